Source: an optimization exercise on an open RTL-to-GDS flow (aim: small area and a short achievable clock period). Production flows keep margins and buffers that such runs may drop.
At most, simulation tests tie the RTL to the original design; equivalence was not proved.
The runs stand in the order in which they began. Some may have run side by side, so a run need not build on the results above it, and the first need not be the original design.
Not every run is shown, and edits may drop behaviour that the tests do not exercise.
Only the layout flow was run in runs 2, 3 and 6 to 9; the RTL was not checked for function there.
Power figures rest on the tool's default switching activity, not on a simulated workload.

==> design/flow/design.v <==
module pipeline(
	input				clk,			 
	input				rst_n,		 
	output [9:0]	imem_addr,	 
	input  [15:0]	imem_data,	 
	output			wb_en,		 
	output [3:0]	wb_addr,		 
	output [15:0]	wb_data		 
);
integer i;
reg mult, mult1, mult2, mult3;  
reg [9:0] PC;						 
reg [15:0] IRF; 					 
reg [15:0] IRD; 					 
reg [15:0] IRE; 					 
reg [15:0] IRM0;
reg [15:0] IRM1;
reg [15:0] IRM2;
reg [15:0] IRM3;
reg [15:0] aux1;
reg [15:0] aux2;
reg [15:0] aux3;
reg [15:0] IRW; 					 
reg [15:0] registers [15:0];	 
reg [15:0] saida_ula; 			 
reg [15:0] saida_ulaW; 			 
reg [15:0] R1E; 					 
reg [15:0] R2E; 					 
reg [15:0] ula;					 
reg START;							 
wire run = START & rst_n;
assign imem_addr = PC;
assign wb_en   = run && (IRW != 16'b0000000000000000);
assign wb_addr = IRW[11:8];
assign wb_data = saida_ulaW;
always@(posedge clk)  
begin
		if(rst_n == 0)	 
		begin
			PC <= 1023;
			START <= 0;
			IRF <= 0;
			IRD <= 0;
		end
		else if(START == 0)	 
		begin
			START <= 1;
		end
		else	 
		begin
			IRF <= imem_data;	 
			PC <= PC + 1;			 
			IRD <= IRF;				 
		end
end
always@(posedge clk)  
begin
	if(rst_n == 0)
	begin
		mult <= 0;
		IRE <= 0;
	end
	else if(START == 1)
	begin
		R2E <= registers[IRD[3:0]];	 
		if(IRD[15:12] == 4'b0011)  
		begin
			R1E <= IRD[7:4];  
		end
		else if(IRD[15:12] == 4'b0111)  
		begin
			R1E <= IRD[7:4];
		end
		else if(IRD[15:12] == 4'b1000)  
		begin
			R1E <= IRD[7:4];
		end
		else if(IRD[15:12] == 4'b1001)  
		begin
			R1E <= IRD[7:4];
		end
		else if(IRD[15:12] == 4'b1010)  
		begin
			R1E <= IRD[7:4];
		end
		else if(IRD[15:12] == 4'b1011)  
		begin
			R1E <= IRD[7:4];
		end
		else
		begin
			R1E <= registers[IRD[7:4]];    
		end
		if(IRD[15:12] == 4'b1100)
		begin
			mult <= 1;
			IRM0 <= IRD;
			IRE <= 0;
		end
		else
		begin
			mult <= 0;
			IRE <= IRD;							 
		end
	end
end
always@(*)  
begin
		ula = saida_ula;
		if((IRE[15:12] == 4'b0001) || (IRE[15:12] == 4'b1010))		 
		begin
			ula = R1E + R2E;
		end
		else if((IRE[15:12] == 4'b0010) || (IRE[15:12] == 4'b1011))  
		begin
			ula = R1E - R2E;
		end
		if(IRE[15:12] == 4'b0011)  
		begin
			if(R2E > R1E)
			begin
				ula = 1;
			end
			else
			begin
				ula = 0;
			end
		end
		else if((IRE[15:12] == 4'b0100) || (IRE[15:12] == 4'b0111))  
		begin
			ula = R1E & R2E;
		end
		if((IRE[15:12] == 4'b0101) || (IRE[15:12] == 4'b1000))  
		begin
			ula = R1E | R2E;
		end
		else if((IRE[15:12] == 4'b0110) || (IRE[15:12] == 4'b1001))  
		begin
			ula = R1E ^ R2E;
		end
end
always@(posedge clk)  
begin
	if(rst_n == 0)
	begin
		saida_ula <= 0;
		IRW <= 0;
	end
	else if(START == 1)
	begin
		saida_ula <= ula;
		if(mult3 == 1)  
		begin
			IRW <= IRM3;
			saida_ulaW <= aux3;
		end
		else
		begin
			IRW <= IRE;						 
			saida_ulaW <= ula;
		end
	end
end
always@(posedge clk)  
begin
	if(rst_n == 0)
	begin
		mult1 <= 0;
	end
	else if(START == 1 && mult == 1)
	begin
		mult1 <= 1;
		IRM1 <= IRM0;
		aux1 <= R1E * R2E;
	end
	else if(START == 1 && mult == 0)
	begin
		mult1 <= 0;
	end
end
always@(posedge clk)  
begin
	if(rst_n == 0)
	begin
		mult2 <= 0;
	end
	else if(START == 1 && mult1 == 1)
	begin
		mult2 <= 1;
		IRM2 <= IRM1;
		aux2 <= aux1;
	end
	else if(START == 1 && mult1 == 0)
	begin
		mult2 <= 0;
	end
end
always@(posedge clk)  
begin
	if(rst_n == 0)
	begin
		mult3 <= 0;
	end
	else if(START == 1 && mult2 == 1)
	begin
		mult3 <= 1;
		IRM3 <= IRM2;
		aux3 <= aux2;
	end
	else if(START == 1 && mult2 == 0)
	begin
		mult3 <= 0;
	end
end
always@(posedge clk)  
begin
	if(rst_n == 0)
	begin
		for(i = 0; i < 16; i = i + 1)
		begin
			registers[i] <= 16'b0000000000000000;
		end
		registers[1] <= 16'b0000000000000011;
		registers[2] <= 16'b0000000000000011;
	end
	else if(wb_en)
	begin
		registers[IRW[11:8]] <= saida_ulaW;	 
	end
end
endmodule
==> design/flow/run.sh <==
#!/bin/bash
# synth_recipe.tcl (not shown) runs the flow's synth.tcl, then flattens the netlist and writes it again
# the make line also repeats each setting of config.mk as NAME=value (left out here)
make -C /OpenROAD-flow-scripts/flow DESIGN_CONFIG=/design/flow/config.mk WORK_HOME=/design/flow/orfs CLKGATE_MAP_FILE= SYNTH_SCRIPT=/design/flow/synth_recipe.tcl finish
==> design/flow/config.mk <==
export PLATFORM = sky130hd
export DESIGN_NAME = pipeline
export DESIGN_NICKNAME = pipeline
export VERILOG_FILES = /design/flow/design.v
export SDC_FILE = /design/flow/constraint.sdc
export NUM_CORES = 4
export LEC_CHECK = 0
export CAP_MARGIN = 20
export CORE_MARGIN = 2
export CORE_UTILIZATION = 40
export SLEW_MARGIN = 20
==> design/flow/constraint.sdc <==
create_clock -name core_clock -period 6.0 [get_ports {clk}]
set_input_delay 1.2000 -clock core_clock [delete_from_list [all_inputs] [get_ports {clk}]]
set_output_delay 1.2000 -clock core_clock [all_outputs]
set_load 0.01 [all_outputs]
==> results by group, run 1 <==
Worst setup path
  – Critical Setup Path Class: register to register
  – Max FO, Critical Path: 7
  – WP data arrival: 6.04 ns
  – CP Launch Type: register
  – CP endpoint kind: register
  – CP Data Required Time: 6.35 ns
  – Reg2reg setup slack: 0.31 ns

Clocking
  – Clock latency on the worst-skew pair: 0.62 ns
  – Reg clk slew, reported paths: 0.06 ns
  – Post-CTS sizing: 0
  – Clock sinks: 515
  – CTS root buf: clkbuf_16
  – Clock tree buffer depth: 3
  – CTS tree: yes
  – Number of H-tree levels: 2
  – Post-CTS setup buffers: 0
  – Hold_buf cts: 0
  – Total CTS buffers: 54

STA
  – Final Setup Violations: 0
  – Slew margin rel.: 0.271
  – Fin crit period: 5.69 ns
  – Final period utilization: 0.948
  – Post-route setup TNS: 0 ns
  – Max Clock Skew: 0.0230 ns
  – Unrepaired setup endpoints after global routing: false
  – Fin. Hold Viols: 0
  – Slew Limit Fails: 0
  – Post-route setup slack: 0.309 ns
  – Worst Tran Pin Value: 1.09 ns
  – Fmax: 0.176 GHz

Finish
  – Share of post-route cells with drive strength above 1: 0.145
  – Commonest non-fill, non-tap cell in the layout: edfxtp_1
  – Area of the multi-input gates: 0.0129 mm²
  – FILL cells: 6448
  – Diodes inserted: 0
  – Most frequent cells in the layout: 416 x edfxtp_1, 343 x nor2_1, 185 x nand2_1, 160 x inv_1, 160 x mux4_2
  – Area Overhead vs Synth: 11.6%
  – Nets@finish: 2519
  – Register area: 0.0145 mm²
  – Design area: 0.0320 mm²

Synthesis
  – Netlist Area Pre-Place: 0.0287 mm²
  – Post-synth top flop: edfxtp_1
  – Synth Instances: 2321
  – Post-synthesis sequential area ratio: 0.505
  – #FFs+latches synth: 515
  – Syn nets: 2520
  – Warnings, synthesis: 1
  – Synth async-reset ratio: 0
  – Netlist cell types: 84
  – Number of flops mapped to enable cells by yosys: 416
  – Avg Cell Area, Syn: 12.3 µm²

Worst hold path
  – HP Class: register to register

Route
  – Post-DRT Antenna Nets: 0
  – Routed vias/inst: 5.67
  – Vias: 18800
  – DRC Markers: 0
  – Total Routed Length: 80.3 mm
  – TritonRoute pass-1 iters: 7
  – Avg WL per Cell: 24.2 µm
  – Drt first-iter violations: 2036

GRT
  – Initial antenna violation count: 1
  – Largest net degree at the start of global routing: 76
  – First-pass GRT wire length: 122 mm
  – Total GRT Usage: 0.218
  – Grt ovf: 0
  – Number of global-route vias before repair: 19000

Floorplanning
  – Initial core utilization: 0.402
  – Die Y: 272 µm
  – Die X: 272 µm
  – Core area: 0.0712 mm²
  – IO Pins: 49
  – Die area: 0.0738 mm²
  – Row count: 98

Placement
  – Area post-placement: 0.0301 mm²
  – Pre-CTS WS: 0.354 ns
  – I/O Buffers: 48
  – DP HPWL: 60.1 mm
  – Placer Congestion: 0.906

Run status
  – Status: no timing/DRC/antenna violations

Power and ir drop
  – Pwr Density: 326 mW/mm²
  – Tot Pwr: 10.4 mW
  – P_leak: 11.9 nW
  – Peak VDD IR: 0.254 mV

Flow run
  – Max_cap viols: 0
## cell usage after synthesis (49+ instances only)
master | n | area [µm²]
nor2_1 | 343 | 1290
mux4_2 | 160 | 3600
ha_1 | 100 | 1250
nor2b_1 | 59 | 369
dfxtp_1 | 99 | 1980
clkbuf_1 | 116 | 435
edfxtp_1 | 416 | 12500
inv_1 | 161 | 604
mux2i_1 | 54 | 541
nand2_1 | 185 | 694
fa_1 | 81 | 1620
a21oi_1 | 69 | 345
o21ai_0 | 49 | 245
## layout make-up
type / instances / area share
multi-input combinational: 1482 / 0.404
tap: 950 / 0.0372
timing repair buffer: 99 / 0.0268
clock buffer: 77 / 0.0484
inverter: 168 / 0.0197
sequential: 515 / 0.453
clock inverter: 25 / 0.0104
## path summary, 6_finish.rpt
kind                               start  endpoint  depth (start not counted)
worst max-delay path              R2E[5]  aux1[15]                         18
worst min-delay path            IRM0[10]  IRM1[10]                          0
worst max register to register    R2E[5]  aux1[15]                         18
worst min register to register  IRM0[10]  IRM1[10]                          0
## critical path, cell delays in order (launching register included)
cell,delay [ns]
edfxtp_1,0.52
ha_1,0.29
xnor2_1,0.15
ha_1,0.19
a31oi_1,0.25
fa_1,0.50
fa_1,0.52
fa_1,0.55
inv_1,0.05
fa_1,0.47
inv_1,0.05
fa_1,0.48
inv_1,0.05
ha_1,0.34
and2_1,0.19
o21ai_0,0.18
o21ai_0,0.16
o41ai_1,0.36
xnor2_1,0.12
## cells by family after synthesis
| logic type | count (synthesis) | share of synthesized area |
|---|---|---|
| buf+inv | 324 | 0.0442 |
| fa+ha+maj | 181 | 0.100 |
| mux | 224 | 0.149 |
| simple gates | 715 | 0.109 |
| flops | 515 | 0.505 |
| xor+xnor | 52 | 0.0159 |
| compound gates | 310 | 0.0765 |
## sequential cells by signal (all words and copies together) (netlist names), named ones only
register and count:
START 1, IRM3 16, R2E 16, mult3 1, mult1 1, IRM0 16, R1E 16, mult2 1
registers 256, saida_ulaW 16, aux3 16, IRE 16, aux1 16, IRW 16, saida_ula 16, IRF 16
aux2 16, IRM1 16, mult 1, IRM2 16, IRD 16, PC 10
## layer usage
layer  GRT usage  part of all wire
met5           0           0.00016
met4      0.0590             0.027
met3      0.0292             0.057
met2       0.366              0.49
met1       0.298              0.43
## report_power, final
part / internal [mW] / switching [mW] / total [mW]
sequential: 4.08 / 0.129 / 4.21
clock: 2.07 / 1.44 / 3.51
combinational: 1.19 / 1.52 / 2.71
total: 7.34 / 3.09 / 10.4
## through the flow
step	util	hold slack, ns	cells
finish	0.449	0.412	3316
global route	0.449	0.421	3316
CTS	0.449	0.413	3316
detailed placement	0.422	0.405	3214
global placement	0.422	0.401	3214
floorplan	-	0.400	2321
==> run 2: changes to the inputs <==
==> design/flow/design.v (replaced) <==
module pipeline(
	input				clk,			 
	input				rst_n,		 
	output [9:0]	imem_addr,	 
	input  [15:0]	imem_data,	 
	output			wb_en,		 
	output [3:0]	wb_addr,		 
	output [15:0]	wb_data		 
);
reg [9:0]  PC;
reg        START;
reg [15:0] IRF;
reg [15:0] IRD;
reg [3:0]  E_op;      
reg [3:0]  E_rd;
reg        E_nz;      
reg        E_sub;     
reg [15:0] R1E;
reg [15:0] R2E;       
reg [15:0] saida_ula;
reg        mult, mult1, mult2, mult3;
reg [3:0]  M0_rd, M1_rd, M2_rd, M3_rd;
reg [15:0] aux2, aux3;
reg [3:0]  W_rd;
reg        W_nz;
reg [15:0] saida_ulaW;
reg [15:0] registers [15:0];
assign imem_addr = PC;
assign wb_en   = rst_n & W_nz;
assign wb_addr = W_rd;
assign wb_data = saida_ulaW;
always @(posedge clk) begin
	if (!rst_n) begin
		PC <= 10'd1023;
		START <= 1'b0;
		IRF <= 16'd0;
	end else if (!START) begin
		START <= 1'b1;
	end else begin
		IRF <= imem_data;
		PC <= PC + 10'd1;
	end
end
always @(posedge clk) begin
	if (!rst_n) IRD <= 16'd0;
	else        IRD <= IRF;
end
wire [3:0] D_op = IRD[15:12];
wire D_imm = (D_op == 4'h3) || (D_op == 4'h7) || (D_op == 4'h8) ||
             (D_op == 4'h9) || (D_op == 4'hA) || (D_op == 4'hB);
wire D_sub = (D_op == 4'h2) || (D_op == 4'h3) || (D_op == 4'hB);
wire D_mul = (D_op == 4'hC);
wire [15:0] rs_val = registers[IRD[7:4]];
wire [15:0] rt_val = registers[IRD[3:0]];
always @(posedge clk) begin
	if (!rst_n) begin
		E_op <= 4'd0;
		E_nz <= 1'b0;
		mult <= 1'b0;
	end else begin
		E_op <= D_mul ? 4'd0 : D_op;
		E_nz <= !D_mul && (IRD != 16'd0);
		mult <= D_mul;
	end
end
always @(posedge clk) begin
	E_rd  <= IRD[11:8];
	E_sub <= D_sub;
	M0_rd <= IRD[11:8];
	R1E   <= D_imm ? {12'd0, IRD[7:4]} : rs_val;
	R2E   <= D_sub ? ~rt_val : rt_val;
end
wire [17:0] sum = {1'b0, R1E, 1'b1} + {1'b0, R2E, E_sub};
wire E_add = (E_op == 4'h1) || (E_op == 4'h2) || (E_op == 4'hA) || (E_op == 4'hB);
wire E_slt = (E_op == 4'h3);
wire E_and = (E_op == 4'h4) || (E_op == 4'h7);
wire E_or  = (E_op == 4'h5) || (E_op == 4'h8);
wire E_xor = (E_op == 4'h6) || (E_op == 4'h9);
reg [15:0] ula;
always @(*) begin
	ula = saida_ula;
	if (E_add) ula = sum[16:1];
	if (E_slt) ula = {15'd0, ~sum[17]};
	if (E_and) ula = R1E & R2E;
	if (E_or)  ula = R1E | R2E;
	if (E_xor) ula = R1E ^ R2E;
end
always @(posedge clk) begin
	if (!rst_n) saida_ula <= 16'd0;
	else        saida_ula <= ula;
end
wire mw0 = R1E[0] & R2E[0];
wire mw1 = R1E[1] & R2E[0];
wire mw2 = R1E[2] & R2E[0];
wire mw3 = R1E[3] & R2E[0];
wire mw4 = R1E[4] & R2E[0];
wire mw5 = R1E[5] & R2E[0];
wire mw6 = R1E[6] & R2E[0];
wire mw7 = R1E[7] & R2E[0];
wire mw8 = R1E[8] & R2E[0];
wire mw9 = R1E[9] & R2E[0];
wire mw10 = R1E[10] & R2E[0];
wire mw11 = R1E[11] & R2E[0];
wire mw12 = R1E[12] & R2E[0];
wire mw13 = R1E[13] & R2E[0];
wire mw14 = R1E[14] & R2E[0];
wire mw15 = R1E[15] & R2E[0];
wire mw16 = R1E[0] & R2E[1];
wire mw17 = R1E[1] & R2E[1];
wire mw18 = R1E[2] & R2E[1];
wire mw19 = R1E[3] & R2E[1];
wire mw20 = R1E[4] & R2E[1];
wire mw21 = R1E[5] & R2E[1];
wire mw22 = R1E[6] & R2E[1];
wire mw23 = R1E[7] & R2E[1];
wire mw24 = R1E[8] & R2E[1];
wire mw25 = R1E[9] & R2E[1];
wire mw26 = R1E[10] & R2E[1];
wire mw27 = R1E[11] & R2E[1];
wire mw28 = R1E[12] & R2E[1];
wire mw29 = R1E[13] & R2E[1];
wire mw30 = R1E[14] & R2E[1];
wire mw31 = R1E[0] & R2E[2];
wire mw32 = R1E[1] & R2E[2];
wire mw33 = R1E[2] & R2E[2];
wire mw34 = R1E[3] & R2E[2];
wire mw35 = R1E[4] & R2E[2];
wire mw36 = R1E[5] & R2E[2];
wire mw37 = R1E[6] & R2E[2];
wire mw38 = R1E[7] & R2E[2];
wire mw39 = R1E[8] & R2E[2];
wire mw40 = R1E[9] & R2E[2];
wire mw41 = R1E[10] & R2E[2];
wire mw42 = R1E[11] & R2E[2];
wire mw43 = R1E[12] & R2E[2];
wire mw44 = R1E[13] & R2E[2];
wire mw45 = R1E[0] & R2E[3];
wire mw46 = R1E[1] & R2E[3];
wire mw47 = R1E[2] & R2E[3];
wire mw48 = R1E[3] & R2E[3];
wire mw49 = R1E[4] & R2E[3];
wire mw50 = R1E[5] & R2E[3];
wire mw51 = R1E[6] & R2E[3];
wire mw52 = R1E[7] & R2E[3];
wire mw53 = R1E[8] & R2E[3];
wire mw54 = R1E[9] & R2E[3];
wire mw55 = R1E[10] & R2E[3];
wire mw56 = R1E[11] & R2E[3];
wire mw57 = R1E[12] & R2E[3];
wire mw58 = R1E[0] & R2E[4];
wire mw59 = R1E[1] & R2E[4];
wire mw60 = R1E[2] & R2E[4];
wire mw61 = R1E[3] & R2E[4];
wire mw62 = R1E[4] & R2E[4];
wire mw63 = R1E[5] & R2E[4];
wire mw64 = R1E[6] & R2E[4];
wire mw65 = R1E[7] & R2E[4];
wire mw66 = R1E[8] & R2E[4];
wire mw67 = R1E[9] & R2E[4];
wire mw68 = R1E[10] & R2E[4];
wire mw69 = R1E[11] & R2E[4];
wire mw70 = R1E[0] & R2E[5];
wire mw71 = R1E[1] & R2E[5];
wire mw72 = R1E[2] & R2E[5];
wire mw73 = R1E[3] & R2E[5];
wire mw74 = R1E[4] & R2E[5];
wire mw75 = R1E[5] & R2E[5];
wire mw76 = R1E[6] & R2E[5];
wire mw77 = R1E[7] & R2E[5];
wire mw78 = R1E[8] & R2E[5];
wire mw79 = R1E[9] & R2E[5];
wire mw80 = R1E[10] & R2E[5];
wire mw81 = R1E[0] & R2E[6];
wire mw82 = R1E[1] & R2E[6];
wire mw83 = R1E[2] & R2E[6];
wire mw84 = R1E[3] & R2E[6];
wire mw85 = R1E[4] & R2E[6];
wire mw86 = R1E[5] & R2E[6];
wire mw87 = R1E[6] & R2E[6];
wire mw88 = R1E[7] & R2E[6];
wire mw89 = R1E[8] & R2E[6];
wire mw90 = R1E[9] & R2E[6];
wire mw91 = R1E[0] & R2E[7];
wire mw92 = R1E[1] & R2E[7];
wire mw93 = R1E[2] & R2E[7];
wire mw94 = R1E[3] & R2E[7];
wire mw95 = R1E[4] & R2E[7];
wire mw96 = R1E[5] & R2E[7];
wire mw97 = R1E[6] & R2E[7];
wire mw98 = R1E[7] & R2E[7];
wire mw99 = R1E[8] & R2E[7];
wire mw100 = R1E[0] & R2E[8];
wire mw101 = R1E[1] & R2E[8];
wire mw102 = R1E[2] & R2E[8];
wire mw103 = R1E[3] & R2E[8];
wire mw104 = R1E[4] & R2E[8];
wire mw105 = R1E[5] & R2E[8];
wire mw106 = R1E[6] & R2E[8];
wire mw107 = R1E[7] & R2E[8];
wire mw108 = R1E[0] & R2E[9];
wire mw109 = R1E[1] & R2E[9];
wire mw110 = R1E[2] & R2E[9];
wire mw111 = R1E[3] & R2E[9];
wire mw112 = R1E[4] & R2E[9];
wire mw113 = R1E[5] & R2E[9];
wire mw114 = R1E[6] & R2E[9];
wire mw115 = R1E[0] & R2E[10];
wire mw116 = R1E[1] & R2E[10];
wire mw117 = R1E[2] & R2E[10];
wire mw118 = R1E[3] & R2E[10];
wire mw119 = R1E[4] & R2E[10];
wire mw120 = R1E[5] & R2E[10];
wire mw121 = R1E[0] & R2E[11];
wire mw122 = R1E[1] & R2E[11];
wire mw123 = R1E[2] & R2E[11];
wire mw124 = R1E[3] & R2E[11];
wire mw125 = R1E[4] & R2E[11];
wire mw126 = R1E[0] & R2E[12];
wire mw127 = R1E[1] & R2E[12];
wire mw128 = R1E[2] & R2E[12];
wire mw129 = R1E[3] & R2E[12];
wire mw130 = R1E[0] & R2E[13];
wire mw131 = R1E[1] & R2E[13];
wire mw132 = R1E[2] & R2E[13];
wire mw133 = R1E[0] & R2E[14];
wire mw134 = R1E[1] & R2E[14];
wire mw135 = R1E[0] & R2E[15];
wire mw136 = mw13 ^ mw28;
wire mw137 = mw13 & mw28;
wire mw138 = mw14 ^ mw29 ^ mw43;
wire mw139 = (mw14 & mw29) | (mw14 & mw43) | (mw29 & mw43);
wire mw140 = mw56 ^ mw68;
wire mw141 = mw56 & mw68;
wire mw142 = mw15 ^ mw30 ^ mw44;
wire mw143 = mw57 ^ mw69 ^ mw80;
wire mw144 = mw90 ^ mw99;
wire mw145 = mw9 ^ mw24;
wire mw146 = mw9 & mw24;
wire mw147 = mw10 ^ mw25 ^ mw39;
wire mw148 = (mw10 & mw25) | (mw10 & mw39) | (mw25 & mw39);
wire mw149 = mw52 ^ mw64;
wire mw150 = mw52 & mw64;
wire mw151 = mw11 ^ mw26 ^ mw40;
wire mw152 = (mw11 & mw26) | (mw11 & mw40) | (mw26 & mw40);
wire mw153 = mw53 ^ mw65 ^ mw76;
wire mw154 = (mw53 & mw65) | (mw53 & mw76) | (mw65 & mw76);
wire mw155 = mw86 ^ mw95;
wire mw156 = mw86 & mw95;
wire mw157 = mw12 ^ mw27 ^ mw41;
wire mw158 = (mw12 & mw27) | (mw12 & mw41) | (mw27 & mw41);
wire mw159 = mw54 ^ mw66 ^ mw77;
wire mw160 = (mw54 & mw66) | (mw54 & mw77) | (mw66 & mw77);
wire mw161 = mw87 ^ mw96 ^ mw104;
wire mw162 = (mw87 & mw96) | (mw87 & mw104) | (mw96 & mw104);
wire mw163 = mw111 ^ mw117;
wire mw164 = mw111 & mw117;
wire mw165 = mw136 ^ mw42 ^ mw55;
wire mw166 = (mw136 & mw42) | (mw136 & mw55) | (mw42 & mw55);
wire mw167 = mw67 ^ mw78 ^ mw88;
wire mw168 = (mw67 & mw78) | (mw67 & mw88) | (mw78 & mw88);
wire mw169 = mw97 ^ mw105 ^ mw112;
wire mw170 = (mw97 & mw105) | (mw97 & mw112) | (mw105 & mw112);
wire mw171 = mw118 ^ mw123 ^ mw127;
wire mw172 = (mw118 & mw123) | (mw118 & mw127) | (mw123 & mw127);
wire mw173 = mw138 ^ mw140 ^ mw79;
wire mw174 = (mw138 & mw140) | (mw138 & mw79) | (mw140 & mw79);
wire mw175 = mw89 ^ mw98 ^ mw106;
wire mw176 = (mw89 & mw98) | (mw89 & mw106) | (mw98 & mw106);
wire mw177 = mw113 ^ mw119 ^ mw124;
wire mw178 = (mw113 & mw119) | (mw113 & mw124) | (mw119 & mw124);
wire mw179 = mw128 ^ mw131 ^ mw133;
wire mw180 = (mw128 & mw131) | (mw128 & mw133) | (mw131 & mw133);
wire mw181 = mw142 ^ mw143 ^ mw144;
wire mw182 = mw107 ^ mw114 ^ mw120;
wire mw183 = mw125 ^ mw129 ^ mw132;
wire mw184 = mw134 ^ mw135 ^ mw139;
wire mw185 = mw6 ^ mw21;
wire mw186 = mw6 & mw21;
wire mw187 = mw7 ^ mw22 ^ mw36;
wire mw188 = (mw7 & mw22) | (mw7 & mw36) | (mw22 & mw36);
wire mw189 = mw49 ^ mw61;
wire mw190 = mw49 & mw61;
wire mw191 = mw8 ^ mw23 ^ mw37;
wire mw192 = (mw8 & mw23) | (mw8 & mw37) | (mw23 & mw37);
wire mw193 = mw50 ^ mw62 ^ mw73;
wire mw194 = (mw50 & mw62) | (mw50 & mw73) | (mw62 & mw73);
wire mw195 = mw83 ^ mw92;
wire mw196 = mw83 & mw92;
wire mw197 = mw145 ^ mw38 ^ mw51;
wire mw198 = (mw145 & mw38) | (mw145 & mw51) | (mw38 & mw51);
wire mw199 = mw63 ^ mw74 ^ mw84;
wire mw200 = (mw63 & mw74) | (mw63 & mw84) | (mw74 & mw84);
wire mw201 = mw93 ^ mw101 ^ mw108;
wire mw202 = (mw93 & mw101) | (mw93 & mw108) | (mw101 & mw108);
wire mw203 = mw147 ^ mw149 ^ mw75;
wire mw204 = (mw147 & mw149) | (mw147 & mw75) | (mw149 & mw75);
wire mw205 = mw85 ^ mw94 ^ mw102;
wire mw206 = (mw85 & mw94) | (mw85 & mw102) | (mw94 & mw102);
wire mw207 = mw109 ^ mw115 ^ mw146;
wire mw208 = (mw109 & mw115) | (mw109 & mw146) | (mw115 & mw146);
wire mw209 = mw151 ^ mw153 ^ mw155;
wire mw210 = (mw151 & mw153) | (mw151 & mw155) | (mw153 & mw155);
wire mw211 = mw103 ^ mw110 ^ mw116;
wire mw212 = (mw103 & mw110) | (mw103 & mw116) | (mw110 & mw116);
wire mw213 = mw121 ^ mw148 ^ mw150;
wire mw214 = (mw121 & mw148) | (mw121 & mw150) | (mw148 & mw150);
wire mw215 = mw157 ^ mw159 ^ mw161;
wire mw216 = (mw157 & mw159) | (mw157 & mw161) | (mw159 & mw161);
wire mw217 = mw163 ^ mw122 ^ mw126;
wire mw218 = (mw163 & mw122) | (mw163 & mw126) | (mw122 & mw126);
wire mw219 = mw152 ^ mw154 ^ mw156;
wire mw220 = (mw152 & mw154) | (mw152 & mw156) | (mw154 & mw156);
wire mw221 = mw165 ^ mw167 ^ mw169;
wire mw222 = (mw165 & mw167) | (mw165 & mw169) | (mw167 & mw169);
wire mw223 = mw171 ^ mw130 ^ mw158;
wire mw224 = (mw171 & mw130) | (mw171 & mw158) | (mw130 & mw158);
wire mw225 = mw160 ^ mw162 ^ mw164;
wire mw226 = (mw160 & mw162) | (mw160 & mw164) | (mw162 & mw164);
wire mw227 = mw173 ^ mw175 ^ mw177;
wire mw228 = (mw173 & mw175) | (mw173 & mw177) | (mw175 & mw177);
wire mw229 = mw179 ^ mw137 ^ mw166;
wire mw230 = (mw179 & mw137) | (mw179 & mw166) | (mw137 & mw166);
wire mw231 = mw168 ^ mw170 ^ mw172;
wire mw232 = (mw168 & mw170) | (mw168 & mw172) | (mw170 & mw172);
wire mw233 = mw181 ^ mw182 ^ mw183;
wire mw234 = mw184 ^ mw141 ^ mw174;
wire mw235 = mw176 ^ mw178 ^ mw180;
wire mw236 = mw4 ^ mw19;
wire mw237 = mw4 & mw19;
wire mw238 = mw5 ^ mw20 ^ mw34;
wire mw239 = (mw5 & mw20) | (mw5 & mw34) | (mw20 & mw34);
wire mw240 = mw47 ^ mw59;
wire mw241 = mw47 & mw59;
wire mw242 = mw185 ^ mw35 ^ mw48;
wire mw243 = (mw185 & mw35) | (mw185 & mw48) | (mw35 & mw48);
wire mw244 = mw60 ^ mw71 ^ mw81;
wire mw245 = (mw60 & mw71) | (mw60 & mw81) | (mw71 & mw81);
wire mw246 = mw187 ^ mw189 ^ mw72;
wire mw247 = (mw187 & mw189) | (mw187 & mw72) | (mw189 & mw72);
wire mw248 = mw82 ^ mw91 ^ mw186;
wire mw249 = (mw82 & mw91) | (mw82 & mw186) | (mw91 & mw186);
wire mw250 = mw191 ^ mw193 ^ mw195;
wire mw251 = (mw191 & mw193) | (mw191 & mw195) | (mw193 & mw195);
wire mw252 = mw100 ^ mw188 ^ mw190;
wire mw253 = (mw100 & mw188) | (mw100 & mw190) | (mw188 & mw190);
wire mw254 = mw197 ^ mw199 ^ mw201;
wire mw255 = (mw197 & mw199) | (mw197 & mw201) | (mw199 & mw201);
wire mw256 = mw192 ^ mw194 ^ mw196;
wire mw257 = (mw192 & mw194) | (mw192 & mw196) | (mw194 & mw196);
wire mw258 = mw203 ^ mw205 ^ mw207;
wire mw259 = (mw203 & mw205) | (mw203 & mw207) | (mw205 & mw207);
wire mw260 = mw198 ^ mw200 ^ mw202;
wire mw261 = (mw198 & mw200) | (mw198 & mw202) | (mw200 & mw202);
wire mw262 = mw209 ^ mw211 ^ mw213;
wire mw263 = (mw209 & mw211) | (mw209 & mw213) | (mw211 & mw213);
wire mw264 = mw204 ^ mw206 ^ mw208;
wire mw265 = (mw204 & mw206) | (mw204 & mw208) | (mw206 & mw208);
wire mw266 = mw215 ^ mw217 ^ mw219;
wire mw267 = (mw215 & mw217) | (mw215 & mw219) | (mw217 & mw219);
wire mw268 = mw210 ^ mw212 ^ mw214;
wire mw269 = (mw210 & mw212) | (mw210 & mw214) | (mw212 & mw214);
wire mw270 = mw221 ^ mw223 ^ mw225;
wire mw271 = (mw221 & mw223) | (mw221 & mw225) | (mw223 & mw225);
wire mw272 = mw216 ^ mw218 ^ mw220;
wire mw273 = (mw216 & mw218) | (mw216 & mw220) | (mw218 & mw220);
wire mw274 = mw227 ^ mw229 ^ mw231;
wire mw275 = (mw227 & mw229) | (mw227 & mw231) | (mw229 & mw231);
wire mw276 = mw222 ^ mw224 ^ mw226;
wire mw277 = (mw222 & mw224) | (mw222 & mw226) | (mw224 & mw226);
wire mw278 = mw233 ^ mw234 ^ mw235;
wire mw279 = mw228 ^ mw230 ^ mw232;
reg [57:0] mcs;  
always @(posedge clk) mcs <= {mw277, mw275, mw279, mw278, mw273, mw271, mw276, mw274, mw269, mw267, mw272, mw270, mw265, mw263, mw268, mw266, mw261, mw259, mw264, mw262, mw257, mw255, mw260, mw258, mw253, mw251, mw256, mw254, mw249, mw247, mw252, mw250, mw245, mw243, mw248, mw246, mw241, mw239, mw244, mw242, mw237, mw70, mw240, mw238, mw58, mw46, mw33, mw236, mw45, mw32, mw18, mw3, mw31, mw17, mw2, mw16, mw1, mw0};
wire mw280 = mcs[6] ^ mcs[7];
wire mw281 = mcs[6] & mcs[7];
wire mw282 = mcs[10] ^ mcs[11] ^ mcs[12];
wire mw283 = (mcs[10] & mcs[11]) | (mcs[10] & mcs[12]) | (mcs[11] & mcs[12]);
wire mw284 = mcs[14] ^ mcs[15] ^ mcs[16];
wire mw285 = (mcs[14] & mcs[15]) | (mcs[14] & mcs[16]) | (mcs[15] & mcs[16]);
wire mw286 = mcs[18] ^ mcs[19] ^ mcs[20];
wire mw287 = (mcs[18] & mcs[19]) | (mcs[18] & mcs[20]) | (mcs[19] & mcs[20]);
wire mw288 = mcs[22] ^ mcs[23] ^ mcs[24];
wire mw289 = (mcs[22] & mcs[23]) | (mcs[22] & mcs[24]) | (mcs[23] & mcs[24]);
wire mw290 = mcs[26] ^ mcs[27] ^ mcs[28];
wire mw291 = (mcs[26] & mcs[27]) | (mcs[26] & mcs[28]) | (mcs[27] & mcs[28]);
wire mw292 = mcs[30] ^ mcs[31] ^ mcs[32];
wire mw293 = (mcs[30] & mcs[31]) | (mcs[30] & mcs[32]) | (mcs[31] & mcs[32]);
wire mw294 = mcs[34] ^ mcs[35] ^ mcs[36];
wire mw295 = (mcs[34] & mcs[35]) | (mcs[34] & mcs[36]) | (mcs[35] & mcs[36]);
wire mw296 = mcs[38] ^ mcs[39] ^ mcs[40];
wire mw297 = (mcs[38] & mcs[39]) | (mcs[38] & mcs[40]) | (mcs[39] & mcs[40]);
wire mw298 = mcs[42] ^ mcs[43] ^ mcs[44];
wire mw299 = (mcs[42] & mcs[43]) | (mcs[42] & mcs[44]) | (mcs[43] & mcs[44]);
wire mw300 = mcs[46] ^ mcs[47] ^ mcs[48];
wire mw301 = (mcs[46] & mcs[47]) | (mcs[46] & mcs[48]) | (mcs[47] & mcs[48]);
wire mw302 = mcs[50] ^ mcs[51] ^ mcs[52];
wire mw303 = (mcs[50] & mcs[51]) | (mcs[50] & mcs[52]) | (mcs[51] & mcs[52]);
wire mw304 = mcs[54] ^ mcs[55] ^ mcs[56];
wire mw305 = mcs[3] ^ mcs[4];
wire mw306 = mcs[3] & mcs[4];
wire mw307 = mw280 ^ mcs[8] ^ mcs[9];
wire mw308 = (mw280 & mcs[8]) | (mw280 & mcs[9]) | (mcs[8] & mcs[9]);
wire mw309 = mw282 ^ mcs[13] ^ mw281;
wire mw310 = (mw282 & mcs[13]) | (mw282 & mw281) | (mcs[13] & mw281);
wire mw311 = mw284 ^ mcs[17] ^ mw283;
wire mw312 = (mw284 & mcs[17]) | (mw284 & mw283) | (mcs[17] & mw283);
wire mw313 = mw286 ^ mcs[21] ^ mw285;
wire mw314 = (mw286 & mcs[21]) | (mw286 & mw285) | (mcs[21] & mw285);
wire mw315 = mw288 ^ mcs[25] ^ mw287;
wire mw316 = (mw288 & mcs[25]) | (mw288 & mw287) | (mcs[25] & mw287);
wire mw317 = mw290 ^ mcs[29] ^ mw289;
wire mw318 = (mw290 & mcs[29]) | (mw290 & mw289) | (mcs[29] & mw289);
wire mw319 = mw292 ^ mcs[33] ^ mw291;
wire mw320 = (mw292 & mcs[33]) | (mw292 & mw291) | (mcs[33] & mw291);
wire mw321 = mw294 ^ mcs[37] ^ mw293;
wire mw322 = (mw294 & mcs[37]) | (mw294 & mw293) | (mcs[37] & mw293);
wire mw323 = mw296 ^ mcs[41] ^ mw295;
wire mw324 = (mw296 & mcs[41]) | (mw296 & mw295) | (mcs[41] & mw295);
wire mw325 = mw298 ^ mcs[45] ^ mw297;
wire mw326 = (mw298 & mcs[45]) | (mw298 & mw297) | (mcs[45] & mw297);
wire mw327 = mw300 ^ mcs[49] ^ mw299;
wire mw328 = (mw300 & mcs[49]) | (mw300 & mw299) | (mcs[49] & mw299);
wire mw329 = mw302 ^ mcs[53] ^ mw301;
wire mw330 = (mw302 & mcs[53]) | (mw302 & mw301) | (mcs[53] & mw301);
wire mw331 = mw304 ^ mcs[57] ^ mw303;
wire [15:0] mrow0 = {mw331, mw329, mw327, mw325, mw323, mw321, mw319, mw317, mw315, mw313, mw311, mw309, mw307, mw305, mcs[1], mcs[0]};
wire [15:0] mrow1 = {mw330, mw328, mw326, mw324, mw322, mw320, mw318, mw316, mw314, mw312, mw310, mw308, mw306, mcs[5], mcs[2], 1'b0};
wire [15:0] mprod = mrow0 + mrow1;
always @(posedge clk) begin
	if (!rst_n) begin
		mult1 <= 1'b0;
		mult2 <= 1'b0;
		mult3 <= 1'b0;
	end else begin
		mult1 <= mult;
		mult2 <= mult1;
		mult3 <= mult2;
	end
end
always @(posedge clk) begin
	M1_rd <= M0_rd;
	M2_rd <= M1_rd;
	M3_rd <= M2_rd;
	aux2  <= mprod;
	aux3  <= aux2;
end
always @(posedge clk) begin
	if (!rst_n) W_nz <= 1'b0;
	else        W_nz <= mult3 | E_nz;
	W_rd       <= mult3 ? M3_rd : E_rd;
	saida_ulaW <= mult3 ? aux3 : ula;
end
integer i;
always @(posedge clk) begin
	for (i = 0; i < 16; i = i + 1) begin
		if (!rst_n)
			registers[i] <= (i == 1 || i == 2) ? 16'd3 : 16'd0;
		else if (W_nz && W_rd == i)
			registers[i] <= saida_ulaW;
	end
end
endmodule
--- a/design/flow/config.mk
+++ b/design/flow/config.mk
@@ -9,3 +9,4 @@
 export CORE_MARGIN = 2
 export CORE_UTILIZATION = 40
+export SETUP_SLACK_MARGIN = 3.2
 export SLEW_MARGIN = 20
==> results by group, run 2 <==
Route
  – Routed vias/inst: 6.23
  – DRC Markers: 0
  – Avg WL per Cell: 28.1 µm
  – Post-DRT Antenna Nets: 0
  – TritonRoute pass-1 iters: 10
  – Vias: 23700
  – Total Routed Length: 107 mm
  – Drt first-iter violations: 3386

Worst setup path
  – CP endpoint kind: register
  – Reg2reg end: aux2[14]
  – Reg2reg setup slack: 3.02 ns
  – Critical Setup Path Class: register to register
  – Max FO, Critical Path: 4
  – CP Launch Type: register
  – WP data arrival: 3.51 ns
  – CP Data Required Time: 6.53 ns
  – Reg2Reg Depth: 10
  – Reg2reg start: mcs[12]

Synthesis
  – Post-synthesis sequential area ratio: 0.399
  – Warnings, synthesis: 2
  – Synth async-reset ratio: 0
  – Yosys top cell by area: dfxtp_1
  – Top cells by area, synth: dfxtp_1 40%, nand2_1 10%, a21oi_1 7.3%
  – Synth Instances: 2966
  – #FFs+latches synth: 484
  – Commonest cells in the netlist: 652 x nand2_1, 484 x dfxtp_1, 354 x a21oi_1
  – Netlist Area Pre-Place: 0.0243 mm²
  – Share of the synthesized area in the top cell type: 0.399
  – Syn nets: 3124
  – Netlist cell types: 84
  – Avg Cell Area, Syn: 8.18 µm²
  – Number of flops mapped to enable cells by yosys: 0
  – Most common cell in the netlist: nand2_1
  – Post-synth top flop: dfxtp_1

Worst hold path
  – WHS Path Cells: 0
  – HP Class: register to register
  – Hold Crit Endpoint: M3_rd[0]
  – Hold_sp: M2_rd[0]

Power and ir drop
  – Combinational power share: 0.195
  – Tot Pwr: 8.85 mW
  – Internal: 6.11 mW
  – Pwr Density: 316 mW/mm²
  – Switching Fraction: 0.309
  – P_leak: 10.4 nW
  – Psw: 2.74 mW
  – Clk pwr share: 0.384
  – Flop pwr share: 0.422
  – Peak VDD IR: 0.232 mV

Finish
  – Commonest non-fill, non-tap cell in the layout: nand2_1
  – Design area: 0.0280 mm²
  – FILL cells: 5911
  – Area Overhead vs Synth: 15.6%
  – Post-layout util: 0.466
  – Nets@finish: 3133
  – Max reg flops: 256
  – Share of post-route cells with drive strength above 1: 0.123
  – Most frequent cells in the layout: 649 x nand2_1, 442 x dfxtp_1, 348 x a21oi_1, 226 x nor2_1, 100 x inv_1
  – Regs by FF count: registers: 256 flops, mcs: 58 flops
  – Largest Register: registers

Floorplanning
  – IO Pins: 49
  – Core area: 0.0601 mm²
  – Die X: 250 µm
  – Row count: 90
  – Initial core utilization: 0.403
  – Die Y: 250 µm
  – Die area: 0.0626 mm²

STA
  – Post-route setup slack: 3.02 ns
  – Fin. Hold Viols: 0
  – Unrepaired setup endpoints after global routing: true
  – Fin crit period: 2.98 ns
  – Max Clock Skew: 0.0415 ns
  – Slew margin rel.: 0.139
  – Final Setup Violations: 0
  – Post-route setup TNS: 0 ns
  – Slew Limit Fails: 0
  – Worst Tran Pin Value: 1.29 ns
  – Final period utilization: 0.497
  – Fmax: 0.335 GHz

Clocking
  – Reg clk slew, reported paths: 0.06 ns
  – Clock tree buffer depth: 3
  – Total CTS buffers: 52
  – Clock sinks: 484
  – Clock latency on the worst-skew pair: 0.64 ns
  – Number of H-tree levels: 2
  – CTS root buf: clkbuf_16
  – Hold_buf cts: 0
  – CTS tree: yes

Placement
  – Pre-CTS WS: 2.68 ns
  – Placer Congestion: 1.06
  – DP HPWL: 72.0 mm
  – I/O Buffers: 48
  – Area post-placement: 0.0255 mm²

GRT
  – GR Util met2: 0.522
  – Largest net degree at the start of global routing: 163
  – Number of global-route vias before repair: 22800
  – Met3 usage: 0.0794
  – Total GRT Usage: 0.332
  – Routing usage on met1: 0.397
  – Grt ovf: 0
  – Busiest grt layer: met2
  – First-pass GRT wire length: 154 mm
  – Initial antenna violation count: 2

Flow run
  – Max_cap viols: 0

Run status
  – Status: no timing/DRC/antenna violations
==> run 2: layer usage <==
layer	part of all wire	vias up	routed length, µm
met5	0	-	0
met4	0.085	0	9080
met3	0.11	554	11200
met2	0.44	1605	46800
met1	0.37	11300	39500
li1	-	10200	-
==> run 2: worst max path at each step <==
stage	start	end	slack (ns)	cells after the start
floorplan	rst_n	wb_en	3.18	3
global placement	IRD[1]	R2E[2]	2.71	8
detailed placement	mcs[12]	aux2[15]	2.68	10
CTS	mcs[12]	aux2[14]	2.99	10
global route	mcs[12]	aux2[10]	2.89	10
finish	mcs[12]	aux2[14]	3.02	10
==> run 2: final cells by class <==
class,instances,area (µm²),share of cell area
Multi-Input combinational cell,2165,13600,0.487
Sequential cell,484,9810,0.350
Clock buffer,71,1470,0.0525
Timing Repair Buffer,156,1350,0.0482
Tap cell,782,978,0.0349
Inverter,116,472,0.0168
Clock inverter,23,310,0.0111
Antenna cell,1,2.50,0.0000893
==> run 2: critical path, cell delays in order, from the launching register on <==
cell and delay, ns:
dfxtp_2 0.32, fa_1 0.55, fa_1 0.46, ha_4 0.26, and2_4 0.13, a311o_1 0.32, o22ai_4 0.24, o21ai_2 0.08
a21o_1 0.21, a21oi_2 0.16, xnor2_1 0.14
==> run 2: timing repair <==
item                                    4_1_cts  5_1_grt
setup buffers                                29       15
endpoints found under the setup margin       70       45
resized for setup                           127       53
pin swaps                                    13        3
cloned                                        0        0
==> run 2: logic make-up (layout without fill, tap and decap cells) <==
logic type               after synthesis  after routing  synth area share
AND/OR/NAND/NOR                     1110           1110             0.191
AO/OA/AOI/OAI                        779            779             0.205
flip-flops                           484            484             0.399
buffers and inverters                317            366            0.0526
adder cells (fa/ha/maj)              142            142            0.0978
multiplexers                          68             68            0.0301
XOR/XNOR                              66             66            0.0238
other                                  0              1                 0
==> run 2: power groups by stage <==
stage | Clock (mW) | Sequential (mW) | Combinational [mW]
2_1_floorplan | 0 | 3.66 | 1.03
3_3_place_gp | 0 | 3.88 | 1.42
3_5_place_dp | 0 | 3.89 | 1.44
4_1_cts | 3.44 | 3.73 | 1.64
5_1_grt | 3.56 | 3.75 | 1.84
6_report | 3.39 | 3.73 | 1.72
==> run 2: stage by stage <==
stage	hold slack, ns	cells
3_3_place_gp	0.310	3657
4_1_cts	0.315	3781
2_1_floorplan	0.310	2966
5_1_grt	0.323	3797
6_report	0.316	3798
3_5_place_dp	0.312	3658
==> run 3: changes to the inputs <==
--- a/design/flow/config.mk
+++ b/design/flow/config.mk
@@ -9,4 +9,4 @@
 export CORE_MARGIN = 2
 export CORE_UTILIZATION = 40
-export SETUP_SLACK_MARGIN = 3.2
+export SETUP_SLACK_MARGIN = 3.5
 export SLEW_MARGIN = 20
==> results by group, run 3 <==
Synthesis
  – Synth async-reset ratio: 0
  – Compound-cell area share of the yosys netlist: 0.205
  – #FFs+latches synth: 484
  – Netlist Area Pre-Place: 0.0243 mm²
  – Synth Area in Adders: 0.0978
  – Top cells by area, synth: dfxtp_1 40%, nand2_1 10%, a21oi_1 7.3%
  – Yosys top cell by area: dfxtp_1
  – Commonest cells in the netlist: 652 x nand2_1, 484 x dfxtp_1, 354 x a21oi_1
  – Post-synthesis sequential area ratio: 0.399
  – Area share of xor/xnor cells in the synthesized design: 0.0238
  – Avg Cell Area, Syn: 8.18 µm²
  – Most common cell in the netlist: nand2_1
  – Netlist cell types: 84
  – Warnings, synthesis: 2
  – Main combinational cell family by area after synthesis: compound AO/OA/AOI/OAI gates
  – Syn nets: 3124
  – Post-synth top flop: dfxtp_1
  – Synth Area in Simple Gates: 0.191
  – Fraction of synthesized area in multiplexers: 0.0301
  – Share of the synthesized area in the top cell type: 0.399
  – Synth Instances: 2966
  – Number of flops mapped to enable cells by yosys: 0

Clocking
  – Clock sinks: 484
  – CTS root buf: clkbuf_16
  – Clock tree buffer depth: 3
  – CTS tree: yes
  – Clock latency on the worst-skew pair: 0.63 ns
  – Reg clk slew, reported paths: 0.06 ns
  – Number of H-tree levels: 2
  – Hold_buf cts: 0
  – Total CTS buffers: 54

STA
  – Slew margin rel.: 0.196
  – Final period utilization: 0.501
  – Worst Tran Pin Value: 1.20 ns
  – Final Setup Violations: 0
  – Post-route setup TNS: 0 ns
  – Unrepaired setup endpoints after global routing: true
  – Fmax: 0.332 GHz
  – Fin Hold WS: 0.304 ns
  – Slew Limit Fails: 0
  – Fin. Hold Viols: 0
  – Fin crit period: 3.01 ns
  – Max Clock Skew: 0.0425 ns

Route
  – Metal-1 WL: 41.0 mm
  – Routed vias/inst: 6.23
  – DR WL met3: 11.0 mm
  – Drt first-iter violations: 3516
  – Vias: 24000
  – Avg WL per Cell: 28.6 µm
  – DRC Markers: 0
  – Post-DRT Antenna Nets: 0
  – Highest Signal Layer: met5
  – Metal2 WL: 48.7 mm
  – TritonRoute pass-1 iters: 7
  – Total Routed Length: 110 mm

Worst setup path
  – CP endpoint kind: register
  – Reg2reg start: mcs[12]
  – Reg2reg end: aux2[14]
  – WP data arrival: 3.53 ns
  – Slowest cell on crit path: fa_1
  – CP dominant cell by count: fa_1
  – Crit path cell chain: fa_1 -> fa_1 -> ha_4 -> and2_4 -> a311o_1 -> o22ai_4 -> o21ai_2 -> a21o_1 -> a21oi_2 -> xnor2_2
  – Reg2Reg Depth: 10
  – CP Launch Type: register
  – CP startpoint: mcs[12]
  – CP Data Required Time: 6.52 ns
  – Reg2reg setup slack: 2.99 ns
  – Crit-path max cell delay: 0.56 ns
  – Max FO, Critical Path: 5
  – Setup crit end: aux2[14]
  – Critical Setup Path Class: register to register

GRT
  – Initial antenna violation count: 2
  – Largest net degree at the start of global routing: 154
  – Grt ovf: 0
  – First-pass GRT wire length: 157 mm
  – Total GRT Usage: 0.340
  – Number of global-route vias before repair: 22800

Floorplanning
  – Row count: 90
  – Die Y: 250 µm
  – Die X: 250 µm
  – Core area: 0.0601 mm²
  – Die area: 0.0626 mm²
  – Initial core utilization: 0.403
  – IO Pins: 49

Placement
  – DP HPWL: 72.5 mm
  – I/O Buffers: 48
  – Placer Congestion: 1.06
  – Placed Instances: 3663

Finish
  – Max reg flops: 256
  – Largest Register: registers
  – Regs by FF count: registers: 256 flops, mcs: 58 flops
  – Share of post-route cells with drive strength above 1: 0.168
  – Non-filler cells, final: 3843
  – Area Overhead vs Synth: 20.0%
  – Nets@finish: 3176
  – Commonest non-fill, non-tap cell in the layout: nand2_1
  – Diodes inserted: 0
  – Most frequent cells in the layout: 644 x nand2_1, 432 x dfxtp_1, 345 x a21oi_1, 217 x nor2_1, 127 x buf_4
  – FILL cells: 5802
  – Area of the multi-input gates: 0.0141 mm²
  – Register area: 0.00983 mm²

Flow run
  – Max_cap viols: 0

Power and ir drop
  – Tot Pwr: 9.12 mW
  – Peak VDD IR: 0.195 mV
  – Pwr Density: 313 mW/mm²
  – P_leak: 10.8 nW

Worst hold path
  – HP Class: register to register

Run status
  – Status: no timing/DRC/antenna violations
[run 3: how the worst min path moves through the flow]
stage / endpoint / start / cells after the start
2_1_floorplan: M2_rd[0] / M1_rd[0] / 0
3_3_place_gp: M2_rd[1] / M1_rd[1] / 0
3_5_place_dp: aux3[5] / aux2[5] / 0
6_report: aux3[8] / aux2[8] / 0
5_1_grt: aux3[8] / aux2[8] / 0
4_1_cts: aux3[8] / aux2[8] / 0
[run 3: worst max-delay path: cells and delay by family (launching register included)]
family / cells / cell delay, ns
fa+ha+maj: 3 / 1.29
compound gates: 5 / 1.02
flops: 1 / 0.32
xor+xnor: 1 / 0.14
simple gates: 1 / 0.13
[run 3: power breakdown]
part | internal, mW | total, mW | switching (mW)
Clock | 2.11 | 3.55 | 1.44
Sequential | 3.49 | 3.71 | 0.225
Combinational | 0.710 | 1.86 | 1.15
Total | 6.31 | 9.12 | 2.81
[run 3: stage by stage]
stage | worst slack, ns | cell area (µm²) | util
finish | 2.99 | 29100 | 0.484
global route | 2.88 | 29100 | 0.484
CTS | 2.95 | 28600 | 0.476
detailed placement | 2.69 | 25600 | 0.425
global placement | 2.71 | 25500 | 0.425
floorplan | 3.18 | 24400 | -
[run 3: final cells by class]
type | count | area share
clock buffers | 70 | 0.0516
clock inverters | 29 | 0.0130
inverters | 116 | 0.0167
multi-input cells | 2165 | 0.485
flip-flops and latches | 484 | 0.338
well taps | 782 | 0.0336
repair buffers | 197 | 0.0617
[run 3: cell families after synthesis]
family	after synthesis
compound gates	779
xor+xnor	66
fa+ha+maj	142
buf+inv	317
flops	484
mux	68
simple gates	1110
[run 3: what timing repair did]
item                       in CTS  in global routing
pin swaps                      27                 24
resized for setup             252                 98
cloned                          1                  1
setup endpoints to repair     259                222
setup buffers                  61                 18
[run 3: routing by layer]
| layer | track usage | vias to the layer above |
|---|---|---|
| met2 | 0.540 | 1632 |
| met3 | 0.0677 | 546 |
| li1 | - | 10300 |
| met4 | 0.226 | 4 |
| met1 | 0.419 | 11500 |
| met5 | 0 | - |
==> run 4: changes to the inputs <==
--- a/design/flow/design.v
+++ b/design/flow/design.v
@@ -21,5 +21,5 @@
 reg        mult, mult1, mult2, mult3;
 reg [3:0]  M0_rd, M1_rd, M2_rd, M3_rd;
-reg [15:0] aux2, aux3;
+reg [15:0] aux3;
 reg [3:0]  W_rd;
 reg        W_nz;
@@ -51,6 +51,14 @@
 wire D_sub = (D_op == 4'h2) || (D_op == 4'h3) || (D_op == 4'hB);
 wire D_mul = (D_op == 4'hC);
-wire [15:0] rs_val = registers[IRD[7:4]];
-wire [15:0] rt_val = registers[IRD[3:0]];
+reg [15:0] rs_val, rt_val;
+integer j;
+always @(*) begin
+	rs_val = 16'd0;
+	rt_val = 16'd0;
+	for (j = 0; j < 16; j = j + 1) begin
+		rs_val = rs_val | (registers[j] & {16{IRD[7:4] == j}});
+		rt_val = rt_val | (registers[j] & {16{IRD[3:0] == j}});
+	end
+end
 always @(posedge clk) begin
 	if (!rst_n) begin
@@ -424,6 +432,8 @@
 wire mw330 = (mw302 & mcs[53]) | (mw302 & mw301) | (mcs[53] & mw301);
 wire mw331 = mw304 ^ mcs[57] ^ mw303;
-wire [15:0] mrow0 = {mw331, mw329, mw327, mw325, mw323, mw321, mw319, mw317, mw315, mw313, mw311, mw309, mw307, mw305, mcs[1], mcs[0]};
-wire [15:0] mrow1 = {mw330, mw328, mw326, mw324, mw322, mw320, mw318, mw316, mw314, mw312, mw310, mw308, mw306, mcs[5], mcs[2], 1'b0};
+reg [30:0] mcs2;  
+always @(posedge clk) mcs2 <= {mw330, mw331, mw328, mw329, mw326, mw327, mw324, mw325, mw322, mw323, mw320, mw321, mw318, mw319, mw316, mw317, mw314, mw315, mw312, mw313, mw310, mw311, mw308, mw309, mw306, mw307, mcs[5], mw305, mcs[2], mcs[1], mcs[0]};
+wire [15:0] mrow0 = {mcs2[29], mcs2[27], mcs2[25], mcs2[23], mcs2[21], mcs2[19], mcs2[17], mcs2[15], mcs2[13], mcs2[11], mcs2[9], mcs2[7], mcs2[5], mcs2[3], mcs2[1], mcs2[0]};
+wire [15:0] mrow1 = {mcs2[30], mcs2[28], mcs2[26], mcs2[24], mcs2[22], mcs2[20], mcs2[18], mcs2[16], mcs2[14], mcs2[12], mcs2[10], mcs2[8], mcs2[6], mcs2[4], mcs2[2], 1'b0};
 wire [15:0] mprod = mrow0 + mrow1;
 always @(posedge clk) begin
@@ -442,6 +452,5 @@
 	M2_rd <= M1_rd;
 	M3_rd <= M2_rd;
-	aux2  <= mprod;
-	aux3  <= aux2;
+	aux3  <= mprod;
 end
 always @(posedge clk) begin
@@ -451,12 +460,10 @@
 	saida_ulaW <= mult3 ? aux3 : ula;
 end
-integer i;
-always @(posedge clk) begin
-	for (i = 0; i < 16; i = i + 1) begin
-		if (!rst_n)
-			registers[i] <= (i == 1 || i == 2) ? 16'd3 : 16'd0;
-		else if (W_nz && W_rd == i)
-			registers[i] <= saida_ulaW;
-	end
-end
+wire [15:0] wd_rst = saida_ulaW & {16{rst_n}};
+genvar g;
+generate for (g = 0; g < 16; g = g + 1) begin : rf
+	wire we = !rst_n || (W_nz && W_rd == g);
+	wire [15:0] wd = (g == 1 || g == 2) ? (wd_rst | {14'd0, !rst_n, !rst_n}) : wd_rst;
+	always @(posedge clk) if (we) registers[g] <= wd;
+end endgenerate
 endmodule
--- a/design/flow/config.mk
+++ b/design/flow/config.mk
@@ -9,4 +9,4 @@
 export CORE_MARGIN = 2
 export CORE_UTILIZATION = 40
-export SETUP_SLACK_MARGIN = 3.5
+export SETUP_SLACK_MARGIN = 3.4
 export SLEW_MARGIN = 20
==> results by group, run 4 <==
Run status
  – Status: no timing/DRC/antenna violations

Finish
  – Max reg flops: 256
  – Nets@finish: 2247
  – Regs by FF count: registers: 256 flops, mcs: 58 flops, mcs2: 31 flops
  – Largest Register: registers
  – Share of post-route cells with drive strength above 1: 0.168
  – Most frequent cells in the layout: 256 x edfxtp_1, 204 x dfxtp_1, 173 x nor2_1, 108 x nand2_1, 99 x a22oi_1
  – Non-filler cells, final: 2898
  – FILL cells: 5252
  – Area Overhead vs Synth: 16.6%
  – Commonest non-fill, non-tap cell in the layout: edfxtp_1

Worst setup path
  – Critical Setup Path Class: input port to primary output
  – WP data arrival: 1.53 ns
  – CP startpoint: rst_n
  – Reg2Reg Depth: 6
  – Reg2reg start: IRD[6]
  – Reg2reg setup slack: 3.32 ns
  – CP Data Required Time: 4.80 ns
  – CP endpoint kind: primary output
  – CP Launch Type: input port
  – Reg2reg end: R1E[12]
  – Setup crit end: wb_en
  – Max FO, Critical Path: 2

Route
  – Vias: 17900
  – TritonRoute pass-1 iters: 7
  – Post-DRT Antenna Nets: 0
  – DRC Markers: 0
  – Routed vias/inst: 6.19
  – Total Routed Length: 81.2 mm
  – Drt first-iter violations: 2659
  – Avg WL per Cell: 28.0 µm

Floorplanning
  – Die area: 0.0605 mm²
  – Core area: 0.0578 mm²
  – Row count: 88
  – Initial core utilization: 0.405
  – IO Pins: 49
  – Die Y: 246 µm
  – Die X: 246 µm

STA
  – Unrepaired setup endpoints after global routing: true
  – Slew margin rel.: 0.343
  – Fin crit period: 2.73 ns
  – Fin Hold WS: 0.326 ns
  – Final Setup Violations: 0
  – Worst Tran Pin Value: 0.985 ns
  – Slew Limit Fails: 0
  – Final period utilization: 0.454
  – Post-route setup TNS: 0 ns
  – Fmax: 0.367 GHz
  – Fin. Hold Viols: 0
  – Max Clock Skew: 0.0282 ns

Synthesis
  – Warnings, synthesis: 2
  – Synth Instances: 2009
  – Share of the synthesized area in the top cell type: 0.328
  – Synth async-reset ratio: 0
  – Main combinational cell family by area after synthesis: compound AO/OA/AOI/OAI gates
  – Fraction of synthesized area in multiplexers: 0.0249
  – Avg Cell Area, Syn: 11.7 µm²
  – Area share of xor/xnor cells in the synthesized design: 0.0246
  – Compound-cell area share of the yosys netlist: 0.156
  – Yosys top cell by area: edfxtp_1
  – Number of flops mapped to enable cells by yosys: 256
  – Synth Area in Adders: 0.101
  – Netlist cell types: 91
  – Most common cell in the netlist: edfxtp_1
  – Commonest cells in the netlist: 256 x edfxtp_1, 243 x dfxtp_1, 184 x nor2_1
  – Post-synthesis sequential area ratio: 0.536
  – Syn nets: 2167
  – Top cells by area, synth: edfxtp_1 33%, dfxtp_1 21%, fa_1 6.8%
  – Post-synth top flop: edfxtp_1
  – #FFs+latches synth: 499
  – Netlist Area Pre-Place: 0.0234 mm²
  – Synth Area in Simple Gates: 0.121

Clocking
  – Number of H-tree levels: 2
  – CTS tree: yes
  – Hold_buf cts: 0
  – Reg clk slew, reported paths: 0.06 ns
  – Total CTS buffers: 51
  – Clock sinks: 499
  – CTS root buf: clkbuf_16
  – Clock latency on the worst-skew pair: 0.61 ns
  – Clock tree buffer depth: 3

Placement
  – DP HPWL: 53.6 mm
  – Placer Congestion: 0.966
  – Placed Instances: 2764
  – I/O Buffers: 48

Power and ir drop
  – Psw: 3.10 mW
  – Internal: 6.90 mW
  – Switching Fraction: 0.310
  – P_leak: 10.3 nW
  – Flop pwr share: 0.458
  – Clk pwr share: 0.318
  – Pwr Density: 366 mW/mm²
  – Peak VDD IR: 0.251 mV
  – Combinational power share: 0.223

GRT
  – Number of global-route vias before repair: 18000
  – Largest net degree at the start of global routing: 80
  – Total GRT Usage: 0.265
  – Initial antenna violation count: 2
  – First-pass GRT wire length: 118 mm
  – Grt ovf: 0

Worst hold path
  – HP Class: register to register

Flow run
  – Max_cap viols: 0
==> run 4: changes by cell type after synthesis, sizes merged, moves of 15 or more <==
cell / delta
a21oi: -290
o21ai: -20
dfxtp: -241
clkbuf: -78
o22ai: -20
nand2: -544
nor2: -63
edfxtp: +256
a22oi: +26
inv: -17
a221oi: +24
nor3: -15
==> run 4: kinds of logic (layout without fill, tap and decap cells) <==
| family | after synthesis | after routing |
|---|---|---|
| compound gates | 493 | 493 |
| xor+xnor | 65 | 65 |
| fa+ha+maj | 141 | 141 |
| buf+inv | 211 | 333 |
| flops | 499 | 499 |
| mux | 55 | 55 |
| other cells | 0 | 2 |
| simple gates | 545 | 545 |
==> run 4: cell type report <==
cell class | instances | area, µm² | area share
Antenna cell | 2 | 5.00 | 0.000183
Timing Repair Buffer | 139 | 1150 | 0.0420
Clock buffer | 67 | 1450 | 0.0531
Clock inverter | 28 | 239 | 0.00875
Sequential cell | 499 | 12600 | 0.463
Inverter | 99 | 403 | 0.0148
Tap cell | 765 | 957 | 0.0350
Multi-Input combinational cell | 1299 | 10500 | 0.384
==> run 4: power groups by stage <==
stage                     sequential (mW)  clock [mW]  combinational, mW
after floorplan                      4.46           0               1.39
after global placement               4.62           0               2.08
after detailed placement             4.62           0               2.11
after CTS                            4.57        3.23               2.18
after global routing                 4.63        3.37               2.47
final                                4.58        3.18               2.23
==> run 4: worst min-delay path by stage <==
stage	cells past startpoint	from	endpoint
finish	0	M1_rd[2]	M2_rd[2]
detailed placement	0	M1_rd[1]	M2_rd[1]
floorplan	0	M1_rd[0]	M2_rd[0]
global route	0	M1_rd[3]	M2_rd[3]
CTS	0	M1_rd[2]	M2_rd[2]
global placement	0	M1_rd[1]	M2_rd[1]
==> run 4: through the flow <==
step                worst slack (ns)  cell area (µm²)  power (mW)  utilization
floorplan                       3.20            23500        5.85            -
global placement                2.66            24900        6.69        0.431
detailed placement              2.86            24900        6.74        0.431
CTS                             3.27            27000        9.98        0.467
global route                    3.24            27300        10.5        0.472
finish                          3.27            27300        10.0        0.472
==> run 4: layer usage <==
metal | vias to the layer above | global-route usage | routed length, µm
li1 | 7634 | - | -
met1 | 8748 | 0.340 | 31800
met2 | 1212 | 0.410 | 35800
met3 | 347 | 0.0687 | 8750
met4 | 2 | 0.144 | 4810
met5 | - | 0 | 12
==> run 4: timing repair <==
action	4_1_cts	5_1_grt
pin swaps	3	15
buffers inserted	18	19
gates resized for setup	137	51
endpoints found under the setup margin	101	41
==> run 4: worst max-delay path, stage by stage <==
cell    delay (ns)
buf_6         0.09
and2_4        0.12
buf_6         0.11
==> run 5: changes to the inputs <==
--- a/design/flow/config.mk
+++ b/design/flow/config.mk
@@ -9,4 +9,6 @@
 export CORE_MARGIN = 2
 export CORE_UTILIZATION = 40
+export CTS_BUF_LIST = sky130_fd_sc_hd__clkbuf_8
+export CTS_CLUSTER_SIZE = 30
 export SETUP_SLACK_MARGIN = 3.4
 export SLEW_MARGIN = 20
==> results by group, run 5 <==
Run status
  – Status: no timing/DRC/antenna violations

Synthesis
  – Yosys top cell by area: edfxtp_1
  – Netlist Area Pre-Place: 0.0234 mm²
  – #FFs+latches synth: 499
  – Number of flops mapped to enable cells by yosys: 256
  – Avg Cell Area, Syn: 11.7 µm²
  – Top cells by area, synth: edfxtp_1 33%, dfxtp_1 21%, fa_1 6.8%
  – Most common cell in the netlist: edfxtp_1
  – Warnings, synthesis: 2
  – Synth async-reset ratio: 0
  – Post-synth top flop: edfxtp_1
  – Post-synthesis sequential area ratio: 0.536
  – Synth Instances: 2009
  – Commonest cells in the netlist: 256 x edfxtp_1, 243 x dfxtp_1, 184 x nor2_1
  – Syn nets: 2167
  – Netlist cell types: 91
  – Share of the synthesized area in the top cell type: 0.328

STA
  – Max Clock Skew: 0.0414 ns
  – Worst Tran Pin Value: 1.00 ns
  – Slew margin rel.: 0.331
  – Slew Limit Fails: 0
  – Fmax: 0.367 GHz
  – Post-route setup TNS: 0 ns
  – Fin Hold WS: 0.325 ns
  – Final period utilization: 0.454
  – Fin crit period: 2.73 ns
  – Fin. Hold Viols: 0
  – Post-route setup slack: 3.27 ns
  – Final Setup Violations: 0
  – Unrepaired setup endpoints after global routing: true

GRT
  – Initial antenna violation count: 2
  – Number of global-route vias before repair: 18300
  – Total GRT Usage: 0.268
  – Largest net degree at the start of global routing: 80
  – First-pass GRT wire length: 119 mm
  – Grt ovf: 0

Placement
  – DP HPWL: 53.6 mm
  – Area post-placement: 0.0249 mm²
  – Placer Congestion: 0.966
  – Pre-CTS WS: 2.86 ns
  – I/O Buffers: 48
  – Placed Instances: 2764

Floorplanning
  – IO Pins: 49
  – Initial core utilization: 0.405
  – Row count: 88
  – Die Y: 246 µm
  – Core area: 0.0578 mm²
  – Die area: 0.0605 mm²
  – Die X: 246 µm

Power and ir drop
  – Tot Pwr: 9.71 mW
  – Peak VDD IR: 0.207 mV
  – P_leak: 10.4 nW
  – Internal: 6.61 mW
  – Clk pwr share: 0.300
  – Switching Fraction: 0.319
  – Pwr Density: 357 mW/mm²
  – Flop pwr share: 0.472
  – Combinational power share: 0.228
  – Psw: 3.10 mW

Route
  – Total Routed Length: 81.8 mm
  – Post-DRT Antenna Nets: 0
  – Avg WL per Cell: 27.7 µm
  – DRC Markers: 0
  – Drt first-iter violations: 2483
  – Routed vias/inst: 6.20
  – Vias: 18300
  – TritonRoute pass-1 iters: 7

Clocking
  – Clock tree buffer depth: 3
  – Total CTS buffers: 81
  – Number of H-tree levels: 3
  – Clock sinks: 499
  – Reg clk slew, reported paths: 0.06 ns
  – Clock latency on the worst-skew pair: 0.69 ns
  – CTS tree: yes
  – CTS root buf: clkbuf_8

Worst hold path
  – HP Class: register to register

Finish
  – Regs by FF count: registers: 256 flops, mcs: 58 flops, mcs2: 31 flops
  – FILL cells: 5256
  – Max reg flops: 256
  – Commonest non-fill, non-tap cell in the layout: edfxtp_1
  – Post-layout util: 0.470
  – Most frequent cells in the layout: 256 x edfxtp_1, 200 x dfxtp_1, 175 x nor2_1, 113 x inv_1, 108 x nand2_1
  – Non-filler cells, final: 2954
  – Nets@finish: 2279
  – Design area: 0.0272 mm²
  – Area Overhead vs Synth: 16.0%
  – Share of post-route cells with drive strength above 1: 0.179
  – Largest Register: registers

Worst setup path
  – CP endpoint kind: primary output
  – WP data arrival: 1.53 ns
  – CP Data Required Time: 4.80 ns
  – Critical Setup Path Class: input port to primary output
  – Max FO, Critical Path: 2
  – CP Launch Type: input port

Flow run
  – Max_cap viols: 0
[run 5: worst paths after layout]
kind / endpoint / startpoint / slack, ns / cells after the start
worst max-delay path: wb_en / rst_n / 3.27 / 3
worst min-delay path: M3_rd[3] / M2_rd[3] / 0.33 / 0
worst max register to register: saida_ula[15] / R1E[1] / 3.33 / 9
worst min register to register: M3_rd[3] / M2_rd[3] / 0.33 / 0
[run 5: routing by layer]
layer / global-route usage / wire length [µm]
met1: 0.338 / 31500
met2: 0.412 / 36000
met4: 0.143 / 4890
met3: 0.0814 / 9440
met5: 0 / 12
[run 5: power groups by stage]
stage	logic [mW]	clock network [mW]	registers [mW]
2_1_floorplan	1.39	0	4.46
3_3_place_gp	2.08	0	4.62
3_5_place_dp	2.11	0	4.62
4_1_cts	2.19	2.97	4.57
5_1_grt	2.44	3.12	4.63
6_report	2.22	2.91	4.58
[run 5: repair_timing]
item	4_1_cts	5_1_grt
setup endpoints to repair	98	59
buffers inserted	27	12
gates resized for setup	151	53
hold buffers	0	0
pin swaps	4	5
[run 5: kinds of logic (layout without fill, tap and decap cells)]
family / count (synthesis) / count (layout) / share of synthesized area
AO/OA/AOI/OAI: 493 / 493 / 0.156
multiplexers: 55 / 55 / 0.0249
buffers and inverters: 211 / 389 / 0.0369
other: 0 / 2 / 0
XOR/XNOR: 65 / 65 / 0.0246
flip-flops: 499 / 499 / 0.536
AND/OR/NAND/NOR: 545 / 545 / 0.121
adder cells (fa/ha/maj): 141 / 141 / 0.101
[run 5: worst max-delay path, stage by stage]
cell and delay (ns):
buf_6 0.09, and2_4 0.12, buf_6 0.11
[run 5: area by class of cell]
| type | count | area [µm²] | area share |
|---|---|---|---|
| multi-input combinational | 1299 | 10400 | 0.383 |
| timing repair buffer | 141 | 1180 | 0.0435 |
| antenna | 2 | 5.00 | 0.000184 |
| sequential | 499 | 12600 | 0.465 |
| inverter | 99 | 400 | 0.0147 |
| clock buffer | 91 | 1250 | 0.0461 |
| tap | 765 | 957 | 0.0352 |
| clock inverter | 58 | 343 | 0.0126 |
==> run 6: changes to the inputs <==
--- a/design/flow/design.v
+++ b/design/flow/design.v
@@ -432,9 +432,10 @@
 wire mw330 = (mw302 & mcs[53]) | (mw302 & mw301) | (mcs[53] & mw301);
 wire mw331 = mw304 ^ mcs[57] ^ mw303;
-reg [30:0] mcs2;  
-always @(posedge clk) mcs2 <= {mw330, mw331, mw328, mw329, mw326, mw327, mw324, mw325, mw322, mw323, mw320, mw321, mw318, mw319, mw316, mw317, mw314, mw315, mw312, mw313, mw310, mw311, mw308, mw309, mw306, mw307, mcs[5], mw305, mcs[2], mcs[1], mcs[0]};
-wire [15:0] mrow0 = {mcs2[29], mcs2[27], mcs2[25], mcs2[23], mcs2[21], mcs2[19], mcs2[17], mcs2[15], mcs2[13], mcs2[11], mcs2[9], mcs2[7], mcs2[5], mcs2[3], mcs2[1], mcs2[0]};
-wire [15:0] mrow1 = {mcs2[30], mcs2[28], mcs2[26], mcs2[24], mcs2[22], mcs2[20], mcs2[18], mcs2[16], mcs2[14], mcs2[12], mcs2[10], mcs2[8], mcs2[6], mcs2[4], mcs2[2], 1'b0};
-wire [15:0] mprod = mrow0 + mrow1;
+wire [12:0] mlo = {1'b0, mw323, mw321, mw319, mw317, mw315, mw313, mw311, mw309, mw307, mw305, mcs[1], mcs[0]} + {1'b0, mw322, mw320, mw318, mw316, mw314, mw312, mw310, mw308, mw306, mcs[5], mcs[2], 1'b0};
+reg [12:0] mlo_q;  
+reg [7:0] mcs2;  
+always @(posedge clk) begin mlo_q <= mlo; mcs2 <= {mw330, mw331, mw328, mw329, mw326, mw327, mw324, mw325}; end
+wire [3:0] mhi = {mcs2[6], mcs2[4], mcs2[2], mcs2[0]} + {mcs2[7], mcs2[5], mcs2[3], mcs2[1]} + mlo_q[12];
+wire [15:0] mprod = {mhi, mlo_q[11:0]};
 always @(posedge clk) begin
 	if (!rst_n) begin
--- a/design/flow/config.mk
+++ b/design/flow/config.mk
@@ -8,7 +8,8 @@
 export CAP_MARGIN = 20
 export CORE_MARGIN = 2
-export CORE_UTILIZATION = 40
+export CORE_UTILIZATION = 55
 export CTS_BUF_LIST = sky130_fd_sc_hd__clkbuf_8
-export CTS_CLUSTER_SIZE = 30
-export SETUP_SLACK_MARGIN = 3.4
+export CTS_CLUSTER_DIAMETER = 60
+export CTS_CLUSTER_SIZE = 15
+export SETUP_SLACK_MARGIN = 3.28
 export SLEW_MARGIN = 20
==> results by group, run 6 <==
Run status
  – Status: no timing/DRC/antenna violations

Worst setup path
  – Reg2Reg Depth: 7
  – CP Data Required Time: 6.51 ns
  – CP endpoint kind: register
  – WP data arrival: 3.29 ns
  – Max FO, Critical Path: 18
  – CP Launch Type: register
  – Critical Setup Path Class: register to register

Finish
  – Largest Register: registers
  – Diodes inserted: 0
  – Design area: 0.0260 mm²
  – Area Overhead vs Synth: 13.6%
  – FILL cells: 3238
  – Max reg flops: 256
  – Register area: 0.0124 mm²
  – Regs by FF count: registers: 256 flops, mcs: 58 flops
  – Area of the multi-input gates: 0.0102 mm²
  – Share of post-route cells with drive strength above 1: 0.161
  – Commonest non-fill, non-tap cell in the layout: edfxtp_1
  – Nets@finish: 2232
  – Most frequent cells in the layout: 256 x edfxtp_1, 192 x dfxtp_1, 171 x nor2_1, 135 x nand2_1, 116 x inv_1
  – Post-layout util: 0.635

Floorplanning
  – Initial core utilization: 0.559
  – Die area: 0.0433 mm²
  – IO Pins: 49
  – Die X: 208 µm
  – Core area: 0.0410 mm²
  – Row count: 74
  – Die Y: 208 µm

Synthesis
  – Top cells by area, synth: edfxtp_1 34%, dfxtp_1 20%, fa_1 7.2%
  – Post-synthesis sequential area ratio: 0.539
  – Share of the synthesized area in the top cell type: 0.335
  – Post-synth top flop: edfxtp_1
  – Number of flops mapped to enable cells by yosys: 256
  – #FFs+latches synth: 489
  – Netlist Area Pre-Place: 0.0229 mm²
  – Synth Instances: 1971
  – Netlist cell types: 90
  – Most common cell in the netlist: edfxtp_1
  – Syn nets: 2130
  – Commonest cells in the netlist: 256 x edfxtp_1, 233 x dfxtp_1, 183 x nor2_1
  – Yosys top cell by area: edfxtp_1
  – Synth async-reset ratio: 0
  – Warnings, synthesis: 2
  – Avg Cell Area, Syn: 11.6 µm²

Route
  – Routed vias/inst: 6.79
  – Vias: 17900
  – DRC Markers: 0
  – Drt first-iter violations: 2773
  – Total Routed Length: 80.6 mm
  – Post-DRT Antenna Nets: 0
  – TritonRoute pass-1 iters: 9
  – Avg WL per Cell: 30.6 µm

Power and ir drop
  – P_leak: 10.1 nW
  – Peak VDD IR: 0.217 mV
  – Pwr Density: 335 mW/mm²
  – Tot Pwr: 8.73 mW

GRT
  – Total GRT Usage: 0.370
  – Number of global-route vias before repair: 17500
  – Grt ovf: 0
  – Largest net degree at the start of global routing: 44
  – First-pass GRT wire length: 116 mm
  – Initial antenna violation count: 2

STA
  – Final period utilization: 0.463
  – Unrepaired setup endpoints after global routing: true
  – Fin crit period: 2.78 ns
  – Fin. Hold Viols: 0
  – Max Clock Skew: 0.0439 ns
  – Slew Limit Fails: 0
  – Final Setup Violations: 0
  – Slew margin rel.: 0.299
  – Fmax: 0.360 GHz
  – Worst Tran Pin Value: 1.03 ns
  – Post-route setup TNS: 0 ns

Clocking
  – Clock tree buffer depth: 3
  – Reg clk slew, reported paths: 0.10 ns
  – Clock sinks: 489
  – Number of H-tree levels: 2
  – CTS tree: yes
  – CTS root buf: clkbuf_8
  – Total CTS buffers: 44
  – Hold_buf cts: 0
  – Clock latency on the worst-skew pair: 0.67 ns

Worst hold path
  – HP Class: register to register
  – WHS Path Cells: 0

Flow run
  – Max_cap viols: 0

Placement
  – I/O Buffers: 48
  – DP HPWL: 53.1 mm
  – Placer Congestion: 0.978
  – Area post-placement: 0.0242 mm²
## run 6: cell count changes after synthesis, moves of 12 or more
| cell | previous run | this run |
|---|---|---|
| a221oi_1 | 43 | 63 |
| a22o_1 | 45 | 64 |
| a22oi_1 | 99 | 61 |
| clkbuf_1 | 62 | 44 |
| inv_1 | 92 | 110 |
| mux2_2 | 26 | 12 |
| nand2_1 | 108 | 135 |
| o21a_1 | 20 | 8 |
## run 6: cell type report
| cell class | instances | share of cell area |
|---|---|---|
| clock buffer | 46 | 0.0243 |
| tap | 532 | 0.0256 |
| sequential | 489 | 0.478 |
| inverter | 115 | 0.0180 |
| clock inverter | 29 | 0.00956 |
| timing repair buffer | 158 | 0.0537 |
| multi-input combinational | 1265 | 0.391 |
## run 6: path summary, 6_finish.rpt
path | startpoint | to | slack (ns)
worst min-delay path | mlo_q[10] | aux3[10] | 0.32
worst max register to register | IRD[4] | R1E[5] | 3.22
worst max-delay path | IRD[4] | R1E[5] | 3.22
worst min register to register | mlo_q[10] | aux3[10] | 0.32
## run 6: layer usage
layer | track usage | vias to the layer above | share of wire
met5 | 0 | - | 0
met3 | 0.0836 | 375 | 0.11
met2 | 0.587 | 1364 | 0.45
li1 | - | 7451 | -
met1 | 0.464 | 8700 | 0.36
met4 | 0.225 | 0 | 0.074
## run 6: metrics by stage
stage	instances	hold WS (ns)	setup WS, ns
2_1_floorplan	1971	0.310	3.20
3_3_place_gp	2500	0.312	2.05
3_5_place_dp	2500	0.312	2.01
4_1_cts	2606	0.332	3.14
5_1_grt	2634	0.337	3.17
6_report	2634	0.324	3.22
## run 6: cell families (layout without fill, tap and decap cells)
family	count (synthesis)	after routing	synth area share
and+or+nand+nor	541	541	0.116
DFF	489	489	0.539
AOI/OAI and AO/OA	469	469	0.154
buffers and inverters	217	348	0.0396
adders and majority gates	142	142	0.104
xor gates and xnor gates	67	67	0.0256
muxes	46	46	0.0215
## run 6: where the power goes
part           total, mW  switching (mW)  internal, mW
Sequential          4.42           0.370          4.05
Clock               2.05            1.18         0.866
Combinational       2.26            1.34         0.919
## run 6: worst max-delay path, cell delays in order (launching register included)
cell,delay [ns]
dfxtp_2,0.45
buf_4,0.28
nor4b_4,0.67
buf_4,0.40
a22o_1,0.20
a221oi_1,0.07
o221a_2,0.18
a31oi_1,0.36
## run 6: repair_timing
action	in CTS	in global routing
cloned	1	0
setup endpoints to repair	120	38
gates resized for setup	133	34
setup buffers	30	27
pin swaps	11	15
==> run 7: changes to the inputs <==
--- a/design/flow/config.mk
+++ b/design/flow/config.mk
@@ -8,8 +8,7 @@
 export CAP_MARGIN = 20
 export CORE_MARGIN = 2
-export CORE_UTILIZATION = 55
+export CORE_UTILIZATION = 40
 export CTS_BUF_LIST = sky130_fd_sc_hd__clkbuf_8
-export CTS_CLUSTER_DIAMETER = 60
-export CTS_CLUSTER_SIZE = 15
+export CTS_CLUSTER_SIZE = 30
 export SETUP_SLACK_MARGIN = 3.28
 export SLEW_MARGIN = 20
==> results by group, run 7 <==
Run status
  – Status: no timing/DRC/antenna violations

Finish
  – Regs by FF count: registers: 256 flops, mcs: 58 flops
  – Share of post-route cells with drive strength above 1: 0.175
  – Max reg flops: 256
  – Nets@finish: 2271
  – Largest Register: registers
  – Commonest non-fill, non-tap cell in the layout: edfxtp_1
  – Non-filler cells, final: 2933
  – Area Overhead vs Synth: 17.9%
  – Design area: 0.0270 mm²
  – Most frequent cells in the layout: 256 x edfxtp_1, 202 x dfxtp_1, 166 x nor2_1, 135 x nand2_1, 130 x inv_1

GRT
  – Initial antenna violation count: 8
  – First-pass GRT wire length: 119 mm
  – Number of global-route vias before repair: 17700
  – Total GRT Usage: 0.273
  – Grt ovf: 0
  – Largest net degree at the start of global routing: 50

STA
  – Fmax: 0.362 GHz
  – Post-route setup TNS: 0 ns
  – Final period utilization: 0.460
  – Max Clock Skew: 0.0410 ns
  – Fin. Hold Viols: 0
  – Post-route setup slack: 3.24 ns
  – Worst Tran Pin Value: 1.10 ns
  – Final Setup Violations: 0
  – Slew margin rel.: 0.267
  – Slew Limit Fails: 0
  – Unrepaired setup endpoints after global routing: true
  – Fin crit period: 2.76 ns

Synthesis
  – Commonest cells in the netlist: 256 x edfxtp_1, 233 x dfxtp_1, 183 x nor2_1
  – Synth Instances: 1971
  – Netlist cell types: 90
  – Avg Cell Area, Syn: 11.6 µm²
  – Synth async-reset ratio: 0
  – Main combinational cell family by area after synthesis: compound AO/OA/AOI/OAI gates
  – Warnings, synthesis: 2
  – Post-synth top flop: edfxtp_1
  – #FFs+latches synth: 489
  – Share of the synthesized area in the top cell type: 0.335
  – Number of flops mapped to enable cells by yosys: 256
  – Top cells by area, synth: edfxtp_1 34%, dfxtp_1 20%, fa_1 7.2%
  – Compound-cell area share of the yosys netlist: 0.154
  – Syn nets: 2130
  – Yosys top cell by area: edfxtp_1
  – Post-synthesis sequential area ratio: 0.539
  – Most common cell in the netlist: edfxtp_1
  – Synth Area in Simple Gates: 0.116
  – Synth Area in Adders: 0.104
  – Area share of xor/xnor cells in the synthesized design: 0.0256
  – Fraction of synthesized area in multiplexers: 0.0215
  – Netlist Area Pre-Place: 0.0229 mm²

Clocking
  – CTS root buf: clkbuf_8
  – Clock sinks: 489
  – CTS tree: yes
  – Clock tree buffer depth: 3
  – Reg clk slew, reported paths: 0.06 ns
  – Clock latency on the worst-skew pair: 0.70 ns
  – Number of H-tree levels: 3
  – Total CTS buffers: 80

Power and ir drop
  – Peak VDD IR: 0.276 mV
  – Pwr Density: 356 mW/mm²
  – Tot Pwr: 9.61 mW
  – P_leak: 10.6 nW

Placement
  – Placer Congestion: 0.965
  – Placed Instances: 2719
  – Pre-CTS WS: 2.48 ns
  – I/O Buffers: 48
  – DP HPWL: 53.0 mm
  – Area post-placement: 0.0245 mm²

Floorplanning
  – Die area: 0.0593 mm²
  – Die X: 243 µm
  – IO Pins: 49
  – Core area: 0.0565 mm²
  – Initial core utilization: 0.406
  – Row count: 87
  – Die Y: 243 µm

Route
  – Avg WL per Cell: 28.0 µm
  – Post-DRT Antenna Nets: 0
  – Vias: 17900
  – Routed vias/inst: 6.12
  – Total Routed Length: 82.0 mm
  – DRC Markers: 0
  – Drt first-iter violations: 2470
  – TritonRoute pass-1 iters: 7

Worst setup path
  – CP Launch Type: register
  – Reg2Reg Depth: 7
  – CP endpoint kind: register
  – Reg2reg setup slack: 3.24 ns
  – CP Data Required Time: 6.51 ns
  – WP data arrival: 3.27 ns
  – Critical Setup Path Class: register to register
  – Max FO, Critical Path: 27

Worst hold path
  – HP Class: register to register
  – WHS Path Cells: 0

Flow run
  – Max_cap viols: 0
## run 7: cell counts after synthesis
No cell type changed its count.
## run 7: logic make-up after synthesis
logic type | Yosys count
buffers and inverters | 217
XOR/XNOR | 67
adder cells (fa/ha/maj) | 142
AND/OR/NAND/NOR | 541
flip-flops | 489
multiplexers | 46
AO/OA/AOI/OAI | 469
## run 7: path summary, 6_finish.rpt
| path | start | to |
|---|---|---|
| max | IRD[7] | R1E[9] |
| min | M2_rd[3] | M3_rd[3] |
| max reg2reg | IRD[7] | R1E[9] |
| min reg2reg | M2_rd[3] | M3_rd[3] |
## run 7: per-layer routing
layer | vias up | wire, µm | track usage
met5 | - | 30 | 0.00245
met4 | 6 | 4780 | 0.144
met3 | 350 | 8680 | 0.0757
met2 | 1283 | 37100 | 0.430
met1 | 8740 | 31400 | 0.342
li1 | 7566 | - | -
## run 7: through the flow
step / hold slack (ns) / utilization
2_1_floorplan: 0.310 / -
3_3_place_gp: 0.310 / 0.433
3_5_place_dp: 0.314 / 0.433
4_1_cts: 0.330 / 0.472
5_1_grt: 0.331 / 0.478
6_report: 0.310 / 0.478
## run 7: timing repair
item                                    in CTS  in global routing
hold buffers                                 0                  0
resized for setup                          110                 43
setup buffers                               43                 23
gates cloned                                 0                  1
endpoints found under the setup margin      93                 45
pin swaps                                   15                 16
## run 7: final cells by class
type | instances | area, µm²
multi-input cells | 1265 | 10200
clock inverters | 54 | 352
repair buffers | 161 | 1390
flip-flops and latches | 489 | 12400
well taps | 756 | 946
diodes | 1 | 2.50
inverters | 115 | 469
fillers | 4998 | 29500
clock buffers | 92 | 1270
## run 7: critical path: stages (launching register included)
cell and delay [ns]:
dfxtp_1 0.30, buf_4 0.39, nand2_1 0.34, nor3_2 0.48, buf_4 0.34, a222oi_1 0.14
and3_1 0.20, a31oi_1 0.38
## run 7: power by group
part | switching (mW) | internal (mW) | total, mW
clock network | 1.36 | 1.58 | 2.95
logic | 1.32 | 0.918 | 2.23
registers | 0.374 | 4.06 | 4.43
total | 3.05 | 6.56 | 9.61
==> run 8: changes to the inputs <==
--- a/design/flow/config.mk
+++ b/design/flow/config.mk
@@ -8,7 +8,8 @@
 export CAP_MARGIN = 20
 export CORE_MARGIN = 2
-export CORE_UTILIZATION = 40
+export CORE_UTILIZATION = 55
 export CTS_BUF_LIST = sky130_fd_sc_hd__clkbuf_8
-export CTS_CLUSTER_SIZE = 30
-export SETUP_SLACK_MARGIN = 3.28
+export CTS_CLUSTER_DIAMETER = 60
+export CTS_CLUSTER_SIZE = 15
+export SETUP_SLACK_MARGIN = 3.4
 export SLEW_MARGIN = 20
==> results by group, run 8 <==
Run status
  – Status: no timing/DRC/antenna violations

Finish
  – Nets@finish: 2242
  – Non-filler cells, final: 2644
  – Largest Register: registers
  – Area Overhead vs Synth: 14.5%
  – Commonest non-fill, non-tap cell in the layout: edfxtp_1
  – Max reg flops: 256
  – Post-layout util: 0.640
  – Share of post-route cells with drive strength above 1: 0.183
  – Most frequent cells in the layout: 256 x edfxtp_1, 178 x dfxtp_1, 166 x nor2_1, 135 x nand2_1, 114 x inv_1
  – Diodes inserted: 0
  – Regs by FF count: registers: 256 flops, mcs: 58 flops

GRT
  – Total GRT Usage: 0.373
  – Largest net degree at the start of global routing: 34
  – Initial antenna violation count: 3
  – Number of global-route vias before repair: 17600
  – First-pass GRT wire length: 117 mm
  – Grt ovf: 0

Route
  – DRC Markers: 0
  – Vias: 17800
  – TritonRoute pass-1 iters: 9
  – Drt first-iter violations: 2664
  – Total Routed Length: 81.2 mm
  – Post-DRT Antenna Nets: 0
  – Routed vias/inst: 6.75
  – Avg WL per Cell: 30.7 µm

Floorplanning
  – IO Pins: 49
  – Initial core utilization: 0.559
  – Die Y: 208 µm
  – Row count: 74
  – Core area: 0.0410 mm²
  – Die area: 0.0433 mm²
  – Die X: 208 µm

Power and ir drop
  – Clk pwr share: 0.225
  – Switching Fraction: 0.336
  – Combinational power share: 0.267
  – P_leak: 10.2 nW
  – Internal: 5.81 mW
  – Flop pwr share: 0.508
  – Psw: 2.94 mW
  – Pwr Density: 333 mW/mm²
  – Peak VDD IR: 0.214 mV
  – Tot Pwr: 8.75 mW

STA
  – Fin. Hold Viols: 0
  – Final period utilization: 0.475
  – Unrepaired setup endpoints after global routing: true
  – Post-route setup slack: 3.15 ns
  – Slew Limit Fails: 0
  – Post-route setup TNS: 0 ns
  – Final Setup Violations: 0
  – Max Clock Skew: 0.0418 ns
  – Fin crit period: 2.85 ns
  – Fmax: 0.351 GHz
  – Worst Tran Pin Value: 0.892 ns
  – Slew margin rel.: 0.401

Synthesis
  – Share of the synthesized area in the top cell type: 0.335
  – Synth async-reset ratio: 0
  – Warnings, synthesis: 2
  – #FFs+latches synth: 489
  – Top cells by area, synth: edfxtp_1 34%, dfxtp_1 20%, fa_1 7.2%
  – Synth Instances: 1971
  – Most common cell in the netlist: edfxtp_1
  – Yosys top cell by area: edfxtp_1
  – Avg Cell Area, Syn: 11.6 µm²
  – Syn nets: 2130
  – Post-synthesis sequential area ratio: 0.539
  – Post-synth top flop: edfxtp_1
  – Netlist Area Pre-Place: 0.0229 mm²
  – Commonest cells in the netlist: 256 x edfxtp_1, 233 x dfxtp_1, 183 x nor2_1
  – Netlist cell types: 90
  – Number of flops mapped to enable cells by yosys: 256

Placement
  – Pre-CTS WS: 2.41 ns
  – I/O Buffers: 48
  – DP HPWL: 52.5 mm
  – Placer Congestion: 0.989
  – Placed Instances: 2497

Worst setup path
  – CP endpoint kind: primary output
  – CP Data Required Time: 4.80 ns
  – CP Launch Type: input port
  – WP data arrival: 1.65 ns
  – Max FO, Critical Path: 2
  – Critical Setup Path Class: input port to primary output

Clocking
  – CTS root buf: clkbuf_8
  – Total CTS buffers: 43
  – Number of H-tree levels: 2
  – Clock tree buffer depth: 3
  – Reg clk slew, reported paths: 0.09 ns
  – CTS tree: yes
  – Clock latency on the worst-skew pair: 0.68 ns
  – Clock sinks: 489

Worst hold path
  – HP Class: register to register

Flow run
  – Max_cap viols: 0
==> run 8: cell counts after synthesis <==
No cell type changed its count.
==> run 8: cell families (layout without fill, tap and decap cells) <==
kind of cell | after synthesis | count (layout) | share of synthesized area
flops | 489 | 489 | 0.539
simple gates | 541 | 541 | 0.116
fa+ha+maj | 142 | 142 | 0.104
compound gates | 469 | 469 | 0.154
xor+xnor | 67 | 67 | 0.0256
buf+inv | 217 | 358 | 0.0396
mux | 46 | 46 | 0.0215
==> run 8: worst paths after layout <==
kind / from / to / slack, ns / cells past startpoint
setup / recovery: rst_n / wb_en / 3.15 / 4
hold reg to reg: M1_rd[3] / M2_rd[3] / 0.33 / 0
setup reg to reg: R2E[0] / mcs[50] / 3.27 / 9
hold / removal: M1_rd[3] / M2_rd[3] / 0.33 / 0
==> run 8: power groups by stage <==
stage	Combinational (mW)	Clock (mW)	Sequential (mW)
after floorplan	1.35	0	4.31
after global placement	2.00	0	4.48
after detailed placement	2.03	0	4.48
after CTS	2.25	1.98	4.42
after global routing	2.55	2.10	4.48
final	2.33	1.97	4.44
==> run 8: area by class of cell <==
type	count	area [µm²]
clock buffer	46	633
clock inverter	28	186
fill	3272	14800
inverter	115	469
multi-input combinational	1265	10300
sequential	489	12500
tap	532	666
timing repair buffer	169	1540
==> run 8: layer usage <==
layer / GRT usage / vias up / share of wire
met5: 0 / - / 0.00015
met4: 0.225 / 2 / 0.074
met3: 0.0712 / 385 / 0.11
met2: 0.601 / 1394 / 0.46
met1: 0.469 / 8599 / 0.36
li1: - / 7461 / -
==> run 8: timing repair <==
item                       CTS  global route
setup endpoints to repair  109            43
setup buffers               47            24
hold buffers                 0             0
pin swaps                   32            27
gates cloned                 2             0
gates resized for setup    168            57
==> run 8: stage by stage <==
step           area, µm²  hold slack (ns)
4_1_cts            25900            0.335
3_5_place_dp       24200            0.313
2_1_floorplan      23000            0.310
6_report           26300            0.325
3_3_place_gp       24200            0.313
5_1_grt            26300            0.328
==> run 8: critical path, cell delays in order <==
cell and delay (ns):
buf_12 0.10, buf_12 0.11, and2_4 0.13, buf_6 0.11
==> run 9: changes to the inputs <==
==> design/flow/flow/run.sh (new file) <==
#!/bin/bash
set -euo pipefail
export BUFFER_PORTS_ARGS="-buffer_cell sky130_fd_sc_hd__buf_2"
bash standard.sh finish > standard_flow.log 2>&1
==> design/flow/standard.sh (new file) <==
#!/bin/bash
# synth_recipe.tcl (not shown) runs the flow's synth.tcl, then flattens the netlist and writes it again
# the make line also repeats each setting of config.mk as NAME=value (left out here)
make -C /OpenROAD-flow-scripts/flow DESIGN_CONFIG=/design/flow/config.mk WORK_HOME=/design/flow/orfs CLKGATE_MAP_FILE= SYNTH_SCRIPT=/design/flow/synth_recipe.tcl "${@:-finish}"
removed: design/flow/run.sh
==> results by group, run 9 <==
Route
  – Avg WL per Cell: 31.0 µm
  – Vias: 17800
  – Post-DRT Antenna Nets: 0
  – DRC Markers: 0
  – TritonRoute pass-1 iters: 9
  – Drt first-iter violations: 2494
  – Routed vias/inst: 6.75
  – Total Routed Length: 81.5 mm

Finish
  – Diodes inserted: 0
  – Most frequent cells in the layout: 256 x edfxtp_1, 198 x dfxtp_1, 166 x nor2_1, 135 x nand2_1, 118 x inv_1
  – Register area: 0.0124 mm²
  – FILL cells: 3319
  – Max reg flops: 256
  – Nets@finish: 2229
  – Area Overhead vs Synth: 13.2%
  – Share of post-route cells with drive strength above 1: 0.187
  – Area of the multi-input gates: 0.0103 mm²
  – Commonest non-fill, non-tap cell in the layout: edfxtp_1
  – Largest Register: registers
  – Regs by FF count: registers: 256 flops, mcs: 58 flops

STA
  – Slew Limit Fails: 0
  – Final period utilization: 0.458
  – Slew margin rel.: 0.198
  – Post-route setup TNS: 0 ns
  – Max Clock Skew: 0.0412 ns
  – Worst Tran Pin Value: 1.20 ns
  – Fin Hold WS: 0.329 ns
  – Unrepaired setup endpoints after global routing: true
  – Fmax: 0.364 GHz
  – Fin. Hold Viols: 0
  – Final Setup Violations: 0
  – Fin crit period: 2.75 ns

Placement
  – Placer Congestion: 0.993
  – I/O Buffers: 48
  – DP HPWL: 52.2 mm

Synthesis
  – Post-synth top flop: edfxtp_1
  – Yosys top cell by area: edfxtp_1
  – Synth async-reset ratio: 0
  – Number of flops mapped to enable cells by yosys: 256
  – Netlist Area Pre-Place: 0.0229 mm²
  – Top cells by area, synth: edfxtp_1 34%, dfxtp_1 20%, fa_1 7.2%
  – Avg Cell Area, Syn: 11.6 µm²
  – #FFs+latches synth: 489
  – Commonest cells in the netlist: 256 x edfxtp_1, 233 x dfxtp_1, 183 x nor2_1
  – Syn nets: 2130
  – Synth Instances: 1971
  – Most common cell in the netlist: edfxtp_1
  – Post-synthesis sequential area ratio: 0.539
  – Warnings, synthesis: 2
  – Share of the synthesized area in the top cell type: 0.335
  – Netlist cell types: 90

GRT
  – Met3 usage: 0.0798
  – First-pass GRT wire length: 117 mm
  – Number of global-route vias before repair: 17500
  – GR Util met2: 0.602
  – Routing usage on met1: 0.469
  – Initial antenna violation count: 0
  – Busiest grt layer: met2
  – Grt ovf: 0
  – Largest net degree at the start of global routing: 55
  – Total GRT Usage: 0.375

Floorplanning
  – Core area: 0.0410 mm²
  – Row count: 74
  – Die Y: 208 µm
  – Initial core utilization: 0.559
  – Die area: 0.0433 mm²
  – Die X: 208 µm
  – IO Pins: 49

Clocking
  – Clock sinks: 489
  – CTS tree: yes
  – CTS root buf: clkbuf_8
  – Reg clk slew, reported paths: 0.09 ns
  – Clock latency on the worst-skew pair: 0.68 ns
  – Total CTS buffers: 42
  – Number of H-tree levels: 2
  – Clock tree buffer depth: 3

Worst setup path
  – CP endpoint kind: primary output
  – Max FO, Critical Path: 2
  – WP data arrival: 1.55 ns
  – CP Data Required Time: 4.80 ns
  – CP Launch Type: input port
  – Critical Setup Path Class: input port to primary output

Power and ir drop
  – Peak VDD IR: 0.234 mV
  – Flop pwr share: 0.503
  – Combinational power share: 0.264
  – Internal: 5.91 mW
  – Pwr Density: 340 mW/mm²
  – Psw: 2.92 mW
  – Switching Fraction: 0.330
  – Clk pwr share: 0.233
  – P_leak: 10.1 nW

Worst hold path
  – HP Class: register to register

Flow run
  – Max_cap viols: 0

Run status
  – Status: no timing/DRC/antenna violations
## run 9: area by class of cell
| class | count | area share |
|---|---|---|
| repair buffers | 157 | 0.0461 |
| flip-flops and latches | 489 | 0.478 |
| multi-input cells | 1265 | 0.398 |
| well taps | 532 | 0.0256 |
| inverters | 115 | 0.0183 |
| clock inverters | 30 | 0.0101 |
| clock buffers | 45 | 0.0239 |
## run 9: final timing paths
| path | end | slack [ns] | from | depth (start not counted) |
|---|---|---|---|---|
| hold reg to reg | M3_rd[1] | 0.33 | M2_rd[1] | 0 |
| hold / removal | M3_rd[1] | 0.33 | M2_rd[1] | 0 |
| setup / recovery | wb_en | 3.25 | rst_n | 3 |
| setup reg to reg | mlo_q[10] | 3.32 | mcs[20] | 7 |
## run 9: power by group through the flow
stage	logic (mW)	registers [mW]	clock network, mW
2_1_floorplan	1.35	4.31	0
3_3_place_gp	1.96	4.49	0
3_5_place_dp	2.00	4.49	0
4_1_cts	2.21	4.43	2.07
5_1_grt	2.55	4.47	2.19
6_report	2.33	4.44	2.06
## run 9: stage by stage
step	utilization	cells	total power [mW]	worst slack, ns	cell area [µm²]
2_1_floorplan	-	1971	5.67	3.20	23000
3_3_place_gp	0.585	2494	6.45	2.86	24000
3_5_place_dp	0.585	2496	6.48	2.83	24000
4_1_cts	0.624	2613	8.70	3.26	25600
5_1_grt	0.633	2633	9.21	3.25	26000
6_report	0.633	2633	8.83	3.25	26000
## run 9: kinds of logic after synthesis
| kind of cell | Yosys count | synth area share |
|---|---|---|
| fa+ha+maj | 142 | 0.104 |
| simple gates | 541 | 0.116 |
| mux | 46 | 0.0215 |
| buf+inv | 217 | 0.0396 |
| xor+xnor | 67 | 0.0256 |
| compound gates | 469 | 0.154 |
| flops | 489 | 0.539 |
## run 9: repair_timing
action,4_1_cts,5_1_grt
hold buffers,0,0
endpoints found under the setup margin,72,46
gates cloned,1,0
pin swaps,19,17
buffers inserted,41,20
gates resized for setup,94,51
## run 9: worst max-delay path, cell delays in order
cell	delay, ns
buf_12	0.10
and2_4	0.13
buf_6	0.11
## run 9: routing by layer
| layer | wire [µm] | vias up |
|---|---|---|
| li1 | - | 7430 |
| met1 | 29600 | 8683 |
| met2 | 37600 | 1284 |
| met3 | 8610 | 365 |
| met4 | 5700 | 0 |
| met5 | 0 | - |
==> run 10: changes to the inputs <==
--- a/design/flow/design.v
+++ b/design/flow/design.v
@@ -11,5 +11,5 @@
 reg        START;
 reg [15:0] IRF;
-reg [15:0] IRD;
+reg [15:8] IRD;       
 reg [3:0]  E_op;      
 reg [3:0]  E_rd;
@@ -42,8 +42,21 @@
 	end
 end
+reg [7:0] rs_oh, rt_oh;    
+function [3:0] oh2(input [1:0] v);
+	oh2 = 4'b0001 << v;
+endfunction
 always @(posedge clk) begin
-	if (!rst_n) IRD <= 16'd0;
-	else        IRD <= IRF;
+	if (!rst_n) begin
+		IRD[15:8] <= 8'd0;
+		rs_oh <= 8'h11;
+		rt_oh <= 8'h11;
+	end else begin
+		IRD[15:8] <= IRF[15:8];
+		rs_oh <= {oh2(IRF[7:6]), oh2(IRF[5:4])};
+		rt_oh <= {oh2(IRF[3:2]), oh2(IRF[1:0])};
+	end
 end
+wire [3:0] D_imm4 = {rs_oh[6] | rs_oh[7], rs_oh[5] | rs_oh[7], rs_oh[2] | rs_oh[3], rs_oh[1] | rs_oh[3]};
+wire D_low0 = rs_oh[0] & rs_oh[4] & rt_oh[0] & rt_oh[4];    
 wire [3:0] D_op = IRD[15:12];
 wire D_imm = (D_op == 4'h3) || (D_op == 4'h7) || (D_op == 4'h8) ||
@@ -57,6 +70,6 @@
 	rt_val = 16'd0;
 	for (j = 0; j < 16; j = j + 1) begin
-		rs_val = rs_val | (registers[j] & {16{IRD[7:4] == j}});
-		rt_val = rt_val | (registers[j] & {16{IRD[3:0] == j}});
+		rs_val = rs_val | (registers[j] & {16{rs_oh[4 + j / 4] & rs_oh[j % 4]}});
+		rt_val = rt_val | (registers[j] & {16{rt_oh[4 + j / 4] & rt_oh[j % 4]}});
 	end
 end
@@ -68,5 +81,5 @@
 	end else begin
 		E_op <= D_mul ? 4'd0 : D_op;
-		E_nz <= !D_mul && (IRD != 16'd0);
+		E_nz <= !D_mul && (IRD[15:8] != 8'd0 || !D_low0);
 		mult <= D_mul;
 	end
@@ -76,5 +89,5 @@
 	E_sub <= D_sub;
 	M0_rd <= IRD[11:8];
-	R1E   <= D_imm ? {12'd0, IRD[7:4]} : rs_val;
+	R1E   <= D_imm ? {12'd0, D_imm4} : rs_val;
 	R2E   <= D_sub ? ~rt_val : rt_val;
 end
==> design/flow/run.sh (new file) <==
#!/bin/bash
# synth_recipe.tcl (not shown) runs the flow's synth.tcl, then flattens the netlist and writes it again
# the make line also repeats each setting of config.mk as NAME=value (left out here)
make -C /OpenROAD-flow-scripts/flow DESIGN_CONFIG=/design/flow/config.mk WORK_HOME=/design/flow/orfs CLKGATE_MAP_FILE= SYNTH_SCRIPT=/design/flow/synth_recipe.tcl finish
removed: design/flow/flow/run.sh
removed: design/flow/standard.sh
==> results by group, run 10 <==
Run status
  – Status: no timing/DRC/antenna violations

Floorplanning
  – Core area: 0.0417 mm²
  – Initial core utilization: 0.554
  – Die Y: 209 µm
  – Row count: 75
  – IO Pins: 49
  – Die X: 209 µm
  – Die area: 0.0436 mm²

Synthesis
  – Yosys top cell by area: edfxtp_1
  – Avg Cell Area, Syn: 11.6 µm²
  – Netlist Area Pre-Place: 0.0231 mm²
  – Share of the synthesized area in the top cell type: 0.333
  – Syn nets: 2153
  – Commonest cells in the netlist: 256 x edfxtp_1, 241 x dfxtp_1, 171 x nor2_1
  – #FFs+latches synth: 497
  – Netlist cell types: 87
  – Synth async-reset ratio: 0
  – Post-synth top flop: edfxtp_1
  – Warnings, synthesis: 2
  – Top cells by area, synth: edfxtp_1 33%, dfxtp_1 21%, fa_1 7.1%
  – Most common cell in the netlist: edfxtp_1
  – Synth Instances: 1994
  – Number of flops mapped to enable cells by yosys: 256
  – Post-synthesis sequential area ratio: 0.542

Clocking
  – Clock sinks: 497
  – CTS tree: yes
  – Hold_buf cts: 0
  – Clock tree buffer depth: 3
  – Clock latency on the worst-skew pair: 0.70 ns
  – Total CTS buffers: 43
  – Number of H-tree levels: 2
  – Reg clk slew, reported paths: 0.09 ns
  – CTS root buf: clkbuf_8

Worst setup path
  – CP Launch Type: input port
  – Crit-path max cell delay: 0.12 ns
  – CP Data Required Time: 4.80 ns
  – CP endpoint kind: primary output
  – Critical Setup Path Class: input port to primary output
  – Max FO, Critical Path: 2
  – Crit path cell chain: buf_2 -> and2_4 -> clkbuf_2
  – WP data arrival: 1.55 ns
  – Slowest cell on crit path: and2_4

Finish
  – Diodes inserted: 0
  – Largest Register: registers
  – Nets@finish: 2193
  – Most frequent cells in the layout: 256 x edfxtp_1, 190 x dfxtp_1, 166 x nor2_1, 119 x inv_1, 114 x nand2_1
  – Commonest non-fill, non-tap cell in the layout: edfxtp_1
  – Share of post-route cells with drive strength above 1: 0.138
  – Area Overhead vs Synth: 10.8%
  – Regs by FF count: registers: 256 flops, mcs: 58 flops
  – Max reg flops: 256

Route
  – DRC Markers: 0
  – Vias: 17700
  – Routed vias/inst: 6.80
  – TritonRoute pass-1 iters: 10
  – Total Routed Length: 78.2 mm
  – Post-DRT Antenna Nets: 0
  – Drt first-iter violations: 2918
  – Avg WL per Cell: 30.1 µm

Power and ir drop
  – Switching Fraction: 0.339
  – Tot Pwr: 9.16 mW
  – Psw: 3.11 mW
  – Peak VDD IR: 0.228 mV
  – P_leak: 9.87 nW
  – Clk pwr share: 0.221
  – Flop pwr share: 0.502
  – Internal: 6.05 mW
  – Combinational power share: 0.277
  – Pwr Density: 358 mW/mm²

GRT
  – Initial antenna violation count: 3
  – Total GRT Usage: 0.359
  – Largest net degree at the start of global routing: 87
  – Grt ovf: 0
  – First-pass GRT wire length: 114 mm
  – Number of global-route vias before repair: 17500

Placement
  – DP HPWL: 50.9 mm
  – Placer Congestion: 0.941
  – I/O Buffers: 48

STA
  – Fmax: 0.364 GHz
  – Max Clock Skew: 0.0459 ns
  – Worst Tran Pin Value: 1.09 ns
  – Slew Limit Fails: 0
  – Final Setup Violations: 0
  – Fin. Hold Viols: 0
  – Post-route setup TNS: 0 ns
  – Final period utilization: 0.458
  – Unrepaired setup endpoints after global routing: true
  – Fin Hold WS: 0.335 ns
  – Fin crit period: 2.75 ns
  – Slew margin rel.: 0.273

Flow run
  – Max_cap viols: 0

Worst hold path
  – HP Class: register to register
==> run 10: cell types whose count changed after synthesis, moves of 12 or more <==
cell and delta:
a222oi_1 +42, clkbuf_1 +42, a221oi_1 -40, buf_2 -30, nand2_1 -20, buf_1 +15, nand4_1 -15, a21oi_1 +14
mux2i_1 -12, nor2_1 -12
==> run 10: logic make-up (layout without fill, tap and decap cells) <==
logic type	after synthesis	after routing	synth area share
AOI/OAI and AO/OA	531	531	0.177
xor gates and xnor gates	65	65	0.0247
adders and majority gates	142	142	0.104
buffers and inverters	250	315	0.0415
DFF	497	497	0.542
muxes	26	26	0.0116
and+or+nand+nor	483	483	0.0994
==> run 10: power groups by stage <==
stage,clock network (mW),registers (mW),logic [mW]
floorplan,0,4.44,1.59
global placement,0,4.65,2.33
detailed placement,0,4.65,2.36
CTS,2.04,4.59,2.44
global route,2.17,4.63,2.78
finish,2.03,4.60,2.53
==> run 10: cell type report <==
class	instances	area [µm²]
Sequential cell	497	12600
Inverter	130	551
Tap cell	539	674
Fill cell	3413	16100
Clock buffer	46	633
Multi-Input combinational cell	1247	9930
Timing Repair Buffer	115	941
Clock inverter	24	206
==> run 10: timing repair <==
item                       4_1_cts  5_1_grt
setup buffers                   15       12
gates resized for setup        122       56
setup endpoints to repair       78       47
pin swaps                       13        2
==> run 10: stage by stage <==
stage,util,instance area (µm²),setup WS (ns),instances
6_report,0.614,25600,3.25,2598
5_1_grt,0.614,25600,3.19,2598
4_1_cts,0.607,25300,3.15,2586
3_5_place_dp,0.580,24200,2.87,2501
3_3_place_gp,0.580,24200,2.86,2501
2_1_floorplan,-,23100,3.20,1994
==> run 10: worst max-delay path: cells and delay by family <==
family | cells | cell delay, ns
buf+inv | 2 | 0.23
simple gates | 1 | 0.12
==> run 10: layer usage <==
metal,global-route usage,vias up,share of wire
met4,0.204,4,0.063
met1,0.447,8574,0.36
met2,0.572,1318,0.46
li1,-,7461,-
met5,0,-,0.00035
met3,0.0942,303,0.12
==> run 10: final timing paths <==
path                  start   endpoint  slack (ns)  cells after the start
hold reg to reg   mlo_q[10]   aux3[10]        0.34                      0
setup reg to reg    mcs[10]  mlo_q[11]        3.29                     10
setup / recovery      rst_n      wb_en        3.25                      3
hold / removal    mlo_q[10]   aux3[10]        0.34                      0
==> run 11: changes to the inputs <==
--- a/design/flow/design.v
+++ b/design/flow/design.v
@@ -445,10 +445,10 @@
 wire mw330 = (mw302 & mcs[53]) | (mw302 & mw301) | (mcs[53] & mw301);
 wire mw331 = mw304 ^ mcs[57] ^ mw303;
-wire [12:0] mlo = {1'b0, mw323, mw321, mw319, mw317, mw315, mw313, mw311, mw309, mw307, mw305, mcs[1], mcs[0]} + {1'b0, mw322, mw320, mw318, mw316, mw314, mw312, mw310, mw308, mw306, mcs[5], mcs[2], 1'b0};
-reg [12:0] mlo_q;  
-reg [7:0] mcs2;  
-always @(posedge clk) begin mlo_q <= mlo; mcs2 <= {mw330, mw331, mw328, mw329, mw326, mw327, mw324, mw325}; end
-wire [3:0] mhi = {mcs2[6], mcs2[4], mcs2[2], mcs2[0]} + {mcs2[7], mcs2[5], mcs2[3], mcs2[1]} + mlo_q[12];
-wire [15:0] mprod = {mhi, mlo_q[11:0]};
+wire [10:0] mlo = {1'b0, mw319, mw317, mw315, mw313, mw311, mw309, mw307, mw305, mcs[1], mcs[0]} + {1'b0, mw318, mw316, mw314, mw312, mw310, mw308, mw306, mcs[5], mcs[2], 1'b0};
+reg [10:0] mlo_q;  
+reg [11:0] mcs2;  
+always @(posedge clk) begin mlo_q <= mlo; mcs2 <= {mw330, mw331, mw328, mw329, mw326, mw327, mw324, mw325, mw322, mw323, mw320, mw321}; end
+wire [5:0] mhi = {mcs2[10], mcs2[8], mcs2[6], mcs2[4], mcs2[2], mcs2[0]} + {mcs2[11], mcs2[9], mcs2[7], mcs2[5], mcs2[3], mcs2[1]} + mlo_q[10];
+wire [15:0] mprod = {mhi, mlo_q[9:0]};
 always @(posedge clk) begin
 	if (!rst_n) begin
==> design/flow/flow/run.sh (new file) <==
#!/bin/bash
set -euo pipefail
export BUFFER_PORTS_ARGS="-buffer_cell sky130_fd_sc_hd__buf_2"
bash standard.sh finish > standard_flow.log 2>&1
==> design/flow/standard.sh (new file) <==
#!/bin/bash
# synth_recipe.tcl (not shown) runs the flow's synth.tcl, then flattens the netlist and writes it again
# the make line also repeats each setting of config.mk as NAME=value (left out here)
make -C /OpenROAD-flow-scripts/flow DESIGN_CONFIG=/design/flow/config.mk WORK_HOME=/design/flow/orfs CLKGATE_MAP_FILE= SYNTH_SCRIPT=/design/flow/synth_recipe.tcl "${@:-finish}"
removed: design/flow/run.sh
==> results by group, run 11 <==
Synthesis
  – #FFs+latches synth: 499
  – Avg Cell Area, Syn: 11.8 µm²
  – Yosys top cell by area: edfxtp_1
  – Top cells by area, synth: edfxtp_1 34%, dfxtp_1 21%, fa_1 7.2%
  – Share of the synthesized area in the top cell type: 0.339
  – Netlist Area Pre-Place: 0.0227 mm²
  – Warnings, synthesis: 2
  – Post-synth top flop: edfxtp_1
  – Number of flops mapped to enable cells by yosys: 256
  – Netlist cell types: 80
  – Most common cell in the netlist: edfxtp_1
  – Post-synthesis sequential area ratio: 0.553
  – Syn nets: 2090
  – Commonest cells in the netlist: 256 x edfxtp_1, 243 x dfxtp_1, 166 x nor2_1
  – Synth Instances: 1931
  – Synth async-reset ratio: 0

Worst setup path
  – Reg2Reg Depth: 11
  – CP top delay family: buffers and inverters
  – Max FO, Critical Path: 8
  – CP startpoint: rst_n
  – Critical Setup Path Class: input port to primary output
  – Crit path cell chain: buf_16 -> and2_4 -> buf_6
  – CP Launch Type: input port
  – CP bufs+invs: 2
  – WP data arrival: 1.57 ns
  – Reg2reg start: R2E[1]
  – Reg2reg end: saida_ulaW[11]
  – Crit-path max cell delay: 0.14 ns
  – CP Data Required Time: 4.80 ns
  – Reg2reg setup slack: 3.27 ns
  – Slowest cell on crit path: and2_4
  – CP endpoint kind: primary output

Clocking
  – Total CTS buffers: 42
  – CTS root buf: clkbuf_8
  – Number of H-tree levels: 2
  – CTS tree: yes
  – Reg clk slew, reported paths: 0.09 ns
  – Clock tree buffer depth: 3
  – Hold_buf cts: 0
  – Clock sinks: 499
  – Clock latency on the worst-skew pair: 0.67 ns

Power and ir drop
  – Flop pwr share: 0.515
  – Clk pwr share: 0.224
  – Combinational power share: 0.261
  – Internal: 5.84 mW
  – P_leak: 9.89 nW
  – Tot Pwr: 8.71 mW
  – Pwr Density: 343 mW/mm²
  – Psw: 2.88 mW
  – Peak VDD IR: 0.232 mV
  – Switching Fraction: 0.330

GRT
  – Total GRT Usage: 0.353
  – Routing usage on met1: 0.439
  – GR Util met2: 0.570
  – Largest net degree at the start of global routing: 48
  – Busiest grt layer: met2
  – Number of global-route vias before repair: 17300
  – Initial antenna violation count: 4
  – Met3 usage: 0.0761
  – First-pass GRT wire length: 112 mm
  – Grt ovf: 0

Floorplanning
  – IO Pins: 49
  – Die Y: 207 µm
  – Die X: 207 µm
  – Core area: 0.0408 mm²
  – Row count: 74
  – Initial core utilization: 0.556
  – Die area: 0.0429 mm²

Finish
  – Non-filler cells, final: 2566
  – Register area: 0.0126 mm²
  – Largest Register: registers
  – Most frequent cells in the layout: 256 x edfxtp_1, 214 x dfxtp_1, 151 x nor2_1, 121 x inv_1, 112 x nand2_1
  – Area of the multi-input gates: 0.00967 mm²
  – Design area: 0.0254 mm²
  – Regs by FF count: registers: 256 flops, mcs: 58 flops
  – FILL cells: 3321
  – Post-layout util: 0.622
  – Area Overhead vs Synth: 11.8%
  – Nets@finish: 2165
  – Share of post-route cells with drive strength above 1: 0.173
  – Commonest non-fill, non-tap cell in the layout: edfxtp_1
  – Max reg flops: 256

Placement
  – Area post-placement: 0.0236 mm²
  – Placed Instances: 2440
  – DP HPWL: 48.6 mm
  – Pre-CTS WS: 2.35 ns
  – I/O Buffers: 48
  – Placer Congestion: 0.975

STA
  – Final Setup Violations: 0
  – Post-route setup slack: 3.23 ns
  – Fin crit period: 2.77 ns
  – Slew margin rel.: 0.344
  – Fmax: 0.361 GHz
  – Max Clock Skew: 0.0261 ns
  – Unrepaired setup endpoints after global routing: true
  – Worst Tran Pin Value: 0.981 ns
  – Slew Limit Fails: 0
  – Post-route setup TNS: 0 ns
  – Fin. Hold Viols: 0
  – Final period utilization: 0.462
  – Fin Hold WS: 0.333 ns

Route
  – Vias: 17200
  – Drt first-iter violations: 2977
  – Avg WL per Cell: 29.7 µm
  – TritonRoute pass-1 iters: 10
  – Total Routed Length: 76.1 mm
  – Routed vias/inst: 6.70
  – Post-DRT Antenna Nets: 0
  – DRC Markers: 0

Worst hold path
  – WHS Path Cells: 0
  – Hold_sp: M1_rd[2]
  – HP Class: register to register
  – Hold Crit Endpoint: M2_rd[2]

Run status
  – Status: no timing/DRC/antenna violations

Flow run
  – Max_cap viols: 0
## run 11: cell types whose count changed after synthesis, sizes merged, moves of 8 or more
cell	previous run	this run
nand3	41	19
a22o	75	58
a22oi	67	50
a21oi	75	89
a222oi	64	76
nor3	15	6
o21ai	61	70
o22ai	11	19
## run 11: power by group through the flow
stage | Combinational [mW] | Clock, mW | Sequential, mW
CTS | 2.18 | 1.99 | 4.48
finish | 2.28 | 1.95 | 4.49
global route | 2.50 | 2.10 | 4.53
detailed placement | 2.00 | 0 | 4.55
floorplan | 1.33 | 0 | 4.40
global placement | 1.97 | 0 | 4.54
## run 11: repair_timing
action | 4_1_cts | 5_1_grt
pin swaps | 21 | 24
resized for setup | 102 | 51
setup endpoints to repair | 80 | 45
cloned | 2 | 0
setup buffers | 30 | 22
## run 11: area by class of cell
type                    count  area share
repair buffers            144      0.0423
well taps                 532      0.0262
clock inverters            25     0.00705
flip-flops and latches    499       0.497
diodes                      2    0.000197
inverters                 134      0.0222
multi-input cells        1185       0.381
clock buffers              45      0.0244
## run 11: how the worst max path moves through the flow
stage                     cells after the start  slack (ns)      end
after floorplan                               3        3.20    wb_en
after global placement                        3        2.43    wb_en
after detailed placement                      3        2.35    wb_en
after CTS                                     3        3.21    wb_en
after global routing                          8        3.18  mcs[50]
final                                         3        3.23    wb_en
## run 11: per-layer routing
metal	share of wire	routed length (µm)	up-vias
met5	0.00051	39	-
li1	-	-	7294
met1	0.36	27200	8363
met2	0.46	35300	1214
met4	0.070	5300	6
met3	0.11	8240	327
## run 11: worst register-to-register path, stage by stage, from the launching register on
cell and delay (ns):
dfxtp_4 0.43, inv_8 0.05, buf_4 0.17, ha_4 0.26, nor2b_4 0.14, o31a_1 0.30
buf_4 0.16, a2111oi_4 0.38, nor2_1 0.11, xor2_1 0.16, o211ai_1 0.31, a21oi_1 0.13
## run 11: cell families (layout without fill, tap and decap cells)
family,count (synthesis),in the layout,share of synthesized area
AOI/OAI and AO/OA,522,522,0.175
DFF,499,499,0.553
and+or+nand+nor,426,426,0.0868
buffers and inverters,247,348,0.0417
adders and majority gates,142,142,0.105
xor gates and xnor gates,64,64,0.0247
muxes,31,31,0.0142
other,0,2,0
==> run 12: changes to the inputs <==
==> design/flow/flow/run.sh (replaced) <==
#!/bin/bash
set -euo pipefail
export BUFFER_PORTS_ARGS="-buffer_cell sky130_fd_sc_hd__buf_2"
export CTS_ARGS="-sink_clustering_enable -repair_clock_nets -sink_clustering_size 15 -sink_clustering_max_diameter 60 -buf_list sky130_fd_sc_hd__clkbuf_8 -dont_use_dummy_load"
bash standard.sh finish > standard_flow.log 2>&1
--- a/design/flow/config.mk
+++ b/design/flow/config.mk
@@ -8,5 +8,5 @@
 export CAP_MARGIN = 20
 export CORE_MARGIN = 2
-export CORE_UTILIZATION = 55
+export CORE_UTILIZATION = 65
 export CTS_BUF_LIST = sky130_fd_sc_hd__clkbuf_8
 export CTS_CLUSTER_DIAMETER = 60
==> results by group, run 12 <==
Synthesis
  – Netlist Area Pre-Place: 0.0227 mm²
  – Yosys top cell by area: edfxtp_1
  – Syn nets: 2090
  – Avg Cell Area, Syn: 11.8 µm²
  – Number of flops mapped to enable cells by yosys: 256
  – Synth Instances: 1931
  – Main combinational cell family by area after synthesis: compound AO/OA/AOI/OAI gates
  – Synth Area in Simple Gates: 0.0868
  – Compound-cell area share of the yosys netlist: 0.175
  – Share of the synthesized area in the top cell type: 0.339
  – Netlist cell types: 80
  – Most common cell in the netlist: edfxtp_1
  – Top cells by area, synth: edfxtp_1 34%, dfxtp_1 21%, fa_1 7.2%
  – Synth async-reset ratio: 0
  – Post-synthesis sequential area ratio: 0.553
  – #FFs+latches synth: 499
  – Warnings, synthesis: 2
  – Commonest cells in the netlist: 256 x edfxtp_1, 243 x dfxtp_1, 166 x nor2_1
  – Fraction of synthesized area in multiplexers: 0.0142
  – Area share of xor/xnor cells in the synthesized design: 0.0247
  – Post-synth top flop: edfxtp_1
  – Synth Area in Adders: 0.105

Clocking
  – Total CTS buffers: 40
  – Clock tree buffer depth: 3
  – Clock latency on the worst-skew pair: 0.67 ns
  – CTS root buf: clkbuf_8
  – Clock sinks: 499
  – Reg clk slew, reported paths: 0.09 ns
  – Number of H-tree levels: 2
  – CTS tree: yes

Power and ir drop
  – Peak VDD IR: 0.287 mV
  – Psw: 2.76 mW
  – Switching Fraction: 0.330
  – Tot Pwr: 8.39 mW
  – P_leak: 9.67 nW
  – Internal: 5.62 mW
  – Pwr Density: 337 mW/mm²
  – Combinational power share: 0.268
  – Flop pwr share: 0.536
  – Clk pwr share: 0.196

Placement
  – Placer Congestion: 1.02
  – Pre-CTS WS: 2.86 ns
  – I/O Buffers: 48
  – DP HPWL: 47.9 mm

Worst setup path
  – Max FO, Critical Path: 3
  – Critical Setup Path Class: register to register
  – CP Launch Type: register
  – WP data arrival: 3.30 ns
  – CP endpoint kind: register
  – CP Data Required Time: 6.54 ns
  – Reg2reg setup slack: 3.24 ns

Floorplanning
  – Core area: 0.0345 mm²
  – IO Pins: 49
  – Die Y: 191 µm
  – Initial core utilization: 0.659
  – Die X: 191 µm
  – Row count: 68
  – Die area: 0.0364 mm²

Finish
  – Most frequent cells in the layout: 256 x edfxtp_1, 219 x dfxtp_1, 157 x nor2_1, 111 x nand2_1, 108 x inv_1
  – Area Overhead vs Synth: 9.54%
  – Share of post-route cells with drive strength above 1: 0.161
  – Max reg flops: 256
  – FILL cells: 2398
  – Regs by FF count: registers: 256 flops, mcs: 58 flops
  – Commonest non-fill, non-tap cell in the layout: edfxtp_1
  – Nets@finish: 2159
  – Largest Register: registers

Run status
  – Status: no timing/DRC/antenna violations

STA
  – Final Setup Violations: 0
  – Slew margin rel.: 0.385
  – Post-route setup slack: 3.24 ns
  – Fin. Hold Viols: 0
  – Fin crit period: 2.76 ns
  – Slew Limit Fails: 0
  – Final period utilization: 0.461
  – Worst Tran Pin Value: 0.922 ns
  – Post-route setup TNS: 0 ns
  – Unrepaired setup endpoints after global routing: true
  – Max Clock Skew: 0.0784 ns
  – Fin Hold WS: 0.333 ns
  – Fmax: 0.362 GHz

GRT
  – Total GRT Usage: 0.409
  – First-pass GRT wire length: 108 mm
  – Largest net degree at the start of global routing: 61
  – Initial antenna violation count: 5
  – Number of global-route vias before repair: 17500
  – Grt ovf: 0

Route
  – DRC Markers: 0
  – Avg WL per Cell: 30.4 µm
  – Metal2 WL: 33.5 mm
  – Metal-1 WL: 25.0 mm
  – Vias: 17600
  – TritonRoute pass-1 iters: 13
  – Highest Signal Layer: met5
  – Post-DRT Antenna Nets: 0
  – Drt first-iter violations: 3383
  – Routed vias/inst: 7.19
  – Total Routed Length: 74.5 mm
  – DR WL met3: 9.97 mm

Worst hold path
  – HP Class: register to register

Flow run
  – Max_cap viols: 0
run 12: cell count changes in the layout (fill, tap and decap cells not counted), sizes merged:
cell	delta
bufbuf	-1
clkinv	-2
clkbuf	-5
clkinvlp	-3
diode	-1
buf	-3
inv	-18
bufinv	-2
run 12: stage by stage:
step,instances,instance area (µm²),utilization
floorplan,1931,22700,-
global placement,2368,23500,0.682
detailed placement,2368,23500,0.682
CTS,2442,24600,0.714
global route,2453,24900,0.722
finish,2454,24900,0.722
run 12: timing repair:
action	CTS	global route
pin swaps	15	27
hold buffers	0	0
buffers inserted	33	11
cloned	1	0
resized for setup	80	50
endpoints found under the setup margin	52	40
run 12: kinds of logic after synthesis:
group | after synthesis
compound gates | 522
flops | 499
simple gates | 426
buf+inv | 247
fa+ha+maj | 142
xor+xnor | 64
mux | 31
run 12: area by class of cell:
type / count / area [µm²] / share of cell area
diodes: 1 / 2.50 / 0.000101
clock buffers: 40 / 551 / 0.0221
inverters: 134 / 566 / 0.0227
multi-input cells: 1185 / 9560 / 0.385
flip-flops and latches: 499 / 12600 / 0.507
well taps: 455 / 569 / 0.0229
repair buffers: 140 / 1020 / 0.0411
run 12: critical path: stages (launching register included):
cell        delay, ns
dfxtp_4          0.37
clkinvlp_4       0.13
buf_12           0.16
ha_4             0.25
a21o_1           0.16
nand4_1          0.20
a211oi_2         0.37
o41ai_4          0.12
buf_4            0.17
or4_1            0.47
o311a_1          0.15
mux2i_1          0.13
run 12: metal layers:
metal,vias up,track usage
met4,2,0.270
met5,-,0
met3,465,0.129
met1,8350,0.486
met2,1562,0.643
li1,7260,-
run 12: power groups by stage:
stage               clock network (mW)  logic [mW]  registers [mW]
CTS                               1.66        2.15            4.47
global placement                     0        1.92            4.53
detailed placement                   0        1.99            4.54
finish                            1.65        2.25            4.49
floorplan                            0        1.33            4.40
global route                      1.77        2.43            4.53
run 12: final timing paths:
path	startpoint	to	cells after the start
max	R2E[0]	saida_ulaW[12]	11
min	mlo_q[2]	aux3[2]	0
max reg2reg	R2E[0]	saida_ulaW[12]	11
min reg2reg	mlo_q[2]	aux3[2]	0
==> run 13: changes to the inputs <==
--- a/design/flow/config.mk
+++ b/design/flow/config.mk
@@ -8,5 +8,5 @@
 export CAP_MARGIN = 20
 export CORE_MARGIN = 2
-export CORE_UTILIZATION = 65
+export CORE_UTILIZATION = 55
 export CTS_BUF_LIST = sky130_fd_sc_hd__clkbuf_8
 export CTS_CLUSTER_DIAMETER = 60
==> results by group, run 13 <==
Finish
  – Regs by FF count: registers: 256 flops, mcs: 58 flops
  – Largest Register: registers
  – Area Overhead vs Synth: 10.5%
  – FILL cells: 3353
  – Share of post-route cells with drive strength above 1: 0.165
  – Register area: 0.0126 mm²
  – Max reg flops: 256
  – Area of the multi-input gates: 0.00965 mm²
  – Non-filler cells, final: 2532
  – Nets@finish: 2160
  – Commonest non-fill, non-tap cell in the layout: edfxtp_1
  – Most frequent cells in the layout: 256 x edfxtp_1, 217 x dfxtp_1, 157 x nor2_1, 112 x nand2_1, 104 x inv_1

GRT
  – Number of global-route vias before repair: 17300
  – Total GRT Usage: 0.353
  – Initial antenna violation count: 2
  – First-pass GRT wire length: 112 mm
  – Largest net degree at the start of global routing: 48
  – Grt ovf: 0

STA
  – Final Setup Violations: 0
  – Worst Tran Pin Value: 0.993 ns
  – Fin crit period: 2.78 ns
  – Post-route setup TNS: 0 ns
  – Fin. Hold Viols: 0
  – Slew Limit Fails: 0
  – Max Clock Skew: 0.0554 ns
  – Fmax: 0.359 GHz
  – Unrepaired setup endpoints after global routing: true
  – Final period utilization: 0.464
  – Slew margin rel.: 0.336

Clocking
  – Clock latency on the worst-skew pair: 0.68 ns
  – CTS tree: yes
  – CTS root buf: clkbuf_8
  – Clock tree buffer depth: 3
  – Reg clk slew, reported paths: 0.09 ns
  – Clock sinks: 499
  – Number of H-tree levels: 2
  – Total CTS buffers: 42

Floorplanning
  – Die Y: 207 µm
  – Die X: 207 µm
  – Row count: 74
  – Die area: 0.0429 mm²
  – Core area: 0.0408 mm²
  – IO Pins: 49
  – Initial core utilization: 0.556

Synthesis
  – Commonest cells in the netlist: 256 x edfxtp_1, 243 x dfxtp_1, 166 x nor2_1
  – Post-synthesis sequential area ratio: 0.553
  – Syn nets: 2090
  – Synth async-reset ratio: 0
  – Share of the synthesized area in the top cell type: 0.339
  – Netlist Area Pre-Place: 0.0227 mm²
  – Warnings, synthesis: 2
  – Synth Instances: 1931
  – Top cells by area, synth: edfxtp_1 34%, dfxtp_1 21%, fa_1 7.2%
  – #FFs+latches synth: 499
  – Post-synth top flop: edfxtp_1
  – Netlist cell types: 80
  – Avg Cell Area, Syn: 11.8 µm²
  – Number of flops mapped to enable cells by yosys: 256
  – Yosys top cell by area: edfxtp_1
  – Most common cell in the netlist: edfxtp_1

Route
  – Post-DRT Antenna Nets: 0
  – Total Routed Length: 76.4 mm
  – Drt first-iter violations: 2842
  – Avg WL per Cell: 30.2 µm
  – TritonRoute pass-1 iters: 8
  – Routed vias/inst: 6.80
  – DRC Markers: 0
  – Vias: 17200

Worst hold path
  – WHS Path Cells: 0
  – Hold Crit Endpoint: mlo_q[0]
  – Hold_sp: mcs[0]
  – HP Class: register to register

Power and ir drop
  – P_leak: 9.70 nW
  – Pwr Density: 336 mW/mm²
  – Peak VDD IR: 0.231 mV

Placement
  – Placer Congestion: 0.975
  – Placed Instances: 2440
  – DP HPWL: 48.6 mm
  – I/O Buffers: 48

Worst setup path
  – CP endpoint kind: primary output
  – CP Data Required Time: 4.80 ns
  – WP data arrival: 1.58 ns
  – Reg2reg setup slack: 3.24 ns
  – Max FO, Critical Path: 7
  – CP Launch Type: input port
  – Reg2reg end: saida_ulaW[5]
  – Reg2reg start: R2E[0]
  – Critical Setup Path Class: input port to primary output
  – Reg2Reg Depth: 12

Flow run
  – Max_cap viols: 0

Run status
  – Status: no timing/DRC/antenna violations
[run 13: cell counts after synthesis]
No cell type changed its count.
[run 13: cells by family (layout without fill, tap and decap cells)]
group                      count (synthesis)  in the layout  share of synthesized area
buffers and inverters                    247            315                     0.0417
xor gates and xnor gates                  64             64                     0.0247
AOI/OAI and AO/OA                        522            522                      0.175
muxes                                     31             31                     0.0142
adders and majority gates                142            142                      0.105
and+or+nand+nor                          426            426                     0.0868
other                                      0              1                          0
DFF                                      499            499                      0.553
[run 13: final cells by class]
cell class | count | area share
antenna | 1 | 0.0000997
clock buffer | 42 | 0.0230
inverter | 134 | 0.0223
multi-input combinational | 1185 | 0.385
sequential | 499 | 0.502
tap | 532 | 0.0265
timing repair buffer | 139 | 0.0409
[run 13: metrics by stage]
stage                     hold WS, ns  area, µm²   util  total power [mW]  setup WS (ns)
after floorplan                 0.310      22700      -              5.73           3.20
after global placement          0.310      23600  0.577              6.51           2.43
after detailed placement        0.312      23600  0.578              6.55           2.35
after CTS                       0.333      24800  0.608              8.40           3.20
after global routing            0.338      25100  0.614              8.84           3.19
final                           0.332      25100  0.614              8.44           3.22
[run 13: worst max path at each step]
stage | start | end | slack [ns] | cells past startpoint
global route | R2E[0] | mcs[50] | 3.19 | 8
detailed placement | rst_n | wb_en | 2.35 | 3
floorplan | rst_n | wb_en | 3.20 | 3
finish | rst_n | wb_en | 3.22 | 3
global placement | rst_n | wb_en | 2.43 | 3
CTS | rst_n | wb_en | 3.20 | 3
[run 13: worst max-delay path: stages]
cell,delay (ns)
buf_16,0.13
and2_4,0.14
buf_6,0.11
[run 13: where the power goes]
group / internal [mW] / total, mW / leakage [nW] / switching, mW
combinational: 0.891 / 2.25 / 4.75 / 1.36
sequential: 4.13 / 4.49 / 4.65 / 0.352
clock: 0.627 / 1.70 / 0.302 / 1.07
total: 5.65 / 8.44 / 9.70 / 2.78
[run 13: metal layers]
layer / vias up / share of wire / track usage
met5: - / 0 / 0
met4: 0 / 0.066 / 0.206
met3: 332 / 0.11 / 0.0741
met2: 1239 / 0.47 / 0.573
met1: 8404 / 0.36 / 0.440
li1: 7255 / - / -
[run 13: timing repair]
action                     CTS  global route
buffers inserted            35            12
cloned                       2             0
hold buffers                 0             0
pin swaps                   23            24
setup endpoints to repair   89            43
resized for setup          102            42
==> run 14: changes to the inputs <==
--- a/design/flow/design.v
+++ b/design/flow/design.v
@@ -12,5 +12,5 @@
 reg [15:0] IRF;
 reg [15:8] IRD;       
-reg [3:0]  E_op;      
+reg        E_add, E_slt, E_and, E_or, E_xor;    
 reg [3:0]  E_rd;
 reg        E_nz;      
@@ -76,9 +76,13 @@
 always @(posedge clk) begin
 	if (!rst_n) begin
-		E_op <= 4'd0;
+		{E_add, E_slt, E_and, E_or, E_xor} <= 5'd0;
 		E_nz <= 1'b0;
 		mult <= 1'b0;
 	end else begin
-		E_op <= D_mul ? 4'd0 : D_op;
+		E_add <= (D_op == 4'h1) || (D_op == 4'h2) || (D_op == 4'hA) || (D_op == 4'hB);
+		E_slt <= (D_op == 4'h3);
+		E_and <= (D_op == 4'h4) || (D_op == 4'h7);
+		E_or  <= (D_op == 4'h5) || (D_op == 4'h8);
+		E_xor <= (D_op == 4'h6) || (D_op == 4'h9);
 		E_nz <= !D_mul && (IRD[15:8] != 8'd0 || !D_low0);
 		mult <= D_mul;
@@ -93,9 +97,4 @@
 end
 wire [17:0] sum = {1'b0, R1E, 1'b1} + {1'b0, R2E, E_sub};
-wire E_add = (E_op == 4'h1) || (E_op == 4'h2) || (E_op == 4'hA) || (E_op == 4'hB);
-wire E_slt = (E_op == 4'h3);
-wire E_and = (E_op == 4'h4) || (E_op == 4'h7);
-wire E_or  = (E_op == 4'h5) || (E_op == 4'h8);
-wire E_xor = (E_op == 4'h6) || (E_op == 4'h9);
 reg [15:0] ula;
 always @(*) begin
==> results by group, run 14 <==
STA
  – Fin. Hold Viols: 0
  – Final Setup Violations: 0
  – Fin crit period: 2.76 ns
  – Slew Limit Fails: 0
  – Final period utilization: 0.459
  – Fmax: 0.363 GHz
  – Max Clock Skew: 0.0703 ns
  – Worst Tran Pin Value: 1.11 ns
  – Unrepaired setup endpoints after global routing: true
  – Post-route setup TNS: 0 ns
  – Slew margin rel.: 0.257
  – Post-route setup slack: 3.24 ns

Worst setup path
  – Critical Setup Path Class: input port to primary output
  – CP endpoint kind: primary output
  – CP Data Required Time: 4.80 ns
  – Max FO, Critical Path: 4
  – CP Launch Type: input port
  – WP data arrival: 1.56 ns

Finish
  – Commonest non-fill, non-tap cell in the layout: edfxtp_1
  – Share of post-route cells with drive strength above 1: 0.143
  – Area Overhead vs Synth: 8.81%
  – FILL cells: 3306
  – Most frequent cells in the layout: 256 x edfxtp_1, 218 x dfxtp_1, 165 x nor2_1, 113 x nand2_1, 100 x inv_1
  – Largest Register: registers
  – Nets@finish: 2092
  – Max reg flops: 256
  – Diodes inserted: 0
  – Regs by FF count: registers: 256 flops, mcs: 58 flops

Clocking
  – Total CTS buffers: 42
  – Hold_buf cts: 0
  – Clock sinks: 500
  – Reg clk slew, reported paths: 0.10 ns
  – Clock tree buffer depth: 3
  – Clock latency on the worst-skew pair: 0.66 ns
  – CTS tree: yes
  – CTS root buf: clkbuf_8
  – Number of H-tree levels: 2

Power and ir drop
  – Pwr Density: 335 mW/mm²
  – P_leak: 9.47 nW
  – Peak VDD IR: 0.182 mV
  – Tot Pwr: 8.21 mW

Synthesis
  – Post-synthesis sequential area ratio: 0.559
  – Synth async-reset ratio: 0
  – Top cells by area, synth: edfxtp_1 34%, dfxtp_1 22%, fa_1 7.3%
  – Commonest cells in the netlist: 256 x edfxtp_1, 244 x dfxtp_1, 166 x nor2_1
  – Most common cell in the netlist: edfxtp_1
  – Post-synth top flop: edfxtp_1
  – Netlist cell types: 80
  – #FFs+latches synth: 500
  – Yosys top cell by area: edfxtp_1
  – Avg Cell Area, Syn: 11.9 µm²
  – Share of the synthesized area in the top cell type: 0.342
  – Number of flops mapped to enable cells by yosys: 256
  – Synth Instances: 1892
  – Netlist Area Pre-Place: 0.0225 mm²
  – Warnings, synthesis: 2
  – Syn nets: 2051

Route
  – Vias: 16400
  – Total Routed Length: 71.9 mm
  – Post-DRT Antenna Nets: 0
  – Drt first-iter violations: 2430
  – Avg WL per Cell: 29.2 µm
  – DRC Markers: 0
  – TritonRoute pass-1 iters: 12
  – Routed vias/inst: 6.67

Floorplanning
  – IO Pins: 49
  – Core area: 0.0406 mm²
  – Row count: 74
  – Initial core utilization: 0.554
  – Die area: 0.0426 mm²
  – Die X: 206 µm
  – Die Y: 206 µm

Placement
  – I/O Buffers: 48
  – Placer Congestion: 0.964
  – Pre-CTS WS: 2.67 ns
  – DP HPWL: 46.8 mm

GRT
  – First-pass GRT wire length: 104 mm
  – Largest net degree at the start of global routing: 52
  – Number of global-route vias before repair: 16200
  – Grt ovf: 0
  – Total GRT Usage: 0.341
  – Initial antenna violation count: 2

Flow run
  – Max_cap viols: 0

Run status
  – Status: no timing/DRC/antenna violations

Worst hold path
  – HP Class: register to register
run 14: changes by cell type in the layout (fill, tap and decap cells not counted), moves of 6 or more:
cell      previous run  this run
a21oi_1             78        71
a21oi_2              9         3
a22o_1              58        71
a22oi_1             48        60
a32oi_1             10        17
and2_1              41        35
and2_2               1         8
and3_1              18        12
buf_4               85        57
nor2_1             157       165
o221ai_1             8         1
o22ai_1             16        10
run 14: layout make-up:
cell class	count	area, µm²	share of cell area
inverter	121	494	0.0202
sequential	500	12600	0.515
tap	532	666	0.0272
clock buffer	42	578	0.0236
timing repair buffer	109	768	0.0314
multi-input combinational	1159	9360	0.382
run 14: path summary, 6_finish.rpt:
kind / cells after the start / slack [ns] / endpoint / from
setup / recovery: 3 / 3.24 / wb_en / rst_n
hold / removal: 0 / 0.32 / M2_rd[3] / M1_rd[3]
setup reg to reg: 8 / 3.30 / mcs[50] / R2E[1]
hold reg to reg: 0 / 0.32 / M2_rd[3] / M1_rd[3]
run 14: cells by family (layout without fill, tap and decap cells):
group,count (synthesis),count (layout),synth area share
multiplexers,31,31,0.0145
XOR/XNOR,65,65,0.0253
buffers and inverters,233,272,0.0393
adder cells (fa/ha/maj),141,141,0.106
flip-flops,500,500,0.559
AO/OA/AOI/OAI,495,495,0.169
AND/OR/NAND/NOR,427,427,0.0878
run 14: stage by stage:
stage	area (µm²)	utilization	instances	hold WS, ns
after global routing	24500	0.602	2463	0.333
after global placement	23400	0.575	2402	0.311
after detailed placement	23400	0.576	2403	0.312
after floorplan	22500	-	1892	0.310
after CTS	24200	0.597	2458	0.329
final	24500	0.602	2463	0.324
run 14: routing by layer:
layer  global-route usage  wire length [µm]  vias to the layer above  part of all wire
li1                     -                 -                     7030                 -
met1                0.432             26800                     7964              0.37
met2                0.555             33700                     1150              0.47
met3               0.0629              7240                      274              0.10
met4                0.189              4260                        0             0.059
met5                    0                 0                        -                 0
run 14: timing repair:
action                                  4_1_cts  5_1_grt
setup buffers                                13        4
hold endpoints to repair                      0        0
cloned                                        0        1
pin swaps                                     3        4
endpoints found under the setup margin       90       35
gates resized for setup                      47       59
run 14: worst max-delay path, cell delays in order:
cell and delay, ns:
buf_16 0.11, and2_4 0.13, buf_6 0.11
run 14: report_power, final:
group | internal (mW) | leakage, nW | switching, mW
clock network | 0.627 | 0.302 | 1.05
registers | 4.13 | 4.66 | 0.351
logic | 0.840 | 4.51 | 1.21
==> run 15: changes to the inputs <==
--- a/design/flow/design.v
+++ b/design/flow/design.v
@@ -12,5 +12,5 @@
 reg [15:0] IRF;
 reg [15:8] IRD;       
-reg        E_add, E_slt, E_and, E_or, E_xor;    
+reg [3:0]  E_op;      
 reg [3:0]  E_rd;
 reg        E_nz;      
@@ -76,13 +76,9 @@
 always @(posedge clk) begin
 	if (!rst_n) begin
-		{E_add, E_slt, E_and, E_or, E_xor} <= 5'd0;
+		E_op <= 4'd0;
 		E_nz <= 1'b0;
 		mult <= 1'b0;
 	end else begin
-		E_add <= (D_op == 4'h1) || (D_op == 4'h2) || (D_op == 4'hA) || (D_op == 4'hB);
-		E_slt <= (D_op == 4'h3);
-		E_and <= (D_op == 4'h4) || (D_op == 4'h7);
-		E_or  <= (D_op == 4'h5) || (D_op == 4'h8);
-		E_xor <= (D_op == 4'h6) || (D_op == 4'h9);
+		E_op <= D_mul ? 4'd0 : D_op;
 		E_nz <= !D_mul && (IRD[15:8] != 8'd0 || !D_low0);
 		mult <= D_mul;
@@ -97,4 +93,9 @@
 end
 wire [17:0] sum = {1'b0, R1E, 1'b1} + {1'b0, R2E, E_sub};
+wire E_add = (E_op == 4'h1) || (E_op == 4'h2) || (E_op == 4'hA) || (E_op == 4'hB);
+wire E_slt = (E_op == 4'h3);
+wire E_and = (E_op == 4'h4) || (E_op == 4'h7);
+wire E_or  = (E_op == 4'h5) || (E_op == 4'h8);
+wire E_xor = (E_op == 4'h6) || (E_op == 4'h9);
 reg [15:0] ula;
 always @(*) begin
--- a/design/flow/config.mk
+++ b/design/flow/config.mk
@@ -12,4 +12,4 @@
 export CTS_CLUSTER_DIAMETER = 60
 export CTS_CLUSTER_SIZE = 15
-export SETUP_SLACK_MARGIN = 3.4
+export SETUP_SLACK_MARGIN = 3.3
 export SLEW_MARGIN = 20
==> results by group, run 15 <==
Run status
  – Status: no timing/DRC/antenna violations

STA
  – Fin. Hold Viols: 0
  – Final period utilization: 0.460
  – Slew Limit Fails: 0
  – Final Setup Violations: 0
  – Max Clock Skew: 0.0832 ns
  – Slew margin rel.: 0.221
  – Unrepaired setup endpoints after global routing: true
  – Worst Tran Pin Value: 1.17 ns
  – Post-route setup TNS: 0 ns
  – Fin crit period: 2.76 ns
  – Post-route setup slack: 3.24 ns
  – Fmax: 0.362 GHz

Synthesis
  – Warnings, synthesis: 2
  – #FFs+latches synth: 499
  – Netlist cell types: 80
  – Syn nets: 2090
  – Post-synth top flop: edfxtp_1
  – Commonest cells in the netlist: 256 x edfxtp_1, 243 x dfxtp_1, 166 x nor2_1
  – Number of flops mapped to enable cells by yosys: 256
  – Share of the synthesized area in the top cell type: 0.339
  – Most common cell in the netlist: edfxtp_1
  – Post-synthesis sequential area ratio: 0.553
  – Yosys top cell by area: edfxtp_1
  – Top cells by area, synth: edfxtp_1 34%, dfxtp_1 21%, fa_1 7.2%
  – Avg Cell Area, Syn: 11.8 µm²
  – Netlist Area Pre-Place: 0.0227 mm²
  – Synth async-reset ratio: 0
  – Synth Instances: 1931

Placement
  – Placed Instances: 2442
  – Placer Congestion: 0.944
  – I/O Buffers: 48
  – DP HPWL: 49.4 mm
  – Pre-CTS WS: 2.51 ns

Floorplanning
  – IO Pins: 49
  – Core area: 0.0408 mm²
  – Die X: 207 µm
  – Die Y: 207 µm
  – Die area: 0.0429 mm²
  – Row count: 74
  – Initial core utilization: 0.556

Route
  – Routed vias/inst: 6.74
  – TritonRoute pass-1 iters: 13
  – Post-DRT Antenna Nets: 0
  – Avg WL per Cell: 29.7 µm
  – Total Routed Length: 74.9 mm
  – DR WL met3: 8.05 mm
  – DRC Markers: 0
  – Metal-1 WL: 27.5 mm
  – Highest Signal Layer: met5
  – Vias: 17000
  – Drt first-iter violations: 2726
  – Metal2 WL: 35.4 mm

Finish
  – Commonest non-fill, non-tap cell in the layout: edfxtp_1
  – Regs by FF count: registers: 256 flops, mcs: 58 flops
  – Share of post-route cells with drive strength above 1: 0.149
  – Max reg flops: 256
  – Area Overhead vs Synth: 9.16%
  – Register area: 0.0126 mm²
  – Largest Register: registers
  – FILL cells: 3338
  – Nets@finish: 2153
  – Most frequent cells in the layout: 256 x edfxtp_1, 221 x dfxtp_1, 159 x nor2_1, 112 x nand2_1, 111 x inv_1
  – Non-filler cells, final: 2524
  – Diodes inserted: 0
  – Area of the multi-input gates: 0.00947 mm²

Power and ir drop
  – Tot Pwr: 8.32 mW
  – P_leak: 9.61 nW
  – Flop pwr share: 0.541
  – Psw: 2.72 mW
  – Pwr Density: 336 mW/mm²
  – Peak VDD IR: 0.216 mV
  – Internal: 5.60 mW
  – Clk pwr share: 0.200
  – Combinational power share: 0.259
  – Switching Fraction: 0.327

Worst setup path
  – CP endpoint kind: register
  – CP startpoint: R1E[1]
  – Slowest cell on crit path: a2111oi_4
  – CP Data Required Time: 6.53 ns
  – CP dominant cell by count: buf_4
  – Critical Setup Path Class: register to register
  – WP data arrival: 3.29 ns
  – Crit path cell chain: clkinvlp_4 -> ha_4 -> nor2b_2 -> o31a_1 -> buf_4 -> a2111oi_4 -> nor2_1 -> xor2_1 -> o211ai_1 -> buf_4 -> a21oi_4
  – Reg2reg start: R1E[1]
  – Crit-path max cell delay: 0.45 ns
  – Max FO, Critical Path: 5
  – CP Launch Type: register

GRT
  – Initial antenna violation count: 2
  – Grt ovf: 0
  – First-pass GRT wire length: 110 mm
  – Number of global-route vias before repair: 16900
  – Total GRT Usage: 0.346
  – Largest net degree at the start of global routing: 66

Clocking
  – CTS root buf: clkbuf_8
  – Clock tree buffer depth: 3
  – CTS tree: yes
  – Total CTS buffers: 41
  – Number of H-tree levels: 2
  – Clock sinks: 499
  – Reg clk slew, reported paths: 0.09 ns
  – Clock latency on the worst-skew pair: 0.67 ns

Worst hold path
  – HP Class: register to register
  – Hold_sp: mlo_q[6]

Flow run
  – Max_cap viols: 0
## run 15: power groups by stage
| stage | combinational [mW] | sequential [mW] | clock, mW |
|---|---|---|---|
| 3_5_place_dp | 1.99 | 4.56 | 0 |
| 3_3_place_gp | 1.97 | 4.56 | 0 |
| 6_report | 2.15 | 4.50 | 1.67 |
| 2_1_floorplan | 1.33 | 4.40 | 0 |
| 5_1_grt | 2.36 | 4.55 | 1.81 |
| 4_1_cts | 2.09 | 4.50 | 1.70 |
## run 15: per-layer routing
layer / vias up / global-route usage
met5: - / 0
met4: 4 / 0.178
met3: 283 / 0.0760
met2: 1204 / 0.566
met1: 8287 / 0.433
li1: 7246 / -
## run 15: worst paths after layout
kind,endpoint,slack [ns],cells after the start
worst max-delay path,saida_ulaW[11],3.24,11
worst max register to register,saida_ulaW[11],3.24,11
worst min register to register,aux3[6],0.31,0
worst min-delay path,aux3[6],0.31,0
## run 15: worst max-delay path: cells and delay by family (launching register included)
kind	cells	cell delay, ns
AO/OA/AOI/OAI	4	1.04
XOR/XNOR	1	0.20
adder cells (fa/ha/maj)	1	0.24
buffers and inverters	3	0.49
flip-flops	1	0.40
AND/OR/NAND/NOR	2	0.25
## run 15: area by class of cell
type,instances,area share
multi-input cells,1185,0.382
flip-flops and latches,499,0.509
clock buffers,41,0.0228
well taps,532,0.0269
repair buffers,133,0.0369
inverters,134,0.0229
## run 15: cell families (layout without fill, tap and decap cells)
| group | Yosys count | in the layout | synth area share |
|---|---|---|---|
| DFF | 499 | 499 | 0.553 |
| muxes | 31 | 31 | 0.0142 |
| AOI/OAI and AO/OA | 522 | 522 | 0.175 |
| adders and majority gates | 142 | 142 | 0.105 |
| buffers and inverters | 247 | 308 | 0.0417 |
| xor gates and xnor gates | 64 | 64 | 0.0247 |
| and+or+nand+nor | 426 | 426 | 0.0868 |
## run 15: stage by stage
step | hold WS [ns] | cell area, µm² | utilization
2_1_floorplan | 0.310 | 22700 | -
3_3_place_gp | 0.310 | 23600 | 0.577
3_5_place_dp | 0.315 | 23600 | 0.578
4_1_cts | 0.317 | 24500 | 0.601
5_1_grt | 0.332 | 24800 | 0.607
6_report | 0.313 | 24800 | 0.607
## run 15: repair_timing
item,4_1_cts,5_1_grt
hold buffers,0,0
setup endpoints to repair,56,41
gates resized for setup,73,40
endpoints found under the hold margin,0,0
pin swaps,10,18
buffers inserted,21,20
==> run 16: changes to the inputs <==
--- a/design/flow/design.v
+++ b/design/flow/design.v
@@ -12,5 +12,5 @@
 reg [15:0] IRF;
 reg [15:8] IRD;       
-reg [3:0]  E_op;      
+reg        E_add, E_slt, E_and, E_or, E_xor;    
 reg [3:0]  E_rd;
 reg        E_nz;      
@@ -76,9 +76,13 @@
 always @(posedge clk) begin
 	if (!rst_n) begin
-		E_op <= 4'd0;
+		{E_add, E_slt, E_and, E_or, E_xor} <= 5'd0;
 		E_nz <= 1'b0;
 		mult <= 1'b0;
 	end else begin
-		E_op <= D_mul ? 4'd0 : D_op;
+		E_add <= (D_op == 4'h1) || (D_op == 4'h2) || (D_op == 4'hA) || (D_op == 4'hB);
+		E_slt <= (D_op == 4'h3);
+		E_and <= (D_op == 4'h4) || (D_op == 4'h7);
+		E_or  <= (D_op == 4'h5) || (D_op == 4'h8);
+		E_xor <= (D_op == 4'h6) || (D_op == 4'h9);
 		E_nz <= !D_mul && (IRD[15:8] != 8'd0 || !D_low0);
 		mult <= D_mul;
@@ -93,9 +97,4 @@
 end
 wire [17:0] sum = {1'b0, R1E, 1'b1} + {1'b0, R2E, E_sub};
-wire E_add = (E_op == 4'h1) || (E_op == 4'h2) || (E_op == 4'hA) || (E_op == 4'hB);
-wire E_slt = (E_op == 4'h3);
-wire E_and = (E_op == 4'h4) || (E_op == 4'h7);
-wire E_or  = (E_op == 4'h5) || (E_op == 4'h8);
-wire E_xor = (E_op == 4'h6) || (E_op == 4'h9);
 reg [15:0] ula;
 always @(*) begin
==> results by group, run 16 <==
Synthesis
  – Most common cell in the netlist: edfxtp_1
  – Share of the synthesized area in the top cell type: 0.342
  – Yosys top cell by area: edfxtp_1
  – Syn nets: 2051
  – Synth Instances: 1892
  – Netlist cell types: 80
  – Post-synthesis sequential area ratio: 0.559
  – Warnings, synthesis: 2
  – Netlist Area Pre-Place: 0.0225 mm²
  – Commonest cells in the netlist: 256 x edfxtp_1, 244 x dfxtp_1, 166 x nor2_1
  – Avg Cell Area, Syn: 11.9 µm²
  – #FFs+latches synth: 500
  – Number of flops mapped to enable cells by yosys: 256
  – Top cells by area, synth: edfxtp_1 34%, dfxtp_1 22%, fa_1 7.3%
  – Synth async-reset ratio: 0
  – Post-synth top flop: edfxtp_1

Finish
  – Max reg flops: 256
  – Most frequent cells in the layout: 256 x edfxtp_1, 223 x dfxtp_1, 164 x nor2_1, 113 x nand2_1, 104 x inv_1
  – Area Overhead vs Synth: 8.72%
  – Largest Register: registers
  – Commonest non-fill, non-tap cell in the layout: edfxtp_1
  – Regs by FF count: registers: 256 flops, mcs: 58 flops
  – Share of post-route cells with drive strength above 1: 0.137
  – Nets@finish: 2093
  – Post-layout util: 0.602

Worst setup path
  – WP data arrival: 1.55 ns
  – CP Data Required Time: 4.80 ns
  – Reg2Reg Depth: 5
  – Reg2reg start: rs_oh[4]
  – CP Launch Type: input port
  – CP endpoint kind: primary output
  – Max FO, Critical Path: 2
  – Reg2reg setup slack: 3.34 ns
  – Crit-path max cell delay: 0.13 ns
  – Reg2reg end: R1E[10]
  – Critical Setup Path Class: input port to primary output
  – CP bufs+invs: 2
  – Crit path cell chain: buf_16 -> and2_4 -> buf_6
  – CP top delay family: buffers and inverters
  – Slowest cell on crit path: and2_4

STA
  – Final period utilization: 0.458
  – Fin crit period: 2.75 ns
  – Fmax: 0.364 GHz
  – Unrepaired setup endpoints after global routing: true
  – Slew Limit Fails: 0
  – Worst Tran Pin Value: 1.02 ns
  – Fin. Hold Viols: 0
  – Post-route setup TNS: 0 ns
  – Final Setup Violations: 0
  – Slew margin rel.: 0.318
  – Max Clock Skew: 0.0396 ns

Floorplanning
  – Initial core utilization: 0.554
  – Die Y: 206 µm
  – Row count: 74
  – IO Pins: 49
  – Die X: 206 µm
  – Core area: 0.0406 mm²
  – Die area: 0.0426 mm²

Power and ir drop
  – Pwr Density: 336 mW/mm²
  – Peak VDD IR: 0.210 mV
  – P_leak: 9.48 nW

Placement
  – I/O Buffers: 48
  – Placer Congestion: 0.944
  – DP HPWL: 47.0 mm

Route
  – TritonRoute pass-1 iters: 13
  – Vias: 16600
  – Routed vias/inst: 6.72
  – DRC Markers: 0
  – Avg WL per Cell: 29.8 µm
  – Total Routed Length: 73.5 mm
  – Post-DRT Antenna Nets: 0
  – Drt first-iter violations: 2518

GRT
  – Initial antenna violation count: 3
  – Number of global-route vias before repair: 16400
  – First-pass GRT wire length: 106 mm
  – Total GRT Usage: 0.346
  – Grt ovf: 0
  – Largest net degree at the start of global routing: 54

Run status
  – Status: no timing/DRC/antenna violations

Clocking
  – Number of H-tree levels: 2
  – Clock tree buffer depth: 3
  – Clock latency on the worst-skew pair: 0.65 ns
  – CTS tree: yes
  – CTS root buf: clkbuf_8
  – Total CTS buffers: 41
  – Reg clk slew, reported paths: 0.09 ns
  – Hold_buf cts: 0
  – Clock sinks: 500

Worst hold path
  – HP Class: register to register
  – Hold Crit Endpoint: M2_rd[1]
  – WHS Path Cells: 0
  – Hold_sp: M1_rd[1]

Flow run
  – Max_cap viols: 0
-- run 16: changes by cell type after synthesis, moves of 7 or more --
| cell | previous run | this run |
|---|---|---|
| a21oi_1 | 88 | 74 |
| a22o_1 | 58 | 71 |
| a22oi_1 | 49 | 60 |
| inv_1 | 124 | 114 |
| o22ai_1 | 18 | 10 |
| a32oi_1 | 10 | 17 |
| o221ai_1 | 9 | 2 |
-- run 16: layout make-up --
class | instances | area (µm²)
clock buffers | 41 | 564
multi-input cells | 1159 | 9330
well taps | 532 | 666
fillers | 3335 | 16200
inverters | 121 | 500
diodes | 2 | 5.00
flip-flops and latches | 500 | 12600
repair buffers | 111 | 787
-- run 16: cell families (layout without fill, tap and decap cells) --
group | count (synthesis) | count (layout) | synth area share
simple gates | 427 | 427 | 0.0878
other cells | 0 | 2 | 0
fa+ha+maj | 141 | 141 | 0.106
compound gates | 495 | 495 | 0.169
buf+inv | 233 | 273 | 0.0393
xor+xnor | 65 | 65 | 0.0253
mux | 31 | 31 | 0.0145
flops | 500 | 500 | 0.559
-- run 16: routing by layer --
metal | vias to the layer above | wire length [µm] | track usage
li1 | 7055 | - | -
met1 | 8143 | 26800 | 0.433
met2 | 1144 | 34800 | 0.571
met3 | 241 | 8090 | 0.0710
met4 | 0 | 3840 | 0.177
met5 | - | 0 | 0
-- run 16: repair_timing --
| action | CTS | global route |
|---|---|---|
| resized for setup | 49 | 46 |
| pin swaps | 7 | 5 |
| setup endpoints to repair | 39 | 25 |
| gates cloned | 1 | 0 |
| buffers inserted | 14 | 8 |
-- run 16: worst max-delay path by stage --
stage / start / endpoint / slack [ns] / cells past startpoint
6_report: rst_n / wb_en / 3.25 / 3
5_1_grt: rst_n / wb_en / 3.25 / 3
4_1_cts: R2E[1] / mcs[50] / 3.23 / 8
3_5_place_dp: rst_n / registers[4][11] / 2.71 / 4
3_3_place_gp: rst_n / E_and / 2.75 / 7
2_1_floorplan: R2E[2] / mcs[50] / 3.32 / 8
-- run 16: per-stage QoR --
| stage | worst slack, ns | total power, mW | std cells | cell area [µm²] | hold WS (ns) |
|---|---|---|---|---|---|
| after CTS | 3.23 | 8.19 | 2456 | 24300 | 0.331 |
| final | 3.25 | 8.22 | 2466 | 24500 | 0.328 |
| after global routing | 3.25 | 8.62 | 2464 | 24500 | 0.324 |
| after global placement | 2.75 | 6.42 | 2400 | 23400 | 0.311 |
| after floorplan | 3.32 | 5.69 | 1892 | 22500 | 0.310 |
| after detailed placement | 2.71 | 6.45 | 2400 | 23400 | 0.313 |
-- run 16: worst register-to-register path: cells and delay by family (launching register included) --
| family | cells | cell delay, ns |
|---|---|---|
| AO/OA/AOI/OAI | 2 | 0.64 |
| buffers and inverters | 1 | 0.45 |
| flip-flops | 1 | 0.32 |
| AND/OR/NAND/NOR | 2 | 1.07 |
-- run 16: power by group --
group / switching, mW / internal (mW)
registers: 0.347 / 4.13
clock network: 1.06 / 0.613
logic: 1.24 / 0.834
==> run 17: changes to the inputs <==
--- a/design/flow/config.mk
+++ b/design/flow/config.mk
@@ -8,8 +8,8 @@
 export CAP_MARGIN = 20
 export CORE_MARGIN = 2
-export CORE_UTILIZATION = 55
+export CORE_UTILIZATION = 65
 export CTS_BUF_LIST = sky130_fd_sc_hd__clkbuf_8
 export CTS_CLUSTER_DIAMETER = 60
 export CTS_CLUSTER_SIZE = 15
-export SETUP_SLACK_MARGIN = 3.3
+export SETUP_SLACK_MARGIN = 3.4
 export SLEW_MARGIN = 20
==> results by group, run 17 <==
Clocking
  – CTS tree: yes
  – Clock sinks: 500
  – Clock latency on the worst-skew pair: 0.66 ns
  – Clock tree buffer depth: 3
  – Reg clk slew, reported paths: 0.09 ns
  – Number of H-tree levels: 2
  – CTS root buf: clkbuf_8
  – Total CTS buffers: 40

Synthesis
  – Netlist Area Pre-Place: 0.0225 mm²
  – Commonest cells in the netlist: 256 x edfxtp_1, 244 x dfxtp_1, 166 x nor2_1
  – Netlist cell types: 80
  – Post-synthesis sequential area ratio: 0.559
  – Synth async-reset ratio: 0
  – Most common cell in the netlist: edfxtp_1
  – Share of the synthesized area in the top cell type: 0.342
  – Syn nets: 2051
  – Top cells by area, synth: edfxtp_1 34%, dfxtp_1 22%, fa_1 7.3%
  – Avg Cell Area, Syn: 11.9 µm²
  – Post-synth top flop: edfxtp_1
  – Synth Instances: 1892
  – Number of flops mapped to enable cells by yosys: 256
  – #FFs+latches synth: 500
  – Yosys top cell by area: edfxtp_1
  – Warnings, synthesis: 2

GRT
  – Total GRT Usage: 0.402
  – Grt ovf: 0
  – Number of global-route vias before repair: 17000
  – First-pass GRT wire length: 105 mm
  – Initial antenna violation count: 1
  – Largest net degree at the start of global routing: 49

Worst hold path
  – Hold_sp: M2_rd[3]
  – HP Class: register to register

Route
  – Total Routed Length: 71.7 mm
  – Drt first-iter violations: 3076
  – Vias: 16900
  – Post-DRT Antenna Nets: 0
  – DRC Markers: 0
  – Routed vias/inst: 7.09
  – Avg WL per Cell: 30.1 µm
  – TritonRoute pass-1 iters: 12

Worst setup path
  – Max FO, Critical Path: 2
  – Critical Setup Path Class: input port to primary output
  – CP startpoint: rst_n
  – CP Data Required Time: 4.80 ns
  – CP Launch Type: input port
  – WP data arrival: 1.55 ns
  – CP endpoint kind: primary output
  – Reg2reg start: mcs[10]

STA
  – Slew Limit Fails: 0
  – Worst Tran Pin Value: 1.21 ns
  – Fin. Hold Viols: 0
  – Fin Hold WS: 0.329 ns
  – Post-route setup TNS: 0 ns
  – Fin crit period: 2.75 ns
  – Max Clock Skew: 0.0912 ns
  – Fmax: 0.364 GHz
  – Unrepaired setup endpoints after global routing: true
  – Final Setup Violations: 0
  – Slew margin rel.: 0.195
  – Final period utilization: 0.458

Power and ir drop
  – Pwr Density: 338 mW/mm²
  – Switching Fraction: 0.324
  – Psw: 2.67 mW
  – Internal: 5.58 mW
  – Peak VDD IR: 0.253 mV
  – Clk pwr share: 0.198
  – Tot Pwr: 8.26 mW
  – Combinational power share: 0.260
  – Flop pwr share: 0.543
  – P_leak: 9.48 nW

Finish
  – Share of post-route cells with drive strength above 1: 0.143
  – Diodes inserted: 0
  – Commonest non-fill, non-tap cell in the layout: edfxtp_1
  – Most frequent cells in the layout: 256 x edfxtp_1, 224 x dfxtp_1, 163 x nor2_1, 112 x nand2_1, 102 x inv_1
  – Nets@finish: 2092
  – Largest Register: registers
  – Area Overhead vs Synth: 8.59%
  – Design area: 0.0244 mm²
  – Max reg flops: 256
  – Regs by FF count: registers: 256 flops, mcs: 58 flops

Floorplanning
  – Die X: 190 µm
  – Die area: 0.0361 mm²
  – Row count: 68
  – IO Pins: 49
  – Initial core utilization: 0.656
  – Core area: 0.0343 mm²
  – Die Y: 190 µm

Placement
  – Placer Congestion: 0.976
  – DP HPWL: 45.4 mm
  – Area post-placement: 0.0233 mm²
  – I/O Buffers: 48

Run status
  – Status: no timing/DRC/antenna violations

Flow run
  – Max_cap viols: 0
run 17: power groups by stage:
| stage | clock network [mW] | logic (mW) | registers, mW |
|---|---|---|---|
| floorplan | 0 | 1.31 | 4.39 |
| global placement | 0 | 1.88 | 4.53 |
| detailed placement | 0 | 1.93 | 4.54 |
| CTS | 1.65 | 2.05 | 4.47 |
| global route | 1.77 | 2.33 | 4.52 |
| finish | 1.63 | 2.14 | 4.48 |
run 17: path summary, 6_finish.rpt:
path,endpoint,cells past startpoint,slack (ns)
hold / removal,M3_rd[3],0,0.33
hold reg to reg,M3_rd[3],0,0.33
setup / recovery,wb_en,3,3.25
setup reg to reg,mlo_q[9],10,3.31
run 17: area by class of cell:
class | count | area, µm²
Clock buffer | 40 | 551
Fill cell | 2447 | 9850
Inverter | 121 | 504
Multi-Input combinational cell | 1159 | 9410
Sequential cell | 500 | 12600
Tap cell | 455 | 569
Timing Repair Buffer | 111 | 796
run 17: kinds of logic (layout without fill, tap and decap cells):
logic type / after synthesis / after routing / synth area share
flops: 500 / 500 / 0.559
compound gates: 495 / 495 / 0.169
simple gates: 427 / 427 / 0.0878
buf+inv: 233 / 272 / 0.0393
fa+ha+maj: 141 / 141 / 0.106
xor+xnor: 65 / 65 / 0.0253
mux: 31 / 31 / 0.0145
run 17: metrics by stage:
step	setup WS [ns]	cells	util
floorplan	3.32	1892	-
global placement	2.79	2318	0.678
detailed placement	2.71	2319	0.679
CTS	3.25	2381	0.707
global route	3.24	2386	0.713
finish	3.25	2386	0.713
run 17: critical path, cell delays in order:
cell and delay, ns:
buf_16 0.10, and2_4 0.13, buf_6 0.11
run 17: repair_timing:
item	CTS	global route
pin swaps	1	5
hold buffers	0	0
endpoints found under the setup margin	45	31
gates resized for setup	59	45
setup buffers	21	5
cloned	1	0
run 17: per-layer routing:
layer,track usage,wire (µm),share of wire
met1,0.473,23900,0.33
met2,0.648,33300,0.46
met5,0,13,0.00018
met4,0.274,5380,0.075
met3,0.108,9140,0.13

## port drivers added, routing unchanged
The flow's constraints put no driver on any port. The routed layouts listed below were extracted and timed again, unchanged, in two steps. Step 1, drivers: a clkbuf_16 drives clk and a buf_2 each remaining input, both assumed. Step 2 adds t to the input delays and takes it off the output delays; t is the mean of the earliest and latest rising clock arrival at the registers after step 1. Input paths then give back, and output paths get back, about the clock's delay inside the block. a / b / c = ideal ports / drivers / drivers and shift; a / b = the first two.
run | t, ns | slack for setup (ns) | hold slack, ns | worst setup path after step 2 | clock arrival spread, ns
run 1 | 0.669 | 0.309 / 0.309 / 0.309 | 0.412 / 0.412 / 0.412 | register to register | 0.023 / 0.024
run 2 | 0.688 | 3.018 / 3.018 / 2.737 | 0.316 / 0.316 / 0.316 | input to register | 0.042 / 0.042
run 3 | 0.680 | 2.992 / 2.992 / 2.992 | 0.304 / 0.304 / 0.304 | register to register | 0.043 / 0.044
run 4 | 0.657 | 3.273 / 3.243 / 2.822 | 0.326 / 0.326 / 0.326 | input to register | 0.032 / 0.032
run 5 | 0.724 | 3.274 / 3.244 / 2.825 | 0.325 / 0.325 / 0.325 | input to register | 0.045 / 0.045
run 6 | 0.706 | 3.222 / 3.162 / 2.609 | 0.324 / 0.324 / 0.324 | input to register | 0.044 / 0.044
run 7 | 0.724 | 3.238 / 3.150 / 2.795 | 0.310 / 0.310 / 0.310 | input to register | 0.047 / 0.047
run 8 | 0.724 | 3.148 / 3.101 / 3.009 | 0.325 / 0.325 / 0.325 | input to register | 0.046 / 0.046
run 9 | 0.712 | 3.255 / 3.179 / 2.725 | 0.329 / 0.329 / 0.329 | input to register | 0.041 / 0.041
run 10 | 0.721 | 3.252 / 3.232 / 2.787 | 0.335 / 0.335 / 0.335 | input to register | 0.057 / 0.058
run 11 | 0.704 | 3.228 / 3.063 / 3.063 | 0.333 / 0.333 / 0.333 | input to output | 0.033 / 0.033
run 12 | 0.687 | 3.236 / 3.172 / 2.825 | 0.333 / 0.333 / 0.333 | input to register | 0.084 / 0.084
run 13 | 0.700 | 3.218 / 3.047 / 3.047 | 0.332 / 0.332 / 0.332 | input to output | 0.060 / 0.060
run 14 | 0.681 | 3.244 / 3.152 / 2.803 | 0.324 / 0.324 / 0.324 | input to register | 0.071 / 0.071
run 15 | 0.687 | 3.238 / 3.180 / 2.836 | 0.313 / 0.313 / 0.313 | input to register | 0.084 / 0.084
run 16 | 0.683 | 3.252 / 3.154 / 2.716 | 0.328 / 0.328 / 0.328 | input to register | 0.046 / 0.045
run 17 | 0.667 | 3.249 / 3.168 / 2.786 | 0.329 / 0.329 / 0.329 | input to register | 0.092 / 0.091
After both steps setup and hold are still met in every run listed. For run 6, which loses most, drivers alone change the setup slack by -0.060 ns; drivers and shift together by -0.613 ns.
